Source: an optimization exercise on an open RTL-to-GDS flow (aim: small area, a short achievable clock period and few clock cycles per item). Production flows keep margins and buffers that such runs may drop.
At most, simulation tests tie the RTL to the original design; equivalence was not proved.
The runs stand in the order in which they began. Some may have run side by side, so a run need not build on the results above it, and the first need not be the original design.
The series may have gaps, and a smaller design here may also do less where the tests do not look.
Only the layout flow was run in runs 2 to 11, 20, 21, 25 to 28 and 31; the RTL was not checked for function there.
No activity file was given, so power comes from the tool's default toggle rates.

==> design/flow/design.v <==
module full_adder (
    input  a,
    input  b,
    input  cin,
    output sum,
    output cout
);
    wire axb;
    wire ab, ac, bc;
    xor (axb, a, b);             
    xor (sum, axb, cin);         
    and (ab, a, b);              
    and (ac, a, cin);            
    and (bc, b, cin);            
    or  (cout, ab, ac, bc);      
endmodule
module adder_8bit (
    input  [7:0] a,     
    input  [7:0] b,     
    input        cin,    
    output [7:0] sum,   
    output       cout  
);
    wire [6:0] c;
    full_adder fa0 (
        .a   (a[0]),
        .b   (b[0]),
        .cin (cin),
        .sum (sum[0]),
        .cout(c[0])
    );
    full_adder fa1 (a[1], b[1], c[0], sum[1], c[1]);
    full_adder fa2 (a[2], b[2], c[1], sum[2], c[2]);
    full_adder fa3 (a[3], b[3], c[2], sum[3], c[3]);
    full_adder fa4 (a[4], b[4], c[3], sum[4], c[4]);
    full_adder fa5 (a[5], b[5], c[4], sum[5], c[5]);
    full_adder fa6 (a[6], b[6], c[5], sum[6], c[6]);
    full_adder fa7 (
        .a   (a[7]),
        .b   (b[7]),
        .cin (c[6]),
        .sum (sum[7]),
        .cout(cout)
    );
endmodule
module logic_unit (
    input  [7:0] a,
    input  [7:0] b,
    input  [2:0] sel,       
    output reg [7:0] y
);
    always @(*) begin
        case (sel)
            3'b010: y = a & b;    
            3'b011: y = a | b;    
            3'b100: y = a ^ b;    
            3'b101: y = ~a;       
            default: y = 8'b0;
        endcase
    end
endmodule
module alu_top (
    input  [7:0] A,       
    input  [7:0] B,        
    input  [3:0] opcode,   
    output reg [7:0] result, 
    output        Z,          
    output        N,          
    output        C,          
    output        V           
);
    wire is_sub = (opcode == 4'b0001);
    wire [7:0] B_mod = is_sub ? ~B : B;
    wire       cin   = is_sub ? 1'b1 : 1'b0;
    wire [7:0] add_sum;
    wire       add_cout;
    adder_8bit U_ADD (
        .a   (A),
        .b   (B_mod),
        .cin (cin),
        .sum (add_sum),
        .cout(add_cout)
    );
    wire [7:0] logic_out;
    logic_unit U_LOGIC (
        .a   (A),
        .b   (B),
        .sel (opcode[2:0]),
        .y   (logic_out)
    );
    always @(*) begin
        case (opcode)
            4'b0000,  
            4'b0001:  
                result = add_sum;
            4'b0010,  
            4'b0011,  
            4'b0100,  
            4'b0101:  
                result = logic_out;
            default:
                result = 8'b0;
        endcase
    end
    assign Z = (result == 8'b0);
    assign N = result[7];
    assign C = add_cout & (opcode == 4'b0000 || opcode == 4'b0001);
    assign V = (opcode == 4'b0000) ?
               (~(A[7] ^ B[7]) & (A[7] ^ result[7])) :
               (opcode == 4'b0001) ?
               ((A[7] ^ B[7]) & (A[7] ^ result[7])) :
               1'b0;
endmodule
module alu_fsm_controlled (
    input        clk,
    input        rst,
    input        start,
    input  [7:0] A,
    input  [7:0] B,
    input  [3:0] opcode,
    output reg [7:0] result,
    output reg       Z,
    output reg       N,
    output reg       C,
    output reg       V,
    output            busy,
    output            done
);
    parameter EXEC = 2'b01;    
    parameter IDLE = 2'b00;    
    parameter DONE = 2'b10;    
    reg [1:0] state, next_state;
    wire [7:0] alu_result;
    wire Z_int, N_int, C_int, V_int;
    alu_top U_ALU (
        .A(A),
        .B(B),
        .opcode(opcode),
        .result(alu_result),
        .Z(Z_int),
        .N(N_int),
        .C(C_int),
        .V(V_int)
    );
    always @(posedge clk) begin
        if (rst)
            state <= IDLE;
        else
            state <= next_state;
    end
    always @(*) begin
        next_state = state;
        case (state)
            IDLE: begin
                if (start)
                    next_state = EXEC;
            end
            EXEC: begin
                next_state = DONE;
            end
            DONE: begin
                if (start)
                    next_state = EXEC;    
                else
                    next_state = IDLE;
            end
            default: next_state = IDLE;
        endcase
    end
    always @(posedge clk) begin
        if (state == EXEC) begin
            result <= alu_result;
            Z      <= Z_int;
            N      <= N_int;
            C      <= C_int;
            V      <= V_int;
        end
    end
    assign busy = (state == EXEC);
    assign done = (state == DONE);
endmodule
module signed_mag_multiplier (
    input        clk,
    input        rst,
    input        start,
    input  [7:0] A,
    input  [7:0] B,
    output reg [15:0] result,
    output            busy,
    output            done
);
    parameter IDLE      = 3'b000;
    parameter INIT      = 3'b001;
    parameter CHECK     = 3'b010;
    parameter ADD       = 3'b011;
    parameter SHIFT     = 3'b100;
    parameter COUNT_DEC = 3'b101;
    parameter DONE      = 3'b110;
    reg [2:0] state, next_state;
    reg [7:0] M;         
    reg [7:0] Q;         
    reg [7:0] ACC;       
    reg [2:0] COUNT;     
    reg       SIGN;      
    always @(posedge clk) begin
        if (rst)
            state <= IDLE;
        else
            state <= next_state;
    end
    always @(*) begin
        next_state = state;
        case (state)
            IDLE: begin
                if (start)
                    next_state = INIT;
            end
            INIT: begin
                next_state = CHECK;
            end
            CHECK: begin
                if (Q[0])
                    next_state = ADD;
                else
                    next_state = SHIFT;
            end
            ADD: begin
                next_state = SHIFT;
            end
            SHIFT: begin
                next_state = COUNT_DEC;
            end
            COUNT_DEC: begin
                if (COUNT == 3'b000)
                    next_state = DONE;
                else
                    next_state = CHECK;
            end
            DONE: begin
                if (start)
                    next_state = INIT;    
                else
                    next_state = IDLE;
            end
            default: next_state = IDLE;
        endcase
    end
    always @(posedge clk) begin
        case (state)
            INIT: begin
                M     <= A[7] ? (~A + 1'b1) : A;
                Q     <= B[7] ? (~B + 1'b1) : B;
                ACC   <= 8'b0;
                COUNT <= 3'd7;
                SIGN  <= A[7] ^ B[7];
            end
            ADD: begin
                ACC <= ACC + M;
            end
            SHIFT: begin
                {ACC, Q} <= {ACC, Q} >> 1;
            end
            COUNT_DEC: begin
                COUNT <= COUNT - 1'b1;
                if (COUNT == 3'b000)
                    result <= SIGN ? (~{ACC, Q} + 1'b1) : {ACC, Q};
            end
        endcase
    end
    assign busy = (state != IDLE && state != DONE);
    assign done = (state == DONE);
endmodule
module signed_restoring_divider (
    input        clk,
    input        rst,
    input        start,
    input  [7:0] A,         
    input  [7:0] B,         
    output reg [7:0] quotient,
    output reg [7:0] remainder,
    output            busy,
    output            done
);
    parameter IDLE      = 3'b000;
    parameter INIT      = 3'b001;
    parameter SHIFT     = 3'b010;
    parameter SUB       = 3'b011;
    parameter REST      = 3'b100;
    parameter COUNT_DEC = 3'b101;
    parameter DONE      = 3'b110;
    reg [2:0] state, next_state;
    reg [8:0] R;         
    reg [7:0] Q;         
    reg [7:0] M;         
    reg [2:0] COUNT;     
    reg       SIGN;      
    wire [8:0] R_sub = R - {1'b0, M};
    always @(posedge clk) begin
        if (rst)
            state <= IDLE;
        else
            state <= next_state;
    end
    always @(*) begin
        next_state = state;
        case (state)
            IDLE: begin
                if (start)
                    next_state = INIT;
            end
            INIT: begin
                next_state = SHIFT;
            end
            SHIFT: begin
                next_state = SUB;
            end
            SUB: begin
                if (R_sub[8])     
                    next_state = REST;
                else
                    next_state = COUNT_DEC;
            end
            REST: begin
                next_state = COUNT_DEC;
            end
            COUNT_DEC: begin
                if (COUNT == 3'b000)
                    next_state = DONE;
                else
                    next_state = SHIFT;
            end
            DONE: begin
                if (start)
                    next_state = INIT;    
                else
                    next_state = IDLE;
            end
            default: next_state = IDLE;
        endcase
    end
    always @(posedge clk) begin
        case (state)
            INIT: begin
                Q     <= A[7] ? (~A + 1'b1) : A;
                M     <= B[7] ? (~B + 1'b1) : B;
                R     <= 9'b0;
                COUNT <= 3'd7;
                SIGN  <= A[7] ^ B[7];
            end
            SHIFT: begin
                {R, Q} <= {R, Q} << 1;
            end
            SUB: begin
                R <= R_sub;
                if (!R_sub[8])
                    Q[0] <= 1'b1;
            end
            REST: begin
                R <= R + M;
                Q[0] <= 1'b0;
            end
            COUNT_DEC: begin
                COUNT <= COUNT - 1'b1;
                if (COUNT == 3'b000) begin
                    quotient  <= SIGN ? (~Q + 1'b1) : Q;
                    remainder <= R[7:0];    
                end
            end
        endcase
    end
    assign busy = (state != IDLE && state != DONE);
    assign done = (state == DONE);
endmodule
module execution_unit_top (
    input        clk,
    input        rst,
    input        start,
    input  [3:0] opcode,
    input  [7:0] A,
    input  [7:0] B,
    output reg [15:0] result,
    output            busy,
    output            done
);
    reg  [3:0] op_q;
    reg  [7:0] A_q;
    reg  [7:0] B_q;
    always @(posedge clk) begin
        if (start) begin
            op_q <= opcode;
            A_q  <= A;
            B_q  <= B;
        end
    end
    wire [7:0] alu_result;
    wire       alu_busy, alu_done;
    alu_fsm_controlled U_ALU (
        .clk(clk),
        .rst(rst),
        .start(start && (opcode < 4'b1000)),  
        .A(A_q),
        .B(B_q),
        .opcode(op_q),
        .result(alu_result),
        .busy(alu_busy),
        .done(alu_done)
    );
    wire [15:0] mul_result;
    wire        mul_busy, mul_done;
    signed_mag_multiplier U_MUL (
        .clk(clk),
        .rst(rst),
        .start(start && (opcode == 4'b1000)),
        .A(A_q),
        .B(B_q),
        .result(mul_result),
        .busy(mul_busy),
        .done(mul_done)
    );
    wire [7:0] div_quotient;
    wire [7:0] div_remainder;
    wire       div_busy, div_done;
    signed_restoring_divider U_DIV (
        .clk(clk),
        .rst(rst),
        .start(start && (opcode == 4'b1001)),
        .A(A_q),
        .B(B_q),
        .quotient(div_quotient),
        .remainder(div_remainder),
        .busy(div_busy),
        .done(div_done)
    );
    assign busy = alu_busy | mul_busy | div_busy;
    assign done = alu_done | mul_done | div_done;
    always @(*) begin
        case (op_q)
            4'b1000: result = mul_result;                
            4'b1001: result = {8'b0, div_quotient};      
            default: result = {8'b0, alu_result};        
        endcase
    end
endmodule
==> design/flow/run.sh <==
#!/bin/bash
# synth_recipe.tcl (not shown) runs the flow's synth.tcl, then flattens the netlist and writes it again
# the make line also repeats each setting of config.mk as NAME=value (left out here)
make -C /OpenROAD-flow-scripts/flow DESIGN_CONFIG=/design/flow/config.mk WORK_HOME=/design/flow/orfs CLKGATE_MAP_FILE= SYNTH_SCRIPT=/design/flow/synth_recipe.tcl finish
==> design/flow/config.mk <==
export PLATFORM = sky130hd
export DESIGN_NAME = execution_unit_top
export DESIGN_NICKNAME = execution_unit_top
export VERILOG_FILES = /design/flow/design.v
export SDC_FILE = /design/flow/constraint.sdc
export NUM_CORES = 4
export LEC_CHECK = 0
export CAP_MARGIN = 20
export CORE_MARGIN = 2
export CORE_UTILIZATION = 40
export SLEW_MARGIN = 20
==> design/flow/constraint.sdc <==
create_clock -name core_clock -period 6.0 [get_ports {clk}]
set_input_delay 1.2000 -clock core_clock [delete_from_list [all_inputs] [get_ports {clk}]]
set_output_delay 1.2000 -clock core_clock [all_outputs]
set_load 0.01 [all_outputs]
==> qor.yml, run 1 <==
clock_tree:
  cts-buffers-inserted: 17
  ctsHoldBuffers: 0
  cts_resized: 0
  path_clk_slew_ns: 0.06
  cts_tree: "built"
  ctsHtreeMaxLevel: 4
  cts_sinks: 117
  cts_setup_buffers: 0
  clock_latency_ns: 0.42
  cts_buffer_depth: 2
  cts-root-buf: "clkbuf_16"
sta:
  fin_crit_ns: 4.31
  slew_violations: 0
  relSlewSlack: 0.323
  clock_skew_ns: 0.00645
  period_share: 0.719
  layout_setup_ws_ns: 1.69
  rsz0062_at_grt: "false"
  max_freq_ghz: 0.232
  worst_slew_pin_slew_ns: 1.00
  setup_viol: 0
  hold_viol: 0
  final.setup.tns_ns: 0
detailed_routing:
  post-route-drc-count: 0
  routedWlPerCell_microns: 17.8
  totalWireLength_microns: 17200
  vias: 5229
  drtPass1Iterations: 6
  viasPerCell: 5.42
  antenna_left: 0
  drt-initial-drc-count: 438
synth:
  async_flop_share: 0
  synth_area_leaders: "edfxtp_1, ha_1, xnor2_1, nor2_1, inv_1"
  synth-edff-count: 109
  syn_inst: 681
  yosysTopAreaCellShare: 0.454
  synth_top_cell_by_area: "edfxtp_1"
  synth_cell_types: 65
  syn_nets: 760
  synth_seq_area_share: 0.477
  ys_warn_count: 6
  synth_seq_cells: 117
  syn_avg_cell_area_sq_um: 10.6
  ys.flop_type: "edfxtp_1"
  mappedNetlistArea_sq_um: 7200
power:
  p_leak_uw: 0.00323
  p_per_area_nw_per_um2: 289
  peakVddDrop_v: 0.000193
cells_and_area:
  final_cell_mix: "edfxtp_1, nor2_1, inv_1"
  area_growth_pct: 18.7
  regArea_sq_um: 3430
  final_layout_size_suffix_gt1_frac: 0.0842
  stdcell_area_sq_um: 8550
  fillerInstances: 1640
  multiInputGateArea_sq_um: 3470
  final_common_cell: "edfxtp_1"
  n_antenna_cell: 0
  largest_reg_flops: 16
  fin_util: 0.479
  fin_nets: 802
  top_register: "U_MUL.result"
  reg_top3: "U_MUL.result: 16 flops, U_DIV.R: 9 flops"
floorplanning:
  io_pins: 41
  core_sq_um: 17800
  fp.dieH_microns: 138
  die_w_microns: 138
  dieArea_sq_um: 19100
  initial_utilization: 0.404
  row_count: 49
global_route:
  grt_pass1_vias: 5162
  grt_pass1_wl_microns: 27800
  grt_max_degree: 27
  grt_usage: 0.185
  grt_overflow_total: 0
  grt_antenna_before_repair: 0
setup_path:
  crit_type: "register to register"
  cp-end-kind: "register"
  cp_max_fo: 11
  cp-start-kind: "register"
  cp_data_required_time_ns: 6.30
  critPathArrivalTime_ns: 4.61
placed_design:
  placed_cell_area_sq_um: 7860
  io_buffers: 40
  globalplace.congestion: 0.905
  dpl_worst_slack_ns: 1.76
  hpwl_microns: 13100
run:
  maxCapViolCount: 0
hold_path:
  hold_path_class: "register to register"
run_status:
  status: "no timing/DRC/antenna violations"
==> per-stage QoR <==
step | power [uW] | hold slack (ns) | instances
after global routing | 2560 | 0.454 | 965
after floorplan | 1160 | 0.402 | 681
after global placement | 1260 | 0.424 | 933
after detailed placement | 1260 | 0.432 | 933
after CTS | 2480 | 0.440 | 965
final | 2470 | 0.440 | 965
==> final timing paths <==
kind / from / to / slack [ns] / cells after the start
setup / recovery: op_q[2] / U_ALU.result[6] / 1.69 / 14
hold / removal: U_ALU.state[0] / U_ALU.state[0] / 0.44 / 1
hold reg to reg: U_ALU.state[0] / U_ALU.state[0] / 0.44 / 1
setup reg to reg: op_q[2] / U_ALU.result[6] / 1.69 / 14
==> area by class of cell <==
| class | instances | area share |
|---|---|---|
| timing repair buffer | 47 | 0.0524 |
| inverter | 56 | 0.0246 |
| multi-input combinational | 484 | 0.406 |
| clock buffer | 18 | 0.0502 |
| clock inverter | 14 | 0.0317 |
| sequential | 117 | 0.401 |
| tap | 229 | 0.0335 |
==> synth_stat cells (all sizes together), types with 4 or more instances <==
master  instances
mux2i          16
nor4            5
nand3           7
or2             6
nor2           73
edfxtp        109
o31ai           8
xor2            6
nor2b          13
and2            4
nand2          43
nor3b           4
and3            9
a21o            5
nor3            8
o21bai          4
a211oi          4
dfxtp           8
clkbuf         19
o211ai          8
o22ai           5
nand2b         17
xnor2          45
o21ai          37
a21oi          41
ha             47
buf             5
fa              9
a221oi          7
a221o           4
inv            56
==> worst max-delay path: stages, from the launching register on <==
cell and delay (ns):
edfxtp_1 0.56, nor4_2 0.37, buf_4 0.23, xnor2_1 0.16, fa_1 0.20, inv_1 0.05
fa_1 0.37, fa_1 0.41, fa_1 0.41, fa_1 0.37, inv_1 0.08, fa_1 0.39
or2_2 0.27, a21oi_1 0.16, o21ba_2 0.17
==> cell families after synthesis <==
logic type               count (synthesis)  share of synthesized area
flip-flops                             117                      0.477
buffers and inverters                   80                     0.0425
AND/OR/NAND/NOR                        201                      0.139
adder cells (fa/ha/maj)                 56                      0.107
AO/OA/AOI/OAI                          156                      0.144
multiplexers                            20                     0.0300
XOR/XNOR                                51                     0.0620
==> routing by layer <==
metal  vias up  GRT usage  wire length, microns
met2       143      0.298                  7980
li1       2541          -                     -
met1      2521      0.258                  8210
met3        24     0.0287                   740
met4         0     0.0618                   293
met5         -          0                     0
==> report_power, final <==
part | internal, uW | switching [uW]
combinational | 124 | 158
clock | 827 | 397
sequential | 929 | 36.4
Testbench counts, summed over its fixed seeds: cycles 23,117, ops 2,400.
==> run 2: changes to the inputs <==
==> design/flow/design.v (replaced) <==
module execution_unit_top (
    input        clk,
    input        rst,
    input        start,
    input  [3:0] opcode,
    input  [7:0] A,
    input  [7:0] B,
    output reg [15:0] result,
    output reg        busy,
    output reg        done
);
    reg  [7:0] X;        
    reg        aux;      
    reg        isdiv;    
    reg  [1:0] cnt;      
    function [7:0] cneg(input [7:0] x, input s);
        integer i;
        reg     nz;
        begin
            nz = 1'b0;
            for (i = 0; i < 8; i = i + 1) begin
                cneg[i] = x[i] ^ (s & nz);
                nz      = nz | x[i];
            end
        end
    endfunction
    function [15:0] booth_step(input [7:0] acc, input [7:0] q, input qm,
                               input [7:0] m);
        reg        one, two, neg;
        reg [9:0]  pp;
        reg [10:0] sum;
        begin
            one = q[0] ^ qm;
            two = (q[1] & ~q[0] & ~qm) | (~q[1] & q[0] & qm);
            neg = q[1] & ~(q[0] & qm);
            pp  = two ? {m[7], m, 1'b0} : one ? {{2{m[7]}}, m} : 10'd0;
            pp  = pp ^ {10{neg}};
            sum = {{2{acc[7]}}, acc, 1'b1} + {pp, neg};
            booth_step = {sum[10:1], q[7:2]};
        end
    endfunction
    function [15:0] div_step(input [7:0] r, input [7:0] q, input [7:0] d);
        reg [7:0] sh;
        reg [8:0] t;
        begin
            sh = {r[6:0], q[7]};
            t  = {1'b0, sh} - {1'b0, d};
            div_step = {t[8] ? sh : t[7:0], q[6:0], ~t[8]};
        end
    endfunction
    reg [7:0] alu;
    wire [8:0] addsub = {A, 1'b1} + {B ^ {8{opcode[0]}}, opcode[0]};
    always @(*) begin
        case (opcode[2:0])
            3'd0, 3'd1: alu = addsub[8:1];
            3'd2:       alu = A & B;
            3'd3:       alu = A | B;
            3'd4:       alu = A ^ B;
            3'd5:       alu = ~A;
            default:    alu = 8'd0;
        endcase
    end
    wire [15:0] mul0 = booth_step(8'd0, B, 1'b0, A);
    wire [7:0] ma  = cneg(A, A[7]);
    wire [7:0] mb  = cneg(B, B[7]);
    wire       big = |mb[7:2];
    wire       q7  = ~big & ~mb[1] & (ma[7] | ~mb[0]);
    wire       r7  = ma[7] & ~(q7 & mb[0]);
    wire [1:0] sh6 = {r7, ma[6]};
    wire       q6  = ~big & (sh6 >= mb[1:0]);
    wire [1:0] r6  = q6 ? sh6 - mb[1:0] : sh6;
    wire [15:0] div0 = {6'd0, r6, ma[5:0], q7, q6};
    wire [15:0] muln = booth_step(result[15:8], result[7:0], aux, X);
    wire [15:0] diva = div_step(result[15:8], result[7:0], X);
    wire [15:0] divn = div_step(diva[15:8], diva[7:0], X);
    wire [7:0]  quo  = cneg(divn[7:0], aux);
    wire        last = cnt[1];
    always @(posedge clk) begin
        if (busy) begin
            cnt <= cnt + 2'd1;
            if (!isdiv) begin
                result <= muln;
                aux    <= result[1];
            end else if (last) begin
                result <= {8'h00, quo};
            end else begin
                result <= divn;
            end
        end else begin
            cnt   <= 2'd0;
            isdiv <= opcode[0];
            if (!opcode[3]) begin
                result <= {8'h00, alu};
            end else if (!opcode[0]) begin
                result <= mul0;
                X      <= A;
                aux    <= B[1];
            end else begin
                result <= div0;
                X      <= mb;
                aux    <= A[7] ^ B[7];
            end
        end
    end
    always @(posedge clk) begin
        if (rst) begin
            busy <= 1'b0;
            done <= 1'b0;
        end else if (busy) begin
            busy <= ~last;
            done <= last;
        end else begin
            busy <= start & opcode[3];
            done <= start & ~opcode[3];
        end
    end
endmodule
==> qor.yml, run 2 <==
global_route:
  grt_antenna_before_repair: 0  # unchanged
  use_met1: 0.323  # +0.0645
  grt_usage: 0.227  # +0.0415
  grt_max_degree: 45  # +67%
  use_met3: 0.0187  # -0.0100
  grt.busiest_layer: "met2"
  grt_pass1_wl_microns: 23300  # -16%
  grt_overflow_total: 0  # unchanged
  grt_pass1_vias: 4343  # -16%
  use_met2: 0.372  # +0.0747
clock_tree:
  ctsHtreeMaxLevel: 2  # -2
  cts_resized: 0  # unchanged
  cts_setup_buffers: 0  # unchanged
  cts-buffers-inserted: 5  # -12
  cts-root-buf: "clkbuf_16"
  cts_sinks: 30  # -74%
  ctsHoldBuffers: 0  # unchanged
  clock_latency_ns: 0.28  # -0.14 ns
  cts_tree: "built"
  cts_buffer_depth: 2  # unchanged
  path_clk_slew_ns: 0.05  # about the same
synth:
  synth_seq_cells: 30  # -74%
  synth-edff-count: 10  # -91%
  yosys-top-cells-count: "ha_1, nor2_1, nand2_1"
  yosys.cell_count.top_type: "ha_1"
  syn_avg_cell_area_sq_um: 7.75  # -27%
  async_flop_share: 0  # unchanged
  synth_area_leaders: "ha_1, dfxtp_1, xnor2_1, edfxtp_1, xor2_1"
  synth_top_cell_by_area: "ha_1"
  ys.flop_type: "dfxtp_1"
  synth_seq_area_share: 0.148  # -0.329
  yosysTopAreaCellShare: 0.137  # -0.317
  mappedNetlistArea_sq_um: 4750  # -34%
  ys_warn_count: 1  # -5
  syn_nets: 690  # -9.2%
  syn_inst: 612  # -10%
  synth_cell_types: 80  # +23%
setup_path:
  cp-start-kind: "register"
  cp-end-kind: "register"
  critPathArrivalTime_ns: 4.47  # -0.14 ns
  cp_max_fo: 15  # +4
  reg2reg_slack_ns: 1.70  # about the same
  cp_data_required_time_ns: 6.16  # -0.14 ns
  crit_type: "register to register"
power:
  p_leak_uw: 0.00217  # -33%
  p_per_area_nw_per_um2: 254  # -12%
  peakVddDrop_v: 0.0000957  # -50%
  p_sw_frac: 0.423  # +0.184
  switchingPower_uw: 576  # -2.6%
  clock_power_share: 0.211  # -0.284
  pwr-share-comb: 0.581  # +0.467
  seqPwrFrac: 0.208  # -0.183
  p_int_uw: 785  # -58%
hold_path:
  hold_path_class: "register to register"
sta:
  period_share: 0.717  # -0.00151
  hold_viol: 0  # unchanged
  layout_setup_ws_ns: 1.70  # +0.00904 ns
  rsz0062_at_grt: "false"
  setup_viol: 0  # unchanged
  final.setup.tns_ns: 0  # unchanged
  relSlewSlack: 0.360  # +0.0367
  timing.hold.ws_ns: 0.430  # -0.00965 ns
  slew_violations: 0  # unchanged
  fin_crit_ns: 4.30  # -0.00904 ns
  clock_skew_ns: 0.00474  # -0.00171 ns
  max_freq_ghz: 0.232  # +0.21%
  worst_slew_pin_slew_ns: 0.955  # -0.0502 ns
run_status:
  status: "no timing/DRC/antenna violations"
cells_and_area:
  reg_top3: "result: 16 flops, X: 8 flops, cnt: 2 flops"
  final_common_cell: "ha_1"
  final_layout_size_suffix_gt1_frac: 0.0651  # -0.0192
  top_register: "result"
  area_growth_pct: 12.7
  fin_util: 0.465  # -0.0148
  fin_nets: 707  # -12%
  largest_reg_flops: 16  # unchanged
  n_antenna_cell: 0  # unchanged
  final_cell_mix: "ha_1, nor2_1, nand2_1"
  stdcell_area_sq_um: 5350  # -37%
placed_design:
  io_buffers: 40  # unchanged
  placed_cell_area_sq_um: 5190  # -34%
  dpl_worst_slack_ns: 1.55  # -0.209 ns
  hpwl_microns: 11600  # -12%
  globalplace.congestion: 0.858  # -5.1%
floorplanning:
  core_sq_um: 11500  # -35%
  initial_utilization: 0.412  # +0.00829
  fp.dieH_microns: 113  # -18%
  die_w_microns: 113  # -18%
  dieArea_sq_um: 12800  # -33%
  row_count: 39  # -20%
  io_pins: 41  # unchanged
detailed_routing:
  drt-initial-drc-count: 363  # -17%
  totalWireLength_microns: 14400  # -16%
  drtPass1Iterations: 16  # +10
  routedWlPerCell_microns: 18.7  # +4.7%
  vias: 4658  # -11%
  antenna_left: 0  # unchanged
  viasPerCell: 6.03  # +11%
  post-route-drc-count: 0  # unchanged
run:
  maxCapViolCount: 0  # unchanged
[run 2: cell type report]
| type | count | area [sq um] |
|---|---|---|
| clock buffers | 7 | 133 |
| clock inverters | 1 | 30.0 |
| fillers | 1139 | 6170 |
| inverters | 39 | 146 |
| multi-input cells | 509 | 3740 |
| flip-flops and latches | 30 | 701 |
| well taps | 143 | 179 |
| repair buffers | 44 | 425 |
[run 2: path summary, 6_finish.rpt]
kind / from / endpoint / depth (start not counted)
max: X[0] / result[11] / 15
min: cnt[0] / cnt[0] / 1
max reg2reg: X[0] / result[11] / 15
min reg2reg: cnt[0] / cnt[0] / 1
[run 2: cells by family after synthesis]
logic type / count (synthesis) / synth area share
muxes: 22 / 0.0488
and+or+nand+nor: 173 / 0.186
xor gates and xnor gates: 68 / 0.125
adders and majority gates: 55 / 0.150
buffers and inverters: 73 / 0.0651
AOI/OAI and AO/OA: 191 / 0.277
DFF: 30 / 0.148
[run 2: worst max-delay path, stage by stage, from the launching register on]
cell	delay (ns)
edfxtp_1	0.46
ha_1	0.26
fa_1	0.40
nor2b_1	0.17
o31a_1	0.23
o21ai_4	0.17
nor2_1	0.15
a21oi_2	0.07
fa_1	0.48
nor2b_4	0.14
o21a_4	0.15
a311oi_4	0.11
a21oi_2	0.73
mux2_2	0.42
a22oi_1	0.17
o21ai_1	0.08
[run 2: layer usage]
metal	vias to the layer above	wire length [microns]
met5	-	0
met4	0	180
met3	10	746
met2	157	6690
met1	2216	6830
li1	2275	-
[run 2: power by group through the flow]
| stage | Clock, uW | Sequential (uW) | Combinational, uW |
|---|---|---|---|
| global placement | 0 | 286 | 770 |
| floorplan | 0 | 277 | 588 |
| finish | 287 | 283 | 791 |
| CTS | 289 | 283 | 787 |
| global route | 298 | 288 | 873 |
| detailed placement | 0 | 287 | 782 |
[run 2: per-stage QoR]
stage / instances / power (uW)
after floorplan: 612 / 865
after global placement: 765 / 1060
after detailed placement: 765 / 1070
after CTS: 773 / 1360
after global routing: 773 / 1460
final: 773 / 1360
==> run 3: changes to the inputs <==
--- a/design/flow/config.mk
+++ b/design/flow/config.mk
@@ -5,7 +5,9 @@
 export SDC_FILE = /design/flow/constraint.sdc
 export NUM_CORES = 4
 export LEC_CHECK = 0
+export ABC_AREA = 1
 export CAP_MARGIN = 20
 export CORE_MARGIN = 2
 export CORE_UTILIZATION = 40
+export SETUP_SLACK_MARGIN = 2.5
 export SLEW_MARGIN = 20
==> qor.yml, run 3 <==
run_status:
  status: "no timing/DRC/antenna violations"
synth:
  syn_nets: 786  # +14%
  mappedNetlistArea_sq_um: 4600  # -3.0%
  yosys.cell_count.top_type: "nand2_1"
  synth.area.mux_share: 0  # -0.0488
  synthAdderAreaFrac: 0.154  # +0.00460
  async_flop_share: 0  # unchanged
  synth_seq_area_share: 0.152  # +0.00453
  synth_seq_cells: 30  # unchanged
  syn_inst: 708  # +16%
  yosys-top-cells-count: "nand2_1, inv_1, o21ai_0"
  ys_warn_count: 1  # unchanged
  synth_cell_types: 55  # -31%
  synth_compound_area_frac: 0.235  # -0.0426
  ys.flop_type: "dfxtp_1"
  syn_avg_cell_area_sq_um: 6.50  # -16%
  synth_xor_xnor_area_share: 0.0590  # -0.0665
  synth_top_cell_by_area: "ha_1"
  yosysTopAreaCellShare: 0.141  # +0.00421
  synth-edff-count: 10  # unchanged
  synth_top_family_by_area: "simple AND/OR/NAND/NOR gates"
  synth_area_leaders: "ha_1, nand2_1, dfxtp_1, inv_1, edfxtp_1"
  synth-simple-area-share: 0.301  # +0.115
sta:
  setup_viol: 0  # unchanged
  fin_crit_ns: 3.44  # -0.867 ns
  period_share: 0.573  # -0.145
  slew_violations: 0  # unchanged
  rsz0062_at_grt: "true"
  final.setup.tns_ns: 0  # unchanged
  worst_slew_pin_slew_ns: 0.576  # -0.379 ns
  max_freq_ghz: 0.291  # +25%
  hold_viol: 0  # unchanged
  layout_setup_ws_ns: 2.56  # +0.867 ns
  clock_skew_ns: 0.00541  # +0.000661 ns
  relSlewSlack: 0.615  # +0.255
clock_tree:
  cts_buffer_depth: 2  # unchanged
  cts_sinks: 30  # unchanged
  path_clk_slew_ns: 0.05  # about the same
  clock_latency_ns: 0.28  # about the same
  cts-buffers-inserted: 5  # unchanged
  cts-root-buf: "clkbuf_16"
  cts_tree: "built"
  ctsHtreeMaxLevel: 2  # unchanged
global_route:
  grt_pass1_vias: 4723  # +8.7%
  grt_max_degree: 35  # -22%
  grt_overflow_total: 0  # unchanged
  grt_antenna_before_repair: 0  # unchanged
  grt_pass1_wl_microns: 24000  # +2.9%
  grt_usage: 0.237  # +0.0106
floorplanning:
  die_w_microns: 111  # -1.4%
  dieArea_sq_um: 12400  # -2.9%
  io_pins: 41  # unchanged
  core_sq_um: 11300  # -1.7%
  fp.dieH_microns: 111  # -1.4%
  initial_utilization: 0.407  # -0.00538
  row_count: 39  # unchanged
detailed_routing:
  antenna_left: 0  # unchanged
  wl_met2_microns: 7430  # +11%
  dr_wl_met3_microns: 776  # +4.0%
  routedWlPerCell_microns: 16.9  # -9.7%
  drt-initial-drc-count: 328  # -9.6%
  drtPass1Iterations: 5  # -11
  post-route-drc-count: 0  # unchanged
  viasPerCell: 5.61  # -7.0%
  totalWireLength_microns: 15500  # +7.1%
  top_layer_used: "met4"
  vias: 5136  # +10%
  drt-met1-wl_microns: 6790  # -0.48%
placed_design:
  dpl_worst_slack_ns: 1.40  # -0.147 ns
  globalplace.congestion: 0.945  # +10%
  io_buffers: 40  # unchanged
  hpwl_microns: 12000  # +3.8%
cells_and_area:
  final_cell_mix: "nand2_1, inv_1, o21ai_0"
  fin_nets: 850  # +20%
  top_register: "result"
  largest_reg_flops: 16  # unchanged
  final_common_cell: "nand2_1"
  final_layout_size_suffix_gt1_frac: 0.163  # +0.0979
  fillerInstances: 1148  # +0.79%
  reg_top3: "result: 16 flops, X: 8 flops, cnt: 2 flops"
  n_antenna_cell: 0  # unchanged
  area_growth_pct: 21.9
run:
  maxCapViolCount: 0  # unchanged
setup_path:
  critPathArrivalTime_ns: 3.60  # -0.87 ns
  cp-end-kind: "register"
  cp-endpoint: "result[7]"
  cp_data_required_time_ns: 6.16  # about the same
  reg2reg_to: "result[7]"
  reg2reg_slack_ns: 2.56  # +0.87 ns
  reg2reg_depth: 22  # +7
  cp_max_fo: 10  # -5
  crit_type: "register to register"
  crit_start: "X[0]"
  r2r_start: "X[0]"
  cp-start-kind: "register"
power:
  p_leak_uw: 0.00265  # +22%
  seqPwrFrac: 0.191  # -0.017
  p_per_area_nw_per_um2: 258  # +1.3%
  p_int_uw: 768  # -2.1%
  peakVddDrop_v: 0.000132  # +38%
  switchingPower_uw: 678  # +18%
  clock_power_share: 0.163  # -0.048
  pwr-share-comb: 0.646  # +0.065
  p_sw_frac: 0.469  # +0.0455
hold_path:
  min_from: "cnt[0]"
  hold_path_class: "register to register"
-- run 3: timing repair --
| action | 4_1_cts | 5_1_grt |
|---|---|---|
| setup endpoints to repair | 16 | 16 |
| pin swaps | 2 | 14 |
| gates resized for setup | 44 | 55 |
| buffers inserted | 5 | 24 |
| hold buffers | 0 | 0 |
| cloned | 0 | 0 |
-- run 3: cells by family after synthesis --
| kind of cell | Yosys count |
|---|---|
| AO/OA/AOI/OAI | 181 |
| XOR/XNOR | 31 |
| adder cells (fa/ha/maj) | 55 |
| buffers and inverters | 110 |
| flip-flops | 30 |
| AND/OR/NAND/NOR | 301 |
-- run 3: metal layers --
metal  global-route usage  vias to the layer above
met3               0.0290                       35
met5                    0                        -
met1                0.314                     2386
li1                     -                     2560
met4               0.0724                        0
met2                0.404                      155
-- run 3: how the worst min path moves through the flow --
| stage | to | slack [ns] | depth (start not counted) |
|---|---|---|---|
| final | cnt[0] | 0.43 | 1 |
| after global routing | cnt[0] | 0.47 | 1 |
| after CTS | cnt[0] | 0.43 | 1 |
| after detailed placement | cnt[0] | 0.43 | 1 |
| after global placement | cnt[0] | 0.42 | 1 |
| after floorplan | cnt[0] | 0.41 | 1 |
-- run 3: metrics by stage --
step	power, uW	cell area, sq um	cells	util	hold WS [ns]
floorplan	840	4610	708	-	0.407
global placement	1050	5110	879	0.452	0.416
detailed placement	1060	5110	879	0.452	0.425
CTS	1330	5320	892	0.469	0.432
global route	1560	5610	916	0.496	0.466
finish	1450	5610	916	0.496	0.431
-- run 3: layout make-up --
class | count | area [sq um] | share of cell area
tap | 143 | 179 | 0.0319
timing repair buffer | 72 | 627 | 0.112
clock inverter | 3 | 11.3 | 0.00201
multi-input combinational | 568 | 3600 | 0.641
clock buffer | 5 | 125 | 0.0223
sequential | 30 | 706 | 0.126
inverter | 95 | 367 | 0.0653
-- run 3: worst max-delay path, stage by stage (launching register included) --
cell and delay [ns]:
edfxtp_1 0.43, ha_4 0.20, fa_2 0.39, inv_2 0.06, nand3_2 0.09, nand2_4 0.11
nand2_4 0.06, nand2_4 0.09, inv_6 0.05, o21ai_1 0.24, ha_1 0.33, nand2_1 0.10
nand2_1 0.09, a21oi_2 0.19, nand2_4 0.11, nor2_4 0.12, nand4_1 0.15, nand2_2 0.15
nand4_1 0.09, nand3_1 0.09, nand2_1 0.07, nand2_1 0.07, nand2_1 0.05
-- run 3: power by group through the flow --
stage / clock network (uW) / logic, uW / registers [uW]
after global placement: 0 / 769 / 279
final: 236 / 935 / 276
after detailed placement: 0 / 777 / 280
after floorplan: 0 / 566 / 274
after global routing: 246 / 1030 / 279
after CTS: 239 / 812 / 276
==> run 4: changes to the inputs <==
--- a/design/flow/config.mk
+++ b/design/flow/config.mk
@@ -8,6 +8,6 @@
 export ABC_AREA = 1
 export CAP_MARGIN = 20
 export CORE_MARGIN = 2
-export CORE_UTILIZATION = 40
+export CORE_UTILIZATION = 65
 export SETUP_SLACK_MARGIN = 2.5
 export SLEW_MARGIN = 20
==> qor.yml, run 4 <==
setup_path:
  crit_type: "register to register"
  cp_max_fo: 5  # -5
  path_buf_inv: 3  # +1
  critPathArrivalTime_ns: 3.82  # +0.22 ns
  cp_data_required_time_ns: 6.24  # +0.08 ns
  cp-start-kind: "register"
  cp-end-kind: "register"
  critPathMostFrequentCell: "nand2_1"
  crit_start: "X[2]"
  cp_top_family: "simple AND/OR/NAND/NOR gates"
  max_stage_delay_ns: 0.42  # about the same
  critPathSlowestCell: "edfxtp_1"
  r2r_start: "X[2]"
cells_and_area:
  regArea_sq_um: 703  # -0.35%
  area_growth_pct: 19.5
  reg_top3: "result: 16 flops, X: 8 flops, cnt: 2 flops"
  top_register: "result"
  multiInputGateArea_sq_um: 3570  # -0.70%
  fillerInstances: 503  # -56%
  n_antenna_cell: 0  # unchanged
  final_layout_size_suffix_gt1_frac: 0.166  # +0.00345
  fin_nets: 852  # +0.24%
  largest_reg_flops: 16  # unchanged
  final_cell_mix: "nand2_1, inv_1, o21ai_0"
  final_common_cell: "nand2_1"
  fin_util: 0.805  # +0.310
synth:
  syn_inst: 708  # unchanged
  syn_avg_cell_area_sq_um: 6.50  # unchanged
  syn_nets: 786  # unchanged
  synth_area_leaders: "ha_1, nand2_1, dfxtp_1, inv_1, edfxtp_1"
  synth_compound_area_frac: 0.235  # unchanged
  async_flop_share: 0  # unchanged
  synth_top_family_by_area: "simple AND/OR/NAND/NOR gates"
  mappedNetlistArea_sq_um: 4600  # unchanged
  ys.flop_type: "dfxtp_1"
  synth-edff-count: 10  # unchanged
  yosys.cell_count.top_type: "nand2_1"
  synthAdderAreaFrac: 0.154  # unchanged
  synth.area.mux_share: 0  # unchanged
  synth_seq_area_share: 0.152  # unchanged
  synth_xor_xnor_area_share: 0.0590  # unchanged
  synth_cell_types: 55  # unchanged
  yosys-top-cells-count: "nand2_1, inv_1, o21ai_0"
  synth_top_cell_by_area: "ha_1"
  ys_warn_count: 1  # unchanged
  synth_seq_cells: 30  # unchanged
  synth-simple-area-share: 0.301  # unchanged
  yosysTopAreaCellShare: 0.141  # unchanged
clock_tree:
  path_clk_slew_ns: 0.07  # +0.02 ns
  clock_latency_ns: 0.30  # +0.02 ns
  cts_buffer_depth: 2  # unchanged
  ctsHtreeMaxLevel: 2  # unchanged
  cts-root-buf: "clkbuf_8"
  cts_tree: "built"
  cts-buffers-inserted: 5  # unchanged
  cts_sinks: 30  # unchanged
placed_design:
  io_buffers: 40  # unchanged
  globalplace.congestion: 0.985  # +4.1%
  dpl_worst_slack_ns: 1.36  # -0.0455 ns
  hpwl_microns: 11200  # -6.4%
global_route:
  grt_usage: 0.396  # +0.159
  grt_max_degree: 39  # +11%
  grt_pass1_vias: 4956  # +4.9%
  grt_pass1_wl_microns: 24000  # about the same
  grt_overflow_total: 0  # unchanged
  grt_antenna_before_repair: 0  # unchanged
sta:
  hold_viol: 0  # unchanged
  worst_slew_pin_slew_ns: 0.766  # +0.191 ns
  clock_skew_ns: 0.00656  # +0.00116 ns
  relSlewSlack: 0.488  # -0.126
  period_share: 0.596  # +0.0231
  layout_setup_ws_ns: 2.42  # -0.139 ns
  setup_viol: 0  # unchanged
  max_freq_ghz: 0.280  # -3.9%
  rsz0062_at_grt: "true"
  fin_crit_ns: 3.58  # +0.139 ns
  final.setup.tns_ns: 0  # unchanged
  slew_violations: 0  # unchanged
power:
  p_leak_uw: 0.00264  # -0.18%
  peakVddDrop_v: 0.000104  # -21%
  power_uw: 1390  # -3.7%
  p_per_area_nw_per_um2: 253  # -1.8%
detailed_routing:
  routedWlPerCell_microns: 19.1  # +13%
  viasPerCell: 6.42  # +15%
  drt-initial-drc-count: 520  # +59%
  antenna_left: 0  # unchanged
  vias: 5593  # +8.9%
  totalWireLength_microns: 16600  # +7.5%
  drtPass1Iterations: 9  # +4
  post-route-drc-count: 0  # unchanged
floorplanning:
  dieArea_sq_um: 7770  # -37%
  die_w_microns: 88.2  # -21%
  initial_utilization: 0.674  # +0.267
  fp.dieH_microns: 88.2  # -21%
  io_pins: 41  # unchanged
  core_sq_um: 6830  # -40%
  row_count: 30  # -23%
hold_path:
  min_from: "cnt[0]"
  hold_path_class: "register to register"
run:
  maxCapViolCount: 0  # unchanged
run_status:
  status: "no timing/DRC/antenna violations"
[run 4: timing repair]
action,CTS,global route
gates resized for setup,40,54
pin swaps,6,14
endpoints found under the setup margin,16,13
buffers inserted,13,18
hold buffers,0,0
gates cloned,1,1
[run 4: worst reg2reg max path, delay by kind of cell (launching register included)]
kind / cells / cell delay [ns]
xor gates and xnor gates: 1 / 0.16
DFF: 1 / 0.42
buffers and inverters: 3 / 0.30
and+or+nand+nor: 15 / 1.46
adders and majority gates: 2 / 0.48
AOI/OAI and AO/OA: 4 / 0.73
[run 4: stage by stage]
| stage | instances | area (sq um) | hold WS [ns] |
|---|---|---|---|
| 2_1_floorplan | 708 | 4610 | 0.407 |
| 3_3_place_gp | 830 | 5040 | 0.414 |
| 3_5_place_dp | 830 | 5040 | 0.436 |
| 4_1_cts | 852 | 5250 | 0.444 |
| 5_1_grt | 871 | 5500 | 0.467 |
| 6_report | 871 | 5500 | 0.441 |
[run 4: final timing paths]
kind | cells after the start | endpoint | slack [ns]
worst max-delay path | 25 | result[7] | 2.42
worst min-delay path | 1 | cnt[0] | 0.44
worst max register to register | 25 | result[7] | 2.42
worst min register to register | 1 | cnt[0] | 0.44
[run 4: cells by family after synthesis]
kind of cell,Yosys count
flops,30
simple gates,301
fa+ha+maj,55
compound gates,181
buf+inv,110
xor+xnor,31
[run 4: area by class of cell]
type                    instances  share of cell area
clock buffers                   6              0.0132
multi-input cells             568               0.649
well taps                      96              0.0218
flip-flops and latches         30               0.128
inverters                      95              0.0678
repair buffers                 73               0.118
clock inverters                 2             0.00159
repair inverters                1            0.000910
[run 4: routing by layer]
layer / part of all wire / GRT usage
met5: 0 / 0
met4: 0.079 / 0.240
met1: 0.36 / 0.460
met2: 0.46 / 0.681
met3: 0.10 / 0.0622
[run 4: power breakdown]
part,internal [uW],switching (uW),leakage (uW)
clock network,79.8,89.1,0.0000426
logic,358,588,0.00233
registers,239,38.0,0.000265
==> run 5: changes to the inputs <==
==> design/flow/design.v (replaced) <==
module execution_unit_top (
    input        clk,
    input        rst,
    input        start,
    input  [3:0] opcode,
    input  [7:0] A,
    input  [7:0] B,
    output reg [15:0] result,
    output reg        busy,
    output reg        done
);
    reg  [7:0] X;        
    reg        aux;      
    reg        isdiv;    
    reg  [2:0] cnt;      
    function [9:0] cneg(input [9:0] x, input s);
        integer i;
        reg     nz;
        begin
            nz = 1'b0;
            for (i = 0; i < 10; i = i + 1) begin
                cneg[i] = x[i] ^ (s & nz);
                nz      = nz | x[i];
            end
        end
    endfunction
    reg [7:0] alu;
    wire [8:0] addsub = {A, 1'b1} + {B ^ {8{opcode[0]}}, opcode[0]};
    always @(*) begin
        case (opcode[2:0])
            3'd0, 3'd1: alu = addsub[8:1];
            3'd2:       alu = A & B;
            3'd3:       alu = A | B;
            3'd4:       alu = A ^ B;
            3'd5:       alu = ~A;
            default:    alu = 8'd0;
        endcase
    end
    wire [9:0]  mv   = B[0] ? {{2{A[7]}}, A} : B[1] ? {A[7], A, 1'b0} : 10'd0;
    wire [9:0]  mp   = cneg(mv, B[1]);
    wire [15:0] mul0 = {mp, B[7:2]};
    wire [7:0] ma  = cneg({2'b00, A}, A[7]);
    wire [7:0] mb  = cneg({2'b00, B}, B[7]);
    wire       q7  = ~|mb[7:1] & (ma[7] | ~mb[0]);
    wire       r7  = ma[7] & ~(q7 & mb[0]);
    wire [1:0] s6  = {r7, ma[6]};
    wire [2:0] t6  = {1'b0, s6} - {1'b0, mb[1:0]};
    wire       q6  = ~|mb[7:2] & ~t6[2];
    wire [1:0] r6  = q6 ? t6[1:0] : s6;
    wire [15:0] div0 = {6'd0, r6, ma[5:0], q7, q6};
    wire       rneg = result[15];
    wire       one  = isdiv | (result[0] ^ aux);
    wire       two  = ~isdiv & ((result[1] & ~result[0] & ~aux) |
                                (~result[1] & result[0] & aux));
    wire       neg  = isdiv ? ~rneg : (result[1] & ~(result[0] & aux));
    wire       xs   = X[7] & ~isdiv;
    wire [9:0] pp   = (two ? {X[7], X, 1'b0} : one ? {xs, xs, X} : 10'd0)
                      ^ {10{neg}};
    wire [9:0] op1  = isdiv ? {rneg, result[15:8], result[7]}
                            : {{2{rneg}}, result[15:8]};
    wire [10:0] sum = {op1, 1'b1} + {pp, neg};
    wire [9:0]  s   = sum[10:1];
    wire        qb  = ~s[7] | ~|X;
    wire [7:0]  quo = cneg({2'b00, result[6:0], qb}, aux);
    wire        last = isdiv ? (cnt == 3'd5) : (cnt == 3'd2);
    always @(posedge clk) begin
        if (busy) begin
            cnt <= cnt + 3'd1;
            if (!isdiv) begin
                result <= {s, result[7:2]};
                aux    <= result[1];
            end else if (last) begin
                result <= {8'h00, quo};
            end else begin
                result <= {s[7:0], result[6:0], qb};
            end
        end else begin
            cnt   <= 3'd0;
            isdiv <= opcode[0];
            if (!opcode[3]) begin
                result <= {8'h00, alu};
            end else if (!opcode[0]) begin
                result <= mul0;
                X      <= A;
                aux    <= B[1];
            end else begin
                result <= div0;
                X      <= mb;
                aux    <= A[7] ^ B[7];
            end
        end
    end
    always @(posedge clk) begin
        if (rst) begin
            busy <= 1'b0;
            done <= 1'b0;
        end else if (busy) begin
            busy <= ~last;
            done <= last;
        end else begin
            busy <= start & opcode[3];
            done <= start & ~opcode[3];
        end
    end
endmodule
--- a/design/flow/config.mk
+++ b/design/flow/config.mk
@@ -8,6 +8,6 @@
 export ABC_AREA = 1
 export CAP_MARGIN = 20
 export CORE_MARGIN = 2
-export CORE_UTILIZATION = 65
-export SETUP_SLACK_MARGIN = 2.5
+export CORE_UTILIZATION = 40
+export SETUP_SLACK_MARGIN = 3.0
 export SLEW_MARGIN = 20
==> qor.yml, run 5 <==
run_status:
  status: "no timing/DRC/antenna violations"
cells_and_area:
  n_antenna_cell: 0  # unchanged
  fin_nets: 714  # -16%
  final_common_cell: "nand2_1"
  reg_top3: "result: 16 flops, X: 8 flops, cnt: 3 flops"
  top_register: "result"
  fillerInstances: 887  # +76%
  final_cell_mix: "nand2_1, inv_1, nor2_1"
  final_layout_size_suffix_gt1_frac: 0.226  # +0.0592
  largest_reg_flops: 16  # unchanged
  area_growth_pct: 34.2
  stdcell_area_sq_um: 5050  # -8.2%
  fin_util: 0.550  # -0.256
synth:
  synth_cell_types: 52  # -5.5%
  yosys-top-cells-count: "nand2_1, inv_1, o21ai_0"
  synth_compound_area_frac: 0.227  # -0.00753
  ys_warn_count: 1  # unchanged
  synth_area_leaders: "nand2_1, ha_1, dfxtp_1, edfxtp_1, xor2_1"
  synth_top_family_by_area: "simple AND/OR/NAND/NOR gates"
  synth_xor_xnor_area_share: 0.0884  # +0.0294
  synth-simple-area-share: 0.282  # -0.0189
  synth.area.mux_share: 0  # unchanged
  async_flop_share: 0  # unchanged
  synthAdderAreaFrac: 0.122  # -0.0327
  synth_seq_cells: 31  # +3.3%
  syn_inst: 573  # -19%
  syn_avg_cell_area_sq_um: 6.57  # +1.0%
  syn_nets: 632  # -20%
  yosys.cell_count.top_type: "nand2_1"
  synth-edff-count: 10  # unchanged
  synth_top_cell_by_area: "nand2_1"
  ys.flop_type: "dfxtp_1"
  yosysTopAreaCellShare: 0.133  # -0.00870
  mappedNetlistArea_sq_um: 3760  # -18%
  synth_seq_area_share: 0.191  # +0.0393
sta:
  clock_skew_ns: 0.0150  # +0.00840 ns
  setup_viol: 0  # unchanged
  layout_setup_ws_ns: 2.83  # +0.405 ns
  rsz0062_at_grt: "true"
  hold_viol: 0  # unchanged
  fin_crit_ns: 3.17  # -0.405 ns
  slew_violations: 0  # unchanged
  final.setup.tns_ns: 0  # unchanged
  max_freq_ghz: 0.315  # +13%
  timing.hold.ws_ns: 0.466  # +0.0247 ns
  worst_slew_pin_slew_ns: 0.629  # -0.137 ns
  period_share: 0.529  # -0.0675
  relSlewSlack: 0.579  # +0.0903
power:
  p_per_area_nw_per_um2: 254  # +0.32%
  p_leak_uw: 0.00233  # -12%
  clock_power_share: 0.133  # +0.012
  p_int_uw: 687  # +1.5%
  peakVddDrop_v: 0.000111  # +6.9%
  seqPwrFrac: 0.226  # +0.027
  pwr-share-comb: 0.641  # -0.039
  switchingPower_uw: 596  # -17%
  p_sw_frac: 0.465  # -0.0493
detailed_routing:
  totalWireLength_microns: 12600  # -24%
  drt-initial-drc-count: 299  # -43%
  viasPerCell: 5.54  # -14%
  post-route-drc-count: 0  # unchanged
  drtPass1Iterations: 4  # -5
  routedWlPerCell_microns: 16.5  # -14%
  antenna_left: 0  # unchanged
  vias: 4246  # -24%
global_route:
  grt_pass1_wl_microns: 19700  # -18%
  grt_usage: 0.245  # -0.150
  grt_pass1_vias: 3972  # -20%
  grt_overflow_total: 0  # unchanged
  grt_antenna_before_repair: 0  # unchanged
  grt_max_degree: 32  # -18%
floorplanning:
  fp.dieH_microns: 101  # +15%
  die_w_microns: 101  # +15%
  row_count: 35  # +17%
  io_pins: 41  # unchanged
  core_sq_um: 9200  # +35%
  initial_utilization: 0.409  # -0.265
  dieArea_sq_um: 10200  # +31%
placed_design:
  dpl_worst_slack_ns: 1.63  # +0.277 ns
  globalplace.congestion: 0.922  # -6.3%
  placed_cell_area_sq_um: 4260  # -15%
  io_buffers: 40  # unchanged
  hpwl_microns: 8950  # -20%
setup_path:
  cp-end-kind: "register"
  critPathSlowestCell: "edfxtp_1"
  crit_type: "register to register"
  path_buf_inv: 0  # -3
  critPathMostFrequentCell: "nand2_1"
  cp_top_family: "simple AND/OR/NAND/NOR gates"
  cp_data_required_time_ns: 6.18  # -0.06 ns
  path_cells: "ha_4, o21ai_0, nand2_1, o21ai_2, xor2_1, ha_1, nand2_1, nor2_1, nor2_1, nand2_1, nand2_2, nand3_4, nand2_4, nand4_4, nor2_4, xor2_1, nand2_1, nand2_2, nand2_1"
  max_stage_delay_ns: 0.47  # +0.05 ns
  critPathArrivalTime_ns: 3.35  # -0.47 ns
  reg2reg_slack_ns: 2.83  # +0.40 ns
  cp-start-kind: "register"
  cp_max_fo: 8  # +3
clock_tree:
  cts_sinks: 31  # +3.3%
  path_clk_slew_ns: 0.07  # about the same
  cts-buffers-inserted: 5  # unchanged
  cts_buffer_depth: 2  # unchanged
  cts-root-buf: "clkbuf_8"
  clock_latency_ns: 0.29  # about the same
  cts_tree: "built"
  ctsHtreeMaxLevel: 2  # unchanged
hold_path:
  hold_path_class: "register to register"
run:
  maxCapViolCount: 0  # unchanged
[run 5: changes by cell type in the layout (fill, tap and decap cells not counted), moves of 11 or more]
| cell | previous run | this run |
|---|---|---|
| a21oi_1 | 48 | 25 |
| inv_1 | 76 | 54 |
| ha_1 | 49 | 34 |
| a22oi_1 | 14 | 3 |
| nand3_1 | 50 | 19 |
| nand2_1 | 153 | 126 |
| o21ai_0 | 52 | 34 |
| nor2_1 | 33 | 45 |
[run 5: final timing paths]
| path | startpoint | endpoint | cells after the start |
|---|---|---|---|
| worst min register to register | cnt[0] | cnt[0] | 1 |
| worst min-delay path | cnt[0] | cnt[0] | 1 |
| worst max-delay path | aux | result[5] | 19 |
| worst max register to register | aux | result[5] | 19 |
[run 5: final cells by class]
type                       count  area [sq um]  share of cell area
clock inverter                 1          3.75            0.000743
multi-input combinational    460          2940               0.581
inverter                      68           302              0.0597
clock buffer                   7          86.3              0.0171
tap                          111           139              0.0275
timing repair buffer          89           865               0.171
sequential                    31           722               0.143
[run 5: power by group through the flow]
stage | Clock [uW] | Sequential [uW] | Combinational (uW)
3_3_place_gp | 0 | 290 | 683
4_1_cts | 173 | 288 | 742
3_5_place_dp | 0 | 290 | 690
2_1_floorplan | 0 | 292 | 482
5_1_grt | 182 | 294 | 900
6_report | 171 | 290 | 822
[run 5: logic make-up (layout without fill, tap and decap cells)]
logic type / count (synthesis) / in the layout
flip-flops: 31 / 31
adder cells (fa/ha/maj): 36 / 36
AO/OA/AOI/OAI: 144 / 145
buffers and inverters: 84 / 165
XOR/XNOR: 38 / 38
AND/OR/NAND/NOR: 240 / 241
[run 5: per-stage QoR]
stage,total power (uW),instances
after global routing,1380,767
final,1280,767
after detailed placement,980,710
after CTS,1200,749
after global placement,973,710
after floorplan,773,573
[run 5: repair_timing]
item	CTS	global route
buffers inserted	29	16
pin swaps	19	21
gates resized for setup	122	50
gates cloned	2	2
setup endpoints to repair	17	16
hold buffers	0	0
[run 5: metal layers]
layer / vias up / GRT usage / share of wire
met5: - / 0 / 0
met4: 0 / 0.113 / 0.045
met3: 45 / 0.0277 / 0.050
met2: 160 / 0.404 / 0.47
met1: 1936 / 0.321 / 0.43
li1: 2105 / - / -
==> run 6: changes to the inputs <==
==> design/flow/design.v (replaced) <==
module execution_unit_top (
    input        clk,
    input        rst,
    input        start,
    input  [3:0] opcode,
    input  [7:0] A,
    input  [7:0] B,
    output     [15:0] result,
    output reg        busy,
    output reg        done
);
    reg [15:0] R;        
    reg        addm;     
    reg        cin;      
    reg  [7:0] X;        
    reg        aux;      
    reg        isdiv;    
    reg  [2:0] cnt;      
    function [9:0] cneg(input [9:0] x, input s);
        integer i;
        reg     nz;
        begin
            nz = 1'b0;
            for (i = 0; i < 10; i = i + 1) begin
                cneg[i] = x[i] ^ (s & nz);
                nz      = nz | x[i];
            end
        end
    endfunction
    reg [15:0] alu;
    always @(*) begin
        case (opcode[2:0])
            3'd0:    alu = {A & B, A ^ B};
            3'd1:    alu = {A & ~B, ~(A ^ B)};
            3'd2:    alu = {8'h00, A & B};
            3'd3:    alu = {8'h00, A | B};
            3'd4:    alu = {8'h00, A ^ B};
            3'd5:    alu = {8'h00, ~A};
            default: alu = 16'h0000;
        endcase
    end
    wire [9:0]  mv   = B[0] ? {{2{A[7]}}, A} : B[1] ? {A[7], A, 1'b0} : 10'd0;
    wire [9:0]  mp   = cneg(mv, B[1]);
    wire [15:0] mul0 = {mp, B[7:2]};
    wire [7:0] ma  = cneg({2'b00, A}, A[7]);
    wire [7:0] mb  = cneg({2'b00, B}, B[7]);
    wire       bz  = (B == 8'h00);
    wire       b1  = (B == 8'h01) | (B == 8'hFF);
    wire       b2  = (B == 8'h02) | (B == 8'hFE);
    wire       q7  = bz | (b1 & ma[7]);
    wire       q6  = bz | (b1 & ma[6]) | (b2 & ma[7]);
    wire [1:0] r6  = b1 ? 2'b00 : b2 ? {1'b0, ma[6]} : ma[7:6];
    wire [15:0] div0 = {6'd0, r6, ma[5:0], q7, q6};
    wire       rneg = R[15];
    wire       one  = isdiv | (R[0] ^ aux);
    wire       two  = ~isdiv & ((R[1] & ~R[0] & ~aux) |
                                (~R[1] & R[0] & aux));
    wire       neg  = isdiv ? ~rneg : (R[1] & ~(R[0] & aux));
    wire       xs   = X[7] & ~isdiv;
    wire [9:0] pp   = (two ? {X[7], X, 1'b0} : one ? {xs, xs, X} : 10'd0)
                      ^ {10{neg}};
    wire [9:0] op1  = isdiv ? {rneg, R[15:8], R[7]}
                            : {{2{rneg}}, R[15:8]};
    wire [10:0] sum = {op1, 1'b1} + {pp, neg};
    wire [9:0]  s   = sum[10:1];
    wire        qb  = ~s[7] | ~|X;
    wire [7:0]  quo = cneg({2'b00, R[6:0], qb}, aux);
    wire        last = isdiv ? (cnt == 3'd5) : (cnt == 3'd2);
    always @(posedge clk) begin
        addm <= ~busy & ~opcode[3] & ~opcode[2] & ~opcode[1];
        cin  <= opcode[0];
        if (busy) begin
            cnt <= cnt + 3'd1;
            if (!isdiv) begin
                R      <= {s, R[7:2]};
                aux    <= R[1];
            end else if (last) begin
                R      <= {8'h00, quo};
            end else begin
                R      <= {s[7:0], R[6:0], qb};
            end
        end else begin
            cnt   <= 3'd0;
            isdiv <= opcode[0];
            if (!opcode[3]) begin
                R      <= alu;
            end else if (!opcode[0]) begin
                R      <= mul0;
                X      <= A;
                aux    <= B[1];
            end else begin
                R      <= div0;
                X      <= mb;
                aux    <= A[7] ^ B[7];
            end
        end
    end
    always @(posedge clk) begin
        if (rst) begin
            busy <= 1'b0;
            done <= 1'b0;
        end else if (busy) begin
            busy <= ~last;
            done <= last;
        end else begin
            busy <= start & opcode[3];
            done <= start & ~opcode[3];
        end
    end
    reg [7:0] gg, pp2;
    reg [7:0] cy;
    integer   lv, j;
    always @(*) begin
        gg[0]  = cin;
        pp2[0] = 1'b0;
        for (j = 1; j < 8; j = j + 1) begin
            gg[j]  = R[8 + j - 1];
            pp2[j] = R[j - 1];
        end
        for (lv = 1; lv < 8; lv = lv * 2) begin
            for (j = 7; j >= 0; j = j - 1) begin
                if ((j / lv) % 2 == 1) begin
                    gg[j]  = gg[j] | (pp2[j] & gg[(j / lv) * lv - 1]);
                    pp2[j] = pp2[j] & pp2[(j / lv) * lv - 1];
                end
            end
        end
        cy = gg;
    end
    assign result = {R[15:8] & {8{~addm}}, R[7:0] ^ (cy & {8{addm}})};
endmodule
--- a/design/flow/config.mk
+++ b/design/flow/config.mk
@@ -9,5 +9,5 @@
 export CAP_MARGIN = 20
 export CORE_MARGIN = 2
 export CORE_UTILIZATION = 40
-export SETUP_SLACK_MARGIN = 3.0
+export SETUP_SLACK_MARGIN = 2.5
 export SLEW_MARGIN = 20
==> qor.yml, run 6 <==
clock_tree:
  cts-root-buf: "clkbuf_8"
  cts_buffer_depth: 2  # unchanged
  cts_tree: "built"
  cts_sinks: 33  # +6.5%
  cts-buffers-inserted: 5  # unchanged
  ctsHtreeMaxLevel: 2  # unchanged
  ctsHoldBuffers: 0  # unchanged
  path_clk_slew_ns: 0.08  # about the same
  clock_latency_ns: 0.29  # about the same
setup_path:
  cp-start-kind: "register"
  reg2reg_depth: 20  # +1
  reg2reg_slack_ns: 2.80  # -0.03 ns
  reg2reg_to: "R[7]"
  cp-end-kind: "output port"
  cp_data_required_time_ns: 4.80  # -1.38 ns
  r2r_start: "isdiv"
  cp_max_fo: 6  # -2
  critPathArrivalTime_ns: 2.18  # -1.17 ns
  crit_type: "register to output port"
detailed_routing:
  vias: 4029  # -5.1%
  post-route-drc-count: 0  # unchanged
  viasPerCell: 5.34  # -3.6%
  drt-initial-drc-count: 162  # -46%
  drtPass1Iterations: 4  # unchanged
  totalWireLength_microns: 12600  # -0.54%
  routedWlPerCell_microns: 16.7  # +1.0%
  antenna_left: 0  # unchanged
synth:
  synth.area.mux_share: 0  # unchanged
  synth-edff-count: 10  # unchanged
  synth_xor_xnor_area_share: 0.0864  # -0.00201
  ys.flop_type: "dfxtp_1"
  synth_top_cell_by_area: "dfxtp_1"
  synth_area_leaders: "dfxtp_1, nand2_1, ha_1, edfxtp_1, o21ai_0"
  synth-simple-area-share: 0.250  # -0.0324
  synthAdderAreaFrac: 0.114  # -0.00796
  synth_seq_cells: 33  # +6.5%
  ys_warn_count: 1  # unchanged
  async_flop_share: 0  # unchanged
  syn_inst: 587  # +2.4%
  synth_seq_area_share: 0.197  # +0.00604
  synth_compound_area_frac: 0.251  # +0.0244
  synth_top_family_by_area: "compound AO/OA/AOI/OAI gates"
  synth_cell_types: 45  # -13%
  yosys.cell_count.top_type: "nand2_1"
  mappedNetlistArea_sq_um: 3850  # +2.3%
  syn_avg_cell_area_sq_um: 6.56  # -0.11%
  yosys-top-cells-count: "nand2_1, inv_1, o21ai_0"
  yosysTopAreaCellShare: 0.120  # -0.0131
  syn_nets: 645  # +2.1%
sta:
  rsz0062_at_grt: "true"
  worst_slew_pin_slew_ns: 0.876  # +0.246 ns
  clock_skew_ns: 0.0160  # +0.00100 ns
  max_freq_ghz: 0.296  # -6.2%
  hold_viol: 0  # unchanged
  slew_violations: 0  # unchanged
  final.setup.tns_ns: 0  # unchanged
  fin_crit_ns: 3.38  # +0.208 ns
  setup_viol: 0  # unchanged
  period_share: 0.563  # +0.0347
  layout_setup_ws_ns: 2.62  # -0.208 ns
  relSlewSlack: 0.414  # -0.165
cells_and_area:
  reg_top3: "R: 16 flops, X: 8 flops, cnt: 3 flops"
  fillerInstances: 991  # +12%
  area_growth_pct: 17.9
  regArea_sq_um: 766  # +6.1%
  final_cell_mix: "nand2_1, inv_1, o21ai_0"
  top_register: "R"
  multiInputGateArea_sq_um: 2760  # -6.1%
  fin_util: 0.489  # -0.0602
  fin_nets: 683  # -4.3%
  n_antenna_cell: 0  # unchanged
  final_layout_size_suffix_gt1_frac: 0.0783  # -0.147
  final_common_cell: "nand2_1"
  largest_reg_flops: 16  # unchanged
placed_design:
  globalplace.congestion: 0.987  # +7.0%
  hpwl_microns: 9890  # +11%
  io_buffers: 40  # unchanged
  dpl_worst_slack_ns: 2.04  # +0.410 ns
global_route:
  grt_usage: 0.248  # +0.00288
  grt_pass1_vias: 3835  # -3.4%
  grt_overflow_total: 0  # unchanged
  grt_max_degree: 38  # +19%
  grt_pass1_wl_microns: 20000  # +1.8%
  grt_antenna_before_repair: 0  # unchanged
floorplanning:
  io_pins: 41  # unchanged
  initial_utilization: 0.415  # +0.00557
  core_sq_um: 9280  # +0.95%
  die_w_microns: 102  # +1.1%
  row_count: 35  # unchanged
  dieArea_sq_um: 10400  # +2.2%
  fp.dieH_microns: 102  # +1.1%
run:
  maxCapViolCount: 0  # unchanged
hold_path:
  hold_path_class: "register to register"
  min_from: "cnt[0]"
  worstHoldPathCells: 1  # unchanged
  min_to: "cnt[0]"
run_status:
  status: "no timing/DRC/antenna violations"
power:
  peakVddDrop_v: 0.0000933  # -16%
  p_per_area_nw_per_um2: 267  # +5.1%
  p_leak_uw: 0.00206  # -11%
[run 6: area by class of cell]
| cell class | instances | area share |
|---|---|---|
| multi-input cells | 455 | 0.607 |
| flip-flops and latches | 33 | 0.169 |
| repair buffers | 48 | 0.102 |
| inverters | 81 | 0.0683 |
| well taps | 129 | 0.0355 |
| clock buffers | 6 | 0.0160 |
| clock inverters | 2 | 0.00220 |
| repair inverters | 1 | 0.00110 |
[run 6: layer usage]
layer / global-route usage / up-vias / share of wire / routed length (microns)
met5: 0 / - / 0 / 0
met4: 0.0944 / 0 / 0.031 / 386
met3: 0.0260 / 27 / 0.043 / 536
met2: 0.421 / 125 / 0.46 / 5840
met1: 0.326 / 1820 / 0.46 / 5810
li1: - / 2057 / - / -
[run 6: what timing repair did]
action / CTS / global route
endpoints found under the hold margin: 0 / 0
setup buffers: 1 / 4
gates resized for setup: 8 / 21
endpoints found under the setup margin: 12 / 18
gates cloned: 0 / 1
pin swaps: 1 / 5
[run 6: worst max-delay path, cell delays in order, from the launching register on]
cell and delay [ns]:
dfxtp_4 0.36, nand2_1 0.06, nand2_1 0.08, a21oi_2 0.17
o21ai_0 0.09, nand2_1 0.12, o22ai_2 0.10, a22oi_2 0.22
xor2_1 0.16, clkdlybuf4s50_1 0.55
[run 6: logic make-up (layout without fill, tap and decap cells)]
kind of cell,count (synthesis),count (layout)
flops,33,33
fa+ha+maj,35,35
buf+inv,99,138
xor+xnor,38,38
simple gates,221,221
compound gates,161,161
[run 6: worst max path at each step]
stage | start | endpoint | slack, ns | cells after the start
floorplan | B[0] | R[14] | 3.16 | 14
global placement | opcode[0] | R[5] | 2.01 | 12
detailed placement | opcode[0] | R[5] | 2.04 | 12
CTS | isdiv | R[14] | 2.52 | 14
global route | A[2] | R[14] | 2.45 | 13
finish | R[0] | result[5] | 2.62 | 9
[run 6: power by group]
group	internal (uW)	switching, uW
registers	267	35.9
logic	283	464
clock network	80.4	81.5
[run 6: stage by stage]
stage | std cells | instance area [sq um] | total power (uW) | hold slack [ns]
after global routing | 755 | 4540 | 1310 | 0.501
after CTS | 750 | 4450 | 1190 | 0.477
final | 755 | 4540 | 1210 | 0.477
after global placement | 741 | 4350 | 1020 | 0.441
after detailed placement | 741 | 4350 | 1020 | 0.460
after floorplan | 587 | 3850 | 787 | 0.430
==> run 7: changes to the inputs <==
--- a/design/flow/config.mk
+++ b/design/flow/config.mk
@@ -9,5 +9,5 @@
 export CAP_MARGIN = 20
 export CORE_MARGIN = 2
 export CORE_UTILIZATION = 40
-export SETUP_SLACK_MARGIN = 2.5
+export SETUP_SLACK_MARGIN = 3.2
 export SLEW_MARGIN = 20
==> qor.yml, run 7 <==
cells_and_area:
  fillerInstances: 885  # -11%
  final_common_cell: "nand2_1"
  final_cell_mix: "nand2_1, inv_1, buf_4"
  top_register: "R"
  final_layout_size_suffix_gt1_frac: 0.263  # +0.185
  fin_nets: 733  # +7.3%
  reg_top3: "R: 16 flops, X: 8 flops, cnt: 3 flops"
  largest_reg_flops: 16  # unchanged
  regArea_sq_um: 773  # +0.98%
  multiInputGateArea_sq_um: 3060  # +11%
  area_growth_pct: 37.0
  n_antenna_cell: 0  # unchanged
detailed_routing:
  post-route-drc-count: 0  # unchanged
  drtPass1Iterations: 5  # +1
  antenna_left: 0  # unchanged
  totalWireLength_microns: 13800  # +9.4%
  viasPerCell: 5.55  # +4.0%
  vias: 4468  # +11%
  routedWlPerCell_microns: 17.1  # +2.6%
  drt-initial-drc-count: 280  # +73%
power:
  p_sw_frac: 0.462  # -0.0175
  p_int_uw: 800  # +27%
  peakVddDrop_v: 0.000136  # +45%
  p_per_area_nw_per_um2: 282  # +5.7%
  switchingPower_uw: 688  # +18%
  clock_power_share: 0.112  # -0.022
  power_uw: 1490  # +23%
  pwr-share-comb: 0.681  # +0.064
  seqPwrFrac: 0.207  # -0.043
  p_leak_uw: 0.00242  # +17%
synth:
  yosys.cell_count.top_type: "nand2_1"
  async_flop_share: 0  # unchanged
  ys_warn_count: 1  # unchanged
  synth_cell_types: 45  # unchanged
  syn_inst: 587  # unchanged
  ys.flop_type: "dfxtp_1"
  yosys-top-cells-count: "nand2_1, inv_1, o21ai_0"
  synth_seq_area_share: 0.197  # unchanged
  synth-edff-count: 10  # unchanged
  synth_seq_cells: 33  # unchanged
  syn_nets: 645  # unchanged
  synth_area_leaders: "dfxtp_1, nand2_1, ha_1, edfxtp_1, o21ai_0"
  mappedNetlistArea_sq_um: 3850  # unchanged
  yosysTopAreaCellShare: 0.120  # unchanged
  synth_top_cell_by_area: "dfxtp_1"
  syn_avg_cell_area_sq_um: 6.56  # unchanged
sta:
  rsz0062_at_grt: "true"
  worst_slew_pin_slew_ns: 0.552  # -0.323 ns
  hold_viol: 0  # unchanged
  relSlewSlack: 0.631  # +0.216
  max_freq_ghz: 0.321  # +8.6%
  fin_crit_ns: 3.11  # -0.268 ns
  clock_skew_ns: 0.0142  # -0.00174 ns
  final.setup.tns_ns: 0  # unchanged
  setup_viol: 0  # unchanged
  slew_violations: 0  # unchanged
  period_share: 0.519  # -0.0446
clock_tree:
  cts-buffers-inserted: 5  # unchanged
  ctsHoldBuffers: 0  # unchanged
  cts_sinks: 33  # unchanged
  cts_tree: "built"
  path_clk_slew_ns: 0.08  # about the same
  cts_buffer_depth: 2  # unchanged
  ctsHtreeMaxLevel: 2  # unchanged
  clock_latency_ns: 0.29  # about the same
  cts-root-buf: "clkbuf_8"
global_route:
  grt_antenna_before_repair: 0  # unchanged
  grt_overflow_total: 0  # unchanged
  grt_pass1_wl_microns: 21100  # +5.4%
  grt_max_degree: 38  # unchanged
  grt_usage: 0.262  # +0.0136
  grt_pass1_vias: 4139  # +7.9%
run:
  maxCapViolCount: 0  # unchanged
floorplanning:
  fp.dieH_microns: 102  # unchanged
  core_sq_um: 9280  # unchanged
  row_count: 35  # unchanged
  dieArea_sq_um: 10400  # unchanged
  initial_utilization: 0.415  # unchanged
  die_w_microns: 102  # unchanged
  io_pins: 41  # unchanged
setup_path:
  reg2reg_depth: 21  # +5.0%
  reg2reg_to: "R[4]"
  reg2reg_slack_ns: 2.89  # +0.09 ns
  cp_data_required_time_ns: 6.18  # +1.38 ns
  cp-end-kind: "register"
  cp-endpoint: "R[4]"
  critPathArrivalTime_ns: 3.29  # +1.11 ns
  cp-start-kind: "register"
  r2r_start: "R[0]"
  crit_start: "R[0]"
  crit_type: "register to register"
  cp_max_fo: 8  # +2
hold_path:
  worstHoldPathCells: 1  # unchanged
  hold_path_class: "register to register"
placed_design:
  io_buffers: 40  # unchanged
  globalplace.congestion: 0.968  # -1.9%
  hpwl_microns: 9660  # -2.3%
run_status:
  status: "no timing/DRC/antenna violations"
==> run 7: cell count changes in the layout (fill, tap and decap cells not counted), moves of 9 or more <==
cell	delta
nand2_1	-9
o21ai_2	+12
o21ai_0	-22
inv_2	+10
clkdlybuf4s50_1	-16
inv_1	-13
o21ai_1	+9
buf_4	+43
==> run 7: worst max-delay path: stages, from the launching register on <==
cell and delay, ns:
dfxtp_4 0.36, buf_6 0.12, buf_6 0.12, ha_4 0.27
o21ai_2 0.14, nand2_2 0.06, o21ai_2 0.07, xor2_1 0.19
ha_1 0.29, a21oi_2 0.18, nor2_2 0.06, nor2_2 0.12
nand2_1 0.10, nand2_2 0.10, nand3_4 0.09, nand2_4 0.09
nand4_4 0.10, buf_4 0.16, a21oi_2 0.09, o21ai_0 0.10
o211ai_1 0.10, nand2_1 0.07
==> run 7: power groups by stage <==
| stage | clock network (uW) | registers (uW) | logic (uW) |
|---|---|---|---|
| finish | 166 | 308 | 1010 |
| global route | 176 | 313 | 1090 |
| global placement | 0 | 307 | 711 |
| detailed placement | 0 | 308 | 715 |
| CTS | 166 | 306 | 924 |
| floorplan | 0 | 291 | 499 |
==> run 7: layout make-up <==
cell class | instances | area share
Timing Repair Buffer | 96 | 0.163
Inverter | 81 | 0.0626
Timing Repair inverter | 1 | 0.000948
Tap cell | 129 | 0.0306
Multi-Input combinational cell | 457 | 0.580
Clock inverter | 1 | 0.00142
Sequential cell | 33 | 0.147
Clock buffer | 7 | 0.0145
==> run 7: timing repair <==
action / CTS / global route
gates cloned: 3 / 1
endpoints found under the setup margin: 26 / 22
resized for setup: 138 / 66
pin swaps: 42 / 28
endpoints found under the hold margin: 0 / 0
buffers inserted: 35 / 16
==> run 7: cell families (layout without fill, tap and decap cells) <==
logic type | count (synthesis) | after routing | synth area share
AOI/OAI and AO/OA | 161 | 162 | 0.251
xor gates and xnor gates | 38 | 38 | 0.0864
adders and majority gates | 35 | 35 | 0.114
buffers and inverters | 99 | 186 | 0.101
DFF | 33 | 33 | 0.197
and+or+nand+nor | 221 | 222 | 0.250
==> run 7: worst min-delay path by stage <==
stage	end	startpoint
3_5_place_dp	cnt[0]	cnt[0]
5_1_grt	cnt[0]	cnt[0]
2_1_floorplan	cnt[0]	cnt[0]
6_report	cnt[0]	cnt[0]
3_3_place_gp	cnt[0]	cnt[0]
4_1_cts	cnt[0]	cnt[0]
==> run 7: per-stage QoR <==
step / hold slack [ns] / instances / area [sq um] / utilization / setup WS (ns)
after floorplan: 0.430 / 587 / 3880 / - / 3.19
after global placement: 0.441 / 742 / 4380 / 0.472 / 2.03
after detailed placement: 0.453 / 742 / 4380 / 0.472 / 2.06
after CTS: 0.470 / 788 / 4960 / 0.534 / 2.84
after global routing: 0.507 / 805 / 5280 / 0.568 / 2.70
final: 0.468 / 805 / 5280 / 0.568 / 2.89
==> run 7: per-layer routing <==
layer	share of wire	vias to the layer above	routed length, microns	global-route usage
li1	-	2175	-	-
met1	0.41	2019	5710	0.338
met2	0.46	224	6400	0.424
met3	0.068	50	930	0.0274
met4	0.053	0	725	0.155
met5	0	-	0	0
==> run 8: changes to the inputs <==
==> design/flow/flow/run.sh (new file) <==
#!/bin/bash
# Layout flow: the standard ORFS flow (standard.sh), with two changes:
#  - no full/half-adder cell extraction in synthesis (ADDER_MAP_FILE empty),
#    so abc maps the adders together with the rest of the logic;
#  - the port buffers that global placement inserts are buf_2 cells.
# Each tool's output is in orfs/logs/ and the make output in flow_make.log.
set -euo pipefail
bash standard.sh finish ADDER_MAP_FILE= \
    "BUFFER_PORTS_ARGS=-buffer_cell sky130_fd_sc_hd__buf_2" \
    > flow_make.log 2>&1
==> design/flow/standard.sh (new file) <==
#!/bin/bash
# synth_recipe.tcl (not shown) runs the flow's synth.tcl, then flattens the netlist and writes it again
# the make line also repeats each setting of config.mk as NAME=value (left out here)
make -C /OpenROAD-flow-scripts/flow DESIGN_CONFIG=/design/flow/config.mk WORK_HOME=/design/flow/orfs CLKGATE_MAP_FILE= SYNTH_SCRIPT=/design/flow/synth_recipe.tcl "${@:-finish}"
--- a/design/flow/config.mk
+++ b/design/flow/config.mk
@@ -9,5 +9,5 @@
 export CAP_MARGIN = 20
 export CORE_MARGIN = 2
 export CORE_UTILIZATION = 40
-export SETUP_SLACK_MARGIN = 3.2
+export SETUP_SLACK_MARGIN = 2.5
 export SLEW_MARGIN = 20
removed: design/flow/run.sh
==> qor.yml, run 8 <==
run:
  maxCapViolCount: 0  # unchanged
floorplanning:
  die_w_microns: 99.8  # -2.3%
  dieArea_sq_um: 9960  # -4.5%
  fp.dieH_microns: 99.8  # -2.3%
  io_pins: 41  # unchanged
  initial_utilization: 0.417  # +0.00206
  row_count: 34  # -2.9%
  core_sq_um: 8810  # -5.1%
sta:
  period_share: 0.556  # +0.0370
  slew_violations: 0  # unchanged
  timing.hold.ws_ns: 0.472  # +0.00314 ns
  rsz0062_at_grt: "true"
  worst_slew_pin_slew_ns: 0.866  # +0.314 ns
  final.setup.tns_ns: 0  # unchanged
  clock_skew_ns: 0.00975  # -0.00447 ns
  fin_crit_ns: 3.33  # +0.222 ns
  relSlewSlack: 0.418  # -0.212
  max_freq_ghz: 0.300  # -6.7%
  hold_viol: 0  # unchanged
  setup_viol: 0  # unchanged
clock_tree:
  cts_sinks: 33  # unchanged
  cts-buffers-inserted: 5  # unchanged
  ctsHoldBuffers: 0  # unchanged
  path_clk_slew_ns: 0.08  # about the same
  cts_buffer_depth: 2  # unchanged
  ctsHtreeMaxLevel: 2  # unchanged
  cts-root-buf: "clkbuf_8"
  clock_latency_ns: 0.29  # about the same
  cts_tree: "built"
synth:
  syn_nets: 631  # -2.2%
  syn_inst: 608  # +3.6%
  synth_seq_cells: 33  # unchanged
  yosysTopAreaCellShare: 0.144  # +0.0246
  ys_warn_count: 1  # unchanged
  syn_avg_cell_area_sq_um: 6.04  # -8.0%
  synth-edff-count: 10  # unchanged
  mappedNetlistArea_sq_um: 3670  # -4.7%
  yosys.cell_count.top_type: "nand2_1"
  async_flop_share: 0  # unchanged
  synth_area_leaders: "nand2_1, dfxtp_1, o21ai_0, edfxtp_1, nand3_1"
  synth_top_cell_by_area: "nand2_1"
  yosys-top-cells-count: "nand2_1, inv_1, o21ai_0"
  synth_cell_types: 50  # +11%
  ys.flop_type: "dfxtp_1"
  synth_seq_area_share: 0.207  # +0.00969
placed_design:
  io_buffers: 40  # unchanged
  hpwl_microns: 9600  # -0.69%
  globalplace.congestion: 0.954  # -1.5%
  placed_cell_area_sq_um: 3900  # -11%
setup_path:
  cp-start-kind: "register"
  cp-endpoint: "result[7]"
  reg2reg_slack_ns: 2.79  # -0.10 ns
  cp_data_required_time_ns: 4.80  # -1.38 ns
  cp-end-kind: "output port"
  r2r_start: "isdiv"
  crit_type: "register to output port"
  cp_max_fo: 7  # -1
  crit_start: "R[0]"
  critPathArrivalTime_ns: 2.13  # -1.16 ns
  reg2reg_depth: 18  # -14%
  reg2reg_to: "R[5]"
hold_path:
  hold_path_class: "register to register"
  worstHoldPathCells: 1  # unchanged
cells_and_area:
  n_antenna_cell: 0  # unchanged
  stdcell_area_sq_um: 4040  # -23%
  area_growth_pct: 9.98
  final_common_cell: "nand2_1"
  reg_top3: "R: 16 flops, X: 8 flops, cnt: 3 flops"
  final_cell_mix: "nand2_1, inv_1, o21ai_0"
  largest_reg_flops: 16  # unchanged
  final_layout_size_suffix_gt1_frac: 0.150  # -0.113
  fin_nets: 655  # -11%
  fin_util: 0.459  # -0.110
  top_register: "R"
detailed_routing:
  post-route-drc-count: 0  # unchanged
  vias: 4203  # -5.9%
  antenna_left: 0  # unchanged
  drt-initial-drc-count: 234  # -16%
  totalWireLength_microns: 12100  # -12%
  viasPerCell: 5.67  # +2.2%
  drtPass1Iterations: 5  # unchanged
  routedWlPerCell_microns: 16.4  # -4.3%
global_route:
  grt_usage: 0.248  # -0.0143
  grt_max_degree: 24  # -37%
  grt_pass1_wl_microns: 19600  # -7.2%
  grt_overflow_total: 0  # unchanged
  grt_antenna_before_repair: 0  # unchanged
  grt_pass1_vias: 3794  # -8.3%
power:
  p_per_area_nw_per_um2: 246  # -13%
  peakVddDrop_v: 0.0000826  # -39%
  p_leak_uw: 0.00185  # -24%
run_status:
  status: "no timing/DRC/antenna violations"
-- run 8: timing repair --
action,CTS,global route
buffers inserted,1,0
endpoints found under the setup margin,2,4
gates resized for setup,1,5
-- run 8: metrics by stage --
stage          std cells  setup slack (ns)  power (uW)
2_1_floorplan        608              2.97         658
3_3_place_gp         732              2.54         785
3_5_place_dp         732              2.49         788
4_1_cts              741              2.58         988
5_1_grt              741              2.45        1070
6_report             741              2.67         995
-- run 8: worst min-delay path by stage --
stage           start     end
3_3_place_gp   cnt[0]  cnt[0]
3_5_place_dp   cnt[0]  cnt[0]
2_1_floorplan  cnt[0]  cnt[0]
5_1_grt        cnt[0]  cnt[0]
6_report       cnt[0]  cnt[0]
4_1_cts        cnt[0]  cnt[0]
-- run 8: layout make-up --
type                       count  area, sq um
clock buffer                   6         93.8
clock inverter                 2         16.3
fill                         935         4770
inverter                      71          272
multi-input combinational    479         2540
sequential                    33          764
tap                          108          135
timing repair buffer          42          215
-- run 8: report_power, final --
| group | total [uW] | switching (uW) | internal [uW] |
|---|---|---|---|
| clock network | 198 | 90.7 | 108 |
| logic | 502 | 336 | 167 |
| registers | 294 | 32.7 | 261 |
| total | 995 | 459 | 535 |
-- run 8: kinds of logic after synthesis --
kind of cell | synth area share
XOR/XNOR | 0.0692
AO/OA/AOI/OAI | 0.241
flip-flops | 0.207
buffers and inverters | 0.106
AND/OR/NAND/NOR | 0.376
-- run 8: per-layer routing --
| layer | global-route usage | vias up | part of all wire |
|---|---|---|---|
| met5 | 0 | - | 0 |
| met1 | 0.334 | 1897 | 0.44 |
| li1 | - | 2092 | - |
| met3 | 0.0320 | 18 | 0.073 |
| met2 | 0.414 | 196 | 0.47 |
| met4 | 0.0759 | 0 | 0.021 |
-- run 8: worst max-delay path, cell delays in order (launching register included) --
cell,delay [ns]
dfxtp_4,0.38
a21oi_1,0.13
inv_1,0.08
a21oi_2,0.14
o21ai_0,0.10
nand2_1,0.12
o22ai_2,0.10
a22oi_2,0.17
nor2_1,0.06
a21oi_1,0.18
o22ai_1,0.11
xor2_1,0.15
buf_2,0.14
==> run 9: changes to the inputs <==
==> design/flow/run.sh (new file) <==
#!/bin/bash
# synth_recipe.tcl (not shown) runs the flow's synth.tcl, then flattens the netlist and writes it again
# the make line also repeats each setting of config.mk as NAME=value (left out here)
make -C /OpenROAD-flow-scripts/flow DESIGN_CONFIG=/design/flow/config.mk WORK_HOME=/design/flow/orfs CLKGATE_MAP_FILE= SYNTH_SCRIPT=/design/flow/synth_recipe.tcl finish
--- a/design/flow/config.mk
+++ b/design/flow/config.mk
@@ -11,3 +11,4 @@
 export CORE_UTILIZATION = 40
 export SETUP_SLACK_MARGIN = 2.5
 export SLEW_MARGIN = 20
+export TNS_END_PERCENT = 5
removed: design/flow/flow/run.sh
removed: design/flow/standard.sh
==> qor.yml, run 9 <==
synth:
  async_flop_share: 0  # unchanged
  yosysTopAreaCellShare: 0.120  # -0.0246
  yosys.cell_count.top_type: "nand2_1"
  syn_inst: 587  # -3.5%
  yosys-top-cells-count: "nand2_1, inv_1, o21ai_0"
  syn_avg_cell_area_sq_um: 6.56  # +8.7%
  syn_nets: 645  # +2.2%
  mappedNetlistArea_sq_um: 3850  # +4.9%
  synth_seq_cells: 33  # unchanged
  ys.flop_type: "dfxtp_1"
  synth_area_leaders: "dfxtp_1, nand2_1, ha_1, edfxtp_1, o21ai_0"
  synth_seq_area_share: 0.197  # -0.00969
  synth-edff-count: 10  # unchanged
  synth_top_cell_by_area: "dfxtp_1"
  synth_cell_types: 45  # -10%
  ys_warn_count: 1  # unchanged
floorplanning:
  row_count: 35  # +2.9%
  fp.dieH_microns: 102  # +2.3%
  core_sq_um: 9280  # +5.4%
  initial_utilization: 0.415  # -0.00206
  die_w_microns: 102  # +2.3%
  io_pins: 41  # unchanged
  dieArea_sq_um: 10400  # +4.7%
clock_tree:
  cts_sinks: 33  # unchanged
  clock_latency_ns: 0.29  # about the same
  cts_tree: "built"
  cts_buffer_depth: 2  # unchanged
  path_clk_slew_ns: 0.08  # about the same
  ctsHoldBuffers: 0  # unchanged
  ctsHtreeMaxLevel: 2  # unchanged
  cts-root-buf: "clkbuf_8"
  cts-buffers-inserted: 5  # unchanged
detailed_routing:
  dr_wl_met3_microns: 644  # -27%
  totalWireLength_microns: 12500  # +3.0%
  antenna_left: 0  # unchanged
  vias: 4044  # -3.8%
  post-route-drc-count: 0  # unchanged
  routedWlPerCell_microns: 16.6  # +1.6%
  wl_met2_microns: 5810  # +2.3%
  drt-initial-drc-count: 175  # -25%
  top_layer_used: "met4"
  drt-met1-wl_microns: 5680  # +7.1%
  drtPass1Iterations: 4  # -1
  viasPerCell: 5.38  # -5.1%
cells_and_area:
  final_layout_size_suffix_gt1_frac: 0.0675  # -0.0826
  top_register: "R"
  final_cell_mix: "nand2_1, inv_1, o21ai_0"
  area_growth_pct: 17.0
  fin_cells: 751  # +1.3%
  n_antenna_cell: 0  # unchanged
  largest_reg_flops: 16  # unchanged
  fillerInstances: 990  # +5.9%
  fin_nets: 679  # +3.7%
  final_common_cell: "nand2_1"
  reg_top3: "R: 16 flops, X: 8 flops, cnt: 3 flops"
setup_path:
  cp_data_required_time_ns: 4.80  # about the same
  critPathSlowestCell: "clkdlybuf4s50_1"
  path_cells: "nand2_1, nand2_1, a21oi_2, o21ai_0, nand2_1, o22ai_2, buf_4, buf_4, xor2_1, clkdlybuf4s50_1"
  r2r_start: "isdiv"
  path_buf_inv: 3  # +1
  cp-end-kind: "output port"
  reg2reg_depth: 14  # -4
  cp-start-kind: "register"
  cp_top_family: "buffers and inverters"
  max_stage_delay_ns: 0.55  # +0.17 ns
  cp_max_fo: 6  # -1
  critPathMostFrequentCell: "nand2_1"
  reg2reg_to: "R[14]"
  critPathArrivalTime_ns: 2.25  # +0.12 ns
  crit_type: "register to output port"
  reg2reg_slack_ns: 2.64  # -0.15 ns
hold_path:
  min_from: "cnt[0]"
  min_to: "cnt[0]"
  worstHoldPathCells: 1  # unchanged
  hold_path_class: "register to register"
power:
  p_per_area_nw_per_um2: 267  # +8.5%
  p_sw_frac: 0.482  # +0.0200
  pwr-share-comb: 0.614  # +0.109
  clock_power_share: 0.135  # -0.064
  p_int_uw: 624  # +17%
  p_leak_uw: 0.00205  # +11%
  power_uw: 1200  # +21%
  peakVddDrop_v: 0.0000918  # +11%
  seqPwrFrac: 0.251  # -0.045
  switchingPower_uw: 580  # +26%
placed_design:
  globalplace.congestion: 0.987  # +3.5%
  dpl_worst_slack_ns: 2.04  # -0.446 ns
  hpwl_microns: 9890  # +3.1%
  dp_cells: 741  # +1.2%
  io_buffers: 40  # unchanged
sta:
  worst_slew_pin_slew_ns: 0.889  # +0.0230 ns
  clock_skew_ns: 0.0173  # +0.00758 ns
  max_freq_ghz: 0.290  # -3.3%
  hold_viol: 0  # unchanged
  period_share: 0.575  # +0.0189
  layout_setup_ws_ns: 2.55  # -0.114 ns
  slew_violations: 0  # unchanged
  timing.hold.ws_ns: 0.477  # +0.00582 ns
  final.setup.tns_ns: 0  # unchanged
  rsz0062_at_grt: "true"
  setup_viol: 0  # unchanged
  relSlewSlack: 0.405  # -0.0131
  fin_crit_ns: 3.45  # +0.114 ns
global_route:
  grt_pass1_wl_microns: 20000  # +2.2%
  grt_antenna_before_repair: 0  # unchanged
  grt_overflow_total: 0  # unchanged
  grt_usage: 0.248  # +0.000559
  grt_max_degree: 38  # +58%
  grt_pass1_vias: 3831  # +0.98%
run_status:
  status: "no timing/DRC/antenna violations"
run:
  maxCapViolCount: 0  # unchanged
-- run 9: cells by family after synthesis --
logic type	Yosys count	share of synthesized area
AND/OR/NAND/NOR	221	0.250
AO/OA/AOI/OAI	161	0.251
buffers and inverters	99	0.101
XOR/XNOR	38	0.0864
adder cells (fa/ha/maj)	35	0.114
flip-flops	33	0.197
-- run 9: metal layers --
| metal | vias to the layer above | track usage |
|---|---|---|
| met5 | - | 0 |
| met4 | 0 | 0.0944 |
| met3 | 22 | 0.0260 |
| met2 | 138 | 0.421 |
| met1 | 1831 | 0.326 |
| li1 | 2053 | - |
-- run 9: power groups by stage --
stage                     logic (uW)  registers [uW]  clock network [uW]
after floorplan                  497             291                   0
after global placement           711             305                   0
after detailed placement         720             305                   0
after CTS                        725             301                 164
after global routing             822             307                 173
final                            740             303                 162
-- run 9: worst max path at each step --
stage,cells past startpoint,start,end
2_1_floorplan,14,B[0],R[14]
3_3_place_gp,12,opcode[0],R[5]
3_5_place_dp,12,opcode[0],R[5]
4_1_cts,12,opcode[0],R[5]
5_1_grt,12,opcode[0],R[5]
6_report,10,R[0],result[4]
-- run 9: cell type report --
| class | count | area (sq um) | area share |
|---|---|---|---|
| Clock inverter | 2 | 10.0 | 0.00222 |
| Multi-Input combinational cell | 455 | 2750 | 0.610 |
| Tap cell | 129 | 161 | 0.0358 |
| Sequential cell | 33 | 762 | 0.169 |
| Clock buffer | 6 | 72.6 | 0.0161 |
| Inverter | 81 | 308 | 0.0683 |
| Timing Repair Buffer | 45 | 444 | 0.0985 |
-- run 9: metrics by stage --
| step | instance area, sq um | utilization |
|---|---|---|
| floorplan | 3850 | - |
| global placement | 4350 | 0.469 |
| detailed placement | 4350 | 0.469 |
| CTS | 4450 | 0.480 |
| global route | 4510 | 0.486 |
| finish | 4510 | 0.486 |
-- run 9: what timing repair did --
item | 4_1_cts | 5_1_grt
pin swaps | 1 | 1
setup endpoints to repair | 12 | 19
gates resized for setup | 4 | 14
buffers inserted | 1 | 1
==> run 10: changes to the inputs <==
==> design/flow/design.v (replaced) <==
module execution_unit_top (
    input        clk,
    input        rst,
    input        start,
    input  [3:0] opcode,
    input  [7:0] A,
    input  [7:0] B,
    output     [15:0] result,
    output reg        busy,
    output reg        done
);
    reg [15:0] R;        
    reg        addm;     
    reg  [7:0] X;        
    reg        sgn;      
    reg        isdiv;    
    reg  [2:0] cnt;      
    reg        bone;     
    reg        btwo;     
    reg        bneg;     
    function [9:0] cneg(input [9:0] x, input s);
        integer i;
        reg     nz;
        begin
            nz = 1'b0;
            for (i = 0; i < 10; i = i + 1) begin
                cneg[i] = x[i] ^ (s & nz);
                nz      = nz | x[i];
            end
        end
    endfunction
    function [2:0] booth(input q1, input q0, input qm);
        begin
            booth[2] = q0 ^ qm;
            booth[1] = (q1 & ~q0 & ~qm) | (~q1 & q0 & qm);
            booth[0] = q1 & ~(q0 & qm);
        end
    endfunction
    wire [7:0] bx   = B ^ {8{opcode[0]}};
    wire [4:0] slo  = {1'b0, A[3:0]} + {1'b0, bx[3:0]} + {4'd0, opcode[0]};
    wire [3:0] shi0 = A[7:4] + bx[7:4];
    wire [3:0] shi1 = A[7:4] + bx[7:4] + 4'd1;
    reg [15:0] alu;
    always @(*) begin
        case (opcode[2:0])
            3'd0, 3'd1: alu = {3'b000, slo[4], shi1, shi0, slo[3:0]};
            3'd2:       alu = {8'h00, A & B};
            3'd3:       alu = {8'h00, A | B};
            3'd4:       alu = {8'h00, A ^ B};
            3'd5:       alu = {8'h00, ~A};
            default:    alu = 16'h0000;
        endcase
    end
    wire [9:0]  mv   = B[0] ? {{2{A[7]}}, A} : B[1] ? {A[7], A, 1'b0} : 10'd0;
    wire [9:0]  mp   = cneg(mv, B[1]);
    wire [15:0] mul0 = {mp, B[7:2]};
    wire [7:0] ma  = cneg({2'b00, A}, A[7]);
    wire [7:0] mb  = cneg({2'b00, B}, B[7]);
    wire       bz  = (B == 8'h00);
    wire       b1  = (B == 8'h01) | (B == 8'hFF);
    wire       b2  = (B == 8'h02) | (B == 8'hFE);
    wire       q7  = bz | (b1 & ma[7]);
    wire       q6  = bz | (b1 & ma[6]) | (b2 & ma[7]);
    wire [1:0] r6  = b1 ? 2'b00 : b2 ? {1'b0, ma[6]} : ma[7:6];
    wire [15:0] div0 = {6'd0, r6, ma[5:0], q7, q6};
    wire       rneg = R[15];
    wire       xs   = X[7] & ~isdiv;
    wire [9:0] pp   = (btwo ? {X[7], X, 1'b0} : bone ? {xs, xs, X} : 10'd0)
                      ^ {10{bneg}};
    wire [9:0] op1  = isdiv ? {rneg, R[15:8], R[7]}
                            : {{2{rneg}}, R[15:8]};
    wire [9:0] s    = op1 + pp + {9'd0, bneg};
    wire        qb  = ~s[7] | ~|X;
    wire [7:0]  quo = cneg({2'b00, R[6:0], qb}, sgn);
    wire        last = isdiv ? (cnt == 3'd5) : (cnt == 3'd2);
    always @(posedge clk) begin
        addm <= ~busy & ~opcode[3] & ~opcode[2] & ~opcode[1];
        if (busy) begin
            cnt <= cnt + 3'd1;
            if (!isdiv) begin
                R                  <= {s, R[7:2]};
                {bone, btwo, bneg} <= booth(R[3], R[2], R[1]);
            end else begin
                R                  <= last ? {8'h00, quo}
                                           : {s[7:0], R[6:0], qb};
                {bone, btwo, bneg} <= {2'b10, qb};
            end
        end else begin
            cnt   <= 3'd0;
            isdiv <= opcode[0];
            if (!opcode[3]) begin
                R <= alu;
            end else if (!opcode[0]) begin
                R                  <= mul0;
                X                  <= A;
                {bone, btwo, bneg} <= booth(B[3], B[2], B[1]);
            end else begin
                R                  <= div0;
                X                  <= mb;
                sgn                <= A[7] ^ B[7];
                {bone, btwo, bneg} <= 3'b101;
            end
        end
    end
    always @(posedge clk) begin
        if (rst) begin
            busy <= 1'b0;
            done <= 1'b0;
        end else if (busy) begin
            busy <= ~last;
            done <= last;
        end else begin
            busy <= start & opcode[3];
            done <= start & ~opcode[3];
        end
    end
    wire hsel = addm & R[12];
    assign result = {R[15:8] & {8{~addm}},
                     hsel ? R[11:8] : R[7:4],
                     R[3:0]};
endmodule
==> design/flow/flow/run.sh (new file) <==
#!/bin/bash
# Layout flow: the standard ORFS flow (standard.sh), with two changes:
#  - no full/half-adder cell extraction in synthesis (ADDER_MAP_FILE empty),
#    so abc maps the adders together with the rest of the logic;
#  - the port buffers that global placement inserts are buf_2 cells.
# Each tool's output is in orfs/logs/ and the make output in flow_make.log.
set -euo pipefail
bash standard.sh finish ADDER_MAP_FILE= \
    "BUFFER_PORTS_ARGS=-buffer_cell sky130_fd_sc_hd__buf_2" \
    > flow_make.log 2>&1
==> design/flow/standard.sh (new file) <==
#!/bin/bash
# synth_recipe.tcl (not shown) runs the flow's synth.tcl, then flattens the netlist and writes it again
# the make line also repeats each setting of config.mk as NAME=value (left out here)
make -C /OpenROAD-flow-scripts/flow DESIGN_CONFIG=/design/flow/config.mk WORK_HOME=/design/flow/orfs CLKGATE_MAP_FILE= SYNTH_SCRIPT=/design/flow/synth_recipe.tcl "${@:-finish}"
--- a/design/flow/config.mk
+++ b/design/flow/config.mk
@@ -11,4 +11,3 @@
 export CORE_UTILIZATION = 40
 export SETUP_SLACK_MARGIN = 2.5
 export SLEW_MARGIN = 20
-export TNS_END_PERCENT = 5
removed: design/flow/run.sh
==> qor.yml, run 10 <==
run_status:
  status: "no timing/DRC/antenna violations"
sta:
  clock_skew_ns: 0.00929  # -0.00804 ns
  relSlewSlack: 0.315  # -0.0903
  fin_crit_ns: 3.24  # -0.209 ns
  final.setup.tns_ns: 0  # unchanged
  rsz0062_at_grt: "false"
  period_share: 0.540  # -0.0349
  worst_slew_pin_slew_ns: 1.03  # +0.138 ns
  slew_violations: 0  # unchanged
  max_freq_ghz: 0.309  # +6.5%
  setup_viol: 0  # unchanged
  hold_viol: 0  # unchanged
setup_path:
  path_cells: "buf_2, inv_1, nand2_1, nand2_1, xor2_1, nor2_1, a31oi_1, nor2_1, nor2_1, or2_2, nand3_1, o211ai_1, nand2_1, o2111ai_1"
  cp_top_family: "simple AND/OR/NAND/NOR gates"
  cp-end-kind: "register"
  path_buf_inv: 2  # -1
  r2r_start: "bneg"
  crit_start: "opcode[0]"
  max_stage_delay_ns: 0.42  # -0.13 ns
  reg2reg_slack_ns: 3.07  # +0.43 ns
  cp_data_required_time_ns: 6.16  # +1.36 ns
  crit_type: "primary input to register"
  cp-start-kind: "primary input"
  critPathArrivalTime_ns: 3.39  # +1.14 ns
  cp_max_fo: 31  # +25
  critPathSlowestCell: "buf_2"
detailed_routing:
  routedWlPerCell_microns: 15.7  # -5.7%
  antenna_left: 0  # unchanged
  drt-initial-drc-count: 368  # +110%
  vias: 4430  # +9.5%
  viasPerCell: 5.47  # +1.6%
  post-route-drc-count: 0  # unchanged
  drtPass1Iterations: 5  # +1
  totalWireLength_microns: 12700  # +1.7%
run:
  maxCapViolCount: 0  # unchanged
clock_tree:
  cts-buffers-inserted: 5  # unchanged
  path_clk_slew_ns: 0.08  # about the same
  ctsHoldBuffers: 0  # unchanged
  cts_buffer_depth: 2  # unchanged
  ctsHtreeMaxLevel: 2  # unchanged
  cts_resized: 0  # -4
  clock_latency_ns: 0.30  # about the same
  cts_setup_buffers: 0  # -1
  cts_tree: "built"
  cts-root-buf: "clkbuf_8"
  cts_sinks: 35  # +6.1%
cells_and_area:
  largest_reg_flops: 16  # unchanged
  area_growth_pct: 8.70
  n_antenna_cell: 0  # unchanged
  reg_top3: "R: 16 flops, X: 8 flops, cnt: 3 flops"
  fin_nets: 703  # +3.5%
  final_cell_mix: "nand2_1, inv_1, nor2_1"
  final_common_cell: "nand2_1"
  regArea_sq_um: 831  # +9.0%
  multiInputGateArea_sq_um: 2480  # -9.6%
  final_layout_size_suffix_gt1_frac: 0.112  # +0.0441
  top_register: "R"
  fillerInstances: 1034  # +4.4%
synth:
  synth_seq_area_share: 0.217  # +0.0197
  syn_inst: 657  # +12%
  mappedNetlistArea_sq_um: 3830  # -0.68%
  yosys-top-cells-count: "nand2_1, inv_1, nor2_1"
  synth-edff-count: 13  # +3
  syn_avg_cell_area_sq_um: 5.82  # -11%
  synth_cell_types: 44  # -2.2%
  syn_nets: 680  # +5.4%
  synth_area_leaders: "nand2_1, dfxtp_1, edfxtp_1, inv_1, nand3_1"
  async_flop_share: 0  # unchanged
  ys_warn_count: 1  # unchanged
  yosysTopAreaCellShare: 0.168  # +0.0482
  synth_seq_cells: 35  # +6.1%
  ys.flop_type: "dfxtp_1"
  yosys.cell_count.top_type: "nand2_1"
  synth_top_cell_by_area: "nand2_1"
floorplanning:
  fp.dieH_microns: 102  # -0.33%
  dieArea_sq_um: 10400  # -0.67%
  core_sq_um: 9240  # -0.47%
  row_count: 35  # unchanged
  io_pins: 41  # unchanged
  initial_utilization: 0.414  # -0.000877
  die_w_microns: 102  # -0.33%
placed_design:
  globalplace.congestion: 0.958  # -2.9%
  io_buffers: 40  # unchanged
  hpwl_microns: 10400  # +4.8%
global_route:
  grt_max_degree: 32  # -16%
  grt_antenna_before_repair: 0  # unchanged
  grt_overflow_total: 0  # unchanged
  grt_pass1_vias: 4014  # +4.8%
  grt_usage: 0.250  # +0.00185
  grt_pass1_wl_microns: 20000  # +0.28%
power:
  p_sw_frac: 0.448  # -0.0333
  power_uw: 962  # -20%
  pwr-share-comb: 0.462  # -0.152
  peakVddDrop_v: 0.0000791  # -14%
  p_leak_uw: 0.00202  # -1.4%
  p_per_area_nw_per_um2: 231  # -13%
  switchingPower_uw: 431  # -26%
  seqPwrFrac: 0.328  # +0.077
  clock_power_share: 0.211  # +0.076
  p_int_uw: 531  # -15%
hold_path:
  hold_path_class: "register to register"
  min_from: "cnt[0]"
-- run 10: cell count changes after synthesis, moves of 4 or more --
cell	change
inv_1	+18
o22ai_1	-7
o21ai_1	+6
o21ai_0	-4
nor2_1	+13
buf_4	+4
nor2_2	+4
xor2_1	-18
nand3_1	+40
o2111ai_1	+5
a31oi_1	+5
ha_1	-35
nand2_1	+51
-- run 10: routing by layer --
metal	part of all wire	track usage	up-vias
met3	0.077	0.0393	35
li1	-	-	2230
met5	0	0	-
met4	0.038	0.109	0
met1	0.43	0.322	1967
met2	0.45	0.412	198
-- run 10: cell families (layout without fill, tap and decap cells) --
kind of cell,after synthesis,count (layout),share of synthesized area
buf+inv,123,147,0.134
simple gates,332,332,0.377
compound gates,150,150,0.233
xor+xnor,17,17,0.0389
flops,35,35,0.217
-- run 10: path summary, 6_finish.rpt --
kind,end,depth (start not counted)
setup / recovery,R[3],14
hold / removal,cnt[0],1
setup reg to reg,R[6],18
hold reg to reg,cnt[0],1
-- run 10: stage by stage --
stage               std cells  setup slack (ns)  utilization  instance area, sq um  hold WS (ns)
floorplan                 657              3.10            -                  3830         0.426
global placement          802              2.57        0.438                  4050         0.441
detailed placement        802              2.51        0.438                  4050         0.446
CTS                       810              2.83        0.450                  4160         0.464
global route              810              2.51        0.450                  4160         0.491
finish                    810              2.76        0.450                  4160         0.461
-- run 10: power by group through the flow --
stage / registers [uW] / logic (uW) / clock network (uW)
floorplan: 302 / 335 / 0
CTS: 315 / 440 / 205
finish: 315 / 444 / 203
global route: 320 / 495 / 214
global placement: 320 / 433 / 0
detailed placement: 321 / 437 / 0
-- run 10: cell type report --
cell class / instances / area share
Clock buffer: 6 / 0.0226
Clock inverter: 2 / 0.00331
Inverter: 99 / 0.0900
Tap cell: 129 / 0.0388
Timing Repair Buffer: 40 / 0.0481
Multi-Input combinational cell: 499 / 0.597
Sequential cell: 35 / 0.200
==> run 11: changes to the inputs <==
--- a/design/flow/config.mk
+++ b/design/flow/config.mk
@@ -9,5 +9,5 @@
 export CAP_MARGIN = 20
 export CORE_MARGIN = 2
 export CORE_UTILIZATION = 40
-export SETUP_SLACK_MARGIN = 2.5
+export SETUP_SLACK_MARGIN = 3.0
 export SLEW_MARGIN = 20
==> qor.yml, run 11 <==
run_status:
  status: "no timing/DRC/antenna violations"
detailed_routing:
  totalWireLength_microns: 12900  # +1.4%
  vias: 4488  # +1.3%
  antenna_left: 0  # unchanged
  viasPerCell: 5.47  # about the same
  routedWlPerCell_microns: 15.7  # +0.19%
  post-route-drc-count: 0  # unchanged
  drtPass1Iterations: 5  # unchanged
  drt-initial-drc-count: 393  # +6.8%
clock_tree:
  ctsHtreeMaxLevel: 2  # unchanged
  path_clk_slew_ns: 0.08  # about the same
  cts-buffers-inserted: 5  # unchanged
  cts_sinks: 35  # unchanged
  ctsHoldBuffers: 0  # unchanged
  cts-root-buf: "clkbuf_8"
  cts_tree: "built"
  clock_latency_ns: 0.30  # about the same
  cts_buffer_depth: 2  # unchanged
cells_and_area:
  fillerInstances: 1027  # -0.68%
  final_cell_mix: "nand2_1, inv_1, nor2_1"
  reg_top3: "R: 16 flops, X: 8 flops, cnt: 3 flops"
  fin_nets: 713  # +1.4%
  final_layout_size_suffix_gt1_frac: 0.136  # +0.0244
  fin_cells: 820  # +1.2%
  area_growth_pct: 11.4
  top_register: "R"
  n_antenna_cell: 0  # unchanged
  stdcell_area_sq_um: 4260  # +2.5%
  final_common_cell: "nand2_1"
  largest_reg_flops: 16  # unchanged
sta:
  hold_viol: 0  # unchanged
  max_freq_ghz: 0.355  # +15%
  slew_violations: 0  # unchanged
  period_share: 0.469  # -0.0704
  final.setup.tns_ns: 0  # unchanged
  relSlewSlack: 0.327  # +0.0122
  worst_slew_pin_slew_ns: 1.01  # -0.0183 ns
  setup_viol: 0  # unchanged
  fin_crit_ns: 2.82  # -0.423 ns
  timing.hold.ws_ns: 0.461  # +0.000516 ns
  rsz0062_at_grt: "true"
  clock_skew_ns: 0.00961  # +0.000320 ns
placed_design:
  hpwl_microns: 10400  # unchanged
  globalplace.congestion: 0.958  # unchanged
  dp_cells: 802  # unchanged
  io_buffers: 40  # unchanged
  placed_cell_area_sq_um: 4050  # unchanged
hold_path:
  min_to: "cnt[0]"
  worstHoldPathCells: 1  # unchanged
  min_from: "cnt[0]"
  hold_path_class: "register to register"
synth:
  syn_avg_cell_area_sq_um: 5.82  # unchanged
  mappedNetlistArea_sq_um: 3830  # unchanged
  synth-edff-count: 13  # unchanged
  synth_cell_types: 44  # unchanged
  synth_seq_area_share: 0.217  # unchanged
  synth_xor_xnor_area_share: 0.0389  # unchanged
  synthAdderAreaFrac: 0  # unchanged
  synth_top_family_by_area: "simple AND/OR/NAND/NOR gates"
  async_flop_share: 0  # unchanged
  ys_warn_count: 1  # unchanged
  synth_area_leaders: "nand2_1, dfxtp_1, edfxtp_1, inv_1, nand3_1"
  yosys-top-cells-count: "nand2_1, inv_1, nor2_1"
  synth-simple-area-share: 0.377  # unchanged
  syn_nets: 680  # unchanged
  ys.flop_type: "dfxtp_1"
  synth.area.mux_share: 0  # unchanged
  synth_seq_cells: 35  # unchanged
  synth_top_cell_by_area: "nand2_1"
  synth_compound_area_frac: 0.233  # unchanged
  syn_inst: 657  # unchanged
  yosysTopAreaCellShare: 0.168  # unchanged
  yosys.cell_count.top_type: "nand2_1"
setup_path:
  max_stage_delay_ns: 0.28  # -0.14 ns
  path_buf_inv: 4  # +2
  reg2reg_to: "R[6]"
  cp-start-kind: "primary input"
  critPathMostFrequentCell: "inv_1"
  reg2reg_depth: 18  # unchanged
  critPathSlowestCell: "or2_2"
  crit_type: "primary input to register"
  cp_max_fo: 11  # -65%
  cp_top_family: "compound AO/OA/AOI/OAI gates"
  reg2reg_slack_ns: 3.24  # +0.17 ns
  cp_data_required_time_ns: 6.17  # about the same
  critPathArrivalTime_ns: 2.98  # -0.41 ns
  r2r_start: "isdiv"
  path_cells: "buf_2, inv_1, o22ai_1, o21ai_1, inv_1, a21oi_2, o21ai_2, a21oi_1, inv_1, or2_2, nand3_1, o221ai_1"
  cp-end-kind: "register"
power:
  p_sw_frac: 0.448  # about the same
  seqPwrFrac: 0.316  # -0.012
  clock_power_share: 0.211  # about the same
  switchingPower_uw: 439  # +1.6%
  pwr-share-comb: 0.473  # +0.011
  p_int_uw: 540  # +1.6%
  p_leak_uw: 0.00206  # +2.0%
  p_per_area_nw_per_um2: 229  # -0.88%
  peakVddDrop_v: 0.0000760  # -3.9%
floorplanning:
  row_count: 35  # unchanged
  initial_utilization: 0.414  # unchanged
  die_w_microns: 102  # unchanged
  core_sq_um: 9240  # unchanged
  io_pins: 41  # unchanged
  fp.dieH_microns: 102  # unchanged
  dieArea_sq_um: 10400  # unchanged
global_route:
  grt_antenna_before_repair: 0  # unchanged
  grt_overflow_total: 0  # unchanged
  grt_max_degree: 32  # unchanged
  grt_pass1_wl_microns: 20000  # -0.17%
  grt_pass1_vias: 4011  # -0.075%
  grt_usage: 0.250  # about the same
run:
  maxCapViolCount: 0  # unchanged
## run 11: power by group through the flow
stage / Sequential, uW / Clock, uW / Combinational (uW)
floorplan: 302 / 0 / 335
global placement: 320 / 0 / 433
detailed placement: 321 / 0 / 437
CTS: 315 / 205 / 440
global route: 314 / 214 / 513
finish: 309 / 206 / 463
## run 11: logic make-up (layout without fill, tap and decap cells)
group                  Yosys count  in the layout
buffers and inverters          123            157
AO/OA/AOI/OAI                  150            150
flip-flops                      35             35
XOR/XNOR                        17             17
AND/OR/NAND/NOR                332            332
## run 11: metal layers
metal	GRT usage	vias to the layer above	routed length, microns
li1	-	2246	-
met1	0.322	2032	5510
met2	0.412	175	5890
met3	0.0393	35	994
met4	0.109	0	492
met5	0	-	0
## run 11: area by class of cell
class	count	area (sq um)	share of cell area
Inverter	99	384	0.0901
Clock inverter	2	13.8	0.00323
Timing Repair Buffer	50	284	0.0666
Clock buffer	6	93.8	0.0220
Tap cell	129	161	0.0379
Sequential cell	35	831	0.195
Multi-Input combinational cell	499	2500	0.585
## run 11: worst reg2reg max path, delay by kind of cell, from the launching register on
| kind | cells | cell delay [ns] |
|---|---|---|
| compound gates | 2 | 0.62 |
| simple gates | 15 | 1.42 |
| buf+inv | 1 | 0.08 |
| flops | 1 | 0.56 |
## run 11: worst max-delay path by stage
stage / from / to / slack (ns) / cells after the start
CTS: B[1] / R[14] / 3.00 / 15
finish: B[0] / R[13] / 3.18 / 12
global route: B[1] / R[14] / 2.98 / 15
global placement: opcode[0] / R[3] / 2.57 / 14
floorplan: A[1] / R[14] / 3.10 / 15
detailed placement: opcode[0] / R[3] / 2.51 / 14
## run 11: repair_timing
action	4_1_cts	5_1_grt
pin swaps	0	1
endpoints found under the setup margin	4	9
resized for setup	2	11
setup buffers	0	10
## run 11: metrics by stage
step	utilization	power [uW]	setup WS (ns)
after floorplan	-	637	3.10
after global placement	0.438	753	2.57
after detailed placement	0.438	758	2.51
after CTS	0.450	960	3.00
after global routing	0.461	1040	2.98
final	0.461	978	3.18
==> run 12: changes to the inputs <==
--- a/design/flow/design.v
+++ b/design/flow/design.v
@@ -63,6 +63,9 @@
     wire       q6  = bz | (b1 & ma[6]) | (b2 & ma[7]);
     wire [1:0] r6  = b1 ? 2'b00 : b2 ? {1'b0, ma[6]} : ma[7:6];
     wire [15:0] div0 = {6'd0, r6, ma[5:0], q7, q6};
+    wire       dshort = {1'b0, ma} < {mb, 1'b0};
+    wire       dq1    = ma >= mb;
+    wire [7:0] dquo   = {{7{dq1 & (A[7] ^ B[7])}}, dq1};
     wire       rneg = R[15];
     wire       xs   = X[7] & ~isdiv;
     wire [9:0] pp   = (btwo ? {X[7], X, 1'b0} : bone ? {xs, xs, X} : 10'd0)
@@ -95,7 +98,7 @@
                 X                  <= A;
                 {bone, btwo, bneg} <= booth(B[3], B[2], B[1]);
             end else begin
-                R                  <= div0;
+                R                  <= dshort ? {8'h00, dquo} : div0;
                 X                  <= mb;
                 sgn                <= A[7] ^ B[7];
                 {bone, btwo, bneg} <= 3'b101;
@@ -110,8 +113,8 @@
             busy <= ~last;
             done <= last;
         end else begin
-            busy <= start & opcode[3];
-            done <= start & ~opcode[3];
+            busy <= start & opcode[3] & ~(opcode[0] & dshort);
+            done <= start & (~opcode[3] | (opcode[0] & dshort));
         end
     end
     wire hsel = addm & R[12];
--- a/design/flow/config.mk
+++ b/design/flow/config.mk
@@ -9,5 +9,5 @@
 export CAP_MARGIN = 20
 export CORE_MARGIN = 2
 export CORE_UTILIZATION = 40
-export SETUP_SLACK_MARGIN = 3.0
+export SETUP_SLACK_MARGIN = 3.4
 export SLEW_MARGIN = 20
==> qor.yml, run 12 <==
sta:
  rsz0062_at_grt: "true"
  worst_slew_pin_slew_ns: 0.703  # -0.305 ns
  setup_viol: 0  # unchanged
  clock_skew_ns: 0.0178  # +0.00821 ns
  final.setup.tns_ns: 0  # unchanged
  hold_viol: 0  # unchanged
  fin_crit_ns: 3.04  # +0.228 ns
  relSlewSlack: 0.530  # +0.203
  max_freq_ghz: 0.329  # -7.5%
  slew_violations: 0  # unchanged
  period_share: 0.507  # +0.0381
setup_path:
  r2r_start: "isdiv"
  crit_type: "primary input to register"
  cp-start-kind: "primary input"
  critPathSlowestCell: "xor2_2"
  path_buf_inv: 3  # -1
  critPathArrivalTime_ns: 3.28  # +0.30 ns
  cp_top_family: "simple AND/OR/NAND/NOR gates"
  cp_data_required_time_ns: 6.23  # +0.06 ns
  reg2reg_to: "R[6]"
  cp_max_fo: 8  # -3
  max_stage_delay_ns: 0.24  # -0.04 ns
  reg2reg_slack_ns: 3.36  # +0.12 ns
  reg2reg_depth: 18  # unchanged
  path_cells: "buf_8, clkinvlp_4, nand4_1, inv_2, nand4_1, xor2_2, nor3b_4, nand3b_1, nand3_2, nand3_4, o211ai_1, nand3_1, o211ai_1"
  cp-end-kind: "register"
cells_and_area:
  final_common_cell: "nand2_1"
  top_register: "R"
  final_cell_mix: "nand2_1, inv_1, buf_4"
  reg_top3: "R: 16 flops, X: 8 flops, cnt: 3 flops"
  largest_reg_flops: 16  # unchanged
  fin_nets: 838  # +18%
  n_antenna_cell: 0  # unchanged
  fillerInstances: 1026  # -0.097%
  final_layout_size_suffix_gt1_frac: 0.319  # +0.183
  area_growth_pct: 36.2
clock_tree:
  clock_latency_ns: 0.30  # about the same
  cts_sinks: 35  # unchanged
  ctsHtreeMaxLevel: 2  # unchanged
  cts_tree: "built"
  path_clk_slew_ns: 0.09  # about the same
  cts-root-buf: "clkbuf_8"
  cts-buffers-inserted: 5  # unchanged
  cts_buffer_depth: 2  # unchanged
synth:
  yosysTopAreaCellShare: 0.167  # -0.000606
  yosys-top-cells-count: "nand2_1, inv_1, nor2_1"
  syn_nets: 745  # +9.6%
  synth-edff-count: 13  # unchanged
  synth_seq_cells: 35  # unchanged
  syn_avg_cell_area_sq_um: 5.97  # +2.5%
  synth_top_cell_by_area: "nand2_1"
  syn_inst: 722  # +9.9%
  synth_area_leaders: "nand2_1, dfxtp_1, edfxtp_1, nand3_1, inv_1"
  synth_cell_types: 52  # +18%
  ys_warn_count: 1  # unchanged
  yosys.cell_count.top_type: "nand2_1"
  async_flop_share: 0  # unchanged
  mappedNetlistArea_sq_um: 4310  # +13%
  synth_seq_area_share: 0.193  # -0.0244
  ys.flop_type: "dfxtp_1"
detailed_routing:
  drt-initial-drc-count: 450  # +15%
  antenna_left: 0  # unchanged
  routedWlPerCell_microns: 17.0  # +8.4%
  drtPass1Iterations: 5  # unchanged
  post-route-drc-count: 0  # unchanged
  viasPerCell: 5.61  # +2.5%
  vias: 5343  # +19%
  totalWireLength_microns: 16200  # +26%
floorplanning:
  dieArea_sq_um: 11600  # +12%
  io_pins: 41  # unchanged
  die_w_microns: 108  # +5.9%
  row_count: 37  # +5.7%
  fp.dieH_microns: 108  # +5.9%
  initial_utilization: 0.414  # about the same
  core_sq_um: 10400  # +13%
hold_path:
  min_from: "cnt[0]"
  worstHoldPathCells: 1  # unchanged
  hold_path_class: "register to register"
  min_to: "cnt[0]"
power:
  p_leak_uw: 0.00269  # +31%
  p_per_area_nw_per_um2: 201  # -12%
  peakVddDrop_v: 0.000128  # +69%
  power_uw: 1180  # +21%
run:
  maxCapViolCount: 0  # unchanged
placed_design:
  globalplace.congestion: 0.979  # +2.2%
  io_buffers: 40  # unchanged
  hpwl_microns: 11700  # +13%
global_route:
  grt_pass1_vias: 4920  # +23%
  grt_overflow_total: 0  # unchanged
  grt_pass1_wl_microns: 24600  # +23%
  grt_max_degree: 34  # +6.3%
  grt_usage: 0.269  # +0.0195
  grt_antenna_before_repair: 0  # unchanged
run_status:
  status: "no timing/DRC/antenna violations"
## run 12: changes by cell type in the layout (fill, tap and decap cells not counted), sizes merged, moves of 4 or more
| cell | previous run | this run |
|---|---|---|
| a21oi | 35 | 27 |
| clkinvlp | 2 | 7 |
| nand3 | 65 | 74 |
| nand2 | 181 | 207 |
| nor2 | 69 | 74 |
| o2111ai | 8 | 4 |
| buf | 50 | 108 |
| xor2 | 15 | 28 |
| o21ai | 65 | 61 |
| a22oi | 2 | 7 |
| xnor2 | 2 | 8 |
## run 12: kinds of logic after synthesis
family,Yosys count,synth area share
compound gates,140,0.199
xor+xnor,36,0.0766
fa+ha+maj,1,0.00232
flops,35,0.193
simple gates,386,0.403
buf+inv,124,0.126
## run 12: layout make-up
class                   instances  area (sq um)  area share
clock buffers                   6          93.8      0.0160
flip-flops and latches         35           832       0.142
repair inverters                1          5.00    0.000852
well taps                     136           170      0.0290
clock inverters                 2          13.8     0.00234
repair buffers                109           921       0.157
inverters                     100           413      0.0703
multi-input cells             563          3420       0.583
## run 12: worst reg2reg max path, cell delays in order (launching register included)
cell and delay, ns:
edfxtp_1 0.39, buf_4 0.19, o21ai_0 0.32, nand3b_1 0.18
nand2_1 0.09, inv_2 0.07, nand2_1 0.05, nor2_1 0.11
nand2_2 0.08, nand3_1 0.14, nand3_4 0.14, o21bai_4 0.21
nand4_1 0.15, nand2_1 0.09, nand2_1 0.05, nand2_1 0.05
nand2_1 0.07, nand2_1 0.10, nand2_1 0.06
## run 12: worst max path at each step
stage / start / endpoint / depth (start not counted)
floorplan: A[1] / R[7] / 20
global placement: opcode[0] / R[3] / 13
detailed placement: opcode[0] / R[3] / 13
CTS: A[3] / R[4] / 13
global route: A[3] / R[4] / 15
finish: A[3] / R[2] / 13
## run 12: metrics by stage
| stage | hold WS (ns) | instance area (sq um) | cells | setup slack (ns) | util |
|---|---|---|---|---|---|
| finish | 0.469 | 5870 | 952 | 2.96 | 0.564 |
| global route | 0.524 | 5870 | 952 | 2.88 | 0.564 |
| CTS | 0.471 | 5380 | 926 | 3.09 | 0.516 |
| detailed placement | 0.452 | 4630 | 875 | 2.27 | 0.444 |
| global placement | 0.439 | 4630 | 875 | 2.34 | 0.444 |
| floorplan | 0.426 | 4430 | 722 | 3.20 | - |
## run 12: timing repair
item	in CTS	in global routing
setup endpoints to repair	19	23
cloned	1	1
pin swaps	35	25
setup buffers	42	25
hold buffers	0	0
resized for setup	89	68
## run 12: layer usage
layer,track usage,share of wire,vias to the layer above
met1,0.343,0.42,2457
met2,0.451,0.47,263
li1,-,-,2570
met3,0.0339,0.069,53
met4,0.125,0.044,0
met5,0,0,-
## run 12: power by group
part / switching, uW / internal (uW) / total, uW / leakage (uW)
clock: 99.2 / 107 / 206 / 0.0000563
combinational: 412 / 249 / 661 / 0.00233
sequential: 32.9 / 280 / 313 / 0.000310
Testbench counts for the RTL of run 12, summed over its fixed seeds: cycles 3,869, ops 2,400.
==> run 13: changes to the inputs <==
==> design/flow/flow/run.sh (replaced) <==
#!/bin/bash
# Layout flow: the standard ORFS flow (standard.sh), with three changes
# to synthesis and placement:
#  - abc maps with flow/abc.script (ORFS's area script without its buffer /
#    upsize / dnsize steps: sizing is left to OpenROAD's repair, which sees
#    the placed wires);
#  - no full/half-adder cell extraction (ADDER_MAP_FILE empty), so abc maps
#    the adders together with the rest of the logic;
#  - the port buffers that global placement inserts are buf_2 cells.
# The synthesis script is synth_recipe.tcl unchanged except that it sources a
# copy of ORFS's synth.tcl with the abc script swapped.
# Each tool's output is in orfs/logs/ and the make output in flow_make.log.
set -euo pipefail
W=$(pwd)
sed "s#^source \$::env(SCRIPTS_DIR)/synth_preamble.tcl\$#&\nset abc_args [lreplace \$abc_args 1 1 $W/flow/abc.script]#" \
    "$FLOW_HOME/scripts/synth.tcl" > "$W/synth_own.tcl"
grep -q "flow/abc.script" "$W/synth_own.tcl"
sed "s#^source \$::env(SCRIPTS_DIR)/synth.tcl\$#source $W/synth_own.tcl#" \
    synth_recipe.tcl > "$W/synth_top.tcl"
grep -q "synth_own.tcl" "$W/synth_top.tcl"
bash standard.sh finish "SYNTH_SCRIPT=$W/synth_top.tcl" ADDER_MAP_FILE= \
    "BUFFER_PORTS_ARGS=-buffer_cell sky130_fd_sc_hd__buf_2" \
    > flow_make.log 2>&1
==> design/flow/flow/abc.script (new file) <==
strash
dch
map -a
topo
--- a/design/flow/config.mk
+++ b/design/flow/config.mk
@@ -9,5 +9,5 @@
 export CAP_MARGIN = 20
 export CORE_MARGIN = 2
 export CORE_UTILIZATION = 40
-export SETUP_SLACK_MARGIN = 3.4
+export SETUP_SLACK_MARGIN = 3.0
 export SLEW_MARGIN = 20
==> qor.yml, run 13 <==
synth:
  yosys.cell_count.top_type: "nand2_1"
  synthAdderAreaFrac: 0  # -0.00232
  synth-simple-area-share: 0.302  # -0.101
  syn_avg_cell_area_sq_um: 6.01  # +0.67%
  synth-edff-count: 13  # unchanged
  synth_top_cell_by_area: "nand2_1"
  mappedNetlistArea_sq_um: 3670  # -15%
  synth_area_leaders: "nand2_1, dfxtp_1, nor2_1, edfxtp_1, clkinv_1"
  synth_seq_area_share: 0.227  # +0.0339
  async_flop_share: 0  # unchanged
  synth_compound_area_frac: 0.273  # +0.0732
  synth_cell_types: 30  # -42%
  synth_xor_xnor_area_share: 0.0908  # +0.0141
  ys.flop_type: "dfxtp_1"
  yosys-top-cells-count: "nand2_1, nor2_1, clkinv_1"
  yosysTopAreaCellShare: 0.128  # -0.0392
  syn_nets: 633  # -15%
  synth_seq_cells: 35  # unchanged
  ys_warn_count: 1  # unchanged
  syn_inst: 610  # -16%
  synth_top_family_by_area: "simple AND/OR/NAND/NOR gates"
  synth.area.mux_share: 0  # unchanged
detailed_routing:
  post-route-drc-count: 0  # unchanged
  antenna_left: 0  # unchanged
  routedWlPerCell_microns: 18.0  # +5.5%
  viasPerCell: 5.80  # +3.4%
  totalWireLength_microns: 14800  # -8.6%
  drtPass1Iterations: 5  # unchanged
  vias: 4786  # -10%
  drt-initial-drc-count: 340  # -24%
placed_design:
  globalplace.congestion: 0.922  # -5.8%
  hpwl_microns: 10700  # -8.3%
  io_buffers: 40  # unchanged
  placed_cell_area_sq_um: 4180  # -9.7%
  dpl_worst_slack_ns: 1.94  # -0.332 ns
sta:
  worst_slew_pin_slew_ns: 0.858  # +0.155 ns
  relSlewSlack: 0.424  # -0.106
  layout_setup_ws_ns: 2.54  # -0.421 ns
  max_freq_ghz: 0.289  # -12%
  period_share: 0.577  # +0.0702
  fin_crit_ns: 3.46  # +0.421 ns
  hold_viol: 0  # unchanged
  rsz0062_at_grt: "true"
  final.setup.tns_ns: 0  # unchanged
  setup_viol: 0  # unchanged
  timing.hold.ws_ns: 0.478  # +0.00842 ns
  slew_violations: 0  # unchanged
  clock_skew_ns: 0.0163  # -0.00153 ns
clock_tree:
  cts_buffer_depth: 2  # unchanged
  cts-root-buf: "clkbuf_8"
  ctsHtreeMaxLevel: 2  # unchanged
  path_clk_slew_ns: 0.08  # about the same
  cts_tree: "built"
  clock_latency_ns: 0.30  # about the same
  cts_sinks: 35  # unchanged
  cts-buffers-inserted: 5  # unchanged
  ctsHoldBuffers: 0  # unchanged
cells_and_area:
  area_growth_pct: 45.4
  largest_reg_flops: 16  # unchanged
  final_layout_size_suffix_gt1_frac: 0.311  # -0.00761
  n_antenna_cell: 0  # unchanged
  top_register: "R"
  reg_top3: "R: 16 flops, X: 8 flops, cnt: 3 flops"
  fin_nets: 739  # -12%
  stdcell_area_sq_um: 5330  # -9.2%
  final_common_cell: "nand2_1"
  final_cell_mix: "nand2_1, nor2_1, clkinv_1"
floorplanning:
  io_pins: 41  # unchanged
  fp.dieH_microns: 99.8  # -7.5%
  core_sq_um: 8810  # -15%
  initial_utilization: 0.416  # +0.00252
  row_count: 34  # -8.1%
  dieArea_sq_um: 9950  # -14%
  die_w_microns: 99.8  # -7.5%
run_status:
  status: "no timing/DRC/antenna violations"
setup_path:
  cp_data_required_time_ns: 6.17  # -0.06 ns
  cp_max_fo: 4  # -4
  crit_type: "register to register"
  cp-end-kind: "register"
  cp-start-kind: "register"
  critPathArrivalTime_ns: 3.63  # +0.35 ns
power:
  p_leak_uw: 0.00214  # -21%
  peakVddDrop_v: 0.0000901  # -30%
  p_per_area_nw_per_um2: 230  # +14%
global_route:
  grt_antenna_before_repair: 0  # unchanged
  grt_overflow_total: 0  # unchanged
  grt_usage: 0.291  # +0.0215
  grt_max_degree: 33  # -2.9%
  grt_pass1_wl_microns: 22700  # -7.8%
  grt_pass1_vias: 4448  # -9.6%
hold_path:
  hold_path_class: "register to register"
run:
  maxCapViolCount: 0  # unchanged
-- run 13: changes by cell type in the layout (fill, tap and decap cells not counted), moves of 25 or more --
cell      before  now
nand2_1      169  108
nand3_1       60   11
nor2_1        57   96
inv_1         73    0
nand2_2       34    9
clkinv_1       0   67
-- run 13: critical path, cell delays in order, from the launching register on --
cell	delay, ns
edfxtp_1	0.50
buf_6	0.18
a22oi_2	0.20
xor2_2	0.20
or2_4	0.16
nand3_2	0.07
o21ai_2	0.16
clkinv_2	0.11
o21ai_4	0.17
a21oi_2	0.09
clkinv_2	0.06
a21oi_4	0.06
or2_4	0.25
nand2_4	0.07
clkinv_4	0.05
buf_4	0.13
buf_6	0.10
buf_4	0.12
buf_4	0.12
buf_4	0.12
buf_4	0.12
a32oi_2	0.18
o22ai_1	0.10
-- run 13: repair_timing --
item / CTS / global route
gates resized for setup: 86 / 63
gates cloned: 0 / 0
endpoints found under the setup margin: 19 / 18
buffers inserted: 41 / 21
pin swaps: 42 / 18
-- run 13: layout make-up --
type | count | area (sq um)
clock inverters | 2 | 13.8
multi-input cells | 473 | 2930
repair buffers | 103 | 810
fillers | 845 | 3470
well taps | 108 | 135
clock buffers | 6 | 93.8
flip-flops and latches | 35 | 831
inverters | 98 | 515
-- run 13: power breakdown --
| group | total [uW] | switching (uW) | internal [uW] |
|---|---|---|---|
| logic | 708 | 413 | 295 |
| registers | 312 | 32.1 | 280 |
| clock network | 204 | 97.3 | 107 |
| total | 1220 | 542 | 682 |
-- run 13: path summary, 6_finish.rpt --
check / start / depth (start not counted) / slack, ns / to
setup / recovery: btwo / 22 / 2.54 / R[15]
hold / removal: cnt[0] / 1 / 0.48 / cnt[0]
setup reg to reg: btwo / 22 / 2.54 / R[15]
hold reg to reg: cnt[0] / 1 / 0.48 / cnt[0]
-- run 13: per-layer routing --
layer / GRT usage / wire length [microns] / part of all wire / vias up
met5: 0 / 0 / 0 / -
met4: 0.123 / 701 / 0.047 / 0
met3: 0.0457 / 895 / 0.060 / 68
met2: 0.507 / 7220 / 0.49 / 242
met1: 0.356 / 6010 / 0.41 / 2182
li1: - / - / - / 2294
-- run 13: kinds of logic (layout without fill, tap and decap cells) --
| logic type | count (synthesis) | count (layout) |
|---|---|---|
| AO/OA/AOI/OAI | 160 | 160 |
| buffers and inverters | 102 | 209 |
| AND/OR/NAND/NOR | 275 | 275 |
| flip-flops | 35 | 35 |
| XOR/XNOR | 38 | 38 |
-- run 13: through the flow --
stage | power (uW) | utilization | cells
floorplan | 668 | - | 610
global placement | 808 | 0.475 | 755
detailed placement | 812 | 0.475 | 755
CTS | 1140 | 0.560 | 804
global route | 1290 | 0.605 | 825
finish | 1220 | 0.605 | 825
==> run 14: changes to the inputs <==
==> design/flow/flow/run.sh (replaced) <==
#!/bin/bash
# Layout flow: the standard ORFS flow (standard.sh), with two changes:
#  - no full/half-adder cell extraction in synthesis (ADDER_MAP_FILE empty),
#    so abc maps the adders together with the rest of the logic;
#  - the port buffers that global placement inserts are buf_2 cells.
# Each tool's output is in orfs/logs/ and the make output in flow_make.log.
set -euo pipefail
bash standard.sh finish ADDER_MAP_FILE= \
    "BUFFER_PORTS_ARGS=-buffer_cell sky130_fd_sc_hd__buf_2" \
    > flow_make.log 2>&1
removed: design/flow/flow/abc.script
==> qor.yml, run 14 <==
synth:
  synth_area_leaders: "nand2_1, dfxtp_1, edfxtp_1, nand3_1, inv_1"
  synth-edff-count: 13  # unchanged
  async_flop_share: 0  # unchanged
  synth_seq_cells: 35  # unchanged
  synth_cell_types: 52  # +73%
  synth_seq_area_share: 0.193  # -0.0339
  syn_avg_cell_area_sq_um: 5.97  # -0.67%
  ys.flop_type: "dfxtp_1"
  yosysTopAreaCellShare: 0.167  # +0.0392
  mappedNetlistArea_sq_um: 4310  # +18%
  yosys-top-cells-count: "nand2_1, inv_1, nor2_1"
  yosys.cell_count.top_type: "nand2_1"
  syn_nets: 745  # +18%
  ys_warn_count: 1  # unchanged
  syn_inst: 722  # +18%
  synth_top_cell_by_area: "nand2_1"
clock_tree:
  cts_sinks: 35  # unchanged
  cts_buffer_depth: 2  # unchanged
  cts-root-buf: "clkbuf_8"
  ctsHtreeMaxLevel: 2  # unchanged
  clock_latency_ns: 0.30  # about the same
  cts_tree: "built"
  cts-buffers-inserted: 5  # unchanged
  ctsHoldBuffers: 0  # unchanged
  path_clk_slew_ns: 0.08  # about the same
cells_and_area:
  final_cell_mix: "nand2_1, inv_1, nand3_1"
  final_layout_size_suffix_gt1_frac: 0.211  # -0.100
  fin_nets: 805  # +8.9%
  area_growth_pct: 20.3
  top_register: "R"
  final_common_cell: "nand2_1"
  reg_top3: "R: 16 flops, X: 8 flops, cnt: 3 flops"
  largest_reg_flops: 16  # unchanged
  n_antenna_cell: 0  # unchanged
  fin_cells: 919  # +11%
setup_path:
  critPathArrivalTime_ns: 3.22  # -0.41 ns
  cp-endpoint: "R[7]"
  r2r_start: "btwo"
  crit_start: "A[2]"
  cp_max_fo: 9  # +5
  cp_top_family: "simple AND/OR/NAND/NOR gates"
  path_buf_inv: 2  # -8
  cp_data_required_time_ns: 6.19  # +0.02 ns
  critPathMostFrequentCell: "nand2_2"
  critPathSlowestCell: "xor2_2"
  max_stage_delay_ns: 0.26  # -0.24 ns
  reg2reg_to: "R[6]"
  cp-start-kind: "primary input"
  path_cells: "buf_4, inv_4, nand4_1, nand2_1, xor2_2, nor2_1, o21ai_0, nand3b_1, nand3_2, nand3_4, nand2_2, nand2_2, nand2_2, a21oi_2, nand2_1"
  cp-end-kind: "register"
  crit_type: "primary input to register"
  reg2reg_slack_ns: 3.28  # +0.74 ns
  crit_cells: 15  # -32%
  reg2reg_depth: 20  # -9.1%
detailed_routing:
  drtPass1Iterations: 6  # +1
  vias: 5161  # +7.8%
  drt-initial-drc-count: 493  # +45%
  totalWireLength_microns: 15000  # +1.4%
  viasPerCell: 5.62  # -3.2%
  antenna_left: 0  # unchanged
  post-route-drc-count: 0  # unchanged
  routedWlPerCell_microns: 16.4  # -8.9%
global_route:
  grt_pass1_wl_microns: 23300  # +2.7%
  grt_max_degree: 34  # +3.0%
  grt_pass1_vias: 4595  # +3.3%
  grt_usage: 0.256  # -0.0348
  grt_overflow_total: 0  # unchanged
  grt_antenna_before_repair: 0  # unchanged
hold_path:
  hold_path_class: "register to register"
sta:
  slew_violations: 0  # unchanged
  fin_crit_ns: 3.03  # -0.432 ns
  setup_viol: 0  # unchanged
  relSlewSlack: 0.485  # +0.0614
  worst_slew_pin_slew_ns: 0.770  # -0.0883 ns
  final.setup.tns_ns: 0  # unchanged
  max_freq_ghz: 0.330  # +14%
  hold_viol: 0  # unchanged
  rsz0062_at_grt: "true"
  clock_skew_ns: 0.0184  # +0.00212 ns
  period_share: 0.505  # -0.0720
run:
  maxCapViolCount: 0  # unchanged
floorplanning:
  fp.dieH_microns: 108  # +8.1%
  die_w_microns: 108  # +8.1%
  dieArea_sq_um: 11600  # +17%
  initial_utilization: 0.414  # -0.00252
  io_pins: 41  # unchanged
  core_sq_um: 10400  # +18%
  row_count: 37  # +8.8%
placed_design:
  io_buffers: 40  # unchanged
  dp_cells: 875  # +16%
  globalplace.congestion: 1.00  # +8.5%
  hpwl_microns: 11500  # +7.3%
power:
  peakVddDrop_v: 0.0000814  # -9.6%
  p_per_area_nw_per_um2: 211  # -8.3%
  p_leak_uw: 0.00244  # +14%
run_status:
  status: "no timing/DRC/antenna violations"
-- run 14: worst register-to-register path, stage by stage, from the launching register on --
cell      delay, ns
edfxtp_1       0.61
inv_4          0.16
nand3_1        0.15
nand2_1        0.12
nand2_1        0.06
nand3_1        0.09
nand2_1        0.08
inv_2          0.08
nand2_1        0.05
nor2_1         0.13
nand2_2        0.07
nand3_1        0.14
nand3_4        0.14
o21bai_4       0.20
nand4_1        0.14
nand2_1        0.09
nand2_1        0.05
nand2_1        0.06
nand2_1        0.06
nand2_1        0.09
nand2_1        0.06
-- run 14: how the worst min path moves through the flow --
stage	start	endpoint	slack [ns]	depth (start not counted)
global route	cnt[0]	cnt[0]	0.49	1
finish	cnt[0]	cnt[0]	0.47	1
CTS	cnt[0]	cnt[0]	0.47	1
global placement	cnt[0]	cnt[0]	0.44	1
floorplan	cnt[0]	cnt[0]	0.43	1
detailed placement	cnt[0]	cnt[0]	0.45	1
-- run 14: per-layer routing --
layer  track usage  routed length [microns]  vias to the layer above
li1              -                        -                     2521
met1         0.338                     6380                     2322
met2         0.412                     6700                      259
met3        0.0339                     1170                       59
met4         0.123                      788                        0
met5             0                        0                        -
-- run 14: final cells by class --
cell class | instances | area [sq um]
clock inverter | 2 | 13.8
tap | 136 | 170
timing repair inverter | 1 | 5.00
timing repair buffer | 76 | 583
sequential | 35 | 831
clock buffer | 6 | 93.8
inverter | 100 | 405
fill | 1062 | 5230
multi-input combinational | 563 | 3080
-- run 14: logic make-up after synthesis --
logic type	synth area share
compound gates	0.199
xor+xnor	0.0766
fa+ha+maj	0.00232
buf+inv	0.126
flops	0.193
simple gates	0.403
-- run 14: through the flow --
step | util | hold WS, ns | area [sq um] | setup WS, ns | total power, uW
global placement | 0.434 | 0.440 | 4520 | 2.33 | 830
finish | 0.498 | 0.466 | 5190 | 2.97 | 1090
global route | 0.498 | 0.489 | 5190 | 2.86 | 1170
floorplan | - | 0.426 | 4310 | 3.07 | 698
detailed placement | 0.434 | 0.450 | 4520 | 2.24 | 836
CTS | 0.459 | 0.469 | 4790 | 3.01 | 1050
-- run 14: repair_timing --
action	4_1_cts	5_1_grt
pin swaps	6	23
cloned	1	1
endpoints found under the setup margin	15	16
buffers inserted	7	27
resized for setup	22	58
-- run 14: where the power goes --
| part | total (uW) | switching, uW | internal [uW] | leakage [uW] |
|---|---|---|---|---|
| combinational | 578 | 371 | 206 | 0.00207 |
| sequential | 316 | 36.0 | 280 | 0.000309 |
| clock | 199 | 92.1 | 107 | 0.0000563 |
==> run 15: changes to the inputs <==
--- a/design/flow/design.v
+++ b/design/flow/design.v
@@ -11,6 +11,9 @@
 );
     reg [15:0] R;        
     reg        addm;     
+    reg        dsh;      
+    reg        dq;       
+    reg        dqn;      
     reg  [7:0] X;        
     reg        sgn;      
     reg        isdiv;    
@@ -65,7 +68,6 @@
     wire [15:0] div0 = {6'd0, r6, ma[5:0], q7, q6};
     wire       dshort = {1'b0, ma} < {mb, 1'b0};
     wire       dq1    = ma >= mb;
-    wire [7:0] dquo   = {{7{dq1 & (A[7] ^ B[7])}}, dq1};
     wire       rneg = R[15];
     wire       xs   = X[7] & ~isdiv;
     wire [9:0] pp   = (btwo ? {X[7], X, 1'b0} : bone ? {xs, xs, X} : 10'd0)
@@ -78,6 +80,9 @@
     wire        last = isdiv ? (cnt == 3'd5) : (cnt == 3'd2);
     always @(posedge clk) begin
         addm <= ~busy & ~opcode[3] & ~opcode[2] & ~opcode[1];
+        dsh  <= ~busy & opcode[3] & opcode[0] & dshort;
+        dq   <= dq1;
+        dqn  <= dq1 & (A[7] ^ B[7]);
         if (busy) begin
             cnt <= cnt + 3'd1;
             if (!isdiv) begin
@@ -98,7 +103,7 @@
                 X                  <= A;
                 {bone, btwo, bneg} <= booth(B[3], B[2], B[1]);
             end else begin
-                R                  <= dshort ? {8'h00, dquo} : div0;
+                R                  <= div0;
                 X                  <= mb;
                 sgn                <= A[7] ^ B[7];
                 {bone, btwo, bneg} <= 3'b101;
@@ -118,7 +123,7 @@
         end
     end
     wire hsel = addm & R[12];
-    assign result = {R[15:8] & {8{~addm}},
-                     hsel ? R[11:8] : R[7:4],
-                     R[3:0]};
+    assign result = {R[15:8] & {8{~(addm | dsh)}},
+                     dsh ? {4{dqn}} : hsel ? R[11:8] : R[7:4],
+                     dsh ? {dqn, dqn, dqn, dq} : R[3:0]};
 endmodule
==> design/flow/flow/run.sh (replaced) <==
#!/bin/bash
# Layout flow: the standard ORFS flow (standard.sh), with three changes
# to synthesis and placement:
#  - abc maps with flow/abc.script (ORFS's area script without its buffer /
#    upsize / dnsize steps: sizing is left to OpenROAD's repair, which sees
#    the placed wires);
#  - no full/half-adder cell extraction (ADDER_MAP_FILE empty), so abc maps
#    the adders together with the rest of the logic;
#  - the port buffers that global placement inserts are buf_2 cells.
# The synthesis script is synth_recipe.tcl unchanged except that it sources a
# copy of ORFS's synth.tcl with the abc script swapped.
# Each tool's output is in orfs/logs/ and the make output in flow_make.log.
set -euo pipefail
W=$(pwd)
sed "s#^source \$::env(SCRIPTS_DIR)/synth_preamble.tcl\$#&\nset abc_args [lreplace \$abc_args 1 1 $W/flow/abc.script]#" \
    "$FLOW_HOME/scripts/synth.tcl" > "$W/synth_own.tcl"
grep -q "flow/abc.script" "$W/synth_own.tcl"
sed "s#^source \$::env(SCRIPTS_DIR)/synth.tcl\$#source $W/synth_own.tcl#" \
    synth_recipe.tcl > "$W/synth_top.tcl"
grep -q "synth_own.tcl" "$W/synth_top.tcl"
bash standard.sh finish "SYNTH_SCRIPT=$W/synth_top.tcl" ADDER_MAP_FILE= \
    "BUFFER_PORTS_ARGS=-buffer_cell sky130_fd_sc_hd__buf_2" \
    > flow_make.log 2>&1
==> design/flow/flow/abc.script (new file) <==
strash
dch
map -B 0.9
topo
==> qor.yml, run 15 <==
detailed_routing:
  vias: 5059  # -2.0%
  routedWlPerCell_microns: 17.3  # +5.6%
  drtPass1Iterations: 5  # -1
  totalWireLength_microns: 15600  # +3.6%
  drt-initial-drc-count: 340  # -31%
  antenna_left: 0  # unchanged
  viasPerCell: 5.61  # -0.13%
  post-route-drc-count: 0  # unchanged
power:
  p_leak_uw: 0.00205  # -16%
  peakVddDrop_v: 0.0000924  # +14%
  p_per_area_nw_per_um2: 229  # +8.8%
  power_uw: 1110  # +1.3%
cells_and_area:
  stdcell_area_sq_um: 4830  # -6.9%
  regArea_sq_um: 891  # +7.2%
  largest_reg_flops: 16  # unchanged
  n_antenna_cell: 0  # unchanged
  multiInputGateArea_sq_um: 2840  # -8.0%
  fillerInstances: 1054  # -0.75%
  final_cell_mix: "nand2_1, clkinv_1, nor2_1"
  final_layout_size_suffix_gt1_frac: 0.151  # -0.0599
  area_growth_pct: 21.8
  final_common_cell: "nand2_1"
  top_register: "R"
  reg_top3: "R: 16 flops, X: 8 flops, cnt: 3 flops"
  fin_nets: 791  # -1.7%
clock_tree:
  clock_latency_ns: 0.29  # about the same
  cts_tree: "built"
  cts_sinks: 38  # +8.6%
  path_clk_slew_ns: 0.09  # about the same
  cts_buffer_depth: 2  # unchanged
  cts-root-buf: "clkbuf_8"
  cts-buffers-inserted: 5  # unchanged
  ctsHtreeMaxLevel: 2  # unchanged
run_status:
  status: "no timing/DRC/antenna violations"
global_route:
  grt_pass1_wl_microns: 24700  # +6.4%
  grt_antenna_before_repair: 0  # unchanged
  grt_pass1_vias: 4566  # -0.63%
  grt_usage: 0.288  # +0.0315
  grt_overflow_total: 0  # unchanged
  grt_max_degree: 27  # -21%
setup_path:
  path_buf_inv: 2  # unchanged
  reg2reg_slack_ns: 3.24  # -0.04 ns
  cp_top_family: "compound AO/OA/AOI/OAI gates"
  crit_type: "primary input to register"
  critPathArrivalTime_ns: 3.06  # -0.16 ns
  max_stage_delay_ns: 0.27  # about the same
  cp_data_required_time_ns: 6.19  # about the same
  critPathMostFrequentCell: "nand2_1"
  cp-end-kind: "register"
  cp-start-kind: "primary input"
  path_cells: "buf_2, nand2_1, o21ai_1, nor2_1, clkinv_1, o31ai_2, nand2_1, a21oi_2, nand4_1, a32o_1"
  cp_max_fo: 8  # -1
  critPathSlowestCell: "a32o_1"
floorplanning:
  fp.dieH_microns: 104  # -4.0%
  row_count: 36  # -2.7%
  core_sq_um: 9680  # -7.0%
  dieArea_sq_um: 10700  # -7.7%
  io_pins: 41  # unchanged
  initial_utilization: 0.409  # -0.00450
  die_w_microns: 104  # -4.0%
synth:
  syn_inst: 700  # -3.0%
  yosys-top-cells-count: "nand2_1, clkinv_1, nor2_1"
  synth_seq_cells: 38  # +8.6%
  synth_top_cell_by_area: "nand2_1"
  synth-edff-count: 13  # unchanged
  synth_cell_types: 32  # -38%
  mappedNetlistArea_sq_um: 3970  # -8.0%
  ys_warn_count: 1  # unchanged
  synth_area_leaders: "nand2_1, dfxtp_1, clkinv_1, edfxtp_1, nor2_1"
  yosys.cell_count.top_type: "nand2_1"
  yosysTopAreaCellShare: 0.203  # +0.0354
  synth_seq_area_share: 0.225  # +0.0320
  syn_nets: 723  # -3.0%
  syn_avg_cell_area_sq_um: 5.66  # -5.1%
  ys.flop_type: "dfxtp_1"
  async_flop_share: 0  # unchanged
sta:
  hold_viol: 0  # unchanged
  final.setup.tns_ns: 0  # unchanged
  slew_violations: 0  # unchanged
  setup_viol: 0  # unchanged
  relSlewSlack: 0.400  # -0.0852
  period_share: 0.478  # -0.0279
  clock_skew_ns: 0.00774  # -0.0107 ns
  max_freq_ghz: 0.349  # +5.8%
  fin_crit_ns: 2.87  # -0.167 ns
  rsz0062_at_grt: "true"
  worst_slew_pin_slew_ns: 0.893  # +0.124 ns
placed_design:
  globalplace.congestion: 0.976  # -2.5%
  hpwl_microns: 12100  # +5.6%
  io_buffers: 40  # unchanged
  placed_cell_area_sq_um: 4340  # -4.1%
run:
  maxCapViolCount: 0  # unchanged
hold_path:
  hold_path_class: "register to register"
-- run 15: cell types whose count changed in the layout (fill, tap and decap cells not counted), moves of 7 or more --
cell | previous run | this run
inv_1 | 80 | 0
nand2_2 | 20 | 2
clkinv_1 | 0 | 91
buf_4 | 39 | 23
buf_2 | 28 | 35
nand2_1 | 186 | 212
nor2_1 | 66 | 82
-- run 15: layout make-up --
cell class              count  area share
inverters                 105      0.0886
flip-flops and latches     38       0.185
multi-input cells         557       0.588
well taps                 133      0.0345
clock inverters             1     0.00181
clock buffers               7      0.0246
repair buffers             61      0.0783
-- run 15: power breakdown --
group	internal, uW	switching, uW
clock network	133	106
registers	302	35.2
logic	182	349
total	617	490
-- run 15: timing repair --
| item | CTS | global route |
|---|---|---|
| cloned | 0 | 0 |
| hold buffers | 0 | 0 |
| setup buffers | 4 | 16 |
| pin swaps | 2 | 6 |
| endpoints found under the setup margin | 21 | 17 |
| gates resized for setup | 20 | 45 |
-- run 15: final timing paths --
| kind | from | endpoint | depth (start not counted) |
|---|---|---|---|
| worst max-delay path | A[1] | R[15] | 10 |
| worst min-delay path | cnt[0] | cnt[0] | 1 |
| worst max register to register | isdiv | R[6] | 19 |
| worst min register to register | cnt[0] | cnt[0] | 1 |
-- run 15: worst reg2reg max path, delay by kind of cell (launching register included) --
kind                   cells  cell delay (ns)
AO/OA/AOI/OAI              2             0.56
buffers and inverters      2             0.26
AND/OR/NAND/NOR           15             1.43
flip-flops                 1             0.41
-- run 15: kinds of logic after synthesis --
| family | count (synthesis) | share of synthesized area |
|---|---|---|
| buffers and inverters | 105 | 0.0994 |
| DFF | 38 | 0.225 |
| xor gates and xnor gates | 26 | 0.0574 |
| and+or+nand+nor | 394 | 0.408 |
| AOI/OAI and AO/OA | 137 | 0.210 |
-- run 15: layer usage --
metal | wire, microns | part of all wire | up-vias | GRT usage
met2 | 7250 | 0.46 | 227 | 0.501
met1 | 6730 | 0.43 | 2297 | 0.371
met5 | 0 | 0 | - | 0
met4 | 646 | 0.041 | 0 | 0.100
met3 | 965 | 0.062 | 45 | 0.0302
li1 | - | - | 2490 | -
-- run 15: metrics by stage --
stage / cells / util / hold WS, ns / worst slack, ns
after floorplan: 700 / - / 0.426 / 3.05
after global placement: 874 / 0.448 / 0.439 / 2.09
after detailed placement: 874 / 0.448 / 0.455 / 2.02
after CTS: 886 / 0.471 / 0.476 / 3.00
after global routing: 902 / 0.499 / 0.517 / 2.94
final: 902 / 0.499 / 0.480 / 3.13
Testbench counts for the RTL of run 15, summed over its fixed seeds: cycles 3,869, ops 2,400.
==> run 16: changes to the inputs <==
==> design/flow/flow/run.sh (replaced) <==
#!/bin/bash
# Layout flow: the standard ORFS flow (standard.sh), with two changes:
#  - no full/half-adder cell extraction in synthesis (ADDER_MAP_FILE empty),
#    so abc maps the adders together with the rest of the logic;
#  - the port buffers that global placement inserts are buf_2 cells.
# Each tool's output is in orfs/logs/ and the make output in flow_make.log.
set -euo pipefail
bash standard.sh finish ADDER_MAP_FILE= \
    "BUFFER_PORTS_ARGS=-buffer_cell sky130_fd_sc_hd__buf_2" \
    > flow_make.log 2>&1
removed: design/flow/flow/abc.script
==> qor.yml, run 16 <==
synth:
  mappedNetlistArea_sq_um: 4130  # +4.2%
  synth_area_leaders: "nand2_1, dfxtp_1, edfxtp_1, inv_1, nor2_1"
  yosys-top-cells-count: "nand2_1, inv_1, nor2_1"
  syn_inst: 722  # +3.1%
  async_flop_share: 0  # unchanged
  synth_xor_xnor_area_share: 0.0551  # -0.00233
  syn_nets: 745  # +3.0%
  synthAdderAreaFrac: 0  # unchanged
  synth_top_cell_by_area: "nand2_1"
  synth_top_family_by_area: "simple AND/OR/NAND/NOR gates"
  yosysTopAreaCellShare: 0.190  # -0.0128
  synth.area.mux_share: 0  # unchanged
  synth_seq_area_share: 0.216  # -0.00911
  synth-edff-count: 13  # unchanged
  synth_seq_cells: 38  # unchanged
  synth_compound_area_frac: 0.203  # -0.00703
  ys_warn_count: 1  # unchanged
  synth-simple-area-share: 0.404  # -0.00414
  ys.flop_type: "dfxtp_1"
  synth_cell_types: 44  # +38%
  syn_avg_cell_area_sq_um: 5.72  # +1.1%
  yosys.cell_count.top_type: "nand2_1"
cells_and_area:
  top_register: "R"
  fin_nets: 782  # -1.1%
  final_layout_size_suffix_gt1_frac: 0.138  # -0.0127
  final_common_cell: "nand2_1"
  fin_util: 0.465  # -0.0340
  fin_cells: 896  # -0.67%
  n_antenna_cell: 0  # unchanged
  largest_reg_flops: 16  # unchanged
  fillerInstances: 1139  # +8.1%
  reg_top3: "R: 16 flops, X: 8 flops, cnt: 3 flops"
  final_cell_mix: "nand2_1, inv_1, nor2_1"
  area_growth_pct: 14.5
floorplanning:
  core_sq_um: 10200  # +5.2%
  io_pins: 41  # unchanged
  initial_utilization: 0.406  # -0.00366
  dieArea_sq_um: 11200  # +4.1%
  fp.dieH_microns: 106  # +2.0%
  row_count: 37  # +2.8%
  die_w_microns: 106  # +2.0%
setup_path:
  critPathArrivalTime_ns: 3.08  # +0.02 ns
  cp-end-kind: "register"
  crit_type: "primary input to register"
  cp_data_required_time_ns: 6.23  # +0.04 ns
  cp_max_fo: 12  # +4
  cp-start-kind: "primary input"
power:
  p_per_area_nw_per_um2: 235  # +2.5%
  peakVddDrop_v: 0.000115  # +25%
  p_leak_uw: 0.00227  # +11%
  power_uw: 1110  # +0.41%
detailed_routing:
  totalWireLength_microns: 14800  # -5.2%
  viasPerCell: 5.55  # -1.0%
  drt-initial-drc-count: 502  # +48%
  post-route-drc-count: 0  # unchanged
  drtPass1Iterations: 7  # +2
  routedWlPerCell_microns: 16.5  # -4.6%
  vias: 4973  # -1.7%
  antenna_left: 0  # unchanged
sta:
  worst_slew_pin_slew_ns: 0.702  # -0.191 ns
  max_freq_ghz: 0.350  # +0.40%
  final.setup.tns_ns: 0  # unchanged
  period_share: 0.476  # -0.00192
  clock_skew_ns: 0.0145  # +0.00680 ns
  rsz0062_at_grt: "true"
  hold_viol: 0  # unchanged
  fin_crit_ns: 2.85  # -0.0115 ns
  setup_viol: 0  # unchanged
  slew_violations: 0  # unchanged
  relSlewSlack: 0.529  # +0.129
placed_design:
  globalplace.congestion: 0.972  # -0.50%
  dp_cells: 877  # +0.34%
  hpwl_microns: 11700  # -3.4%
  io_buffers: 40  # unchanged
clock_tree:
  cts-root-buf: "clkbuf_8"
  cts_tree: "built"
  path_clk_slew_ns: 0.08  # about the same
  clock_latency_ns: 0.30  # about the same
  cts_sinks: 38  # unchanged
  ctsHtreeMaxLevel: 2  # unchanged
  cts_buffer_depth: 2  # unchanged
  ctsHoldBuffers: 0  # unchanged
  cts-buffers-inserted: 5  # unchanged
run_status:
  status: "no timing/DRC/antenna violations"
global_route:
  grt_antenna_before_repair: 0  # unchanged
  grt_usage: 0.262  # -0.0256
  grt_pass1_vias: 4483  # -1.8%
  grt_pass1_wl_microns: 23200  # -6.1%
  grt_overflow_total: 0  # unchanged
  grt_max_degree: 28  # +3.7%
hold_path:
  hold_path_class: "register to register"
run:
  maxCapViolCount: 0  # unchanged
[run 16: cell types whose count changed after synthesis, sizes merged]
cell and change:
clkinv -105, inv +105, buf +11, clkbuf +11
[run 16: repair_timing]
action                                  in CTS  in global routing
gates resized for setup                      8                 25
pin swaps                                    0                  2
endpoints found under the setup margin      13                 17
buffers inserted                             2                  8
cloned                                       1                  0
[run 16: layout make-up]
type | instances | area, sq um | share of cell area
Sequential cell | 38 | 891 | 0.188
Multi-Input combinational cell | 557 | 2830 | 0.597
Clock buffer | 6 | 93.8 | 0.0198
Inverter | 105 | 410 | 0.0867
Clock inverter | 2 | 38.8 | 0.00820
Timing Repair inverter | 1 | 5.00 | 0.00106
Tap cell | 136 | 170 | 0.0360
Timing Repair Buffer | 51 | 298 | 0.0629
[run 16: kinds of logic after synthesis]
family,Yosys count
AOI/OAI and AO/OA,137
xor gates and xnor gates,26
buffers and inverters,127
DFF,38
and+or+nand+nor,394
[run 16: metal layers]
layer	global-route usage	part of all wire	vias to the layer above
met1	0.359	0.44	2242
met3	0.0359	0.081	28
met2	0.424	0.45	252
met4	0.0865	0.029	0
met5	0	0	-
li1	-	-	2451
[run 16: path summary, 6_finish.rpt]
path	startpoint	to	slack, ns	cells past startpoint
max	A[7]	busy	3.15	14
max reg2reg	isdiv	R[6]	3.19	19
min	cnt[0]	cnt[0]	0.47	1
min reg2reg	cnt[0]	cnt[0]	0.47	1
[run 16: worst max-delay path, stage by stage]
cell,delay [ns]
clkbuf_4,0.21
inv_1,0.13
nor2_2,0.19
xor2_2,0.30
nand2_1,0.09
a31oi_1,0.16
nor2_1,0.07
o22ai_1,0.11
nand2_1,0.07
o221ai_1,0.07
nand3_1,0.12
nand2_2,0.16
nand3_1,0.09
a21oi_1,0.12
[run 16: power by group]
group / switching [uW] / internal [uW] / total (uW)
Sequential: 35.7 / 302 / 338
Combinational: 349 / 177 / 526
Clock: 97.6 / 150 / 247
Total: 482 / 629 / 1110
[run 16: stage by stage]
stage	instance area, sq um	setup slack [ns]	hold slack (ns)
after CTS	4590	3.04	0.472
after global placement	4400	2.42	0.440
after detailed placement	4400	2.32	0.452
final	4730	3.15	0.474
after global routing	4730	2.91	0.514
after floorplan	4130	3.14	0.426
==> run 17: changes to the inputs <==
--- a/design/flow/config.mk
+++ b/design/flow/config.mk
@@ -9,5 +9,5 @@
 export CAP_MARGIN = 20
 export CORE_MARGIN = 2
 export CORE_UTILIZATION = 40
-export SETUP_SLACK_MARGIN = 3.0
+export SETUP_SLACK_MARGIN = 3.3
 export SLEW_MARGIN = 20
==> qor.yml, run 17 <==
hold_path:
  hold_path_class: "register to register"
  min_from: "cnt[0]"
  min_to: "cnt[0]"
  worstHoldPathCells: 1  # unchanged
power:
  p_per_area_nw_per_um2: 222  # -5.3%
  p_sw_frac: 0.434  # about the same
  p_leak_uw: 0.00249  # +9.4%
  pwr-share-comb: 0.500  # +0.027
  switchingPower_uw: 507  # +5.1%
  clock_power_share: 0.213  # -0.010
  p_int_uw: 661  # +5.0%
  peakVddDrop_v: 0.000109  # -5.5%
  seqPwrFrac: 0.286  # -0.018
global_route:
  grt_usage: 0.262  # about the same
  grt_overflow_total: 0  # unchanged
  grt_pass1_vias: 4488  # +0.11%
  grt_pass1_wl_microns: 23000  # -1.1%
  grt_antenna_before_repair: 0  # unchanged
  grt_max_degree: 28  # unchanged
setup_path:
  critPathArrivalTime_ns: 2.89  # -0.19 ns
  cp-start-kind: "primary input"
  cp-end-kind: "register"
  reg2reg_slack_ns: 3.38  # +0.19 ns
  crit_type: "primary input to register"
  cp_data_required_time_ns: 6.21  # -0.02 ns
  cp_max_fo: 15  # +3
  reg2reg_depth: 4  # -15
  r2r_start: "busy"
  reg2reg_to: "bneg"
sta:
  slew_violations: 0  # unchanged
  period_share: 0.446  # -0.0294
  hold_viol: 0  # unchanged
  relSlewSlack: 0.540  # +0.0115
  max_freq_ghz: 0.373  # +6.6%
  timing.hold.ws_ns: 0.464  # -0.00971 ns
  worst_slew_pin_slew_ns: 0.681  # -0.0205 ns
  rsz0062_at_grt: "true"
  clock_skew_ns: 0.0130  # -0.00150 ns
  fin_crit_ns: 2.68  # -0.176 ns
  setup_viol: 0  # unchanged
  final.setup.tns_ns: 0  # unchanged
cells_and_area:
  top_register: "R"
  n_antenna_cell: 0  # unchanged
  fin_nets: 809  # +3.5%
  final_common_cell: "nand2_1"
  final_layout_size_suffix_gt1_frac: 0.229  # +0.0906
  fin_util: 0.515  # +0.0509
  reg_top3: "R: 16 flops, X: 8 flops, cnt: 3 flops"
  final_cell_mix: "nand2_1, inv_1, nor2_1"
  largest_reg_flops: 16  # unchanged
  area_growth_pct: 27.0
detailed_routing:
  drt-initial-drc-count: 511  # +1.8%
  drtPass1Iterations: 5  # -2
  viasPerCell: 5.56  # +0.12%
  antenna_left: 0  # unchanged
  routedWlPerCell_microns: 16.6  # +0.79%
  totalWireLength_microns: 15300  # +3.8%
  vias: 5129  # +3.1%
  post-route-drc-count: 0  # unchanged
clock_tree:
  cts-buffers-inserted: 5  # unchanged
  ctsHtreeMaxLevel: 2  # unchanged
  cts-root-buf: "clkbuf_8"
  path_clk_slew_ns: 0.09  # about the same
  cts_buffer_depth: 2  # unchanged
  cts_tree: "built"
  clock_latency_ns: 0.30  # about the same
  cts_sinks: 38  # unchanged
synth:
  ys_warn_count: 1  # unchanged
  syn_inst: 722  # unchanged
  yosysTopAreaCellShare: 0.190  # unchanged
  ys.flop_type: "dfxtp_1"
  async_flop_share: 0  # unchanged
  synth_seq_area_share: 0.216  # unchanged
  synth_area_leaders: "nand2_1, dfxtp_1, edfxtp_1, inv_1, nor2_1"
  yosys.cell_count.top_type: "nand2_1"
  synth_cell_types: 44  # unchanged
  syn_avg_cell_area_sq_um: 5.72  # unchanged
  syn_nets: 745  # unchanged
  yosys-top-cells-count: "nand2_1, inv_1, nor2_1"
  synth_seq_cells: 38  # unchanged
  synth_top_cell_by_area: "nand2_1"
  mappedNetlistArea_sq_um: 4130  # unchanged
  synth-edff-count: 13  # unchanged
floorplanning:
  row_count: 37  # unchanged
  io_pins: 41  # unchanged
  fp.dieH_microns: 106  # unchanged
  initial_utilization: 0.406  # unchanged
  dieArea_sq_um: 11200  # unchanged
  die_w_microns: 106  # unchanged
  core_sq_um: 10200  # unchanged
placed_design:
  io_buffers: 40  # unchanged
  hpwl_microns: 11500  # -2.1%
  globalplace.congestion: 0.984  # +1.3%
run:
  maxCapViolCount: 0  # unchanged
run_status:
  status: "no timing/DRC/antenna violations"
[run 17: cell counts after synthesis]
No cell type changed its count.
[run 17: how the worst max path moves through the flow]
stage	startpoint	endpoint	depth (start not counted)
3_5_place_dp	opcode[0]	R[11]	15
5_1_grt	B[2]	dqn	13
2_1_floorplan	B[2]	busy	15
4_1_cts	opcode[0]	R[11]	15
3_3_place_gp	opcode[0]	R[11]	15
6_report	B[1]	dqn	13
[run 17: cell type report]
type                       instances  area, sq um
multi-input combinational        557         3060
timing repair inverter             1         5.00
clock buffer                       6         93.8
inverter                         105          413
fill                            1057         4930
timing repair buffer              78          573
tap                              136          170
sequential                        38          892
clock inverter                     2         38.8
[run 17: power groups by stage]
stage                     Combinational [uW]  Clock, uW  Sequential, uW
after floorplan                          369          0             327
after global placement                   489          0             346
after detailed placement                 493          0             346
after CTS                                522        250             337
after global routing                     645        261             339
final                                    584        249             334
[run 17: cells by family (layout without fill, tap and decap cells)]
logic type	after synthesis	in the layout	share of synthesized area
xor gates and xnor gates	26	26	0.0551
AOI/OAI and AO/OA	137	137	0.203
and+or+nand+nor	394	394	0.404
buffers and inverters	127	192	0.122
DFF	38	38	0.216
[run 17: critical path, stage by stage]
cell and delay, ns:
buf_8 0.14, nor2_4 0.12, nand2_2 0.09, nor2_4 0.12, buf_4 0.11, nor3_1 0.04, nor3_2 0.37, nand2_1 0.09
o2111ai_1 0.13, o221ai_2 0.12, nand2_1 0.09, a22oi_2 0.09, and2_1 0.16
[run 17: stage by stage]
stage | worst slack [ns] | power, uW | instances | area [sq um]
finish | 3.32 | 1170 | 923 | 5250
global route | 3.24 | 1250 | 923 | 5250
CTS | 3.25 | 1110 | 900 | 4820
detailed placement | 2.31 | 840 | 877 | 4440
global placement | 2.39 | 835 | 877 | 4440
floorplan | 3.22 | 695 | 722 | 4200
[run 17: routing by layer]
metal | track usage | wire, microns | vias up
li1 | - | - | 2508
met1 | 0.352 | 6440 | 2326
met2 | 0.418 | 6970 | 248
met3 | 0.0309 | 1310 | 47
met4 | 0.123 | 624 | 0
met5 | 0 | 0 | -
[run 17: what timing repair did]
item | CTS | global route
setup endpoints to repair | 20 | 28
pin swaps | 10 | 22
resized for setup | 39 | 72
hold endpoints to repair | 0 | 0
hold buffers | 0 | 0
gates cloned | 1 | 1
setup buffers | 14 | 22
==> run 18: changes to the inputs <==
--- a/design/flow/config.mk
+++ b/design/flow/config.mk
@@ -8,6 +8,6 @@
 export ABC_AREA = 1
 export CAP_MARGIN = 20
 export CORE_MARGIN = 2
-export CORE_UTILIZATION = 40
-export SETUP_SLACK_MARGIN = 3.3
+export CORE_UTILIZATION = 55
+export SETUP_SLACK_MARGIN = 3.0
 export SLEW_MARGIN = 20
==> qor.yml, run 18 <==
run_status:
  status: "no timing/DRC/antenna violations"
run:
  maxCapViolCount: 0  # unchanged
sta:
  clock_skew_ns: 0.00269  # -0.0103 ns
  worst_slew_pin_slew_ns: 0.674  # -0.00718 ns
  fin_crit_ns: 2.89  # +0.211 ns
  rsz0062_at_grt: "true"
  setup_viol: 0  # unchanged
  max_freq_ghz: 0.346  # -7.3%
  slew_violations: 0  # unchanged
  final.setup.tns_ns: 0  # unchanged
  relSlewSlack: 0.547  # +0.00709
  hold_viol: 0  # unchanged
  period_share: 0.481  # +0.0351
synth:
  syn_nets: 745  # unchanged
  synth_area_leaders: "nand2_1, dfxtp_1, edfxtp_1, inv_1, nor2_1"
  yosys-top-cells-count: "nand2_1, inv_1, nor2_1"
  synth-edff-count: 13  # unchanged
  yosysTopAreaCellShare: 0.190  # unchanged
  mappedNetlistArea_sq_um: 4130  # unchanged
  ys_warn_count: 1  # unchanged
  async_flop_share: 0  # unchanged
  synth_seq_area_share: 0.216  # unchanged
  syn_avg_cell_area_sq_um: 5.72  # unchanged
  synth_cell_types: 44  # unchanged
  yosys.cell_count.top_type: "nand2_1"
  synth_top_cell_by_area: "nand2_1"
  synth_seq_cells: 38  # unchanged
  syn_inst: 722  # unchanged
  ys.flop_type: "dfxtp_1"
floorplanning:
  initial_utilization: 0.570  # +0.164
  row_count: 31  # -16%
  die_w_microns: 90.7  # -14%
  dieArea_sq_um: 8220  # -26%
  fp.dieH_microns: 90.7  # -14%
  io_pins: 41  # unchanged
  core_sq_um: 7250  # -29%
global_route:
  grt_pass1_wl_microns: 22700  # -1.4%
  grt_pass1_vias: 4739  # +5.6%
  grt_overflow_total: 0  # unchanged
  grt_antenna_before_repair: 0  # unchanged
  grt_max_degree: 28  # unchanged
  grt_usage: 0.338  # +0.0758
setup_path:
  cp-start-kind: "primary input"
  path_buf_inv: 3  # +1
  critPathArrivalTime_ns: 3.08  # +0.19 ns
  critPathMostFrequentCell: "nand3_1"
  crit_type: "primary input to register"
  cp_max_fo: 7  # -8
  reg2reg_to: "R[6]"
  crit_cells: 14  # +1
  reg2reg_depth: 20  # +16
  cp-endpoint: "busy"
  r2r_start: "isdiv"
  max_stage_delay_ns: 0.25  # -0.12 ns
  critPathSlowestCell: "xor2_4"
  crit_start: "A[3]"
  path_cells: "buf_2, clkinvlp_4, nand3_1, nand2_1, xor2_4, inv_1, o21ai_0, o22ai_1, nand2_1, o221ai_1, nand3_1, nand2_2, nand3_1, a21oi_1"
  cp_top_family: "simple AND/OR/NAND/NOR gates"
  cp-end-kind: "register"
  cp_data_required_time_ns: 6.19  # -0.02 ns
  reg2reg_slack_ns: 3.43  # +0.05 ns
detailed_routing:
  totalWireLength_microns: 14200  # -7.4%
  drtPass1Iterations: 6  # +1
  antenna_left: 0  # unchanged
  routedWlPerCell_microns: 16.5  # -0.80%
  vias: 5106  # -0.45%
  post-route-drc-count: 0  # unchanged
  drt-initial-drc-count: 545  # +6.7%
  viasPerCell: 5.92  # +6.6%
cells_and_area:
  fin_nets: 785  # -3.0%
  n_antenna_cell: 0  # unchanged
  final_layout_size_suffix_gt1_frac: 0.134  # -0.0950
  final_common_cell: "nand2_1"
  largest_reg_flops: 16  # unchanged
  fillerInstances: 716  # -32%
  stdcell_area_sq_um: 4680  # -11%
  final_cell_mix: "nand2_1, inv_1, nor2_1"
  reg_top3: "R: 16 flops, X: 8 flops, cnt: 3 flops"
  area_growth_pct: 13.3
  top_register: "R"
clock_tree:
  cts_sinks: 38  # unchanged
  path_clk_slew_ns: 0.08  # about the same
  cts-root-buf: "clkbuf_8"
  cts-buffers-inserted: 5  # unchanged
  clock_latency_ns: 0.29  # about the same
  cts_buffer_depth: 2  # unchanged
  cts_tree: "built"
  ctsHtreeMaxLevel: 2  # unchanged
hold_path:
  min_from: "cnt[0]"
  hold_path_class: "register to register"
power:
  p_leak_uw: 0.00229  # -8.1%
  p_per_area_nw_per_um2: 233  # +4.9%
  peakVddDrop_v: 0.000104  # -5.0%
placed_design:
  io_buffers: 40  # unchanged
  hpwl_microns: 11200  # -1.8%
  placed_cell_area_sq_um: 4360  # -1.9%
  globalplace.congestion: 1.09  # +11%
[run 18: where the power goes]
part	internal (uW)	switching (uW)	leakage (uW)
sequential	302	30.7	0.000335
clock	133	102	0.0000647
combinational	178	347	0.00189
[run 18: metrics by stage]
step | utilization | std cells | setup WS (ns) | total power, uW | hold WS, ns
floorplan | - | 722 | 3.14 | 691 | 0.426
global placement | 0.601 | 840 | 2.46 | 818 | 0.437
detailed placement | 0.601 | 840 | 2.38 | 828 | 0.451
CTS | 0.622 | 849 | 2.98 | 1060 | 0.472
global route | 0.646 | 862 | 2.95 | 1170 | 0.510
finish | 0.646 | 862 | 3.11 | 1090 | 0.467
[run 18: area by class of cell]
type	instances	area (sq um)	share of cell area
Clock buffer	7	119	0.0254
Sequential cell	38	891	0.190
Multi-Input combinational cell	557	2810	0.600
Timing Repair Buffer	54	320	0.0684
Clock inverter	1	8.76	0.00187
Inverter	105	408	0.0871
Timing Repair inverter	1	5.00	0.00107
Tap cell	99	124	0.0264
[run 18: kinds of logic (layout without fill, tap and decap cells)]
logic type      count (synthesis)  after routing  share of synthesized area
buf+inv                       127            168                      0.122
compound gates                137            137                      0.203
xor+xnor                       26             26                     0.0551
simple gates                  394            394                      0.404
flops                          38             38                      0.216
[run 18: repair_timing]
action / in CTS / in global routing
setup buffers: 0 / 13
setup endpoints to repair: 10 / 17
hold buffers: 0 / 0
hold endpoints to repair: 0 / 0
gates resized for setup: 4 / 21
pin swaps: 0 / 1
cloned: 1 / 0
[run 18: metal layers]
metal | global-route usage | up-vias | wire (microns)
li1 | - | 2460 | -
met1 | 0.416 | 2264 | 5610
met2 | 0.540 | 314 | 6390
met3 | 0.0693 | 68 | 1400
met4 | 0.205 | 0 | 815
met5 | 0 | - | 0
[run 18: worst register-to-register path, cell delays in order (launching register included)]
cell	delay (ns)
edfxtp_1	0.39
buf_4	0.19
buf_4	0.14
o21ai_1	0.25
nand2_1	0.08
o21ai_0	0.14
nor2_2	0.08
nand2_1	0.08
nand2_2	0.07
nand2_1	0.08
nand2_1	0.08
nand2_2	0.09
nand3_4	0.11
o21bai_2	0.21
nand4_1	0.13
nand2_1	0.10
nand2_1	0.05
nand2_1	0.05
nand2_1	0.04
nand2_1	0.05
nand2_1	0.05
[run 18: how the worst min path moves through the flow]
stage,slack (ns),depth (start not counted),end
2_1_floorplan,0.43,1,cnt[0]
3_3_place_gp,0.44,1,cnt[0]
3_5_place_dp,0.45,1,cnt[0]
4_1_cts,0.47,1,cnt[0]
5_1_grt,0.51,1,cnt[0]
6_report,0.47,1,cnt[0]
==> run 19: changes to the inputs <==
--- a/design/flow/config.mk
+++ b/design/flow/config.mk
@@ -8,6 +8,6 @@
 export ABC_AREA = 1
 export CAP_MARGIN = 20
 export CORE_MARGIN = 2
-export CORE_UTILIZATION = 55
-export SETUP_SLACK_MARGIN = 3.0
+export CORE_UTILIZATION = 40
+export SETUP_SLACK_MARGIN = 2.7
 export SLEW_MARGIN = 20
==> qor.yml, run 19 <==
power:
  p_per_area_nw_per_um2: 239  # +2.7%
  p_leak_uw: 0.00223  # -2.3%
  peakVddDrop_v: 0.000116  # +12%
  pwr-share-comb: 0.462  # -0.018
  clock_power_share: 0.227  # +0.012
  power_uw: 1090  # +0.13%
  p_sw_frac: 0.435  # -0.00379
  p_int_uw: 618  # +0.81%
  switchingPower_uw: 476  # -0.73%
  seqPwrFrac: 0.311  # +0.006
clock_tree:
  ctsHtreeMaxLevel: 2  # unchanged
  ctsHoldBuffers: 0  # unchanged
  cts_tree: "built"
  cts_buffer_depth: 2  # unchanged
  cts_sinks: 38  # unchanged
  cts-buffers-inserted: 5  # unchanged
  path_clk_slew_ns: 0.08  # about the same
  cts-root-buf: "clkbuf_8"
  clock_latency_ns: 0.30  # about the same
floorplanning:
  dieArea_sq_um: 11200  # +36%
  io_pins: 41  # unchanged
  row_count: 37  # +19%
  fp.dieH_microns: 106  # +16%
  initial_utilization: 0.406  # -0.164
  die_w_microns: 106  # +16%
  core_sq_um: 10200  # +40%
run_status:
  status: "no timing/DRC/antenna violations"
synth:
  synth_cell_types: 44  # unchanged
  synth-simple-area-share: 0.404  # unchanged
  synth_seq_area_share: 0.216  # unchanged
  synth_top_cell_by_area: "nand2_1"
  synth_compound_area_frac: 0.203  # unchanged
  syn_avg_cell_area_sq_um: 5.72  # unchanged
  synth_top_family_by_area: "simple AND/OR/NAND/NOR gates"
  syn_inst: 722  # unchanged
  ys_warn_count: 1  # unchanged
  synth_xor_xnor_area_share: 0.0551  # unchanged
  synthAdderAreaFrac: 0  # unchanged
  ys.flop_type: "dfxtp_1"
  mappedNetlistArea_sq_um: 4130  # unchanged
  synth-edff-count: 13  # unchanged
  yosysTopAreaCellShare: 0.190  # unchanged
  syn_nets: 745  # unchanged
  synth.area.mux_share: 0  # unchanged
  yosys-top-cells-count: "nand2_1, inv_1, nor2_1"
  synth_area_leaders: "nand2_1, dfxtp_1, edfxtp_1, inv_1, nor2_1"
  yosys.cell_count.top_type: "nand2_1"
  synth_seq_cells: 38  # unchanged
  async_flop_share: 0  # unchanged
global_route:
  grt_usage: 0.261  # -0.0767
  grt_pass1_wl_microns: 23100  # +2.1%
  grt_pass1_vias: 4437  # -6.4%
  grt_antenna_before_repair: 0  # unchanged
  grt_max_degree: 28  # unchanged
  grt_overflow_total: 0  # unchanged
cells_and_area:
  top_register: "R"
  final_common_cell: "nand2_1"
  stdcell_area_sq_um: 4570  # -2.5%
  area_growth_pct: 10.5
  n_antenna_cell: 0  # unchanged
  fin_nets: 774  # -1.4%
  reg_top3: "R: 16 flops, X: 8 flops, cnt: 3 flops"
  final_layout_size_suffix_gt1_frac: 0.102  # -0.0313
  largest_reg_flops: 16  # unchanged
  fin_cells: 888  # +3.0%
  final_cell_mix: "nand2_1, inv_1, nor2_1"
hold_path:
  hold_path_class: "register to register"
sta:
  hold_viol: 0  # unchanged
  final.setup.tns_ns: 0  # unchanged
  timing.hold.ws_ns: 0.469  # +0.00135 ns
  rsz0062_at_grt: "true"
  worst_slew_pin_slew_ns: 0.708  # +0.0338 ns
  setup_viol: 0  # unchanged
  relSlewSlack: 0.524  # -0.0227
  clock_skew_ns: 0.0125  # +0.00984 ns
  fin_crit_ns: 3.17  # +0.284 ns
  slew_violations: 0  # unchanged
  max_freq_ghz: 0.315  # -9.0%
  period_share: 0.529  # +0.0474
detailed_routing:
  viasPerCell: 5.54  # -6.5%
  post-route-drc-count: 0  # unchanged
  totalWireLength_microns: 14600  # +2.4%
  drt-initial-drc-count: 460  # -16%
  drtPass1Iterations: 6  # unchanged
  vias: 4917  # -3.7%
  routedWlPerCell_microns: 16.4  # -0.59%
  antenna_left: 0  # unchanged
setup_path:
  cp_data_required_time_ns: 6.24  # +0.05 ns
  cp-end-kind: "register"
  cp_max_fo: 12  # +5
  crit_type: "primary input to register"
  cp-start-kind: "primary input"
  critPathArrivalTime_ns: 3.41  # +0.33 ns
placed_design:
  dp_cells: 877  # +4.4%
  hpwl_microns: 11700  # +4.0%
  globalplace.congestion: 0.972  # -11%
  placed_cell_area_sq_um: 4400  # +1.1%
  io_buffers: 40  # unchanged
run:
  maxCapViolCount: 0  # unchanged
-- run 19: cell counts after synthesis --
No cell type changed its count.
-- run 19: worst paths after layout --
kind	from	to	slack, ns	depth (start not counted)
hold reg to reg	cnt[0]	cnt[0]	0.47	1
setup / recovery	A[7]	busy	2.83	14
hold / removal	cnt[0]	cnt[0]	0.47	1
setup reg to reg	bneg	R[6]	3.15	19
-- run 19: area by class of cell --
cell class                      count  area [sq um]
Clock buffer                        6          93.8
Sequential cell                    38           891
Timing Repair inverter              1          5.00
Multi-Input combinational cell    557          2740
Clock inverter                      2          38.8
Inverter                          105           400
Timing Repair Buffer               43           225
Tap cell                          136           170
Fill cell                        1146          5620
-- run 19: worst max-delay path, cell delays in order --
cell	delay, ns
buf_2	0.24
inv_1	0.15
nor2_1	0.14
xor2_1	0.51
nand2_1	0.10
a31oi_1	0.17
nor2_1	0.07
o22ai_1	0.11
nand2_1	0.07
o221ai_1	0.08
nand3_1	0.10
nand2_1	0.21
nand3_1	0.11
a21oi_1	0.13
-- run 19: cell families (layout without fill, tap and decap cells) --
family / after synthesis / in the layout
simple gates: 394 / 394
compound gates: 137 / 137
buf+inv: 127 / 157
flops: 38 / 38
xor+xnor: 26 / 26
-- run 19: power groups by stage --
| stage | clock network, uW | registers [uW] | logic [uW] |
|---|---|---|---|
| 6_report | 248 | 341 | 505 |
| 5_1_grt | 260 | 346 | 564 |
| 4_1_cts | 251 | 340 | 497 |
| 3_5_place_dp | 0 | 346 | 493 |
| 3_3_place_gp | 0 | 345 | 487 |
| 2_1_floorplan | 0 | 327 | 364 |
-- run 19: layer usage --
metal	global-route usage	wire length, microns
met5	0	0
met4	0.0912	428
met3	0.0303	1190
met2	0.416	6400
met1	0.364	6540
-- run 19: what timing repair did --
item,CTS,global route
gates resized for setup,2,1
endpoints found under the setup margin,1,3
buffers inserted,0,2
gates cloned,1,0
-- run 19: per-stage QoR --
stage | util | worst slack [ns]
floorplan | - | 3.14
global route | 0.448 | 2.65
detailed placement | 0.432 | 2.32
global placement | 0.432 | 2.42
finish | 0.448 | 2.83
CTS | 0.446 | 2.90
==> run 20: changes to the inputs <==
--- a/design/flow/design.v
+++ b/design/flow/design.v
@@ -68,6 +68,7 @@
     wire [15:0] div0 = {6'd0, r6, ma[5:0], q7, q6};
     wire       dshort = {1'b0, ma} < {mb, 1'b0};
     wire       dq1    = ma >= mb;
+    wire       dmid   = {4'd0, ma} < {mb, 4'd0};
     wire       rneg = R[15];
     wire       xs   = X[7] & ~isdiv;
     wire [9:0] pp   = (btwo ? {X[7], X, 1'b0} : bone ? {xs, xs, X} : 10'd0)
@@ -94,7 +95,7 @@
                 {bone, btwo, bneg} <= {2'b10, qb};
             end
         end else begin
-            cnt   <= 3'd0;
+            cnt   <= (opcode[0] & dmid) ? 3'd2 : 3'd0;
             isdiv <= opcode[0];
             if (!opcode[3]) begin
                 R <= alu;
@@ -103,7 +104,7 @@
                 X                  <= A;
                 {bone, btwo, bneg} <= booth(B[3], B[2], B[1]);
             end else begin
-                R                  <= div0;
+                R                  <= dmid ? {4'd0, ma, 4'd0} : div0;
                 X                  <= mb;
                 sgn                <= A[7] ^ B[7];
                 {bone, btwo, bneg} <= 3'b101;
--- a/design/flow/config.mk
+++ b/design/flow/config.mk
@@ -9,5 +9,5 @@
 export CAP_MARGIN = 20
 export CORE_MARGIN = 2
 export CORE_UTILIZATION = 40
-export SETUP_SLACK_MARGIN = 2.7
+export SETUP_SLACK_MARGIN = 3.0
 export SLEW_MARGIN = 20
==> qor.yml, run 20 <==
run_status:
  status: "no timing/DRC/antenna violations"
floorplanning:
  core_sq_um: 10700  # +5.0%
  fp.dieH_microns: 108  # +2.3%
  initial_utilization: 0.405  # -0.000511
  die_w_microns: 108  # +2.3%
  row_count: 38  # +2.7%
  dieArea_sq_um: 11700  # +4.7%
  io_pins: 41  # unchanged
global_route:
  grt_usage: 0.271  # +0.0104
  grt_pass1_vias: 4651  # +4.8%
  grt_overflow_total: 0  # unchanged
  grt_max_degree: 30  # +7.1%
  grt_antenna_before_repair: 0  # unchanged
  grt_pass1_wl_microns: 24500  # +5.9%
clock_tree:
  path_clk_slew_ns: 0.08  # about the same
  ctsHtreeMaxLevel: 2  # unchanged
  clock_latency_ns: 0.29  # about the same
  cts_buffer_depth: 2  # unchanged
  cts_sinks: 38  # unchanged
  cts-root-buf: "clkbuf_8"
  cts-buffers-inserted: 5  # unchanged
  cts_tree: "built"
synth:
  synth-edff-count: 13  # unchanged
  synth_top_cell_by_area: "nand2_1"
  syn_inst: 741  # +2.6%
  mappedNetlistArea_sq_um: 4340  # +4.9%
  syn_nets: 764  # +2.6%
  yosysTopAreaCellShare: 0.179  # -0.0106
  ys_warn_count: 1  # unchanged
  ys.flop_type: "dfxtp_1"
  yosys.cell_count.top_type: "nand2_1"
  synth_seq_area_share: 0.205  # -0.0101
  synth_area_leaders: "nand2_1, dfxtp_1, edfxtp_1, inv_1, nor2_1"
  yosys-top-cells-count: "nand2_1, inv_1, nor2_1"
  async_flop_share: 0  # unchanged
  syn_avg_cell_area_sq_um: 5.85  # +2.2%
  synth_seq_cells: 38  # unchanged
  synth_cell_types: 51  # +16%
cells_and_area:
  n_antenna_cell: 0  # unchanged
  final_layout_size_suffix_gt1_frac: 0.204  # +0.102
  final_common_cell: "nand2_1"
  final_cell_mix: "nand2_1, inv_1, nor2_1"
  reg_top3: "R: 16 flops, X: 8 flops, cnt: 3 flops"
  fin_nets: 824  # +6.5%
  top_register: "R"
  fillerInstances: 1112  # -3.0%
  fin_cells: 942  # +6.1%
  area_growth_pct: 22.8
  largest_reg_flops: 16  # unchanged
power:
  p_per_area_nw_per_um2: 220  # -8.2%
  peakVddDrop_v: 0.0000832  # -28%
  p_leak_uw: 0.00249  # +11%
sta:
  hold_viol: 0  # unchanged
  layout_setup_ws_ns: 3.04  # +0.212 ns
  final.setup.tns_ns: 0  # unchanged
  period_share: 0.493  # -0.0354
  relSlewSlack: 0.565  # +0.0407
  rsz0062_at_grt: "true"
  max_freq_ghz: 0.338  # +7.2%
  fin_crit_ns: 2.96  # -0.212 ns
  clock_skew_ns: 0.0111  # -0.00143 ns
  worst_slew_pin_slew_ns: 0.650  # -0.0580 ns
  setup_viol: 0  # unchanged
  timing.hold.ws_ns: 0.463  # -0.00536 ns
  slew_violations: 0  # unchanged
setup_path:
  cp-start-kind: "primary input"
  critPathArrivalTime_ns: 3.15  # -0.26 ns
  crit_type: "primary input to register"
  cp_max_fo: 10  # -2
  cp_data_required_time_ns: 6.19  # -0.05 ns
  cp-end-kind: "register"
detailed_routing:
  vias: 5397  # +9.8%
  routedWlPerCell_microns: 17.4  # +6.2%
  viasPerCell: 5.73  # +3.5%
  totalWireLength_microns: 16400  # +13%
  post-route-drc-count: 0  # unchanged
  drtPass1Iterations: 5  # -1
  drt-initial-drc-count: 614  # +33%
  antenna_left: 0  # unchanged
hold_path:
  hold_path_class: "register to register"
placed_design:
  dp_cells: 897  # +2.3%
  io_buffers: 40  # unchanged
  hpwl_microns: 12700  # +8.4%
  globalplace.congestion: 1.02  # +5.1%
  dpl_worst_slack_ns: 2.02  # -0.303 ns
run:
  maxCapViolCount: 0  # unchanged
[run 20: changes by cell type after synthesis, moves of 4 or more]
cell / change
o21ai_1: +4
o211ai_1: +7
o2111ai_1: -6
o21ai_0: +4
inv_1: -10
buf_2: -4
nor2_4: +4
a21oi_1: +8
inv_2: +5
nor3_1: -6
[run 20: timing repair]
action | CTS | global route
resized for setup | 19 | 89
pin swaps | 5 | 30
cloned | 0 | 1
setup endpoints to repair | 17 | 20
hold buffers | 0 | 0
buffers inserted | 8 | 28
[run 20: cell families after synthesis]
kind of cell	synth area share
compound gates	0.233
simple gates	0.376
xor+xnor	0.0620
buf+inv	0.123
flops	0.205
[run 20: metal layers]
metal	vias up	wire length [microns]	global-route usage
met5	-	0	0
met4	0	413	0.0797
met3	38	1520	0.0416
met2	323	7820	0.453
met1	2460	6650	0.363
li1	2576	-	-
[run 20: where the power goes]
part / switching (uW) / internal, uW
clock: 97.1 / 150
sequential: 38.2 / 301
combinational: 380 / 204
total: 515 / 655
[run 20: critical path: stages]
cell        delay (ns)
buf_4             0.19
clkinvlp_4        0.18
buf_4             0.20
nor3_4            0.25
o211ai_1          0.20
nor3_4            0.19
nand2_4           0.11
buf_6             0.13
a31oi_2           0.16
o21ai_2           0.11
a21o_1            0.20
[run 20: area by class of cell]
| class | instances | area, sq um | area share |
|---|---|---|---|
| timing repair buffer | 77 | 557 | 0.105 |
| inverter | 101 | 417 | 0.0782 |
| clock buffer | 6 | 93.8 | 0.0176 |
| sequential | 38 | 891 | 0.167 |
| timing repair inverter | 1 | 7.51 | 0.00141 |
| multi-input combinational | 577 | 3150 | 0.591 |
| tap | 140 | 175 | 0.0329 |
| clock inverter | 2 | 38.8 | 0.00728 |
[run 20: final timing paths]
check	startpoint	to	slack [ns]	depth (start not counted)
max	A[7]	R[9]	3.04	11
min	cnt[0]	cnt[0]	0.46	1
max reg2reg	isdiv	R[6]	3.24	18
min reg2reg	cnt[0]	cnt[0]	0.46	1
[run 20: metrics by stage]
step                      total power, uW  area, sq um  utilization
after floorplan                       704         4340            -
after global placement                851         4560        0.427
after detailed placement              857         4560        0.427
after CTS                            1110         4820        0.450
after global routing                 1250         5330        0.498
final                                1170         5330        0.498
==> run 21: changes to the inputs <==
--- a/design/flow/design.v
+++ b/design/flow/design.v
@@ -54,9 +54,7 @@
             default:    alu = 16'h0000;
         endcase
     end
-    wire [9:0]  mv   = B[0] ? {{2{A[7]}}, A} : B[1] ? {A[7], A, 1'b0} : 10'd0;
-    wire [9:0]  mp   = cneg(mv, B[1]);
-    wire [15:0] mul0 = {mp, B[7:2]};
+    wire [15:0] mul0 = {8'h00, B};
     wire [7:0] ma  = cneg({2'b00, A}, A[7]);
     wire [7:0] mb  = cneg({2'b00, B}, B[7]);
     wire       bz  = (B == 8'h00);
@@ -78,7 +76,7 @@
     wire [9:0] s    = op1 + pp + {9'd0, bneg};
     wire        qb  = ~s[7] | ~|X;
     wire [7:0]  quo = cneg({2'b00, R[6:0], qb}, sgn);
-    wire        last = isdiv ? (cnt == 3'd5) : (cnt == 3'd2);
+    wire        last = isdiv ? (cnt == 3'd5) : (cnt == 3'd3);
     always @(posedge clk) begin
         addm <= ~busy & ~opcode[3] & ~opcode[2] & ~opcode[1];
         dsh  <= ~busy & opcode[3] & opcode[0] & dshort;
@@ -102,7 +100,7 @@
             end else if (!opcode[0]) begin
                 R                  <= mul0;
                 X                  <= A;
-                {bone, btwo, bneg} <= booth(B[3], B[2], B[1]);
+                {bone, btwo, bneg} <= booth(B[1], B[0], 1'b0);
             end else begin
                 R                  <= dmid ? {4'd0, ma, 4'd0} : div0;
                 X                  <= mb;
==> qor.yml, run 21 <==
cells_and_area:
  final_common_cell: "nand2_1"
  largest_reg_flops: 16  # unchanged
  top_register: "R"
  final_layout_size_suffix_gt1_frac: 0.177  # -0.0270
  reg_top3: "R: 16 flops, X: 8 flops, cnt: 3 flops"
  fillerInstances: 1050  # -5.6%
  n_antenna_cell: 0  # unchanged
  final_cell_mix: "nand2_1, inv_1, nor2_1"
  area_growth_pct: 15.8
  fin_nets: 749  # -9.1%
floorplanning:
  dieArea_sq_um: 10900  # -6.6%
  io_pins: 41  # unchanged
  fp.dieH_microns: 104  # -3.4%
  row_count: 36  # -5.3%
  core_sq_um: 9770  # -8.6%
  die_w_microns: 104  # -3.4%
  initial_utilization: 0.413  # +0.00795
detailed_routing:
  viasPerCell: 5.48  # -4.3%
  routedWlPerCell_microns: 15.4  # -12%
  vias: 4716  # -13%
  drtPass1Iterations: 5  # unchanged
  antenna_left: 0  # unchanged
  drt-initial-drc-count: 338  # -45%
  totalWireLength_microns: 13200  # -19%
  post-route-drc-count: 0  # unchanged
global_route:
  grt_overflow_total: 0  # unchanged
  use_met2: 0.424  # -0.0289
  use_met1: 0.313  # -0.0500
  grt_max_degree: 33  # +10%
  grt_usage: 0.245  # -0.0263
  use_met3: 0.0201  # -0.0215
  grt_antenna_before_repair: 0  # unchanged
  grt_pass1_vias: 4332  # -6.9%
  grt_pass1_wl_microns: 21600  # -12%
  grt.busiest_layer: "met2"
placed_design:
  dpl_worst_slack_ns: 2.04  # +0.0218 ns
  hpwl_microns: 10400  # -18%
  io_buffers: 40  # unchanged
  globalplace.congestion: 0.997  # -2.4%
run:
  maxCapViolCount: 0  # unchanged
setup_path:
  crit_type: "primary input to register"
  reg2reg_depth: 17  # -1
  cp_data_required_time_ns: 6.19  # about the same
  r2r_start: "bneg"
  crit_start: "A[1]"
  cp_max_fo: 7  # -3
  critPathArrivalTime_ns: 3.09  # -0.06 ns
  cp-start-kind: "primary input"
  cp-end-kind: "register"
sta:
  rsz0062_at_grt: "true"
  period_share: 0.483  # -0.00997
  slew_violations: 0  # unchanged
  clock_skew_ns: 0.0148  # +0.00374 ns
  setup_viol: 0  # unchanged
  final.setup.tns_ns: 0  # unchanged
  max_freq_ghz: 0.345  # +2.1%
  layout_setup_ws_ns: 3.10  # +0.0598 ns
  relSlewSlack: 0.587  # +0.0219
  worst_slew_pin_slew_ns: 0.616  # -0.0343 ns
  hold_viol: 0  # unchanged
  fin_crit_ns: 2.90  # -0.0598 ns
clock_tree:
  clock_latency_ns: 0.29  # about the same
  cts-root-buf: "clkbuf_8"
  cts-buffers-inserted: 5  # unchanged
  cts_buffer_depth: 2  # unchanged
  cts_sinks: 38  # unchanged
  ctsHtreeMaxLevel: 2  # unchanged
  ctsHoldBuffers: 0  # unchanged
  cts_tree: "built"
  path_clk_slew_ns: 0.08  # about the same
hold_path:
  min_from: "cnt[0]"
  worstHoldPathCells: 1  # unchanged
  hold_path_class: "register to register"
synth:
  synth_seq_area_share: 0.221  # +0.0151
  synth_seq_cells: 38  # unchanged
  synth-edff-count: 13  # unchanged
  syn_nets: 703  # -8.0%
  synth_cell_types: 53  # +3.9%
  synth_area_leaders: "nand2_1, dfxtp_1, edfxtp_1, nand3_1, inv_1"
  syn_avg_cell_area_sq_um: 5.94  # +1.5%
  ys_warn_count: 1  # unchanged
  yosys-top-cells-count: "nand2_1, inv_1, nor2_1"
  syn_inst: 680  # -8.2%
  mappedNetlistArea_sq_um: 4040  # -6.8%
  async_flop_share: 0  # unchanged
  yosys.cell_count.top_type: "nand2_1"
  synth_top_cell_by_area: "nand2_1"
  ys.flop_type: "dfxtp_1"
  yosysTopAreaCellShare: 0.173  # -0.00636
run_status:
  status: "no timing/DRC/antenna violations"
power:
  power_uw: 978  # -16%
  p_leak_uw: 0.00223  # -11%
  peakVddDrop_v: 0.000108  # +30%
  p_per_area_nw_per_um2: 209  # -4.8%
[run 21: area by class of cell]
| type | instances | area, sq um | share of cell area |
|---|---|---|---|
| Tap cell | 133 | 166 | 0.0356 |
| Clock buffer | 6 | 82.6 | 0.0177 |
| Clock inverter | 2 | 11.3 | 0.00241 |
| Multi-Input combinational cell | 529 | 2800 | 0.600 |
| Inverter | 93 | 363 | 0.0776 |
| Timing Repair Buffer | 59 | 358 | 0.0765 |
| Sequential cell | 38 | 891 | 0.191 |
[run 21: metal layers]
| layer | part of all wire | vias to the layer above |
|---|---|---|
| li1 | - | 2335 |
| met1 | 0.42 | 2153 |
| met2 | 0.48 | 192 |
| met3 | 0.054 | 36 |
| met4 | 0.041 | 0 |
| met5 | 0 | - |
[run 21: final timing paths]
kind,to,slack (ns)
setup / recovery,R[7],3.10
hold reg to reg,cnt[0],0.47
hold / removal,cnt[0],0.47
setup reg to reg,R[6],3.30
[run 21: metrics by stage]
| step | utilization | instances | hold slack (ns) | instance area, sq um |
|---|---|---|---|---|
| after floorplan | - | 680 | 0.413 | 4040 |
| after global placement | 0.440 | 833 | 0.448 | 4300 |
| after detailed placement | 0.440 | 833 | 0.463 | 4300 |
| after CTS | 0.459 | 848 | 0.476 | 4480 |
| after global routing | 0.478 | 860 | 0.529 | 4680 |
| final | 0.478 | 860 | 0.472 | 4680 |
[run 21: cells by family after synthesis]
family / share of synthesized area
xor+xnor: 0.0558
simple gates: 0.402
buf+inv: 0.115
flops: 0.221
compound gates: 0.207
[run 21: timing repair]
| action | CTS | global route |
|---|---|---|
| pin swaps | 2 | 6 |
| cloned | 1 | 0 |
| buffers inserted | 6 | 12 |
| resized for setup | 13 | 29 |
| setup endpoints to repair | 11 | 15 |
[run 21: critical path, stage by stage]
cell	delay, ns
buf_2	0.19
clkinv_2	0.13
nand3_4	0.12
nor2_4	0.04
nand3_2	0.11
nand2_1	0.06
nand2_1	0.06
nand2_1	0.10
inv_2	0.11
nand2_1	0.06
nand3_1	0.09
o21ai_2	0.06
o21ai_2	0.08
nand2_2	0.14
inv_2	0.12
nand2_1	0.05
nand3_1	0.06
nand2_1	0.08
a21oi_1	0.13
o21ai_1	0.08
[run 21: power by group]
group	total (uW)	switching [uW]	internal (uW)
clock network	183	90.3	92.7
logic	464	300	163
registers	332	32.5	299
total	978	423	555
==> run 22: changes to the inputs <==
--- a/design/flow/design.v
+++ b/design/flow/design.v
@@ -66,7 +66,6 @@
     wire [15:0] div0 = {6'd0, r6, ma[5:0], q7, q6};
     wire       dshort = {1'b0, ma} < {mb, 1'b0};
     wire       dq1    = ma >= mb;
-    wire       dmid   = {4'd0, ma} < {mb, 4'd0};
     wire       rneg = R[15];
     wire       xs   = X[7] & ~isdiv;
     wire [9:0] pp   = (btwo ? {X[7], X, 1'b0} : bone ? {xs, xs, X} : 10'd0)
@@ -93,7 +92,7 @@
                 {bone, btwo, bneg} <= {2'b10, qb};
             end
         end else begin
-            cnt   <= (opcode[0] & dmid) ? 3'd2 : 3'd0;
+            cnt   <= 3'd0;
             isdiv <= opcode[0];
             if (!opcode[3]) begin
                 R <= alu;
@@ -102,7 +101,7 @@
                 X                  <= A;
                 {bone, btwo, bneg} <= booth(B[1], B[0], 1'b0);
             end else begin
-                R                  <= dmid ? {4'd0, ma, 4'd0} : div0;
+                R                  <= div0;
                 X                  <= mb;
                 sgn                <= A[7] ^ B[7];
                 {bone, btwo, bneg} <= 3'b101;
==> qor.yml, run 22 <==
synth:
  synth_cell_types: 42  # -21%
  synth_seq_area_share: 0.234  # +0.0136
  ys.flop_type: "dfxtp_1"
  yosys.cell_count.top_type: "nand2_1"
  syn_nets: 674  # -4.1%
  synth-edff-count: 13  # unchanged
  synth_top_cell_by_area: "nand2_1"
  yosysTopAreaCellShare: 0.171  # -0.00219
  async_flop_share: 0  # unchanged
  syn_inst: 651  # -4.3%
  syn_avg_cell_area_sq_um: 5.84  # -1.6%
  mappedNetlistArea_sq_um: 3800  # -5.8%
  synth_seq_cells: 38  # unchanged
  ys_warn_count: 1  # unchanged
  synth_area_leaders: "nand2_1, dfxtp_1, edfxtp_1, inv_1, nor2_1"
  yosys-top-cells-count: "nand2_1, inv_1, nor2_1"
detailed_routing:
  drt-initial-drc-count: 313  # -7.4%
  post-route-drc-count: 0  # unchanged
  vias: 4365  # -7.4%
  drtPass1Iterations: 6  # +1
  antenna_left: 0  # unchanged
  routedWlPerCell_microns: 14.7  # -4.3%
  totalWireLength_microns: 12100  # -9.0%
  viasPerCell: 5.34  # -2.7%
clock_tree:
  cts_buffer_depth: 2  # unchanged
  cts-buffers-inserted: 5  # unchanged
  ctsHtreeMaxLevel: 2  # unchanged
  cts_sinks: 38  # unchanged
  cts-root-buf: "clkbuf_8"
  path_clk_slew_ns: 0.08  # about the same
  cts_tree: "built"
  clock_latency_ns: 0.30  # about the same
  ctsHoldBuffers: 0  # unchanged
setup_path:
  r2r_start: "isdiv"
  cp_max_fo: 7  # unchanged
  reg2reg_slack_ns: 3.28  # -0.02 ns
  crit_start: "B[2]"
  cp-start-kind: "primary input"
  cp-end-kind: "register"
  crit_type: "primary input to register"
  reg2reg_to: "R[6]"
  cp_data_required_time_ns: 6.18  # about the same
  critPathArrivalTime_ns: 3.04  # -0.05 ns
  reg2reg_depth: 20  # +3
cells_and_area:
  area_growth_pct: 12.9
  final_cell_mix: "nand2_1, inv_1, nor2_1"
  final_common_cell: "nand2_1"
  fin_nets: 711  # -5.1%
  largest_reg_flops: 16  # unchanged
  top_register: "R"
  final_layout_size_suffix_gt1_frac: 0.135  # -0.0425
  n_antenna_cell: 0  # unchanged
  reg_top3: "R: 16 flops, X: 8 flops, cnt: 3 flops"
floorplanning:
  die_w_microns: 102  # -2.8%
  core_sq_um: 9240  # -5.5%
  fp.dieH_microns: 102  # -2.8%
  dieArea_sq_um: 10300  # -5.6%
  initial_utilization: 0.412  # -0.00143
  row_count: 35  # -2.8%
  io_pins: 41  # unchanged
global_route:
  use_met1: 0.300  # -0.0128
  grt.busiest_layer: "met2"
  grt_pass1_vias: 4093  # -5.5%
  use_met2: 0.414  # -0.00994
  use_met3: 0.0255  # +0.00548
  grt_pass1_wl_microns: 19400  # -10%
  grt_usage: 0.238  # -0.00723
  grt_antenna_before_repair: 0  # unchanged
  grt_overflow_total: 0  # unchanged
  grt_max_degree: 26  # -21%
power:
  peakVddDrop_v: 0.000112  # +4.1%
  power_uw: 953  # -2.6%
  p_per_area_nw_per_um2: 222  # +5.9%
  p_leak_uw: 0.00209  # -6.0%
placed_design:
  hpwl_microns: 9550  # -8.1%
  io_buffers: 40  # unchanged
  globalplace.congestion: 1.04  # +4.2%
sta:
  period_share: 0.476  # -0.00783
  worst_slew_pin_slew_ns: 0.759  # +0.143 ns
  setup_viol: 0  # unchanged
  hold_viol: 0  # unchanged
  rsz0062_at_grt: "false"
  relSlewSlack: 0.490  # -0.0966
  slew_violations: 0  # unchanged
  clock_skew_ns: 0.0129  # -0.00194 ns
  final.setup.tns_ns: 0  # unchanged
  max_freq_ghz: 0.350  # +1.6%
  fin_crit_ns: 2.85  # -0.0470 ns
hold_path:
  min_to: "cnt[0]"
  min_from: "cnt[0]"
  hold_path_class: "register to register"
  worstHoldPathCells: 1  # unchanged
run_status:
  status: "no timing/DRC/antenna violations"
run:
  maxCapViolCount: 0  # unchanged
==> run 22: logic make-up after synthesis <==
family          share of synthesized area
xor+xnor                           0.0552
fa+ha+maj                         0.00263
simple gates                        0.372
buf+inv                             0.124
compound gates                      0.212
flops                               0.234
==> run 22: worst max-delay path, stage by stage <==
cell and delay [ns]:
buf_2 0.15, inv_1 0.13, nand3_1 0.13, nor2_2 0.14
inv_1 0.05, nor2_1 0.11, inv_1 0.07, nand2_1 0.09
xor2_2 0.18, inv_1 0.06, o21ai_0 0.15, a21oi_1 0.08
o21ai_2 0.28, buf_4 0.16, a21oi_1 0.05
==> run 22: per-stage QoR <==
| step | std cells | util | area [sq um] | setup WS (ns) | hold slack (ns) |
|---|---|---|---|---|---|
| finish | 818 | 0.465 | 4300 | 3.15 | 0.479 |
| floorplan | 651 | - | 3800 | 3.14 | 0.434 |
| CTS | 811 | 0.454 | 4200 | 3.02 | 0.481 |
| global placement | 799 | 0.441 | 4070 | 2.57 | 0.452 |
| detailed placement | 799 | 0.441 | 4070 | 2.51 | 0.461 |
| global route | 818 | 0.465 | 4300 | 2.99 | 0.510 |
==> run 22: repair_timing <==
item | in CTS | in global routing
resized for setup | 1 | 13
setup buffers | 3 | 7
endpoints found under the setup margin | 4 | 12
hold endpoints to repair | 0 | 0
cloned | 1 | 0
pin swaps | 0 | 1
==> run 22: worst max path at each step <==
stage	slack [ns]	endpoint
3_3_place_gp	2.57	R[3]
5_1_grt	2.99	busy
3_5_place_dp	2.51	R[3]
2_1_floorplan	3.14	busy
4_1_cts	3.02	R[3]
6_report	3.15	done
==> run 22: metal layers <==
metal,vias up,part of all wire
li1,2224,-
met3,33,0.051
met5,-,0
met1,1959,0.44
met2,149,0.48
met4,0,0.030
==> run 22: cell type report <==
| type | instances | area, sq um |
|---|---|---|
| Fill cell | 987 | 4940 |
| Multi-Input combinational cell | 492 | 2480 |
| Sequential cell | 38 | 891 |
| Inverter | 100 | 382 |
| Timing Repair Buffer | 50 | 282 |
| Tap cell | 129 | 161 |
| Clock buffer | 6 | 82.6 |
| Clock inverter | 2 | 11.3 |
| Timing Repair inverter | 1 | 5.00 |
==> run 22: power by group <==
part / switching, uW / leakage [uW] / internal [uW]
Combinational: 284 / 0.00171 / 148
Clock: 95.7 / 0.0000515 / 92.8
Sequential: 30.5 / 0.000334 / 301
Testbench counts for the RTL of run 22, summed over its fixed seeds: cycles 4,176, ops 2,400.
==> run 23: changes to the inputs <==
--- a/design/flow/config.mk
+++ b/design/flow/config.mk
@@ -9,5 +9,5 @@
 export CAP_MARGIN = 20
 export CORE_MARGIN = 2
 export CORE_UTILIZATION = 40
-export SETUP_SLACK_MARGIN = 3.0
+export SETUP_SLACK_MARGIN = 3.2
 export SLEW_MARGIN = 20
==> qor.yml, run 23 <==
detailed_routing:
  totalWireLength_microns: 12300  # +2.4%
  drt-initial-drc-count: 338  # +8.0%
  post-route-drc-count: 0  # unchanged
  vias: 4449  # +1.9%
  routedWlPerCell_microns: 14.9  # +0.75%
  drtPass1Iterations: 5  # -1
  viasPerCell: 5.35  # +0.33%
  antenna_left: 0  # unchanged
run_status:
  status: "no timing/DRC/antenna violations"
synth:
  yosys-top-cells-count: "nand2_1, inv_1, nor2_1"
  synth_area_leaders: "nand2_1, dfxtp_1, edfxtp_1, inv_1, nor2_1"
  mappedNetlistArea_sq_um: 3800  # unchanged
  synth_seq_cells: 38  # unchanged
  yosys.cell_count.top_type: "nand2_1"
  syn_avg_cell_area_sq_um: 5.84  # unchanged
  synth_top_cell_by_area: "nand2_1"
  syn_inst: 651  # unchanged
  ys.flop_type: "dfxtp_1"
  synth-edff-count: 13  # unchanged
  yosysTopAreaCellShare: 0.171  # unchanged
  syn_nets: 674  # unchanged
  synth_seq_area_share: 0.234  # unchanged
  async_flop_share: 0  # unchanged
  synth_cell_types: 42  # unchanged
  ys_warn_count: 1  # unchanged
setup_path:
  cp-end-kind: "register"
  r2r_start: "btwo"
  cp-start-kind: "primary input"
  crit_type: "primary input to register"
  reg2reg_slack_ns: 3.45  # +0.17 ns
  reg2reg_to: "R[6]"
  critPathArrivalTime_ns: 2.95  # -0.09 ns
  reg2reg_depth: 21  # +5.0%
  cp_max_fo: 7  # unchanged
  cp_data_required_time_ns: 6.23  # +0.05 ns
power:
  p_leak_uw: 0.00218  # +4.0%
  switchingPower_uw: 427  # +3.9%
  power_uw: 1040  # +9.3%
  pwr-share-comb: 0.447  # -0.008
  seqPwrFrac: 0.316  # -0.032
  p_int_uw: 615  # +13%
  p_per_area_nw_per_um2: 228  # +3.0%
  clock_power_share: 0.237  # +0.039
  p_sw_frac: 0.410  # -0.0216
  peakVddDrop_v: 0.0000926  # -18%
run:
  maxCapViolCount: 0  # unchanged
clock_tree:
  cts_sinks: 38  # unchanged
  path_clk_slew_ns: 0.08  # about the same
  cts_tree: "built"
  cts-buffers-inserted: 5  # unchanged
  ctsHoldBuffers: 0  # unchanged
  clock_latency_ns: 0.29  # about the same
  cts_buffer_depth: 2  # unchanged
  cts-root-buf: "clkbuf_8"
  ctsHtreeMaxLevel: 2  # unchanged
floorplanning:
  initial_utilization: 0.412  # unchanged
  core_sq_um: 9240  # unchanged
  fp.dieH_microns: 102  # unchanged
  dieArea_sq_um: 10300  # unchanged
  row_count: 35  # unchanged
  die_w_microns: 102  # unchanged
  io_pins: 41  # unchanged
placed_design:
  globalplace.congestion: 1.00  # -3.6%
  dp_cells: 799  # unchanged
  hpwl_microns: 9470  # -0.79%
  dpl_worst_slack_ns: 2.47  # -0.0411 ns
  io_buffers: 40  # unchanged
cells_and_area:
  regArea_sq_um: 891  # unchanged
  n_antenna_cell: 0  # unchanged
  largest_reg_flops: 16  # unchanged
  final_cell_mix: "nand2_1, inv_1, nor2_1"
  final_layout_size_suffix_gt1_frac: 0.184  # +0.0488
  final_common_cell: "nand2_1"
  area_growth_pct: 19.9
  top_register: "R"
  multiInputGateArea_sq_um: 2580  # +4.1%
  fin_cells: 831  # +1.6%
  fillerInstances: 969  # -1.8%
  fin_nets: 724  # +1.8%
  reg_top3: "R: 16 flops, X: 8 flops, cnt: 3 flops"
sta:
  final.setup.tns_ns: 0  # unchanged
  max_freq_ghz: 0.368  # +5.0%
  fin_crit_ns: 2.72  # -0.136 ns
  period_share: 0.453  # -0.0227
  hold_viol: 0  # unchanged
  slew_violations: 0  # unchanged
  layout_setup_ws_ns: 3.28  # +0.136 ns
  relSlewSlack: 0.448  # -0.0425
  timing.hold.ws_ns: 0.471  # -0.00782 ns
  worst_slew_pin_slew_ns: 0.822  # +0.0632 ns
  setup_viol: 0  # unchanged
  clock_skew_ns: 0.0105  # -0.00242 ns
  rsz0062_at_grt: "true"
global_route:
  grt_max_degree: 26  # unchanged
  grt_antenna_before_repair: 0  # unchanged
  grt_usage: 0.238  # +0.000534
  grt_pass1_vias: 4042  # -1.2%
  grt_pass1_wl_microns: 19300  # -0.11%
  grt_overflow_total: 0  # unchanged
hold_path:
  min_to: "cnt[0]"
  hold_path_class: "register to register"
  min_from: "cnt[0]"
  worstHoldPathCells: 1  # unchanged
==> run 23: final cells by class <==
type	instances	area share
multi-input combinational	492	0.566
sequential	38	0.195
inverter	100	0.0867
timing repair buffer	62	0.0845
tap	129	0.0354
clock buffer	6	0.0206
clock inverter	2	0.00850
timing repair inverter	2	0.00274
==> run 23: cell families (layout without fill, tap and decap cells) <==
| logic type | count (synthesis) | in the layout | share of synthesized area |
|---|---|---|---|
| flops | 38 | 38 | 0.234 |
| compound gates | 133 | 133 | 0.212 |
| simple gates | 334 | 334 | 0.372 |
| xor+xnor | 24 | 24 | 0.0552 |
| buf+inv | 121 | 172 | 0.124 |
| fa+ha+maj | 1 | 1 | 0.00263 |
==> run 23: through the flow <==
step,instance area [sq um],utilization
floorplan,3820,-
detailed placement,4090,0.442
finish,4560,0.494
global route,4560,0.494
global placement,4090,0.442
CTS,4280,0.463
==> run 23: worst max path at each step <==
stage	start	end	cells after the start
2_1_floorplan	B[2]	busy	15
3_3_place_gp	opcode[0]	R[3]	13
3_5_place_dp	opcode[0]	R[3]	13
4_1_cts	B[0]	busy	15
5_1_grt	B[2]	busy	15
6_report	B[2]	busy	14
==> run 23: per-layer routing <==
metal,track usage,vias up,share of wire
met1,0.299,2026,0.43
met2,0.411,144,0.48
met3,0.0304,32,0.052
met4,0.0998,0,0.038
li1,-,2247,-
met5,0,-,0
==> run 23: power groups by stage <==
stage | registers (uW) | logic (uW) | clock network, uW
after floorplan | 323 | 314 | 0
after global placement | 339 | 410 | 0
after detailed placement | 340 | 412 | 0
after CTS | 332 | 421 | 249
after global routing | 334 | 525 | 259
final | 329 | 466 | 247
==> run 23: timing repair <==
action | CTS | global route
pin swaps | 1 | 9
cloned | 1 | 1
setup endpoints to repair | 10 | 18
gates resized for setup | 3 | 57
buffers inserted | 5 | 17
==> run 23: critical path, cell delays in order <==
cell and delay, ns:
clkbuf_4 0.16, inv_4 0.08, nand3_4 0.08, nor2_4 0.12, inv_1 0.05, nor2_2 0.13
inv_2 0.05, nand2_2 0.06, xor2_2 0.18, buf_4 0.15, o22ai_1 0.10, o21ai_2 0.30
nand3_1 0.13, a21oi_1 0.14
==> run 24: changes to the inputs <==
--- a/design/flow/config.mk
+++ b/design/flow/config.mk
@@ -9,5 +9,6 @@
 export CAP_MARGIN = 20
 export CORE_MARGIN = 2
 export CORE_UTILIZATION = 40
-export SETUP_SLACK_MARGIN = 3.2
+export PLACE_DENSITY = 0.75
+export SETUP_SLACK_MARGIN = 3.0
 export SLEW_MARGIN = 20
==> qor.yml, run 24 <==
run_status:
  status: "no timing/DRC/antenna violations"
synth:
  yosys-top-cells-count: "nand2_1, inv_1, nor2_1"
  mappedNetlistArea_sq_um: 3800  # unchanged
  synth-edff-count: 13  # unchanged
  synth_cell_types: 42  # unchanged
  synth_seq_cells: 38  # unchanged
  yosysTopAreaCellShare: 0.171  # unchanged
  ys.flop_type: "dfxtp_1"
  synth_seq_area_share: 0.234  # unchanged
  ys_warn_count: 1  # unchanged
  synth_area_leaders: "nand2_1, dfxtp_1, edfxtp_1, inv_1, nor2_1"
  yosys.cell_count.top_type: "nand2_1"
  syn_avg_cell_area_sq_um: 5.84  # unchanged
  syn_inst: 651  # unchanged
  async_flop_share: 0  # unchanged
  synth_top_cell_by_area: "nand2_1"
  syn_nets: 674  # unchanged
run:
  maxCapViolCount: 0  # unchanged
sta:
  hold_viol: 0  # unchanged
  slew_violations: 0  # unchanged
  clock_skew_ns: 0.0182  # +0.00768 ns
  fin_crit_ns: 2.85  # +0.135 ns
  setup_viol: 0  # unchanged
  period_share: 0.475  # +0.0225
  max_freq_ghz: 0.351  # -4.7%
  layout_setup_ws_ns: 3.15  # -0.135 ns
  worst_slew_pin_slew_ns: 0.799  # -0.0226 ns
  relSlewSlack: 0.463  # +0.0152
  rsz0062_at_grt: "true"
  final.setup.tns_ns: 0  # unchanged
placed_design:
  globalplace.congestion: 0.965  # -3.7%
  io_buffers: 40  # unchanged
  dpl_worst_slack_ns: 2.50  # +0.0271 ns
  hpwl_microns: 9320  # -1.6%
clock_tree:
  ctsHtreeMaxLevel: 2  # unchanged
  clock_latency_ns: 0.30  # about the same
  path_clk_slew_ns: 0.09  # about the same
  cts_buffer_depth: 2  # unchanged
  cts_sinks: 38  # unchanged
  cts_tree: "built"
  cts-root-buf: "clkbuf_8"
  cts-buffers-inserted: 5  # unchanged
  ctsHoldBuffers: 0  # unchanged
cells_and_area:
  regArea_sq_um: 891  # unchanged
  fin_nets: 707  # -2.3%
  fillerInstances: 973  # +0.41%
  fin_util: 0.460  # -0.0337
  n_antenna_cell: 0  # unchanged
  final_common_cell: "nand2_1"
  largest_reg_flops: 16  # unchanged
  area_growth_pct: 11.7
  final_layout_size_suffix_gt1_frac: 0.128  # -0.0553
  reg_top3: "R: 16 flops, X: 8 flops, cnt: 3 flops"
  top_register: "R"
  multiInputGateArea_sq_um: 2470  # -4.4%
  final_cell_mix: "nand2_1, inv_1, nor2_1"
global_route:
  grt_pass1_wl_microns: 19400  # +0.36%
  grt_pass1_vias: 4092  # +1.2%
  grt_max_degree: 26  # unchanged
  grt_overflow_total: 0  # unchanged
  grt_usage: 0.236  # -0.00214
  grt_antenna_before_repair: 0  # unchanged
setup_path:
  crit_type: "primary input to register"
  cp-start-kind: "primary input"
  cp_max_fo: 7  # unchanged
  cp_data_required_time_ns: 6.24  # about the same
  critPathArrivalTime_ns: 3.09  # +0.14 ns
  cp-end-kind: "register"
power:
  power_uw: 945  # -9.3%
  p_per_area_nw_per_um2: 222  # -2.6%
  peakVddDrop_v: 0.000102  # +11%
  seqPwrFrac: 0.352  # +0.036
  p_sw_frac: 0.431  # +0.0211
  p_leak_uw: 0.00207  # -5.0%
  p_int_uw: 538  # -13%
  clock_power_share: 0.195  # -0.042
  pwr-share-comb: 0.453  # +0.006
  switchingPower_uw: 407  # -4.6%
floorplanning:
  die_w_microns: 102  # unchanged
  fp.dieH_microns: 102  # unchanged
  row_count: 35  # unchanged
  core_sq_um: 9240  # unchanged
  dieArea_sq_um: 10300  # unchanged
  io_pins: 41  # unchanged
  initial_utilization: 0.412  # unchanged
detailed_routing:
  drt-initial-drc-count: 288  # -15%
  routedWlPerCell_microns: 14.5  # -2.3%
  post-route-drc-count: 0  # unchanged
  vias: 4460  # +0.25%
  viasPerCell: 5.48  # +2.3%
  antenna_left: 0  # unchanged
  totalWireLength_microns: 11800  # -4.3%
  drtPass1Iterations: 5  # unchanged
hold_path:
  hold_path_class: "register to register"
## run 24: cell counts after synthesis
Identical to the previous run, type by type.
## run 24: logic make-up after synthesis
family / count (synthesis) / synth area share
xor gates and xnor gates: 24 / 0.0552
and+or+nand+nor: 334 / 0.372
DFF: 38 / 0.234
buffers and inverters: 121 / 0.124
AOI/OAI and AO/OA: 133 / 0.212
adders and majority gates: 1 / 0.00263
## run 24: layout make-up
type,count,area share
clock inverter,2,0.00265
sequential,38,0.210
inverter,100,0.0898
timing repair inverter,1,0.00118
clock buffer,6,0.0194
timing repair buffer,46,0.0583
multi-input combinational,492,0.581
tap,129,0.0380
## run 24: metrics by stage
stage	hold slack (ns)	cell area, sq um	cells
6_report	0.477	4250	814
5_1_grt	0.514	4250	814
4_1_cts	0.478	4190	810
3_5_place_dp	0.460	4070	799
3_3_place_gp	0.448	4070	799
2_1_floorplan	0.434	3800	651
## run 24: timing repair
item / in CTS / in global routing
pin swaps: 0 / 2
buffers inserted: 2 / 4
endpoints found under the setup margin: 3 / 12
cloned: 1 / 0
gates resized for setup: 1 / 11
## run 24: layer usage
metal / up-vias / GRT usage / part of all wire
met2: 200 / 0.402 / 0.46
met4: 0 / 0.0956 / 0.037
met5: - / 0 / 0
met3: 40 / 0.0255 / 0.065
met1: 2010 / 0.305 / 0.43
li1: 2210 / - / -
## run 24: power by group through the flow
stage          logic, uW  registers, uW  clock network (uW)
2_1_floorplan        313            323                   0
3_3_place_gp         402            338                   0
3_5_place_dp         410            339                   0
4_1_cts              415            333                 186
5_1_grt              477            338                 198
6_report             428            332                 184
## run 24: worst paths after layout
check	endpoint	cells past startpoint	startpoint	slack, ns
setup / recovery	busy	12	A[2]	3.15
hold / removal	cnt[0]	1	cnt[0]	0.48
hold reg to reg	cnt[0]	1	cnt[0]	0.48
setup reg to reg	R[6]	19	isdiv	3.29
## run 24: worst max-delay path: stages
cell	delay (ns)
buf_2	0.15
inv_1	0.15
nand4_1	0.14
nor2_1	0.12
inv_1	0.08
nor2_1	0.16
nand3_1	0.23
nor2_1	0.25
o22ai_1	0.11
o21ai_2	0.25
nand3_1	0.11
a21oi_1	0.13
==> run 25: changes to the inputs <==
--- a/design/flow/design.v
+++ b/design/flow/design.v
@@ -94,17 +94,15 @@
         end else begin
             cnt   <= 3'd0;
             isdiv <= opcode[0];
+            sgn   <= A[7] ^ B[7];
+            {bone, btwo, bneg} <= opcode[0] ? 3'b101 : booth(B[1], B[0], 1'b0);
+            X     <= opcode[0] ? mb : A;
             if (!opcode[3]) begin
                 R <= alu;
             end else if (!opcode[0]) begin
-                R                  <= mul0;
-                X                  <= A;
-                {bone, btwo, bneg} <= booth(B[1], B[0], 1'b0);
+                R <= mul0;
             end else begin
-                R                  <= div0;
-                X                  <= mb;
-                sgn                <= A[7] ^ B[7];
-                {bone, btwo, bneg} <= 3'b101;
+                R <= div0;
             end
         end
     end
--- a/design/flow/config.mk
+++ b/design/flow/config.mk
@@ -9,6 +9,5 @@
 export CAP_MARGIN = 20
 export CORE_MARGIN = 2
 export CORE_UTILIZATION = 40
-export PLACE_DENSITY = 0.75
 export SETUP_SLACK_MARGIN = 3.0
 export SLEW_MARGIN = 20
==> qor.yml, run 25 <==
run_status:
  status: "no timing/DRC/antenna violations"
global_route:
  grt_antenna_before_repair: 0  # unchanged
  grt_max_degree: 33  # +27%
  grt_overflow_total: 0  # unchanged
  grt_pass1_wl_microns: 20000  # +2.8%
  grt_usage: 0.247  # +0.0105
  grt_pass1_vias: 4074  # -0.44%
synth:
  yosys-top-cells-count: "nand2_1, inv_1, nor2_1"
  mappedNetlistArea_sq_um: 3880  # +2.0%
  synth.area.mux_share: 0  # unchanged
  synth_seq_area_share: 0.222  # -0.0124
  syn_inst: 652  # +0.15%
  synth_cell_types: 47  # +12%
  yosys.cell_count.top_type: "nand2_1"
  synth_top_cell_by_area: "nand2_1"
  syn_avg_cell_area_sq_um: 5.95  # +1.9%
  async_flop_share: 0  # unchanged
  synth_xor_xnor_area_share: 0.0677  # +0.0124
  synth_seq_cells: 38  # unchanged
  synth_area_leaders: "nand2_1, dfxtp_1, inv_1, edfxtp_1, nor2_1"
  syn_nets: 675  # +0.15%
  synth_top_family_by_area: "simple AND/OR/NAND/NOR gates"
  synth-edff-count: 10  # -3
  yosysTopAreaCellShare: 0.171  # +0.000457
  ys_warn_count: 1  # unchanged
  synth_compound_area_frac: 0.201  # -0.0117
  synthAdderAreaFrac: 0  # -0.00263
  ys.flop_type: "dfxtp_1"
  synth-simple-area-share: 0.388  # +0.0161
cells_and_area:
  final_cell_mix: "nand2_1, inv_1, nor2_1"
  multiInputGateArea_sq_um: 2610  # +5.8%
  largest_reg_flops: 16  # unchanged
  top_register: "R"
  area_growth_pct: 13.0
  reg_top3: "R: 16 flops, X: 8 flops, cnt: 3 flops"
  final_layout_size_suffix_gt1_frac: 0.145  # +0.0160
  fillerInstances: 1040  # +6.9%
  regArea_sq_um: 862  # -3.2%
  n_antenna_cell: 0  # unchanged
  final_common_cell: "nand2_1"
  fin_nets: 714  # +0.99%
placed_design:
  hpwl_microns: 10200  # +9.8%
  globalplace.congestion: 0.980  # +1.6%
  io_buffers: 40  # unchanged
power:
  peakVddDrop_v: 0.0000893  # -13%
  pwr-share-comb: 0.454  # about the same
  p_leak_uw: 0.00213  # +3.2%
  p_int_uw: 595  # +11%
  seqPwrFrac: 0.324  # -0.028
  clock_power_share: 0.222  # +0.027
  switchingPower_uw: 432  # +6.3%
  p_per_area_nw_per_um2: 234  # +5.3%
  p_sw_frac: 0.421  # -0.00980
  power_uw: 1030  # +8.7%
sta:
  relSlewSlack: 0.519  # +0.0560
  clock_skew_ns: 0.0126  # -0.00561 ns
  timing.hold.ws_ns: 0.472  # -0.00542 ns
  fin_crit_ns: 3.07  # +0.215 ns
  rsz0062_at_grt: "true"
  max_freq_ghz: 0.326  # -7.0%
  final.setup.tns_ns: 0  # unchanged
  setup_viol: 0  # unchanged
  hold_viol: 0  # unchanged
  period_share: 0.511  # +0.0358
  worst_slew_pin_slew_ns: 0.716  # -0.0834 ns
  slew_violations: 0  # unchanged
setup_path:
  cp-start-kind: "primary input"
  cp-end-kind: "register"
  crit_type: "primary input to register"
  cp_max_fo: 8  # +1
  cp_data_required_time_ns: 6.20  # -0.04 ns
  r2r_start: "isdiv"
  crit_start: "B[0]"
  critPathArrivalTime_ns: 3.27  # +0.18 ns
floorplanning:
  core_sq_um: 9330  # +0.95%
  dieArea_sq_um: 10500  # +2.0%
  fp.dieH_microns: 103  # +0.98%
  initial_utilization: 0.416  # +0.00445
  die_w_microns: 103  # +0.98%
  io_pins: 41  # unchanged
  row_count: 35  # unchanged
detailed_routing:
  drtPass1Iterations: 5  # unchanged
  vias: 4427  # -0.74%
  routedWlPerCell_microns: 15.5  # +7.0%
  antenna_left: 0  # unchanged
  totalWireLength_microns: 12700  # +7.9%
  post-route-drc-count: 0  # unchanged
  drt-initial-drc-count: 319  # +11%
  viasPerCell: 5.39  # -1.6%
clock_tree:
  ctsHtreeMaxLevel: 2  # unchanged
  clock_latency_ns: 0.29  # about the same
  cts-root-buf: "clkbuf_8"
  path_clk_slew_ns: 0.07  # -0.02 ns
  cts_sinks: 38  # unchanged
  cts_tree: "built"
  cts-buffers-inserted: 5  # unchanged
  cts_buffer_depth: 2  # unchanged
hold_path:
  min_from: "cnt[0]"
  hold_path_class: "register to register"
run:
  maxCapViolCount: 0  # unchanged
-- run 25: cell count changes after synthesis, sizes merged, moves of 6 or more --
cell   previous run  this run
a21oi            24        18
inv              99        93
xor2             21        28
o21ai            60        54
nand2           179       185
-- run 25: final cells by class --
class / count / share of cell area
Inverter: 95 / 0.0821
Clock buffer: 7 / 0.0197
Multi-Input combinational cell: 502 / 0.596
Sequential cell: 38 / 0.196
Tap cell: 129 / 0.0368
Timing Repair Buffer: 49 / 0.0624
Clock inverter: 1 / 0.00684
-- run 25: worst max-delay path: stages --
cell and delay (ns):
buf_2 0.14, inv_2 0.13, nand4_1 0.17, nor2_1 0.11, nand2_1 0.11, nand2_1 0.13, xor2_2 0.27, nor2_1 0.13
nand3b_1 0.23, nor4b_2 0.30, nand2_1 0.16, a21boi_1 0.19
-- run 25: logic make-up after synthesis --
kind of cell / count (synthesis)
and+or+nand+nor: 347
AOI/OAI and AO/OA: 125
buffers and inverters: 112
DFF: 38
xor gates and xnor gates: 30
-- run 25: power groups by stage --
stage / Sequential, uW / Combinational [uW] / Clock, uW
2_1_floorplan: 324 / 338 / 0
3_3_place_gp: 341 / 440 / 0
3_5_place_dp: 341 / 442 / 0
4_1_cts: 336 / 445 / 233
5_1_grt: 338 / 525 / 246
6_report: 333 / 466 / 229
-- run 25: metal layers --
metal | vias up | track usage | routed length (microns) | part of all wire
met1 | 2020 | 0.322 | 5530 | 0.43
met5 | - | 0 | 0 | 0
met4 | 0 | 0.0831 | 438 | 0.034
met2 | 144 | 0.423 | 6120 | 0.48
met3 | 27 | 0.0298 | 657 | 0.052
li1 | 2236 | - | - | -
-- run 25: timing repair --
item | 4_1_cts | 5_1_grt
endpoints found under the hold margin | 0 | 0
setup endpoints to repair | 9 | 12
gates resized for setup | 2 | 17
setup buffers | 0 | 9
pin swaps | 0 | 2
hold buffers | 0 | 0
-- run 25: per-stage QoR --
| step | area (sq um) | util | setup WS, ns | instances |
|---|---|---|---|---|
| floorplan | 3880 | - | 3.15 | 652 |
| global placement | 4130 | 0.442 | 2.48 | 804 |
| detailed placement | 4130 | 0.442 | 2.46 | 804 |
| CTS | 4250 | 0.456 | 3.01 | 812 |
| global route | 4390 | 0.470 | 2.81 | 821 |
| finish | 4390 | 0.470 | 2.93 | 821 |
-- run 25: path summary, 6_finish.rpt --
path	to	slack (ns)	cells after the start
max	dqn	2.93	12
min	cnt[0]	0.47	1
max reg2reg	R[6]	3.34	19
min reg2reg	cnt[0]	0.47	1
==> run 26: changes to the inputs <==
--- a/design/flow/design.v
+++ b/design/flow/design.v
@@ -54,7 +54,9 @@
             default:    alu = 16'h0000;
         endcase
     end
-    wire [15:0] mul0 = {8'h00, B};
+    wire        mfirst = ~B[1];
+    wire [9:0]  m0     = B[0] ? {{2{A[7]}}, A} : 10'd0;
+    wire [15:0] mul0   = mfirst ? {m0, B[7:2]} : {8'h00, B};
     wire [7:0] ma  = cneg({2'b00, A}, A[7]);
     wire [7:0] mb  = cneg({2'b00, B}, B[7]);
     wire       bz  = (B == 8'h00);
@@ -92,17 +94,20 @@
                 {bone, btwo, bneg} <= {2'b10, qb};
             end
         end else begin
-            cnt   <= 3'd0;
+            cnt   <= {2'b00, ~opcode[0] & mfirst};
             isdiv <= opcode[0];
-            sgn   <= A[7] ^ B[7];
-            {bone, btwo, bneg} <= opcode[0] ? 3'b101 : booth(B[1], B[0], 1'b0);
-            X     <= opcode[0] ? mb : A;
             if (!opcode[3]) begin
                 R <= alu;
             end else if (!opcode[0]) begin
-                R <= mul0;
+                R                  <= mul0;
+                X                  <= A;
+                {bone, btwo, bneg} <= mfirst ? booth(B[3], B[2], B[1])
+                                             : booth(B[1], B[0], 1'b0);
             end else begin
-                R <= div0;
+                R                  <= div0;
+                X                  <= mb;
+                sgn                <= A[7] ^ B[7];
+                {bone, btwo, bneg} <= 3'b101;
             end
         end
     end
--- a/design/flow/config.mk
+++ b/design/flow/config.mk
@@ -9,5 +9,5 @@
 export CAP_MARGIN = 20
 export CORE_MARGIN = 2
 export CORE_UTILIZATION = 40
-export SETUP_SLACK_MARGIN = 3.0
+export SETUP_SLACK_MARGIN = 3.2
 export SLEW_MARGIN = 20
==> qor.yml, run 26 <==
run_status:
  status: "no timing/DRC/antenna violations"
clock_tree:
  path_clk_slew_ns: 0.08  # about the same
  ctsHoldBuffers: 0  # unchanged
  clock_latency_ns: 0.29  # about the same
  cts_sinks: 38  # unchanged
  cts-root-buf: "clkbuf_8"
  cts-buffers-inserted: 5  # unchanged
  ctsHtreeMaxLevel: 2  # unchanged
  cts_tree: "built"
  cts_buffer_depth: 2  # unchanged
cells_and_area:
  top_register: "R"
  final_common_cell: "nand2_1"
  fin_cells: 882  # +7.4%
  n_antenna_cell: 0  # unchanged
  final_layout_size_suffix_gt1_frac: 0.234  # +0.0891
  fin_nets: 771  # +8.0%
  area_growth_pct: 25.0
  fillerInstances: 1031  # -0.87%
  fin_util: 0.516  # +0.0451
  final_cell_mix: "nand2_1, inv_1, nor2_1"
  reg_top3: "R: 16 flops, X: 8 flops, cnt: 3 flops"
  largest_reg_flops: 16  # unchanged
power:
  pwr-share-comb: 0.498  # +0.044
  p_sw_frac: 0.436  # +0.0147
  p_int_uw: 582  # -2.1%
  p_per_area_nw_per_um2: 204  # -13%
  seqPwrFrac: 0.320  # -0.004
  switchingPower_uw: 449  # +3.9%
  power_uw: 1030  # +0.43%
  p_leak_uw: 0.00235  # +10%
  clock_power_share: 0.182  # -0.040
  peakVddDrop_v: 0.000113  # +27%
floorplanning:
  initial_utilization: 0.412  # -0.00377
  dieArea_sq_um: 10900  # +4.1%
  io_pins: 41  # unchanged
  die_w_microns: 105  # +2.1%
  fp.dieH_microns: 105  # +2.1%
  core_sq_um: 9820  # +5.3%
  row_count: 36  # +2.9%
setup_path:
  crit_start: "A[0]"
  reg2reg_slack_ns: 3.40  # +0.06 ns
  cp_data_required_time_ns: 6.16  # -0.04 ns
  cp-start-kind: "primary input"
  r2r_start: "bneg"
  critPathArrivalTime_ns: 2.91  # -0.36 ns
  cp_max_fo: 6  # -2
  crit_type: "primary input to register"
  cp-end-kind: "register"
synth:
  synth_top_cell_by_area: "nand2_1"
  syn_inst: 677  # +3.8%
  syn_nets: 700  # +3.7%
  syn_avg_cell_area_sq_um: 5.98  # +0.47%
  synth_area_leaders: "nand2_1, dfxtp_1, edfxtp_1, inv_1, o21ai_0"
  mappedNetlistArea_sq_um: 4050  # +4.3%
  yosys-top-cells-count: "nand2_1, inv_1, nor2_1"
  async_flop_share: 0  # unchanged
  ys.flop_type: "dfxtp_1"
  synth_seq_cells: 38  # unchanged
  synth_cell_types: 51  # +8.5%
  synth-edff-count: 13  # +3
  ys_warn_count: 1  # unchanged
  synth_seq_area_share: 0.220  # -0.00176
  yosysTopAreaCellShare: 0.163  # -0.00801
  yosys.cell_count.top_type: "nand2_1"
sta:
  final.setup.tns_ns: 0  # unchanged
  setup_viol: 0  # unchanged
  rsz0062_at_grt: "true"
  worst_slew_pin_slew_ns: 0.517  # -0.199 ns
  timing.hold.ws_ns: 0.487  # +0.0150 ns
  fin_crit_ns: 2.75  # -0.321 ns
  hold_viol: 0  # unchanged
  relSlewSlack: 0.654  # +0.135
  slew_violations: 0  # unchanged
  clock_skew_ns: 0.00670  # -0.00586 ns
  max_freq_ghz: 0.364  # +12%
  period_share: 0.458  # -0.0534
run:
  maxCapViolCount: 0  # unchanged
detailed_routing:
  post-route-drc-count: 0  # unchanged
  vias: 4934  # +11%
  totalWireLength_microns: 14100  # +11%
  drtPass1Iterations: 6  # +1
  routedWlPerCell_microns: 16.0  # +3.1%
  drt-initial-drc-count: 494  # +55%
  viasPerCell: 5.59  # +3.7%
  antenna_left: 0  # unchanged
hold_path:
  min_from: "cnt[2]"
  hold_path_class: "register to register"
global_route:
  grt_pass1_vias: 4186  # +2.7%
  grt_usage: 0.244  # -0.00317
  grt_antenna_before_repair: 0  # unchanged
  grt_pass1_wl_microns: 21300  # +6.6%
  grt_max_degree: 26  # -21%
  grt_overflow_total: 0  # unchanged
placed_design:
  io_buffers: 40  # unchanged
  hpwl_microns: 10700  # +4.6%
  dp_cells: 825  # +2.6%
  globalplace.congestion: 0.929  # -5.2%
==> run 26: what timing repair did <==
action | in CTS | in global routing
pin swaps | 9 | 23
gates cloned | 1 | 0
resized for setup | 21 | 85
setup buffers | 12 | 36
setup endpoints to repair | 14 | 20
==> run 26: power by group through the flow <==
stage	clock network [uW]	logic, uW	registers, uW
floorplan	0	334	323
global placement	0	431	340
detailed placement	0	433	341
CTS	189	451	333
global route	201	570	335
finish	188	514	330
==> run 26: worst paths after layout <==
| kind | end | depth (start not counted) |
|---|---|---|
| worst max-delay path | R[0] | 14 |
| worst min-delay path | cnt[2] | 2 |
| worst max register to register | R[6] | 20 |
| worst min register to register | cnt[2] | 2 |
==> run 26: cell type report <==
cell class | instances | area, sq um | area share
Clock buffer | 6 | 82.6 | 0.0163
Clock inverter | 2 | 11.3 | 0.00222
Inverter | 92 | 395 | 0.0781
Multi-Input combinational cell | 521 | 2830 | 0.560
Sequential cell | 38 | 891 | 0.176
Tap cell | 133 | 166 | 0.0329
Timing Repair Buffer | 89 | 678 | 0.134
Timing Repair inverter | 1 | 5.00 | 0.000989
==> run 26: routing by layer <==
metal  vias up  part of all wire  GRT usage  wire length [microns]
met1      2262              0.43      0.329                   6120
li1       2380                 -          -                      -
met3        54             0.062     0.0231                    872
met2       238              0.45      0.393                   6330
met4         0             0.057      0.111                    805
met5         -                 0          0                      0
==> run 26: kinds of logic after synthesis <==
| kind of cell | share of synthesized area |
|---|---|
| flip-flops | 0.220 |
| XOR/XNOR | 0.0664 |
| AO/OA/AOI/OAI | 0.216 |
| buffers and inverters | 0.123 |
| AND/OR/NAND/NOR | 0.375 |
==> run 26: critical path, cell delays in order <==
cell and delay, ns:
buf_12 0.11, clkinv_4 0.05, nand4_1 0.18, nor2_1 0.17, nand2_2 0.11, nand2_1 0.08
nand2_1 0.07, nand2_2 0.11, inv_4 0.05, buf_4 0.14, nand2_1 0.06, o211ai_1 0.10
a32oi_1 0.33, o211ai_1 0.14
==> run 26: stage by stage <==
step	setup WS [ns]	instance area, sq um
floorplan	3.20	4080
global placement	2.60	4290
detailed placement	2.55	4290
CTS	3.18	4530
global route	3.10	5060
finish	3.25	5060
==> run 27: changes to the inputs <==
--- a/design/flow/config.mk
+++ b/design/flow/config.mk
@@ -9,5 +9,5 @@
 export CAP_MARGIN = 20
 export CORE_MARGIN = 2
 export CORE_UTILIZATION = 40
-export SETUP_SLACK_MARGIN = 3.2
+export SETUP_SLACK_MARGIN = 3.0
 export SLEW_MARGIN = 20
==> qor.yml, run 27 <==
run_status:
  status: "no timing/DRC/antenna violations"
cells_and_area:
  final_cell_mix: "nand2_1, inv_1, nor2_1"
  fillerInstances: 1078  # +4.6%
  largest_reg_flops: 16  # unchanged
  top_register: "R"
  final_common_cell: "nand2_1"
  area_growth_pct: 11.8
  fin_nets: 731  # -5.2%
  reg_top3: "R: 16 flops, X: 8 flops, cnt: 3 flops"
  n_antenna_cell: 0  # unchanged
  final_layout_size_suffix_gt1_frac: 0.155  # -0.0785
  fin_cells: 842  # -4.5%
sta:
  relSlewSlack: 0.635  # -0.0189
  slew_violations: 0  # unchanged
  fin_crit_ns: 2.84  # +0.0914 ns
  setup_viol: 0  # unchanged
  clock_skew_ns: 0.0145  # +0.00783 ns
  rsz0062_at_grt: "false"
  period_share: 0.473  # +0.0152
  max_freq_ghz: 0.352  # -3.2%
  hold_viol: 0  # unchanged
  final.setup.tns_ns: 0  # unchanged
  worst_slew_pin_slew_ns: 0.544  # +0.0272 ns
synth:
  synth_area_leaders: "nand2_1, dfxtp_1, edfxtp_1, inv_1, o21ai_0"
  synth-edff-count: 13  # unchanged
  mappedNetlistArea_sq_um: 4050  # unchanged
  syn_inst: 677  # unchanged
  yosys-top-cells-count: "nand2_1, inv_1, nor2_1"
  async_flop_share: 0  # unchanged
  ys.flop_type: "dfxtp_1"
  yosysTopAreaCellShare: 0.163  # unchanged
  synth_cell_types: 51  # unchanged
  synth_seq_cells: 38  # unchanged
  syn_nets: 700  # unchanged
  synth_seq_area_share: 0.220  # unchanged
  syn_avg_cell_area_sq_um: 5.98  # unchanged
  ys_warn_count: 1  # unchanged
  synth_top_cell_by_area: "nand2_1"
  yosys.cell_count.top_type: "nand2_1"
run:
  maxCapViolCount: 0  # unchanged
global_route:
  grt_pass1_wl_microns: 22200  # +4.4%
  grt_pass1_vias: 4350  # +3.9%
  grt_antenna_before_repair: 0  # unchanged
  grt_usage: 0.252  # +0.00830
  grt_max_degree: 26  # unchanged
  grt_overflow_total: 0  # unchanged
floorplanning:
  core_sq_um: 9820  # unchanged
  row_count: 36  # unchanged
  initial_utilization: 0.412  # unchanged
  io_pins: 41  # unchanged
  fp.dieH_microns: 105  # unchanged
  die_w_microns: 105  # unchanged
  dieArea_sq_um: 10900  # unchanged
clock_tree:
  clock_latency_ns: 0.30  # about the same
  cts_tree: "built"
  cts-root-buf: "clkbuf_8"
  cts_sinks: 38  # unchanged
  ctsHtreeMaxLevel: 2  # unchanged
  cts_buffer_depth: 2  # unchanged
  ctsHoldBuffers: 0  # unchanged
  path_clk_slew_ns: 0.08  # about the same
  cts-buffers-inserted: 5  # unchanged
detailed_routing:
  vias: 4708  # -4.6%
  routedWlPerCell_microns: 16.3  # +1.7%
  drt-initial-drc-count: 413  # -16%
  antenna_left: 0  # unchanged
  viasPerCell: 5.59  # about the same
  post-route-drc-count: 0  # unchanged
  totalWireLength_microns: 13700  # -2.9%
  drtPass1Iterations: 6  # unchanged
power:
  p_per_area_nw_per_um2: 223  # +9.4%
  peakVddDrop_v: 0.0000983  # -13%
  power_uw: 1010  # -2.2%
  p_leak_uw: 0.00210  # -11%
setup_path:
  cp-start-kind: "primary input"
  cp-end-kind: "register"
  crit_type: "primary input to register"
  critPathArrivalTime_ns: 3.06  # +0.15 ns
  cp_max_fo: 9  # +3
  cp_data_required_time_ns: 6.22  # +0.06 ns
placed_design:
  hpwl_microns: 10800  # +1.1%
  io_buffers: 40  # unchanged
  globalplace.congestion: 0.963  # +3.6%
  dp_cells: 825  # unchanged
hold_path:
  hold_path_class: "register to register"
==> run 27: cell counts after synthesis <==
No cell type changed its count.
==> run 27: routing by layer <==
| metal | share of wire | up-vias | track usage |
|---|---|---|---|
| met5 | 0 | - | 0 |
| met4 | 0.034 | 0 | 0.0781 |
| met3 | 0.071 | 34 | 0.0243 |
| met2 | 0.47 | 205 | 0.419 |
| met1 | 0.43 | 2163 | 0.344 |
| li1 | - | 2306 | - |
==> run 27: area by class of cell <==
cell class / instances / area [sq um] / area share
timing repair buffer: 49 / 274 / 0.0605
sequential: 38 / 891 / 0.197
multi-input combinational: 521 / 2730 / 0.603
inverter: 92 / 349 / 0.0771
tap: 133 / 166 / 0.0368
clock buffer: 8 / 111 / 0.0246
timing repair inverter: 1 / 5.00 / 0.00111
==> run 27: per-stage QoR <==
| step | util | area [sq um] | worst slack (ns) | hold slack, ns |
|---|---|---|---|---|
| finish | 0.461 | 4530 | 3.16 | 0.485 |
| global route | 0.461 | 4530 | 3.00 | 0.530 |
| CTS | 0.449 | 4410 | 3.00 | 0.489 |
| detailed placement | 0.435 | 4270 | 2.45 | 0.478 |
| global placement | 0.435 | 4270 | 2.52 | 0.461 |
| floorplan | - | 4050 | 3.10 | 0.449 |
==> run 27: cells by family (layout without fill, tap and decap cells) <==
| logic type | count (synthesis) | count (layout) | synth area share |
|---|---|---|---|
| AND/OR/NAND/NOR | 348 | 348 | 0.375 |
| buffers and inverters | 118 | 150 | 0.123 |
| XOR/XNOR | 29 | 29 | 0.0664 |
| flip-flops | 38 | 38 | 0.220 |
| AO/OA/AOI/OAI | 144 | 144 | 0.216 |
==> run 27: repair_timing <==
action                     4_1_cts  5_1_grt
gates cloned                     1        0
pin swaps                        0        4
setup endpoints to repair        7       11
setup buffers                    0        8
gates resized for setup          5       27
==> run 27: worst paths after layout <==
kind	startpoint	end	slack, ns	depth (start not counted)
worst max-delay path	B[1]	busy	3.16	12
worst min-delay path	cnt[2]	cnt[2]	0.49	2
worst max register to register	isdiv	R[6]	3.31	19
worst min register to register	cnt[2]	cnt[2]	0.49	2
==> run 27: critical path: stages <==
cell and delay [ns]:
buf_2 0.18, inv_2 0.12, nand3_2 0.12, nor2_4 0.14, nor2_1 0.07, xnor2_1 0.37
xor2_1 0.15, nor2_2 0.18, nand3_2 0.10, nand4_4 0.13, a31oi_1 0.09, nor3b_1 0.21
==> run 27: power by group <==
part	internal [uW]	leakage (uW)	total, uW	switching, uW
Combinational	155	0.00171	467	312
Clock	119	0.0000566	211	92.0
Sequential	300	0.000334	332	32.1
Total	574	0.00210	1010	436
==> run 28: changes to the inputs <==
--- a/design/flow/design.v
+++ b/design/flow/design.v
@@ -10,7 +10,6 @@
     output reg        done
 );
     reg [15:0] R;        
-    reg        addm;     
     reg        dsh;      
     reg        dq;       
     reg        dqn;      
@@ -40,13 +39,11 @@
         end
     endfunction
     wire [7:0] bx   = B ^ {8{opcode[0]}};
-    wire [4:0] slo  = {1'b0, A[3:0]} + {1'b0, bx[3:0]} + {4'd0, opcode[0]};
-    wire [3:0] shi0 = A[7:4] + bx[7:4];
-    wire [3:0] shi1 = A[7:4] + bx[7:4] + 4'd1;
+    wire [7:0] sum8 = A + bx + {7'd0, opcode[0]};
     reg [15:0] alu;
     always @(*) begin
         case (opcode[2:0])
-            3'd0, 3'd1: alu = {3'b000, slo[4], shi1, shi0, slo[3:0]};
+            3'd0, 3'd1: alu = {8'h00, sum8};
             3'd2:       alu = {8'h00, A & B};
             3'd3:       alu = {8'h00, A | B};
             3'd4:       alu = {8'h00, A ^ B};
@@ -54,9 +51,7 @@
             default:    alu = 16'h0000;
         endcase
     end
-    wire        mfirst = ~B[1];
-    wire [9:0]  m0     = B[0] ? {{2{A[7]}}, A} : 10'd0;
-    wire [15:0] mul0   = mfirst ? {m0, B[7:2]} : {8'h00, B};
+    wire [15:0] mul0 = {8'h00, B};
     wire [7:0] ma  = cneg({2'b00, A}, A[7]);
     wire [7:0] mb  = cneg({2'b00, B}, B[7]);
     wire       bz  = (B == 8'h00);
@@ -79,7 +74,6 @@
     wire [7:0]  quo = cneg({2'b00, R[6:0], qb}, sgn);
     wire        last = isdiv ? (cnt == 3'd5) : (cnt == 3'd3);
     always @(posedge clk) begin
-        addm <= ~busy & ~opcode[3] & ~opcode[2] & ~opcode[1];
         dsh  <= ~busy & opcode[3] & opcode[0] & dshort;
         dq   <= dq1;
         dqn  <= dq1 & (A[7] ^ B[7]);
@@ -94,15 +88,14 @@
                 {bone, btwo, bneg} <= {2'b10, qb};
             end
         end else begin
-            cnt   <= {2'b00, ~opcode[0] & mfirst};
+            cnt   <= 3'd0;
             isdiv <= opcode[0];
             if (!opcode[3]) begin
                 R <= alu;
             end else if (!opcode[0]) begin
                 R                  <= mul0;
                 X                  <= A;
-                {bone, btwo, bneg} <= mfirst ? booth(B[3], B[2], B[1])
-                                             : booth(B[1], B[0], 1'b0);
+                {bone, btwo, bneg} <= booth(B[1], B[0], 1'b0);
             end else begin
                 R                  <= div0;
                 X                  <= mb;
@@ -123,8 +116,7 @@
             done <= start & (~opcode[3] | (opcode[0] & dshort));
         end
     end
-    wire hsel = addm & R[12];
-    assign result = {R[15:8] & {8{~(addm | dsh)}},
-                     dsh ? {4{dqn}} : hsel ? R[11:8] : R[7:4],
+    assign result = {R[15:8] & {8{~dsh}},
+                     dsh ? {4{dqn}} : R[7:4],
                      dsh ? {dqn, dqn, dqn, dq} : R[3:0]};
 endmodule
==> qor.yml, run 28 <==
run_status:
  status: "no timing/DRC/antenna violations"
power:
  p_leak_uw: 0.00204  # -2.8%
  clock_power_share: 0.203  # -0.006
  p_sw_frac: 0.421  # -0.0102
  switchingPower_uw: 381  # -13%
  seqPwrFrac: 0.352  # +0.023
  p_per_area_nw_per_um2: 211  # -5.3%
  peakVddDrop_v: 0.0000776  # -21%
  p_int_uw: 523  # -8.8%
  pwr-share-comb: 0.445  # -0.017
detailed_routing:
  antenna_left: 0  # unchanged
  totalWireLength_microns: 11300  # -17%
  vias: 4200  # -11%
  post-route-drc-count: 0  # unchanged
  viasPerCell: 5.27  # -5.8%
  drtPass1Iterations: 5  # -1
  drt-initial-drc-count: 205  # -50%
  routedWlPerCell_microns: 14.2  # -13%
clock_tree:
  ctsHtreeMaxLevel: 2  # unchanged
  cts-buffers-inserted: 5  # unchanged
  cts_tree: "built"
  cts-root-buf: "clkbuf_8"
  ctsHoldBuffers: 0  # unchanged
  path_clk_slew_ns: 0.08  # about the same
  cts_buffer_depth: 2  # unchanged
  clock_latency_ns: 0.29  # about the same
  cts_sinks: 37  # -2.6%
global_route:
  grt_usage: 0.223  # -0.0287
  grt_antenna_before_repair: 0  # unchanged
  grt_pass1_vias: 3779  # -13%
  grt_pass1_wl_microns: 18200  # -18%
  grt_overflow_total: 0  # unchanged
  grt_max_degree: 29  # +12%
floorplanning:
  core_sq_um: 9240  # -5.9%
  initial_utilization: 0.414  # +0.00108
  dieArea_sq_um: 10400  # -5.4%
  row_count: 35  # -2.8%
  fp.dieH_microns: 102  # -2.8%
  io_pins: 41  # unchanged
  die_w_microns: 102  # -2.8%
synth:
  yosys.cell_count.top_type: "nand2_1"
  async_flop_share: 0  # unchanged
  syn_nets: 655  # -6.4%
  synth_seq_area_share: 0.228  # +0.00794
  synth_seq_cells: 37  # -2.6%
  synth-edff-count: 13  # unchanged
  synth_area_leaders: "nand2_1, dfxtp_1, edfxtp_1, inv_1, nor2_1"
  ys_warn_count: 1  # unchanged
  yosysTopAreaCellShare: 0.158  # -0.00496
  synth_cell_types: 52  # +2.0%
  syn_inst: 632  # -6.6%
  yosys-top-cells-count: "nand2_1, inv_1, nor2_1"
  mappedNetlistArea_sq_um: 3820  # -5.7%
  ys.flop_type: "dfxtp_1"
  syn_avg_cell_area_sq_um: 6.05  # +1.1%
  synth_top_cell_by_area: "nand2_1"
cells_and_area:
  final_layout_size_suffix_gt1_frac: 0.183  # +0.0275
  reg_top3: "R: 16 flops, X: 8 flops, cnt: 3 flops"
  top_register: "R"
  final_common_cell: "nand2_1"
  regArea_sq_um: 871  # -2.2%
  fillerInstances: 990  # -8.2%
  n_antenna_cell: 0  # unchanged
  largest_reg_flops: 16  # unchanged
  fin_nets: 690  # -5.6%
  area_growth_pct: 12.1
  stdcell_area_sq_um: 4280  # -5.4%
  final_cell_mix: "nand2_1, inv_1, nor2_1"
  fin_cells: 797  # -5.3%
  multiInputGateArea_sq_um: 2520  # -7.7%
placed_design:
  io_buffers: 40  # unchanged
  hpwl_microns: 9200  # -15%
  globalplace.congestion: 0.938  # -2.5%
  dp_cells: 783  # -5.1%
  placed_cell_area_sq_um: 4080  # -4.5%
sta:
  final.setup.tns_ns: 0  # unchanged
  fin_crit_ns: 2.88  # +0.0464 ns
  rsz0062_at_grt: "true"
  worst_slew_pin_slew_ns: 0.584  # +0.0397 ns
  relSlewSlack: 0.610  # -0.0250
  slew_violations: 0  # unchanged
  timing.hold.ws_ns: 0.445  # -0.0400 ns
  max_freq_ghz: 0.347  # -1.6%
  period_share: 0.481  # +0.00773
  setup_viol: 0  # unchanged
  hold_viol: 0  # unchanged
  clock_skew_ns: 0.00493  # -0.00960 ns
setup_path:
  crit_type: "primary input to register"
  cp-end-kind: "register"
  critPathArrivalTime_ns: 3.12  # +0.06 ns
  cp-start-kind: "primary input"
  cp_max_fo: 7  # -2
  cp_data_required_time_ns: 6.24  # +0.02 ns
hold_path:
  hold_path_class: "register to register"
run:
  maxCapViolCount: 0  # unchanged
[run 28: cell types whose count changed after synthesis, sizes merged, moves of 4 or more]
cell | before | now
o21ai | 66 | 56
nand2 | 185 | 180
xor2 | 24 | 20
buf | 17 | 10
a21oi | 26 | 35
nand3 | 61 | 54
a31oi | 8 | 3
nor3 | 8 | 12
o2111ai | 6 | 1
o31ai | 6 | 1
[run 28: through the flow]
step | worst slack (ns) | power [uW] | utilization
3_5_place_dp | 2.41 | 711 | 0.441
5_1_grt | 2.98 | 972 | 0.464
6_report | 3.12 | 904 | 0.464
2_1_floorplan | 3.16 | 611 | -
4_1_cts | 3.00 | 895 | 0.452
3_3_place_gp | 2.50 | 707 | 0.441
[run 28: metal layers]
layer | global-route usage | vias up | share of wire
li1 | - | 2141 | -
met1 | 0.277 | 1922 | 0.43
met2 | 0.397 | 112 | 0.50
met3 | 0.0207 | 25 | 0.043
met4 | 0.0863 | 0 | 0.032
met5 | 0 | - | 0
[run 28: cells by family after synthesis]
logic type      share of synthesized area
simple gates                        0.398
compound gates                      0.200
xor+xnor                           0.0524
flops                               0.228
buf+inv                             0.121
[run 28: final timing paths]
check	start	endpoint	slack, ns	cells past startpoint
max	B[1]	dqn	3.12	16
min reg2reg	cnt[0]	cnt[0]	0.45	1
max reg2reg	bneg	R[7]	3.38	19
min	cnt[0]	cnt[0]	0.45	1
[run 28: worst max-delay path, cell delays in order]
cell and delay (ns):
buf_2 0.17, inv_2 0.11, nand3_1 0.12, nor2_2 0.14, inv_1 0.06, nor2_2 0.09, inv_1 0.07, nor2_1 0.08
inv_1 0.07, nand2_2 0.07, xor2_2 0.23, a21oi_1 0.14, nand2_1 0.09, o21ai_1 0.07, a31oi_2 0.23, and2_1 0.16
[run 28: timing repair]
item | CTS | global route
gates resized for setup | 2 | 18
setup buffers | 0 | 6
pin swaps | 0 | 2
setup endpoints to repair | 4 | 8
endpoints found under the hold margin | 0 | 0
[run 28: power groups by stage]
stage / Combinational [uW] / Clock, uW / Sequential [uW]
4_1_cts: 389 / 187 / 318
5_1_grt: 452 / 198 / 322
6_report: 402 / 184 / 318
3_5_place_dp: 387 / 0 / 324
2_1_floorplan: 301 / 0 / 310
3_3_place_gp: 383 / 0 / 324
[run 28: layout make-up]
class | count | share of cell area
clock buffer | 7 | 0.0202
clock inverter | 1 | 0.00146
inverter | 90 | 0.0844
multi-input combinational | 485 | 0.589
sequential | 37 | 0.203
tap | 129 | 0.0377
timing repair buffer | 48 | 0.0643
==> run 29: changes to the inputs <==
--- a/design/flow/design.v
+++ b/design/flow/design.v
@@ -10,6 +10,7 @@
     output reg        done
 );
     reg [15:0] R;        
+    reg        addm;     
     reg        dsh;      
     reg        dq;       
     reg        dqn;      
@@ -39,11 +40,13 @@
         end
     endfunction
     wire [7:0] bx   = B ^ {8{opcode[0]}};
-    wire [7:0] sum8 = A + bx + {7'd0, opcode[0]};
+    wire [4:0] slo  = {1'b0, A[3:0]} + {1'b0, bx[3:0]} + {4'd0, opcode[0]};
+    wire [3:0] shi0 = A[7:4] + bx[7:4];
+    wire [3:0] shi1 = A[7:4] + bx[7:4] + 4'd1;
     reg [15:0] alu;
     always @(*) begin
         case (opcode[2:0])
-            3'd0, 3'd1: alu = {8'h00, sum8};
+            3'd0, 3'd1: alu = {3'b000, slo[4], shi1, shi0, slo[3:0]};
             3'd2:       alu = {8'h00, A & B};
             3'd3:       alu = {8'h00, A | B};
             3'd4:       alu = {8'h00, A ^ B};
@@ -74,6 +77,7 @@
     wire [7:0]  quo = cneg({2'b00, R[6:0], qb}, sgn);
     wire        last = isdiv ? (cnt == 3'd5) : (cnt == 3'd3);
     always @(posedge clk) begin
+        addm <= ~busy & ~opcode[3] & ~opcode[2] & ~opcode[1];
         dsh  <= ~busy & opcode[3] & opcode[0] & dshort;
         dq   <= dq1;
         dqn  <= dq1 & (A[7] ^ B[7]);
@@ -116,7 +120,8 @@
             done <= start & (~opcode[3] | (opcode[0] & dshort));
         end
     end
-    assign result = {R[15:8] & {8{~dsh}},
-                     dsh ? {4{dqn}} : R[7:4],
+    wire hsel = addm & R[12];
+    assign result = {R[15:8] & {8{~(addm | dsh)}},
+                     dsh ? {4{dqn}} : hsel ? R[11:8] : R[7:4],
                      dsh ? {dqn, dqn, dqn, dq} : R[3:0]};
 endmodule
--- a/design/flow/config.mk
+++ b/design/flow/config.mk
@@ -5,7 +5,7 @@
 export SDC_FILE = /design/flow/constraint.sdc
 export NUM_CORES = 4
 export LEC_CHECK = 0
-export ABC_AREA = 1
+export ABC_AREA = 0
 export CAP_MARGIN = 20
 export CORE_MARGIN = 2
 export CORE_UTILIZATION = 40
==> qor.yml, run 29 <==
setup_path:
  reg2reg_to: "R[15]"
  cp-end-kind: "register"
  reg2reg_slack_ns: 2.81  # -0.57 ns
  critPathSlowestCell: "or3_4"
  critPathMostFrequentCell: "or3_4"
  crit_type: "primary input to register"
  cp_max_fo: 5  # -2
  max_stage_delay_ns: 0.36  # +0.13 ns
  reg2reg_depth: 11  # -8
  path_cells: "buf_12, or2_4, or3_4, or3_4, or3_4, a22o_1, a221oi_2, nor3_2, o21a_1"
  r2r_start: "isdiv"
  cp-start-kind: "primary input"
  cp_data_required_time_ns: 6.19  # -0.05 ns
  critPathArrivalTime_ns: 3.41  # +0.29 ns
synth:
  yosys-top-cells-count: "nor2_1, a21oi_1, nand2_1"
  async_flop_share: 0  # unchanged
  mappedNetlistArea_sq_um: 4240  # +11%
  yosysTopAreaCellShare: 0.118  # -0.0400
  synth_seq_cells: 38  # +2.7%
  synth_seq_area_share: 0.210  # -0.0176
  syn_inst: 595  # -5.9%
  synth-edff-count: 13  # unchanged
  synth_cell_types: 64  # +23%
  syn_nets: 618  # -5.6%
  ys_warn_count: 1  # unchanged
  syn_avg_cell_area_sq_um: 7.12  # +18%
  synth_area_leaders: "dfxtp_1, edfxtp_1, xnor2_1, a21oi_1, nor2_1"
  yosys.cell_count.top_type: "nor2_1"
  ys.flop_type: "dfxtp_1"
  synth_top_cell_by_area: "dfxtp_1"
floorplanning:
  dieArea_sq_um: 11400  # +10%
  fp.dieH_microns: 107  # +5.1%
  row_count: 37  # +5.7%
  initial_utilization: 0.410  # -0.00317
  io_pins: 41  # unchanged
  die_w_microns: 107  # +5.1%
  core_sq_um: 10300  # +12%
detailed_routing:
  vias: 4745  # +13%
  totalWireLength_microns: 14400  # +27%
  post-route-drc-count: 0  # unchanged
  drt-initial-drc-count: 390  # +90%
  routedWlPerCell_microns: 18.3  # +29%
  viasPerCell: 6.04  # +15%
  drtPass1Iterations: 5  # unchanged
  antenna_left: 0  # unchanged
hold_path:
  hold_path_class: "register to register"
  min_to: "cnt[0]"
  worstHoldPathCells: 1  # unchanged
  min_from: "cnt[0]"
clock_tree:
  cts_buffer_depth: 2  # unchanged
  cts-buffers-inserted: 5  # unchanged
  path_clk_slew_ns: 0.08  # about the same
  ctsHtreeMaxLevel: 2  # unchanged
  cts_sinks: 38  # +2.7%
  ctsHoldBuffers: 0  # unchanged
  cts-root-buf: "clkbuf_8"
  cts_tree: "built"
  clock_latency_ns: 0.30  # about the same
global_route:
  use_met1: 0.336  # +0.0592
  grt_max_degree: 34  # +17%
  use_met2: 0.404  # +0.00770
  grt_pass1_vias: 4145  # +9.7%
  grt_antenna_before_repair: 0  # unchanged
  grt.busiest_layer: "met2"
  grt_pass1_wl_microns: 22000  # +21%
  use_met3: 0.0243  # +0.00361
  grt_overflow_total: 0  # unchanged
  grt_usage: 0.244  # +0.0213
run:
  maxCapViolCount: 0  # unchanged
placed_design:
  dpl_worst_slack_ns: 2.07  # -0.336 ns
  dp_cells: 729  # -6.9%
  globalplace.congestion: 0.961  # +2.5%
  hpwl_microns: 9950  # +8.2%
  io_buffers: 40  # unchanged
cells_and_area:
  n_antenna_cell: 0  # unchanged
  fin_cells: 785  # -1.5%
  fin_nets: 671  # -2.8%
  fillerInstances: 964  # -2.6%
  final_layout_size_suffix_gt1_frac: 0.250  # +0.0670
  area_growth_pct: 29.1
  final_cell_mix: "nor2_1, nand2_1, a21oi_1"
  top_register: "R"
  final_common_cell: "nor2_1"
  largest_reg_flops: 16  # unchanged
  reg_top3: "R: 16 flops, X: 8 flops, cnt: 3 flops"
  fin_util: 0.530  # +0.0662
power:
  peakVddDrop_v: 0.000126  # +62%
  p_per_area_nw_per_um2: 239  # +13%
  p_leak_uw: 0.00211  # +3.6%
sta:
  fin_crit_ns: 3.22  # +0.331 ns
  final.setup.tns_ns: 0  # unchanged
  hold_viol: 0  # unchanged
  clock_skew_ns: 0.00837  # +0.00345 ns
  slew_violations: 0  # unchanged
  period_share: 0.536  # +0.0552
  rsz0062_at_grt: "true"
  layout_setup_ws_ns: 2.78  # -0.331 ns
  relSlewSlack: 0.517  # -0.0937
  setup_viol: 0  # unchanged
  max_freq_ghz: 0.311  # -10%
  worst_slew_pin_slew_ns: 0.719  # +0.136 ns
run_status:
  status: "no timing/DRC/antenna violations"
-- run 29: final cells by class --
| cell class | count | area, sq um | area share |
|---|---|---|---|
| clock buffer | 5 | 68.8 | 0.0126 |
| clock inverter | 3 | 63.8 | 0.0117 |
| multi-input combinational | 489 | 3380 | 0.618 |
| tap | 136 | 170 | 0.0311 |
| inverter | 24 | 98.8 | 0.0181 |
| sequential | 38 | 891 | 0.163 |
| timing repair buffer | 90 | 795 | 0.145 |
-- run 29: how the worst max path moves through the flow --
| stage | from | cells after the start | slack [ns] | endpoint |
|---|---|---|---|---|
| after floorplan | A[1] | 9 | 2.72 | done |
| after global placement | opcode[0] | 11 | 2.20 | R[7] |
| after detailed placement | opcode[0] | 11 | 2.07 | R[7] |
| after CTS | isdiv | 11 | 2.80 | R[15] |
| after global routing | A[1] | 10 | 2.71 | done |
| final | A[1] | 9 | 2.78 | done |
-- run 29: stage by stage --
step / total power, uW / cell area (sq um) / hold slack, ns
after floorplan: 726 / 4300 / 0.457
after global placement: 853 / 4500 / 0.479
after detailed placement: 858 / 4500 / 0.494
after CTS: 1200 / 5060 / 0.512
after global routing: 1380 / 5470 / 0.529
final: 1310 / 5470 / 0.515
-- run 29: repair_timing --
item                                    CTS  global route
pin swaps                                18            21
cloned                                    1             3
gates resized for setup                  51            44
buffers inserted                         21            23
endpoints found under the setup margin   18            18
-- run 29: worst max-delay path, delay by kind of cell --
| kind | cells | cell delay, ns |
|---|---|---|
| AND/OR/NAND/NOR | 5 | 1.39 |
| buffers and inverters | 1 | 0.10 |
| AO/OA/AOI/OAI | 3 | 0.70 |
-- run 29: routing by layer --
layer,wire length (microns),share of wire
met5,0,0
met4,363,0.025
met3,1040,0.072
met2,6830,0.48
met1,6140,0.43
-- run 29: logic make-up after synthesis --
family,after synthesis,share of synthesized area
XOR/XNOR,60,0.124
adder cells (fa/ha/maj),13,0.0319
flip-flops,38,0.210
AO/OA/AOI/OAI,186,0.283
multiplexers,23,0.0567
buffers and inverters,68,0.0620
AND/OR/NAND/NOR,207,0.232
-- run 29: power by group --
| group | total [uW] | internal (uW) | switching [uW] |
|---|---|---|---|
| sequential | 348 | 302 | 46.7 |
| combinational | 698 | 328 | 370 |
| clock | 264 | 165 | 99.0 |
Testbench counts for the RTL of run 29, summed over its fixed seeds: cycles 4,176, ops 2,400.
==> run 30: changes to the inputs <==
==> design/flow/run.sh (new file) <==
#!/bin/bash
# synth_recipe.tcl (not shown) runs the flow's synth.tcl, then flattens the netlist and writes it again
# the make line also repeats each setting of config.mk as NAME=value (left out here)
make -C /OpenROAD-flow-scripts/flow DESIGN_CONFIG=/design/flow/config.mk WORK_HOME=/design/flow/orfs CLKGATE_MAP_FILE= SYNTH_SCRIPT=/design/flow/synth_recipe.tcl finish
--- a/design/flow/config.mk
+++ b/design/flow/config.mk
@@ -5,7 +5,7 @@
 export SDC_FILE = /design/flow/constraint.sdc
 export NUM_CORES = 4
 export LEC_CHECK = 0
-export ABC_AREA = 0
+export ABC_AREA = 1
 export CAP_MARGIN = 20
 export CORE_MARGIN = 2
 export CORE_UTILIZATION = 40
removed: design/flow/flow/run.sh
removed: design/flow/standard.sh
==> qor.yml, run 30 <==
synth:
  synth_area_leaders: "ha_1, dfxtp_1, nand2_1, edfxtp_1, inv_1"
  syn_avg_cell_area_sq_um: 6.88  # -3.4%
  synth_seq_area_share: 0.216  # +0.00548
  yosysTopAreaCellShare: 0.148  # +0.0304
  syn_nets: 675  # +9.2%
  synth_cell_types: 49  # -23%
  async_flop_share: 0  # unchanged
  synth_top_cell_by_area: "ha_1"
  ys_warn_count: 1  # unchanged
  mappedNetlistArea_sq_um: 4130  # -2.5%
  synth-edff-count: 13  # unchanged
  syn_inst: 600  # +0.84%
  yosys.cell_count.top_type: "nand2_1"
  ys.flop_type: "dfxtp_1"
  synth_seq_cells: 38  # unchanged
  yosys-top-cells-count: "nand2_1, inv_1, nor2_1"
placed_design:
  hpwl_microns: 10100  # +1.1%
  globalplace.congestion: 0.919  # -4.4%
  io_buffers: 40  # unchanged
  dp_cells: 760  # +4.3%
  placed_cell_area_sq_um: 4640  # +3.1%
setup_path:
  critPathSlowestCell: "dlygate4sd2_1"
  reg2reg_to: "R[6]"
  r2r_start: "btwo"
  max_stage_delay_ns: 0.39  # +0.03 ns
  cp-end-kind: "register"
  reg2reg_slack_ns: 3.19  # +0.38 ns
  reg2reg_depth: 21  # +10
  crit_type: "primary input to register"
  cp_max_fo: 6  # +1
  cp_data_required_time_ns: 6.20  # about the same
  path_cells: "dlygate4sd2_1, ha_2, inv_1, fa_1, or2_4, nand2_2, o221ai_1, o21ai_1, nand2_1, inv_1, nand2_1"
  critPathArrivalTime_ns: 3.13  # -0.28 ns
  cp-start-kind: "primary input"
global_route:
  grt_pass1_vias: 4064  # -2.0%
  grt_overflow_total: 0  # unchanged
  grt_max_degree: 34  # unchanged
  grt_pass1_wl_microns: 20600  # -6.2%
  grt_antenna_before_repair: 0  # unchanged
  grt_usage: 0.234  # -0.0107
clock_tree:
  clock_latency_ns: 0.29  # about the same
  cts_tree: "built"
  path_clk_slew_ns: 0.08  # about the same
  cts_sinks: 38  # unchanged
  cts_buffer_depth: 2  # unchanged
  cts-buffers-inserted: 5  # unchanged
  ctsHtreeMaxLevel: 2  # unchanged
  cts-root-buf: "clkbuf_8"
floorplanning:
  core_sq_um: 10200  # -1.3%
  row_count: 37  # unchanged
  die_w_microns: 106  # -1.2%
  fp.dieH_microns: 106  # -1.2%
  io_pins: 41  # unchanged
  dieArea_sq_um: 11200  # -2.4%
  initial_utilization: 0.405  # -0.00497
run_status:
  status: "no timing/DRC/antenna violations"
cells_and_area:
  area_growth_pct: 22.3
  fin_nets: 728  # +8.5%
  final_cell_mix: "nand2_1, inv_1, nor2_1"
  fin_cells: 790  # +0.64%
  largest_reg_flops: 16  # unchanged
  reg_top3: "R: 16 flops, X: 8 flops, cnt: 3 flops"
  stdcell_area_sq_um: 5050  # -7.7%
  final_layout_size_suffix_gt1_frac: 0.157  # -0.0921
  top_register: "R"
  final_common_cell: "nand2_1"
  n_antenna_cell: 0  # unchanged
sta:
  final.setup.tns_ns: 0  # unchanged
  hold_viol: 0  # unchanged
  worst_slew_pin_slew_ns: 0.705  # -0.0146 ns
  clock_skew_ns: 0.00783  # -0.000540 ns
  period_share: 0.490  # -0.0460
  slew_violations: 0  # unchanged
  setup_viol: 0  # unchanged
  relSlewSlack: 0.527  # +0.00984
  max_freq_ghz: 0.340  # +9.4%
  fin_crit_ns: 2.94  # -0.276 ns
  rsz0062_at_grt: "true"
hold_path:
  hold_path_class: "register to register"
  min_to: "cnt[0]"
  min_from: "cnt[0]"
  worstHoldPathCells: 1  # unchanged
power:
  p_per_area_nw_per_um2: 222  # -7.4%
  clock_power_share: 0.216  # +0.015
  p_sw_frac: 0.402  # +0.00789
  pwr-share-comb: 0.486  # -0.047
  p_leak_uw: 0.00243  # +15%
  switchingPower_uw: 450  # -13%
  seqPwrFrac: 0.299  # +0.033
  p_int_uw: 671  # -16%
  peakVddDrop_v: 0.0000913  # -27%
detailed_routing:
  vias: 4220  # -11%
  totalWireLength_microns: 12900  # -11%
  viasPerCell: 5.34  # -12%
  drt-initial-drc-count: 252  # -35%
  post-route-drc-count: 0  # unchanged
  drtPass1Iterations: 5  # unchanged
  antenna_left: 0  # unchanged
  routedWlPerCell_microns: 16.3  # -11%
run:
  maxCapViolCount: 0  # unchanged
[run 30: layout make-up]
cell class	instances	area [sq um]
Fill cell	1066	5130
Tap cell	136	170
Inverter	91	349
Sequential cell	38	892
Multi-Input combinational cell	454	2960
Clock buffer	8	133
Timing Repair Buffer	63	546
[run 30: metrics by stage]
stage          setup slack [ns]  power (uW)   util  hold WS [ns]
6_report                   3.06        1120  0.496         0.447
5_1_grt                    2.94        1200  0.496         0.469
4_1_cts                    2.99        1110  0.487         0.452
3_5_place_dp               1.73         841  0.456         0.434
3_3_place_gp               1.86         833  0.456         0.433
2_1_floorplan              3.00         683      -         0.417
[run 30: layer usage]
layer  wire length (microns)  vias to the layer above  GRT usage
li1                        -                     2092          -
met1                    5660                     1973      0.294
met2                    6330                      127      0.422
met3                     531                       28     0.0216
met4                     336                        0     0.0705
met5                       0                        -          0
[run 30: worst max-delay path by stage]
stage | start | endpoint
floorplan | opcode[0] | R[2]
global placement | opcode[0] | R[2]
detailed placement | opcode[0] | R[2]
CTS | opcode[1] | R[4]
global route | A[6] | busy
finish | A[4] | R[6]
[run 30: kinds of logic (layout without fill, tap and decap cells)]
group / after synthesis / in the layout / synth area share
simple gates: 249 / 249 / 0.264
compound gates: 119 / 119 / 0.181
buf+inv: 108 / 162 / 0.104
fa+ha+maj: 52 / 52 / 0.163
flops: 38 / 38 / 0.216
xor+xnor: 34 / 34 / 0.0721
[run 30: timing repair]
action | 4_1_cts | 5_1_grt
setup endpoints to repair | 38 | 25
hold endpoints to repair | 0 | 0
hold buffers | 0 | 0
pin swaps | 9 | 9
setup buffers | 17 | 5
gates resized for setup | 76 | 31
[run 30: power by group through the flow]
stage | combinational [uW] | clock [uW] | sequential [uW]
3_5_place_dp | 499 | 0 | 342
2_1_floorplan | 360 | 0 | 324
3_3_place_gp | 492 | 0 | 341
4_1_cts | 525 | 245 | 336
5_1_grt | 608 | 253 | 339
6_report | 544 | 242 | 335
[run 30: worst max-delay path, delay by kind of cell]
family	cells	cell delay, ns
AO/OA/AOI/OAI	2	0.31
adder cells (fa/ha/maj)	2	0.65
buffers and inverters	3	0.51
AND/OR/NAND/NOR	4	0.46
==> run 31: changes to the inputs <==
--- a/design/flow/design.v
+++ b/design/flow/design.v
@@ -64,8 +64,12 @@
     wire       q6  = bz | (b1 & ma[6]) | (b2 & ma[7]);
     wire [1:0] r6  = b1 ? 2'b00 : b2 ? {1'b0, ma[6]} : ma[7:6];
     wire [15:0] div0 = {6'd0, r6, ma[5:0], q7, q6};
-    wire       dshort = {1'b0, ma} < {mb, 1'b0};
-    wire       dq1    = ma >= mb;
+    wire [7:0] ap     = A ^ {8{A[7]}};
+    wire [7:0] bp     = B ^ {8{B[7]}};
+    wire [8:0] dv     = {1'b0, ap} + {1'b1, ~bp};          
+    wire [9:0] du     = {2'b00, ap} + 10'd1 - {1'b0, bp, 1'b0};
+    wire       dshort = du[9] & ~&dv[8:1];
+    wire       dq1    = ~dv[8];
     wire       rneg = R[15];
     wire       xs   = X[7] & ~isdiv;
     wire [9:0] pp   = (btwo ? {X[7], X, 1'b0} : bone ? {xs, xs, X} : 10'd0)
==> design/flow/flow/run.sh (new file) <==
#!/bin/bash
# Layout flow: the standard ORFS flow (standard.sh), with two changes:
#  - no full/half-adder cell extraction in synthesis (ADDER_MAP_FILE empty),
#    so abc maps the adders together with the rest of the logic;
#  - the port buffers that global placement inserts are buf_2 cells.
# Each tool's output is in orfs/logs/ and the make output in flow_make.log.
set -euo pipefail
bash standard.sh finish ADDER_MAP_FILE= \
    "BUFFER_PORTS_ARGS=-buffer_cell sky130_fd_sc_hd__buf_2" \
    > flow_make.log 2>&1
==> design/flow/standard.sh (new file) <==
#!/bin/bash
# synth_recipe.tcl (not shown) runs the flow's synth.tcl, then flattens the netlist and writes it again
# the make line also repeats each setting of config.mk as NAME=value (left out here)
make -C /OpenROAD-flow-scripts/flow DESIGN_CONFIG=/design/flow/config.mk WORK_HOME=/design/flow/orfs CLKGATE_MAP_FILE= SYNTH_SCRIPT=/design/flow/synth_recipe.tcl "${@:-finish}"
removed: design/flow/run.sh
==> qor.yml, run 31 <==
run_status:
  status: "no timing/DRC/antenna violations"
placed_design:
  io_buffers: 40  # unchanged
  hpwl_microns: 10600  # +5.0%
  globalplace.congestion: 0.937  # +1.9%
global_route:
  grt_antenna_before_repair: 0  # unchanged
  grt_overflow_total: 0  # unchanged
  grt_usage: 0.238  # +0.00463
  grt_max_degree: 30  # -12%
  grt_pass1_wl_microns: 21100  # +2.2%
  grt_pass1_vias: 4262  # +4.9%
synth:
  synth_seq_area_share: 0.215  # -0.00117
  mappedNetlistArea_sq_um: 4150  # +0.55%
  syn_nets: 747  # +11%
  synth_cell_types: 50  # +2.0%
  yosysTopAreaCellShare: 0.166  # +0.0179
  synth_area_leaders: "nand2_1, dfxtp_1, inv_1, edfxtp_1, nor2_1"
  ys.flop_type: "dfxtp_1"
  syn_avg_cell_area_sq_um: 5.73  # -17%
  synth-edff-count: 13  # unchanged
  yosys.cell_count.top_type: "nand2_1"
  synth_top_cell_by_area: "nand2_1"
  syn_inst: 724  # +21%
  ys_warn_count: 1  # unchanged
  yosys-top-cells-count: "nand2_1, inv_1, nor2_1"
  synth_seq_cells: 38  # unchanged
  async_flop_share: 0  # unchanged
cells_and_area:
  fin_nets: 778  # +6.9%
  final_layout_size_suffix_gt1_frac: 0.120  # -0.0371
  largest_reg_flops: 16  # unchanged
  final_cell_mix: "nand2_1, inv_1, nor2_1"
  area_growth_pct: 11.8
  n_antenna_cell: 0  # unchanged
  reg_top3: "R: 16 flops, X: 8 flops, cnt: 3 flops"
  final_common_cell: "nand2_1"
  top_register: "R"
setup_path:
  r2r_start: "bneg"
  reg2reg_to: "R[3]"
  reg2reg_depth: 17  # -19%
  cp-start-kind: "primary input"
  cp_max_fo: 29  # +23
  critPathArrivalTime_ns: 3.04  # -0.09 ns
  cp_data_required_time_ns: 6.18  # -0.02 ns
  reg2reg_slack_ns: 3.36  # +0.17 ns
  crit_type: "primary input to register"
  cp-end-kind: "register"
floorplanning:
  die_w_microns: 106  # +0.26%
  fp.dieH_microns: 106  # +0.26%
  dieArea_sq_um: 11200  # +0.52%
  initial_utilization: 0.408  # +0.00221
  row_count: 37  # unchanged
  io_pins: 41  # unchanged
  core_sq_um: 10200  # unchanged
sta:
  fin_crit_ns: 2.86  # -0.0776 ns
  worst_slew_pin_slew_ns: 0.634  # -0.0710 ns
  slew_violations: 0  # unchanged
  clock_skew_ns: 0.0125  # +0.00469 ns
  hold_viol: 0  # unchanged
  relSlewSlack: 0.574  # +0.0477
  max_freq_ghz: 0.349  # +2.7%
  final.setup.tns_ns: 0  # unchanged
  timing.hold.ws_ns: 0.459  # +0.0126 ns
  rsz0062_at_grt: "false"
  period_share: 0.477  # -0.0129
  setup_viol: 0  # unchanged
clock_tree:
  cts-root-buf: "clkbuf_8"
  ctsHtreeMaxLevel: 2  # unchanged
  path_clk_slew_ns: 0.08  # about the same
  cts-buffers-inserted: 5  # unchanged
  cts_sinks: 38  # unchanged
  ctsHoldBuffers: 0  # unchanged
  clock_latency_ns: 0.29  # about the same
  cts_buffer_depth: 2  # unchanged
  cts_tree: "built"
power:
  p_per_area_nw_per_um2: 213  # -4.0%
  power_uw: 988  # -12%
  peakVddDrop_v: 0.0000908  # -0.61%
  p_leak_uw: 0.00228  # -5.9%
detailed_routing:
  vias: 4680  # +11%
  drtPass1Iterations: 5  # unchanged
  viasPerCell: 5.25  # -1.8%
  totalWireLength_microns: 13100  # +2.1%
  post-route-drc-count: 0  # unchanged
  antenna_left: 0  # unchanged
  drt-initial-drc-count: 307  # +22%
  routedWlPerCell_microns: 14.7  # -9.6%
run:
  maxCapViolCount: 0  # unchanged
hold_path:
  worstHoldPathCells: 1  # unchanged
  hold_path_class: "register to register"
  min_from: "cnt[0]"
  min_to: "cnt[0]"
==> run 31: changes by cell type in the layout (fill, tap and decap cells not counted), sizes merged, moves of 6 or more <==
cell           change
xor2               -6
nor2              +42
o21ai              +8
nand2             +51
ha                -49
buf               +17
a21oi             +16
nand3             +34
inv               +20
clkdlybuf4s50     -20
==> run 31: how the worst max path moves through the flow <==
stage,startpoint,to,cells after the start
floorplan,A[0],R[3],10
global placement,opcode[0],R[3],10
detailed placement,opcode[0],R[11],12
CTS,A[7],busy,12
global route,B[7],dqn,14
finish,opcode[0],R[3],10
==> run 31: cell type report <==
type	instances	area, sq um
clock inverter	2	11.3
timing repair buffer	50	298
tap	136	170
clock buffer	6	82.6
inverter	112	427
sequential	38	891
fill	1144	5550
multi-input combinational	548	2760
==> run 31: cells by family after synthesis <==
| family | share of synthesized area |
|---|---|
| buffers and inverters | 0.134 |
| XOR/XNOR | 0.0612 |
| adder cells (fa/ha/maj) | 0.00241 |
| flip-flops | 0.215 |
| AO/OA/AOI/OAI | 0.206 |
| AND/OR/NAND/NOR | 0.382 |
==> run 31: power breakdown <==
part / leakage (uW) / total, uW / switching (uW) / internal [uW]
Sequential: 0.000333 / 331 / 31.0 / 300
Combinational: 0.00190 / 469 / 306 / 164
Clock: 0.0000515 / 188 / 95.0 / 92.8
Total: 0.00228 / 988 / 432 / 557
==> run 31: routing by layer <==
layer  track usage  part of all wire  up-vias
met1         0.302              0.45     2129
met3        0.0291             0.032       28
met2         0.417              0.49      106
met4        0.0827             0.031        0
li1              -                 -     2417
met5             0                 0        -
==> run 31: what timing repair did <==
action                     CTS  global route
buffers inserted             4             6
setup endpoints to repair    7             9
resized for setup            3            18
pin swaps                    0             2
cloned                       0             0
==> run 31: worst max-delay path: stages <==
cell and delay [ns]:
buf_8 0.18, clkinvlp_4 0.21, o21a_1 0.23, maj3_1 0.35, nor2_1 0.14, a31oi_1 0.07
or2_2 0.30, a32o_1 0.22, nand2_1 0.05, nand3_1 0.07
==> run 31: per-stage QoR <==
step,area [sq um],instances,setup WS [ns],util
after detailed placement,4390,874,2.36,0.431
after CTS,4530,886,3.01,0.444
after floorplan,4150,724,3.07,-
after global placement,4390,874,2.45,0.431
after global routing,4640,892,2.99,0.456
final,4640,892,3.14,0.456

==> separate check: timing with driven ports <==
Ports are ideal in the flow. The routed layouts listed here were re-timed in OpenROAD. Step 1, drivers: a clkbuf_16 drives clk and a buf_2 each remaining input, both assumed. Step 2 times the ports against the registers' clock, not the clock port: input delays grow and output delays shrink by t, the midpoint of the rising clock arrivals with the driver on. Slacks: no drivers / after step 1 / after step 2; pairs: no drivers / after step 1.
run	shift t [ns]	setup slack, ns	worst slew at a driven data input, ns
run 1	0.461	1.686 / 1.686 / 1.686	0.03
run 2	0.316	1.695 / 1.695 / 1.473	0.03
run 3	0.306	2.563 / 2.563 / 2.359	0.04
run 4	0.327	2.424 / 2.424 / 2.287	0.04
run 5	0.312	2.829 / 2.829 / 2.606	0.06
run 6	0.315	2.620 / 2.587 / 2.374	0.04
run 7	0.315	2.888 / 2.860 / 2.864	0.06
run 8	0.319	2.666 / 2.633 / 2.533	0.03
run 9	0.317	2.553 / 2.519 / 2.281	0.04
run 10	0.328	2.762 / 2.777 / 2.449	0.03
run 11	0.331	3.185 / 3.202 / 2.871	0.04
run 12	0.328	2.956 / 2.948 / 2.620	0.17
run 13	0.324	2.535 / 2.535 / 2.412	0.08
run 14	0.325	2.967 / 2.942 / 2.618	0.12
run 15	0.324	3.134 / 3.149 / 2.825	0.04
run 16	0.322	3.146 / 3.153 / 2.831	0.05
run 17	0.330	3.322 / 3.277 / 2.947	0.18
run 18	0.322	3.111 / 3.117 / 2.795	0.05
run 19	0.324	2.827 / 2.836 / 2.513	0.03
run 20	0.319	3.039 / 3.040 / 2.722	0.06
run 21	0.314	3.099 / 3.107 / 2.794	0.06
run 22	0.321	3.146 / 3.158 / 2.838	0.04
run 23	0.321	3.283 / 3.287 / 2.971	0.06
run 24	0.319	3.148 / 3.161 / 2.842	0.03
run 25	0.317	2.933 / 2.946 / 2.630	0.04
run 26	0.325	3.254 / 3.241 / 2.916	0.06
run 27	0.321	3.162 / 3.170 / 2.849	0.04
run 28	0.321	3.116 / 3.127 / 2.807	0.09
run 29	0.325	2.785 / 2.770 / 2.446	0.14
run 30	0.325	3.061 / 3.076 / 2.751	0.06
run 31	0.320	3.139 / 3.119 / 2.800	0.05
After both steps every run listed still meets setup and hold. For run 17, which loses most, drivers alone change the setup slack by -0.045 ns; drivers and shift together by -0.375 ns.
